Background: an optimization exercise with open tools, aiming at small area and a short achievable clock period. Do not read the settings as production practice. Where RTL was checked, it was by simulation tests only, not by an equivalence proof against the original. Runs are listed by start time; runs that overlapped did not see each other's results, and the first one shown may already differ from the original design. The series may have gaps, and a smaller design here may also do less where the tests do not look. Function not checked in runs 2 and 3: the RTL went through the layout flow alone. No activity file was given, so power comes from the tool's default toggle rates.

[flow/design.v]
module output_shift_byte_counter (clk, reset, data, pos, b_left,
                                  av0, av2, av3, av4, av5, av8,
                                  e2, e3, e4, e5, e8, unk,
                                  mss, scale_wnd, sack_nbr, sack, time_stp);
  input clk, reset;
  input [31:0] data;
  input [2:0] pos;
  output reg [5:0] b_left;
  output reg av0, av2, av3, av4, av5, av8;
  output reg e2, e3, e4, e5, e8, unk;
  output reg [15:0] mss;
  output reg [7:0] scale_wnd;
  output reg [2:0] sack_nbr;
  output reg [255:0] sack;      
  output reg [63:0] time_stp;
  wire [7:0] B0 = data[31:24];
  wire [7:0] B1 = data[23:16];
  wire [7:0] B2 = data[15:8];
  wire [7:0] B3 = data[7:0];
  function [7:0] lane;
    input [1:0] l;
    case (l)
      2'd0: lane = B0;
      2'd1: lane = B1;
      2'd2: lane = B2;
      default: lane = B3;
    endcase
  endfunction
  reg k2, k3, k4, k5, k8;
  reg [1:0] a;
  reg [3:0] j;
  wire ready = (b_left == 6'd0);
  wire st = ready & ~pos[2];
  wire [1:0] p = pos[1:0];
  wire [7:0] kb = lane(p);
  wire nk0 = (kb == 8'd0);
  wire nk2 = (kb == 8'd2);
  wire nk3 = (kb == 8'd3);
  wire nk4 = (kb == 8'd4);
  wire nk5 = (kb == 8'd5);
  wire nk8 = (kb == 8'd8);
  wire n_valid = (sack_nbr != 3'd0) && (sack_nbr <= 3'd4);
  wire to_unk = ~ready & ~unk & k5 & (j == {3'b000, a == 2'd3}) & ~n_valid;
  wire cont = ~ready & ~unk & ~to_unk;
  wire act = st | cont;
  wire K2 = st ? nk2 : k2;
  wire K3 = st ? nk3 : k3;
  wire K4 = st ? nk4 : k4;
  wire K5 = st ? nk5 : k5;
  wire K8 = st ? nk8 : k8;
  wire [1:0] A = st ? p : a;
  wire [3:0] J = st ? 4'd0 : j + 4'd1;
  wire LW = (A == 2'd3);
  wire at_len = act & (J == {3'b000, LW});
  wire [7:0] lenb = lane(A + 2'd1);
  wire [7:0] lenm2 = lenb - 8'd2;
  wire [7:0] R0 = lane(A + 2'd2);
  wire [7:0] R1 = lane(A + 2'd3);
  wire [7:0] R2 = lane(A);
  wire [7:0] R3 = lane(A + 2'd1);
  wire [31:0] rot = {R0, R1, R2, R3};
  function in_win;
    input [5:0] b;
    reg [6:0] t;
    begin
      t = {1'b0, b} + {5'd0, A} + 7'd2;
      in_win = (J == t[5:2]);
    end
  endfunction
  wire qa = act & K5 & (A == 2'd2) & (J == 4'd8);    
  wire qb = (A == 2'd3) & (J == 4'd9);               
  integer b;
  always @(posedge clk) begin
    if (reset) begin
      b_left <= 6'd0;
      av0 <= 0; av2 <= 0; av3 <= 0; av4 <= 0; av5 <= 0; av8 <= 0;
      e2 <= 0; e3 <= 0; e4 <= 0; e5 <= 0; e8 <= 0; unk <= 0;
      mss <= 0; scale_wnd <= 0; sack_nbr <= 0; sack <= 0; time_stp <= 0;
    end else begin
      if (to_unk) unk <= 1'b1;
      if (st) begin
        k2 <= nk2; k3 <= nk3; k4 <= nk4; k5 <= nk5; k8 <= nk8;
        a <= p;
        j <= 4'd0;
        if (nk0) av0 <= 1'b1;
        if (nk2) av2 <= 1'b1;
        if (nk3) av3 <= 1'b1;
        if (nk4) av4 <= 1'b1;
        if (nk5) av5 <= 1'b1;
        if (nk8) av8 <= 1'b1;
      end else if (cont) begin
        j <= j + 4'd1;
      end
      if (st) begin
        if (nk2) b_left <= {4'd0, p};
        else if (nk3) b_left <= (p == 2'd0) ? 6'd0 : {4'd0, p - 2'd1};
        else if (nk4) b_left <= (p[1] == 1'b0) ? 6'd0 : {5'd0, p[0]};
        else if (nk8) b_left <= 6'd6 + {4'd0, p};
        else if (nk5) b_left <= (p == 2'd3) ? 6'd1 : (lenb[5:0] - 6'd4);
        else b_left <= 6'd0;
      end else if (cont) begin
        if (K5 & at_len)
          b_left <= lenb[5:0] - 6'd4;
        else if (K5 & (J == {3'b000, LW} + 4'd1))
          b_left <= {sack_nbr, 3'b000} + {4'd0, A} - (LW ? 6'd10 : 6'd6);
        else
          b_left <= (b_left > 6'd4) ? (b_left - 6'd4) : 6'd0;
      end
      if (at_len) begin
        if (K2 && lenb != 8'd4) e2 <= 1'b1;
        if (K3 && lenb != 8'd3) e3 <= 1'b1;
        if (K4 && lenb != 8'd2) e4 <= 1'b1;
        if (K8 && lenb != 8'd10) e8 <= 1'b1;
        if (K5) begin
          if (lenb != 8'd10 && lenb != 8'd18 && lenb != 8'd26 && lenb != 8'd34) e5 <= 1'b1;
          sack_nbr <= lenm2[5:3];
        end
      end
      if (act & K2) begin
        if (in_win(0)) mss[15:8] <= rot[31:24];
        if (in_win(1)) mss[7:0] <= rot[23:16];
      end
      if (act & K3) begin
        if (in_win(0)) scale_wnd <= rot[31:24];
      end
      if (act & K8) begin
        for (b = 0; b < 8; b = b + 1)
          if (in_win(b)) time_stp[63-8*b -: 8] <= rot[31-8*(b%4) -: 8];
      end
      if (act & K5) begin
        for (b = 0; b < 32; b = b + 1)
          if (in_win(b) && (b < 3 || (b / 8) < sack_nbr) && !(qa && b >= 28)) begin
            if (b == 31 && qb)
              sack[255-8*b -: 8] <= rot[15:8];
            else
              sack[255-8*b -: 8] <= rot[31-8*(b%4) -: 8];
          end
      end
      if (qa) sack[255-8*20 -: 32] <= rot;
    end
  end
endmodule
module TCP_option_decoder (data, clk, reset,
                           option_av, mss, scale_wnd,
                           sack_nbr, sack_n0, sack_n1, sack_n2, sack_n3,
                           time_stp, option_err, av0);
  input [31:0] data;
  input clk, reset;
  output [8:0] option_av;
  output [15:0] mss;
  output [7:0] scale_wnd;
  output [2:0] sack_nbr;
  output [63:0] sack_n0, sack_n1, sack_n2, sack_n3;
  output [63:0] time_stp;
  output [8:0] option_err;
  output av0;
  wire [7:0] B0 = data[31:24];
  wire [7:0] B1 = data[23:16];
  wire [7:0] B2 = data[15:8];
  wire [7:0] B3 = data[7:0];
  function is_opt;
    input [7:0] x;
    is_opt = (x == 8'd0) || (x == 8'd2) || (x == 8'd3) ||
             (x == 8'd4) || (x == 8'd5) || (x == 8'd8);
  endfunction
  wire [3:0] det = {is_opt(B3), is_opt(B2), is_opt(B1), is_opt(B0)};
  function [2:0] first_from;
    input [3:0] d;
    input [5:0] s;
    begin
      if (d[0] && s < 6'd1) first_from = 3'd0;
      else if (d[1] && s < 6'd2) first_from = 3'd1;
      else if (d[2] && s < 6'd3) first_from = 3'd2;
      else if (d[3] && s < 6'd4) first_from = 3'd3;
      else first_from = 3'd4;
    end
  endfunction
  wire [5:0] b_left_0, b_left_1;
  wire bz0 = (b_left_0 == 6'd0);
  wire bz1 = (b_left_1 == 6'd0);
  wire fix0 = (b_left_0 == 6'd1) && (B1 == 8'd4);
  wire fix1 = (b_left_1 == 6'd1) && (B1 == 8'd4);
  wire [2:0] pos0_a = first_from(det, 6'd0);
  reg [7:0] kb0;
  always @(*) begin
    case (pos0_a[1:0])
      2'd0: kb0 = B0;
      2'd1: kb0 = B1;
      2'd2: kb0 = B2;
      default: kb0 = B3;
    endcase
  end
  wire [5:0] s1_a = pos0_a[2] ? 6'd4 :
                    (kb0 == 8'd3) ? {3'd0, pos0_a} + 6'd3 :
                    (kb0 == 8'd4) ? {3'd0, pos0_a} + 6'd2 : 6'd4;
  wire [2:0] pos0 = bz1 ? pos0_a : first_from(det, fix1 ? 6'd3 : b_left_1);
  wire [2:0] pos1 = bz0 ? first_from(det, s1_a) : first_from(det, fix0 ? 6'd3 : b_left_0);
  wire enable_fix = (~bz0 & bz1 & fix0) | (bz0 & ~bz1 & fix1);
  reg opt4_av;
  always @(posedge clk)
    if (reset) opt4_av <= 1'b0;
    else if (enable_fix) opt4_av <= 1'b1;
  wire a0_0, a2_0, a3_0, a4_0, a5_0, a8_0, e2_0, e3_0, e4_0, e5_0, e8_0, u_0;
  wire a0_1, a2_1, a3_1, a4_1, a5_1, a8_1, e2_1, e3_1, e4_1, e5_1, e8_1, u_1;
  wire [15:0] mss_0, mss_1;
  wire [7:0] sw_0, sw_1;
  wire [2:0] nbr_0, nbr_1;
  wire [255:0] sack_0, sack_1;
  wire [63:0] ts_0, ts_1;
  output_shift_byte_counter decoder0 (.clk(clk), .reset(reset), .data(data), .pos(pos0),
    .b_left(b_left_0), .av0(a0_0), .av2(a2_0), .av3(a3_0), .av4(a4_0), .av5(a5_0), .av8(a8_0),
    .e2(e2_0), .e3(e3_0), .e4(e4_0), .e5(e5_0), .e8(e8_0), .unk(u_0),
    .mss(mss_0), .scale_wnd(sw_0), .sack_nbr(nbr_0), .sack(sack_0), .time_stp(ts_0));
  output_shift_byte_counter decoder1 (.clk(clk), .reset(reset), .data(data), .pos(pos1),
    .b_left(b_left_1), .av0(a0_1), .av2(a2_1), .av3(a3_1), .av4(a4_1), .av5(a5_1), .av8(a8_1),
    .e2(e2_1), .e3(e3_1), .e4(e4_1), .e5(e5_1), .e8(e8_1), .unk(u_1),
    .mss(mss_1), .scale_wnd(sw_1), .sack_nbr(nbr_1), .sack(sack_1), .time_stp(ts_1));
  wire u = u_0 | u_1;
  assign av0 = a0_0 | a0_1;
  assign option_av = {a8_0 | a8_1, 2'b00, a5_0 | a5_1, a4_0 | a4_1 | opt4_av,
                      a3_0 | a3_1, a2_0 | a2_1, 1'b0, av0};
  assign option_err = {e8_0 | e8_1 | u, u, u, e5_0 | e5_1 | u, e4_0 | e4_1 | u,
                       e3_0 | e3_1 | u, e2_0 | e2_1 | u, u, u};
  assign mss = mss_0 | mss_1;
  assign scale_wnd = sw_0 | sw_1;
  assign sack_nbr = nbr_0 | nbr_1;
  wire [255:0] sack = sack_0 | sack_1;
  assign sack_n0 = sack[255:192];
  assign sack_n1 = sack[191:128];
  assign sack_n2 = sack[127:64];
  assign sack_n3 = sack[63:0];
  assign time_stp = ts_0 | ts_1;
endmodule
module IP_decoder (data, start, clk, reset,
                   version, IHL, type_of_ser, total_length, identification, flag,
                   frag_offset, time_to_live, protocol, src_ip, dest_ip,
                   len_out, data_out, wr_en, ok, fin,
                   s_r3, s_r4, s_r5, dq, n_fin, ok_nx);
  input [31:0] data;
  input start;
  input clk;
  input reset;
  output reg [3:0] version;
  output reg [3:0] IHL;
  output reg [7:0] type_of_ser;
  output reg [15:0] total_length;
  output reg [15:0] identification;
  output reg [2:0] flag;
  output reg [12:0] frag_offset;
  output reg [7:0] time_to_live;
  output reg [7:0] protocol;
  output reg [31:0] src_ip;
  output reg [31:0] dest_ip;
  output reg [15:0] len_out;
  output reg [31:0] data_out;
  output wr_en;
  output reg ok;
  output fin;
  output reg s_r3, s_r4, s_r5;
  output reg [31:0] dq;
  output n_fin;
  output ok_nx;
  reg s_idle, s_r1, s_r2, s_opt, s_data, s_fin;
  reg [13:0] bl_hi;
  reg bl_lo;
  reg [3:0] owl;
  wire bl_nz = (|bl_hi) | bl_lo;
  wire hdr_end = s_r5 | s_opt;
  wire owl_nz = |owl;
  wire n_r1 = s_idle & start;
  wire n_opt = hdr_end & owl_nz;
  wire n_data = ((hdr_end & ~owl_nz) | s_data) & bl_nz;
  assign n_fin = ((hdr_end & ~owl_nz) | s_data) & ~bl_nz | s_fin;
  assign wr_en = s_data;
  assign fin = s_fin;
  always @(posedge clk) begin
    if (reset) begin
      s_idle <= 1'b1; s_r1 <= 1'b0; s_r2 <= 1'b0; s_r3 <= 1'b0; s_r4 <= 1'b0;
      s_r5 <= 1'b0; s_opt <= 1'b0; s_data <= 1'b0; s_fin <= 1'b0;
    end else begin
      s_idle <= s_idle & ~start;
      s_r1 <= n_r1;
      s_r2 <= s_r1;
      s_r3 <= s_r2;
      s_r4 <= s_r3;
      s_r5 <= s_r4;
      s_opt <= n_opt;
      s_data <= n_data;
      s_fin <= n_fin;
    end
  end
  always @(posedge clk) begin
    if (s_r1) begin
      bl_hi <= len_out[15:2];
      bl_lo <= |len_out[1:0];
      owl <= IHL - 4'd5;
    end else begin
      if (n_data) begin
        if (|bl_hi) bl_hi <= bl_hi - 14'd1;
        else bl_lo <= 1'b0;
      end
      if (n_opt) owl <= owl - 4'd1;
    end
  end
  always @(posedge clk) begin
    if (reset) begin
      version <= 0; IHL <= 0; type_of_ser <= 0; total_length <= 0;
      identification <= 0; flag <= 0; frag_offset <= 0; time_to_live <= 0;
      protocol <= 8'hFF; src_ip <= 0; dest_ip <= 0; len_out <= 0;
    end else begin
      if (n_r1) begin
        version <= data[31:28];
        IHL <= data[27:24];
        type_of_ser <= data[23:16];
        total_length <= data[15:0];
        len_out <= {data[15:2] - {10'd0, data[27:24]}, data[1:0]};
      end
      if (s_r1) begin
        identification <= data[31:16];
        flag <= data[15:13];
        frag_offset <= data[12:0];
      end
      if (s_r2) begin
        time_to_live <= data[31:24];
        protocol <= data[23:16];
      end
      if (s_r3) src_ip <= data;
      if (s_r4) dest_ip <= data;
    end
  end
  always @(posedge clk)
    data_out <= (n_data & ~reset) ? data : 32'd0;
  always @(posedge clk) dq <= data;
  reg [15:0] acc;
  wire acc_en = s_r1 | s_r2 | s_r3 | s_r4 | s_r5 | s_opt;
  wire [17:0] t1 = {2'b00, acc} + {2'b00, dq[31:16]} + {2'b00, dq[15:0]};
  wire [16:0] t2 = {1'b0, t1[15:0]} + {15'd0, t1[17:16]};
  wire [15:0] acc_sum = t2[15:0] + {15'd0, t2[16]};
  wire [15:0] acc_d = acc_en ? acc_sum : acc;
  assign ok_nx = n_fin & (acc_d == 16'hFFFF);
  always @(posedge clk) begin
    if (reset) begin
      acc <= 16'd0;
      ok <= 1'b0;
    end else begin
      acc <= acc_d;
      ok <= ok_nx;
    end
  end
endmodule
module TCP_decoder (clk, reset, start, is_tcp, is_udp, len_ip, data,
                    pseudo_en, pseudo,
                    ports, seq_num, ack_num, flags, window, urg_ptr,
                    len_data, data_l4, wr_en, fin, n_fin, l4ok_nx, no_ck,
                    option_av, mss, scale_wnd, sack_nbr,
                    sack_n0, sack_n1, sack_n2, sack_n3, time_stp, option_err);
  input clk, reset, start;
  input is_tcp, is_udp;
  input [15:0] len_ip;
  input [31:0] data;
  input pseudo_en;
  input [31:0] pseudo;
  output reg [31:0] ports;
  output reg [31:0] seq_num;
  output reg [31:0] ack_num;
  output reg [5:0] flags;
  output reg [15:0] window;
  output reg [15:0] urg_ptr;
  output reg [15:0] len_data;
  output reg [31:0] data_l4;
  output wr_en;
  output fin;
  output n_fin;
  output l4ok_nx;
  output reg no_ck;
  output [8:0] option_av;
  output [15:0] mss;
  output [7:0] scale_wnd;
  output [2:0] sack_nbr;
  output [63:0] sack_n0, sack_n1, sack_n2, sack_n3;
  output [63:0] time_stp;
  output [8:0] option_err;
  reg l_idle, l_r1, l_r2, l_r3, l_r4, l_r5, l_opt, l_data, l_fin;
  reg [13:0] bl_hi;
  reg bl_lo;
  reg [3:0] doff;
  reg [3:0] owl;
  wire bl_nz = (|bl_hi) | bl_lo;
  wire hdr_end = l_r5 | l_opt;
  wire owl_nz = |owl;
  wire l_start = l_idle & start;
  wire n_opt = hdr_end & owl_nz;
  wire n_data = ((hdr_end & ~owl_nz) | l_data) & bl_nz | (l_r2 & is_udp);
  assign n_fin = ((hdr_end & ~owl_nz) | l_data) & ~bl_nz | l_fin;
  assign wr_en = l_data;
  assign fin = l_fin;
  always @(posedge clk) begin
    if (reset) begin
      l_idle <= 1'b1; l_r1 <= 1'b0; l_r2 <= 1'b0; l_r3 <= 1'b0; l_r4 <= 1'b0;
      l_r5 <= 1'b0; l_opt <= 1'b0; l_data <= 1'b0; l_fin <= 1'b0;
    end else begin
      l_idle <= l_idle & ~start;
      l_r1 <= l_start;
      l_r2 <= l_r1;
      l_r3 <= l_r2 & is_tcp;
      l_r4 <= l_r3;
      l_r5 <= l_r4;
      l_opt <= n_opt;
      l_data <= n_data;
      l_fin <= n_fin;
    end
  end
  wire [3:0] sub_x = l_r3 ? data[31:28] : l_idle ? 4'd1 : doff;
  wire [13:0] sub_hi = len_ip[15:2] - {10'd0, sub_x};
  always @(posedge clk) begin
    if (l_start | l_r3) begin
      bl_hi <= sub_hi;
      bl_lo <= |len_ip[1:0];
    end else if (l_r1 | n_data) begin
      if (|bl_hi) bl_hi <= bl_hi - 14'd1;
      else bl_lo <= 1'b0;
    end
    if (l_r3) doff <= data[31:28];
    if (l_r4) owl <= doff - 4'd5;
    else if (n_opt) owl <= owl - 4'd1;
  end
  always @(posedge clk) begin
    if (reset) begin
      ports <= 0; seq_num <= 0; ack_num <= 0; flags <= 0; window <= 0;
      urg_ptr <= 0; len_data <= 0; no_ck <= 0;
    end else begin
      if (l_start) ports <= data;
      if (l_r1 & is_tcp) seq_num <= data;
      if (l_r1 & is_udp) begin
        len_data <= data[31:16] - 16'd8;
        if (data[15:0] == 16'd0) no_ck <= 1'b1;
      end
      if (l_r2 & is_tcp) ack_num <= data;
      if (l_r3) begin
        flags <= data[21:16];
        window <= data[15:0];
      end
      if (l_r4) urg_ptr <= data[15:0];
      if (n_fin & is_tcp) len_data <= {sub_hi, len_ip[1:0]};
    end
  end
  always @(posedge clk)
    data_l4 <= (n_data & ~reset) ? data : 32'd0;
  reg [15:0] acc;
  wire acc_en = (~l_idle & ~l_fin & ~n_fin) | l_start | pseudo_en;
  wire [31:0] x = data | pseudo;
  wire [17:0] t1 = {2'b00, acc} + {2'b00, x[31:16]} + {2'b00, x[15:0]};
  wire [16:0] t2 = {1'b0, t1[15:0]} + {15'd0, t1[17:16]};
  wire [15:0] acc_sum = t2[15:0] + {15'd0, t2[16]};
  wire [15:0] acc_d = acc_en ? acc_sum : acc;
  assign l4ok_nx = (acc_d == 16'h0000) | (acc_d == 16'hFFFF);
  always @(posedge clk)
    if (reset) acc <= 16'd0;
    else acc <= acc_d;
  wire av0;
  wire [31:0] opt_data = (n_opt & ~av0) ? data : 32'h0101_0101;
  TCP_option_decoder opt (.data(opt_data), .clk(clk), .reset(reset),
    .option_av(option_av), .mss(mss), .scale_wnd(scale_wnd), .sack_nbr(sack_nbr),
    .sack_n0(sack_n0), .sack_n1(sack_n1), .sack_n2(sack_n2), .sack_n3(sack_n3),
    .time_stp(time_stp), .option_err(option_err), .av0(av0));
endmodule
module combine_decoder (data, start, clk, reset, 
                        version, IHL, type_of_ser, 
                        total_length, identification, flag, frag_offset,
                        time_to_live, protocol, src_ip, dest_ip,
                        len_ip_out, data_ip_out, wr_en_ip, ok_ip, fin_ip,
                        src_port_tcp, dest_port_tcp, seq_num, ack_num,
                        f_urg, f_ack, f_psh, f_rst, f_syn, f_fin, 
                        window, urg_ptr, option_av, mss, scale_wnd,
                        sack_nbr, sack_n0, sack_n1, sack_n2, sack_n3,
                        time_stp, option_err, len_tcp_data, data_tcp_out,
                        wr_en_tcp, ok_tcp, fin_tcp,
                        dest_port_udp, src_port_udp, len_udp_data, data_udp_out,
                        wr_en_udp, ok_udp, fin_udp, ok, fin);
  input [31:0] data;
  input start;
  input clk;
  input reset;
  output [3:0] version;
  output [3:0] IHL;
  output [7:0] type_of_ser;
  output [15:0] total_length;
  output [15:0] identification;
  output [2:0] flag;
  output [12:0] frag_offset;
  output [7:0] time_to_live;
  output [7:0] protocol;
  output [31:0] src_ip;
  output [31:0] dest_ip;
  output [15:0] len_ip_out;
  output [31:0] data_ip_out;
  output wr_en_ip;
  output ok_ip;
  output fin_ip;
  output [15:0] src_port_tcp;
  output [15:0] dest_port_tcp;
  output [31:0] seq_num;
  output [31:0] ack_num;
  output f_urg, f_ack, f_psh, f_rst, f_syn, f_fin;
  output [15:0] window;
  output [15:0] urg_ptr;
  output [8:0] option_av;
    output [15:0] mss;  
    output [7:0] scale_wnd;  
    output [2:0] sack_nbr;  
      output [63:0] sack_n0, sack_n1, sack_n2, sack_n3;  
    output [63:0] time_stp;  
  output [8:0] option_err;
  output [15:0] len_tcp_data;
  output [31:0] data_tcp_out;
  output wr_en_tcp;
  output ok_tcp;
  output fin_tcp;
  output [15:0] dest_port_udp;
  output [15:0] src_port_udp;
  output [15:0] len_udp_data;
  output [31:0] data_udp_out;
  output wr_en_udp;
  output ok_udp;
  output fin_udp;
  output ok;
  output fin;
  wire s_r3, s_r4, s_r5;
  wire [31:0] dq;
  wire ip_n_fin, ip_ok_nx;
  IP_decoder ip_d
  (.data(data), .start(start), .clk(clk), .reset(reset),
   .version(version), .IHL(IHL), .type_of_ser(type_of_ser),
   .total_length(total_length), .identification(identification), .flag(flag),
   .frag_offset(frag_offset), .time_to_live(time_to_live),
   .protocol(protocol), .src_ip(src_ip), .dest_ip(dest_ip),
   .len_out(len_ip_out), .data_out(data_ip_out),
   .wr_en(wr_en_ip), .ok(ok_ip), .fin(fin_ip),
   .s_r3(s_r3), .s_r4(s_r4), .s_r5(s_r5), .dq(dq), .n_fin(ip_n_fin), .ok_nx(ip_ok_nx));
  reg is_tcp, is_udp;
  always @(posedge clk) begin
    if (reset) begin
      is_tcp <= 1'b0;
      is_udp <= 1'b0;
    end else if (s_r3) begin
      is_tcp <= (protocol == 8'd6);
      is_udp <= (protocol == 8'd17);
    end
  end
  wire [31:0] ports, data_l4;
  wire [15:0] len_l4;
  wire wr_l4, fin_l4, l4_n_fin, l4ok_nx, no_ck;
  wire [5:0] flags;
  wire pseudo_en = s_r3 | s_r4 | s_r5;
  wire [31:0] pseudo = ({32{s_r3}} & {len_ip_out, 8'd0, protocol}) |
                       ({32{s_r4 | s_r5}} & dq);
  TCP_decoder l4_d
  (.clk(clk), .reset(reset), .start(wr_en_ip), .is_tcp(is_tcp), .is_udp(is_udp),
   .len_ip(len_ip_out), .data(data_ip_out), .pseudo_en(pseudo_en), .pseudo(pseudo),
   .ports(ports), .seq_num(seq_num), .ack_num(ack_num), .flags(flags),
   .window(window), .urg_ptr(urg_ptr), .len_data(len_l4), .data_l4(data_l4),
   .wr_en(wr_l4), .fin(fin_l4), .n_fin(l4_n_fin), .l4ok_nx(l4ok_nx), .no_ck(no_ck),
   .option_av(option_av), .mss(mss), .scale_wnd(scale_wnd), .sack_nbr(sack_nbr),
   .sack_n0(sack_n0), .sack_n1(sack_n1), .sack_n2(sack_n2), .sack_n3(sack_n3),
   .time_stp(time_stp), .option_err(option_err));
  assign {f_urg, f_ack, f_psh, f_rst, f_syn, f_fin} = flags;
  assign src_port_tcp = ports[31:16] & {16{is_tcp}};
  assign dest_port_tcp = ports[15:0] & {16{is_tcp}};
  assign src_port_udp = ports[31:16] & {16{is_udp}};
  assign dest_port_udp = ports[15:0] & {16{is_udp}};
  assign len_tcp_data = len_l4 & {16{is_tcp}};
  assign len_udp_data = len_l4 & {16{is_udp}};
  assign data_tcp_out = data_l4 & {32{is_tcp}};
  assign data_udp_out = data_l4 & {32{is_udp}};
  assign wr_en_tcp = wr_l4 & is_tcp;
  assign wr_en_udp = wr_l4 & is_udp;
  assign fin_tcp = fin_l4 & is_tcp;
  assign fin_udp = fin_l4 & is_udp;
  reg l4ok;
  always @(posedge clk)
    if (reset) l4ok <= 1'b0;
    else l4ok <= l4ok_nx;
  assign ok_tcp = fin_tcp & l4ok & ~(|option_err);
  assign ok_udp = fin_udp & (no_ck | l4ok);
  assign ok = ok_ip & (~is_tcp | ok_tcp) & (~is_udp | ok_udp);
  assign fin = fin_ip & (~is_tcp | fin_tcp) & (~is_udp | fin_udp);
endmodule
[flow/constraint.sdc]
create_clock -name core_clock -period 35.0 [get_ports {clk}]
set_input_delay 7.0000 -clock core_clock [delete_from_list [all_inputs] [get_ports {clk}]]
set_output_delay 7.0000 -clock core_clock [all_outputs]
set_load 0.01 [all_outputs]
[flow/config.mk]
export PLATFORM = sky130hd
export DESIGN_NAME = combine_decoder
export DESIGN_NICKNAME = combine_decoder
export VERILOG_FILES = /design/flow/design.v
export SDC_FILE = /design/flow/constraint.sdc
export NUM_CORES = 4
export LEC_CHECK = 0
export CAP_MARGIN = 20
export CORE_MARGIN = 2
export CORE_UTILIZATION = 30
export PLACE_DENSITY = 0.45
export SLEW_MARGIN = 20
[flow/run.sh]
#!/bin/bash
# synth_recipe.tcl (not shown) runs the flow's synth.tcl, then flattens the netlist and writes it again
# the make line also repeats each setting of config.mk as NAME=value (left out here)
make -C /OpenROAD-flow-scripts/flow DESIGN_CONFIG=/design/flow/config.mk WORK_HOME=/design/flow/orfs CLKGATE_MAP_FILE= SYNTH_SCRIPT=/design/flow/synth_recipe.tcl finish
==> metrics.md, run 1 <==
| Metric | Value |
|---|---|
| Result of the run | `complete, no violations` |
| Actual transition at the worst max-transition pin | `1.13 ns` |
| Count of cells along the worst register-to-register path | `42` |
| Horizontal die dimension | `about 450 um` |
| Tcrit/Tclk final | `0.298` |
| Synthesized instance count | `around 6900` |
| Hold WC Path Type | `reg -> reg` |
| Max-cap violations | `0` |
| Setup crit end kind | `output port` |
| Core outline area | `202000 um2` |
| Setup repair after global routing missed its margin | `false` |
| EDFF count, synth | `64` |
| Post-route setup TNS | `0 ns` |
| Setup Crit Path Kind | `reg -> out` |
| Effective utilization at floorplan | `0.301` |
| Reg2reg end | `l4ok` |
| Cell internal power dissipation | `between 0.002 and 0.003 W` |
| Number of warnings printed during yosys synthesis | `5` |
| Placement Rows | `165` |
| Maximum net fanout on the critical path | `6` |
| Later-pin clock latency in the skew report | `around 0.84 ns` |
| Iteration count of the initial detailed-routing pass | `13` |
| Synthesized flop and latch total | `1254` |
| Worst Hold Path Cells | `2` |
| Via count of the first global-routing pass | `50278` |
| First-pass GRT wire length | `377 mm` |
| Switching Fraction | `0.397` |
| Peak ir drop on the vdd network | `between 60 and 70 uV` |
| Leakage Power | `slightly above 30 nW` |
| RD Place Congestion | `slightly above 0.9` |
| Fraction of power consumed by combinational cells | `0.355` |
| Startpoint of the most critical hold path | `l4_d.opt.decoder0.av2` |
| Hold Path Sink | `l4_d.opt.decoder0.av2` |
| Reg-to-reg startpoint | `ip_d.s_r4` |
| Final hold viol count | `0` |
| Number of buffer cells added on primary ports | `861` |
| Part of the power in registers | `0.316` |
| Clock slew at reported path FFs | `0.06 ns` |
| Total I/O pin count | `approximately 870` |
| Fmax | `roughly 96 MHz` |
| CTS sink cnt | `~1300` |
| Clock group share of total power | `0.329` |
| HPWL after detailed placement | `190 mm` |
| Endpoints failing setup | `0` |
| Fraction of final layout cells with drive strength greater than 1 | `0.121` |
| Overall die height | `454 um` |
| Reg-to-reg slack, setup | `~25 ns` |
| CTS tree | `yes` |
| Number of buffers added by the clock tree synthesis step | `about 150` |
| Power per cell area | `between 60 and 70 nW/um2` |
| Remaining global-route overflow | `0` |
| Distinct cell type count after synthesis | `about 120` |
| Setup crit start kind | `register` |
| Wire length per cell after detailed routing | `roughly 26 um` |
| Total of fill cells in the finished design | `just over 20000` |
| Detailed-route DRC error count | `0` |
| Final-report max-slew violation count | `0` |
| Post-CTS Repair Setup Buffers | `0` |
| Worst max-slew margin expressed relative to the limit | `0.244` |
| Synth Flop Type | `dfxtp_1` |
| Tot GR Track Use | `0.251` |
| Maximum clock skew at final layout | `between 0.05 and 0.06 ns` |
| Post-cts hold buffer count | `0` |
| Sequential cell area fraction in the yosys report | `0.424` |
| Total power consumption of the routed design | `roughly 0.005 W` |
| H-tree lvl count | `4` |
| Via count | `between 50000 and 60000` |
| Required time of the critical path | `~28 ns` |
| Synthesized cell area | `60700 um2` |
| Post-detailed-route count of antenna-violating nets | `0` |
| Switching power | `approximately 0.0020 W` |
| Worst Path Arrival | `about 3.4 ns` |
| Largest net degree at the start of global routing | `190` |
| Layout overhead on the synthesized area | `27.4%` |
| Share of flip-flops with an asynchronous set or reset | `0` |
| Final nets | `roughly 7700` |
| Per-cell via count in the routed design | `approximately 5.1` |
| Mean instance size in the synthesized netlist | `~8.8 um2` |
| Number of gates given a new drive strength after cts | `0` |
| Antenna violations before repair | `22` |
| Die footprint | `around 200000 um2` |
| Violation count after the first detailed-route iteration | `5156` |
| Highest-count cells in the layout ignoring fill and taps | `1164 x nor2_1, 1164 x dfxtp_1, 860 x mux2i_1, 860 x clkdlybuf4s50_1, 544 x nand2_1` |
| Number of buffers on the longest clock path | `3` |
| Clk Tree Root Cell | `clkbuf_16` |
| Worst hold-check slack | `approximately 0.44 ns` |
| Final WL | `approximately 270 mm` |
| Min Clock Period, post-route | `between 10 and 15 ns` |
-- critical path: stages (launching register included) --
cell and delay (ns):
dfxtp_1 0.35, nor2_1 0.26, inv_1 0.26, or3_1 0.57
nor4_2 0.38, o221a_2 0.23, clkdlybuf4s50_1 0.53
-- metrics by stage --
step                      worst slack [ns]  instances  utilization  area (um2)
after floorplan                      26.16       6870            -       60700
after global placement               23.88      10070        0.357       72100
after detailed placement             23.82      10071        0.357       72100
after CTS                            24.47      10342        0.383       77200
after global routing                 23.81      10345        0.383       77300
final                                24.58      10350        0.383       77300
-- cells by family after synthesis --
| logic type | after synthesis | share of synthesized area |
|---|---|---|
| buf+inv | 611 | 0.0406 |
| xor+xnor | 171 | 0.0255 |
| flops | 1254 | 0.424 |
| simple gates | 2841 | 0.223 |
| fa+ha+maj | 139 | 0.0296 |
| other cells | 1 | 0.0000618 |
| compound gates | 985 | 0.114 |
| mux | 866 | 0.143 |
-- worst max-delay path by stage --
stage,from,endpoint,slack [ns]
6_report,l4_d.opt.decoder1.unk,ok,24.58
5_1_grt,ip_d.s_r4,l4ok,23.81
4_1_cts,l4_d.opt.decoder1.unk,ok,24.47
3_5_place_dp,reset,l4_d.opt.decoder0.j[2],23.82
3_3_place_gp,reset,l4_d.opt.decoder0.j[0],23.88
2_1_floorplan,l4_d.opt.decoder1.unk,ok,26.16
-- power groups by stage --
stage               clock network [W]  logic [W]  registers, W
finish                        0.00162    0.00175       0.00156
global route                  0.00172    0.00187       0.00156
floorplan                           0    0.00109       0.00156
global placement                    0    0.00172       0.00158
CTS                           0.00166    0.00173       0.00155
detailed placement                  0    0.00172       0.00159
-- synth_stat cells, types with 51 or more instances --
cell type | instances | area, um2
nand2_1 | 545 | 2050
a21oi_1 | 361 | 1810
o21ai_0 | 125 | 626
nor2_1 | 1184 | 4440
a211oi_1 | 63 | 473
inv_1 | 117 | 439
nand3_1 | 95 | 475
xnor2_1 | 117 | 1020
clkbuf_1 | 393 | 1480
edfxtp_1 | 64 | 1920
or2_2 | 364 | 2280
nor3_1 | 111 | 556
ha_1 | 129 | 1610
dfxtp_1 | 1190 | 23800
mux2i_1 | 862 | 8630
and2_1 | 252 | 1580
xor2_1 | 51 | 447
-- flip-flops by register name, summed over array words and instances (netlist names), 16 cells and up --
name                        flops
ip_d.data_out                  32
l4_d.len_data                  16
l4_d.ack_num                   32
l4_d.acc                       16
l4_d.data_l4                   32
ip_d.len_out                   16
l4_d.window                    16
ip_d.dest_ip                   32
l4_d.urg_ptr                   16
l4_d.opt.decoder0.mss          16
ip_d.dq                        32
l4_d.opt.decoder0.sack        256
l4_d.opt.decoder1.mss          16
l4_d.ports                     32
l4_d.opt.decoder1.time_stp     64
l4_d.opt.decoder1.sack        256
ip_d.src_ip                    32
ip_d.acc                       16
l4_d.seq_num                   32
ip_d.identification            16
l4_d.opt.decoder0.time_stp     64
-- area by class of cell --
cell class              instances  area (um2)  share of cell area
multi-input cells            5005       32700               0.423
flip-flops and latches       1254       25800               0.333
clock inverters                47         721             0.00932
clock buffers                 224        4420              0.0571
inverters                     120         452             0.00584
repair buffers               1022        9860               0.128
diodes                          6        15.0            0.000194
well taps                    2672        3340              0.0432
-- layer usage --
layer,GRT usage,vias to the layer above,share of wire
met1,0.336,26074,0.44
met3,0.0463,343,0.064
met2,0.406,1869,0.46
met5,0,-,0
met4,0.0803,0,0.033
li1,-,24980,-
==> inputs of run 2 (changes only) <==
--- a/flow/design.v
+++ b/flow/design.v
@@ -3,3 +3,3 @@
                                   e2, e3, e4, e5, e8, unk,
-                                  mss, scale_wnd, sack_nbr, sack, time_stp);
+                                  mss, scale_wnd, sack_nbr, sack, time_stp, err_set);
   input clk, reset;
@@ -15,2 +15,3 @@
   output reg [63:0] time_stp;
+  output err_set;
   wire [7:0] B0 = data[31:24];
@@ -71,72 +72,97 @@
   wire qb = (A == 2'd3) & (J == 4'd9);               
-  integer b;
+  wire [1:0] en_mss;
+  assign en_mss[0] = act & K2 & in_win(0);
+  assign en_mss[1] = act & K2 & in_win(1);
+  wire en_sw = act & K3 & in_win(0);
+  wire [7:0] en_ts;
+  wire [31:0] en_sk;
+  genvar g;
+  generate
+    for (g = 0; g < 8; g = g + 1) begin : ts_en
+      assign en_ts[g] = act & K8 & in_win(g);
+    end
+    for (g = 0; g < 32; g = g + 1) begin : sk_en
+      if (g >= 20 && g < 24)
+        assign en_sk[g] = (act & K5 & in_win(g) & ((g / 8) < sack_nbr)) | qa;
+      else if (g >= 28)
+        assign en_sk[g] = act & K5 & in_win(g) & ((g / 8) < sack_nbr) & ~qa;
+      else if (g < 3)
+        assign en_sk[g] = act & K5 & in_win(g);
+      else
+        assign en_sk[g] = act & K5 & in_win(g) & ((g / 8) < sack_nbr);
+    end
+  endgenerate
+  wire [31:0] rg = rot & {32{~reset}};
+  wire [7:0] last_src = qb ? rg[15:8] : rg[7:0];
+  generate
+    for (g = 0; g < 2; g = g + 1) begin : mss_r
+      always @(posedge clk)
+        if (reset | en_mss[g]) mss[15-8*g -: 8] <= rg[31-8*g -: 8];
+    end
+    for (g = 0; g < 8; g = g + 1) begin : ts_r
+      always @(posedge clk)
+        if (reset | en_ts[g]) time_stp[63-8*g -: 8] <= rg[31-8*(g%4) -: 8];
+    end
+    for (g = 0; g < 32; g = g + 1) begin : sk_r
+      if (g == 31) begin : l
+        always @(posedge clk)
+          if (reset | en_sk[g]) sack[7:0] <= last_src;
+      end else begin : n
+        always @(posedge clk)
+          if (reset | en_sk[g]) sack[255-8*g -: 8] <= rg[31-8*(g%4) -: 8];
+      end
+    end
+  endgenerate
+  always @(posedge clk)
+    if (reset | en_sw) scale_wnd <= rg[31:24];
   always @(posedge clk) begin
-    if (reset) begin
-      b_left <= 6'd0;
-      av0 <= 0; av2 <= 0; av3 <= 0; av4 <= 0; av5 <= 0; av8 <= 0;
-      e2 <= 0; e3 <= 0; e4 <= 0; e5 <= 0; e8 <= 0; unk <= 0;
-      mss <= 0; scale_wnd <= 0; sack_nbr <= 0; sack <= 0; time_stp <= 0;
+    if (st) begin
+      k2 <= nk2; k3 <= nk3; k4 <= nk4; k5 <= nk5; k8 <= nk8;
+      a <= p;
+    end
+    if (st | cont) j <= J;
+  end
+  reg [5:0] bl_nx;
+  always @(*) begin
+    if (st) begin
+      if (nk2) bl_nx = {4'd0, p};
+      else if (nk3) bl_nx = (p == 2'd0) ? 6'd0 : {4'd0, p - 2'd1};
+      else if (nk4) bl_nx = (p[1] == 1'b0) ? 6'd0 : {5'd0, p[0]};
+      else if (nk8) bl_nx = 6'd6 + {4'd0, p};
+      else if (nk5) bl_nx = (p == 2'd3) ? 6'd1 : (lenb[5:0] - 6'd4);
+      else bl_nx = 6'd0;
     end else begin
-      if (to_unk) unk <= 1'b1;
-      if (st) begin
-        k2 <= nk2; k3 <= nk3; k4 <= nk4; k5 <= nk5; k8 <= nk8;
-        a <= p;
-        j <= 4'd0;
-        if (nk0) av0 <= 1'b1;
-        if (nk2) av2 <= 1'b1;
-        if (nk3) av3 <= 1'b1;
-        if (nk4) av4 <= 1'b1;
-        if (nk5) av5 <= 1'b1;
-        if (nk8) av8 <= 1'b1;
-      end else if (cont) begin
-        j <= j + 4'd1;
-      end
-      if (st) begin
-        if (nk2) b_left <= {4'd0, p};
-        else if (nk3) b_left <= (p == 2'd0) ? 6'd0 : {4'd0, p - 2'd1};
-        else if (nk4) b_left <= (p[1] == 1'b0) ? 6'd0 : {5'd0, p[0]};
-        else if (nk8) b_left <= 6'd6 + {4'd0, p};
-        else if (nk5) b_left <= (p == 2'd3) ? 6'd1 : (lenb[5:0] - 6'd4);
-        else b_left <= 6'd0;
-      end else if (cont) begin
-        if (K5 & at_len)
-          b_left <= lenb[5:0] - 6'd4;
-        else if (K5 & (J == {3'b000, LW} + 4'd1))
-          b_left <= {sack_nbr, 3'b000} + {4'd0, A} - (LW ? 6'd10 : 6'd6);
-        else
-          b_left <= (b_left > 6'd4) ? (b_left - 6'd4) : 6'd0;
-      end
-      if (at_len) begin
-        if (K2 && lenb != 8'd4) e2 <= 1'b1;
-        if (K3 && lenb != 8'd3) e3 <= 1'b1;
-        if (K4 && lenb != 8'd2) e4 <= 1'b1;
-        if (K8 && lenb != 8'd10) e8 <= 1'b1;
-        if (K5) begin
-          if (lenb != 8'd10 && lenb != 8'd18 && lenb != 8'd26 && lenb != 8'd34) e5 <= 1'b1;
-          sack_nbr <= lenm2[5:3];
-        end
-      end
-      if (act & K2) begin
-        if (in_win(0)) mss[15:8] <= rot[31:24];
-        if (in_win(1)) mss[7:0] <= rot[23:16];
-      end
-      if (act & K3) begin
-        if (in_win(0)) scale_wnd <= rot[31:24];
-      end
-      if (act & K8) begin
-        for (b = 0; b < 8; b = b + 1)
-          if (in_win(b)) time_stp[63-8*b -: 8] <= rot[31-8*(b%4) -: 8];
-      end
-      if (act & K5) begin
-        for (b = 0; b < 32; b = b + 1)
-          if (in_win(b) && (b < 3 || (b / 8) < sack_nbr) && !(qa && b >= 28)) begin
-            if (b == 31 && qb)
-              sack[255-8*b -: 8] <= rot[15:8];
-            else
-              sack[255-8*b -: 8] <= rot[31-8*(b%4) -: 8];
-          end
-      end
-      if (qa) sack[255-8*20 -: 32] <= rot;
+      if (K5 & at_len)
+        bl_nx = lenb[5:0] - 6'd4;
+      else if (K5 & (J == {3'b000, LW} + 4'd1))
+        bl_nx = {sack_nbr, 3'b000} + {4'd0, A} - (LW ? 6'd10 : 6'd6);
+      else
+        bl_nx = (b_left > 6'd4) ? (b_left - 6'd4) : 6'd0;
     end
   end
+  always @(posedge clk)
+    if (reset | st | cont) b_left <= reset ? 6'd0 : bl_nx;
+  wire len_k5 = at_len & K5;
+  always @(posedge clk)
+    if (reset | len_k5) sack_nbr <= reset ? 3'd0 : lenm2[5:3];
+  wire set_e2 = at_len & K2 & (lenb != 8'd4);
+  wire set_e3 = at_len & K3 & (lenb != 8'd3);
+  wire set_e4 = at_len & K4 & (lenb != 8'd2);
+  wire set_e8 = at_len & K8 & (lenb != 8'd10);
+  wire set_e5 = len_k5 & (lenb != 8'd10) & (lenb != 8'd18) & (lenb != 8'd26) & (lenb != 8'd34);
+  assign err_set = to_unk | set_e2 | set_e3 | set_e4 | set_e5 | set_e8;
+  always @(posedge clk) begin
+    if (reset | to_unk) unk <= ~reset;
+    if (reset | set_e2) e2 <= ~reset;
+    if (reset | set_e3) e3 <= ~reset;
+    if (reset | set_e4) e4 <= ~reset;
+    if (reset | set_e5) e5 <= ~reset;
+    if (reset | set_e8) e8 <= ~reset;
+    if (reset | (st & nk0)) av0 <= ~reset;
+    if (reset | (st & nk2)) av2 <= ~reset;
+    if (reset | (st & nk3)) av3 <= ~reset;
+    if (reset | (st & nk4)) av4 <= ~reset;
+    if (reset | (st & nk5)) av5 <= ~reset;
+    if (reset | (st & nk8)) av8 <= ~reset;
+  end
 endmodule
@@ -145,3 +171,3 @@
                            sack_nbr, sack_n0, sack_n1, sack_n2, sack_n3,
-                           time_stp, option_err, av0);
+                           time_stp, option_err, av0, err_any_nx);
   input [31:0] data;
@@ -156,2 +182,3 @@
   output av0;
+  output err_any_nx;
   wire [7:0] B0 = data[31:24];
@@ -200,4 +227,3 @@
   always @(posedge clk)
-    if (reset) opt4_av <= 1'b0;
-    else if (enable_fix) opt4_av <= 1'b1;
+    if (reset | enable_fix) opt4_av <= ~reset;
   wire a0_0, a2_0, a3_0, a4_0, a5_0, a8_0, e2_0, e3_0, e4_0, e5_0, e8_0, u_0;
@@ -209,2 +235,3 @@
   wire [63:0] ts_0, ts_1;
+  wire es_0, es_1;
   output_shift_byte_counter decoder0 (.clk(clk), .reset(reset), .data(data), .pos(pos0),
@@ -212,3 +239,3 @@
     .e2(e2_0), .e3(e3_0), .e4(e4_0), .e5(e5_0), .e8(e8_0), .unk(u_0),
-    .mss(mss_0), .scale_wnd(sw_0), .sack_nbr(nbr_0), .sack(sack_0), .time_stp(ts_0));
+    .mss(mss_0), .scale_wnd(sw_0), .sack_nbr(nbr_0), .sack(sack_0), .time_stp(ts_0), .err_set(es_0));
   output_shift_byte_counter decoder1 (.clk(clk), .reset(reset), .data(data), .pos(pos1),
@@ -216,3 +243,3 @@
     .e2(e2_1), .e3(e3_1), .e4(e4_1), .e5(e5_1), .e8(e8_1), .unk(u_1),
-    .mss(mss_1), .scale_wnd(sw_1), .sack_nbr(nbr_1), .sack(sack_1), .time_stp(ts_1));
+    .mss(mss_1), .scale_wnd(sw_1), .sack_nbr(nbr_1), .sack(sack_1), .time_stp(ts_1), .err_set(es_1));
   wire u = u_0 | u_1;
@@ -232,2 +259,3 @@
   assign time_stp = ts_0 | ts_1;
+  assign err_any_nx = (|option_err) | es_0 | es_1;
 endmodule
@@ -304,27 +332,23 @@
   end
+  wire [31:0] dg = data & {32{~reset}};
+  wire [13:0] len_hi = data[15:2] - {10'd0, data[27:24]};
   always @(posedge clk) begin
-    if (reset) begin
-      version <= 0; IHL <= 0; type_of_ser <= 0; total_length <= 0;
-      identification <= 0; flag <= 0; frag_offset <= 0; time_to_live <= 0;
-      protocol <= 8'hFF; src_ip <= 0; dest_ip <= 0; len_out <= 0;
-    end else begin
-      if (n_r1) begin
-        version <= data[31:28];
-        IHL <= data[27:24];
-        type_of_ser <= data[23:16];
-        total_length <= data[15:0];
-        len_out <= {data[15:2] - {10'd0, data[27:24]}, data[1:0]};
-      end
-      if (s_r1) begin
-        identification <= data[31:16];
-        flag <= data[15:13];
-        frag_offset <= data[12:0];
-      end
-      if (s_r2) begin
-        time_to_live <= data[31:24];
-        protocol <= data[23:16];
-      end
-      if (s_r3) src_ip <= data;
-      if (s_r4) dest_ip <= data;
+    if (reset | n_r1) begin
+      version <= dg[31:28];
+      IHL <= dg[27:24];
+      type_of_ser <= dg[23:16];
+      total_length <= dg[15:0];
+      len_out <= {len_hi & {14{~reset}}, dg[1:0]};
+    end
+    if (reset | s_r1) begin
+      identification <= dg[31:16];
+      flag <= dg[15:13];
+      frag_offset <= dg[12:0];
+    end
+    if (reset | s_r2) begin
+      time_to_live <= dg[31:24];
+      protocol <= data[23:16] | {8{reset}};
     end
+    if (reset | s_r3) src_ip <= dg;
+    if (reset | s_r4) dest_ip <= dg;
   end
@@ -333,12 +357,11 @@
   always @(posedge clk) dq <= data;
-  reg [15:0] acc;
+  reg [17:0] acc;
   wire acc_en = s_r1 | s_r2 | s_r3 | s_r4 | s_r5 | s_opt;
-  wire [17:0] t1 = {2'b00, acc} + {2'b00, dq[31:16]} + {2'b00, dq[15:0]};
-  wire [16:0] t2 = {1'b0, t1[15:0]} + {15'd0, t1[17:16]};
-  wire [15:0] acc_sum = t2[15:0] + {15'd0, t2[16]};
-  wire [15:0] acc_d = acc_en ? acc_sum : acc;
-  assign ok_nx = n_fin & (acc_d == 16'hFFFF);
+  wire [17:0] acc_sum = {2'b00, acc[15:0]} + {16'd0, acc[17:16]} +
+                        {2'b00, dq[31:16]} + {2'b00, dq[15:0]};
+  wire [17:0] acc_d = acc_en ? acc_sum : acc;
+  assign ok_nx = n_fin & ((acc_d == 18'h0FFFF) | (acc_d == 18'h1FFFE) | (acc_d == 18'h2FFFD));
   always @(posedge clk) begin
     if (reset) begin
-      acc <= 16'd0;
+      acc <= 18'd0;
       ok <= 1'b0;
@@ -355,3 +378,3 @@
                     option_av, mss, scale_wnd, sack_nbr,
-                    sack_n0, sack_n1, sack_n2, sack_n3, time_stp, option_err);
+                    sack_n0, sack_n1, sack_n2, sack_n3, time_stp, option_err, err_any_nx);
   input clk, reset, start;
@@ -382,2 +405,3 @@
   output [8:0] option_err;
+  output err_any_nx;
   reg l_idle, l_r1, l_r2, l_r3, l_r4, l_r5, l_opt, l_data, l_fin;
@@ -426,21 +450,17 @@
   end
+  wire udp_r2 = l_r1 & is_udp;
+  wire tcp_fin = n_fin & is_tcp;
+  wire [31:0] dg = data & {32{~reset}};
+  wire [15:0] len_nx = udp_r2 ? data[31:16] - 16'd8 : {sub_hi, len_ip[1:0]};
   always @(posedge clk) begin
-    if (reset) begin
-      ports <= 0; seq_num <= 0; ack_num <= 0; flags <= 0; window <= 0;
-      urg_ptr <= 0; len_data <= 0; no_ck <= 0;
-    end else begin
-      if (l_start) ports <= data;
-      if (l_r1 & is_tcp) seq_num <= data;
-      if (l_r1 & is_udp) begin
-        len_data <= data[31:16] - 16'd8;
-        if (data[15:0] == 16'd0) no_ck <= 1'b1;
-      end
-      if (l_r2 & is_tcp) ack_num <= data;
-      if (l_r3) begin
-        flags <= data[21:16];
-        window <= data[15:0];
-      end
-      if (l_r4) urg_ptr <= data[15:0];
-      if (n_fin & is_tcp) len_data <= {sub_hi, len_ip[1:0]};
-    end
+    if (reset | l_start) ports <= dg;
+    if (reset | (l_r1 & is_tcp)) seq_num <= dg;
+    if (reset | (l_r2 & is_tcp)) ack_num <= dg;
+    if (reset | l_r3) begin
+      flags <= dg[21:16];
+      window <= dg[15:0];
+    end
+    if (reset | l_r4) urg_ptr <= dg[15:0];
+    if (reset | udp_r2 | tcp_fin) len_data <= len_nx & {16{~reset}};
+    if (reset | (udp_r2 & (data[15:0] == 16'd0))) no_ck <= ~reset;
   end
@@ -448,12 +468,12 @@
     data_l4 <= (n_data & ~reset) ? data : 32'd0;
-  reg [15:0] acc;
+  reg [17:0] acc;
   wire acc_en = (~l_idle & ~l_fin & ~n_fin) | l_start | pseudo_en;
   wire [31:0] x = data | pseudo;
-  wire [17:0] t1 = {2'b00, acc} + {2'b00, x[31:16]} + {2'b00, x[15:0]};
-  wire [16:0] t2 = {1'b0, t1[15:0]} + {15'd0, t1[17:16]};
-  wire [15:0] acc_sum = t2[15:0] + {15'd0, t2[16]};
-  wire [15:0] acc_d = acc_en ? acc_sum : acc;
-  assign l4ok_nx = (acc_d == 16'h0000) | (acc_d == 16'hFFFF);
+  wire [17:0] acc_sum = {2'b00, acc[15:0]} + {16'd0, acc[17:16]} +
+                        {2'b00, x[31:16]} + {2'b00, x[15:0]};
+  wire [17:0] acc_d = acc_en ? acc_sum : acc;
+  assign l4ok_nx = (acc_d == 18'h00000) | (acc_d == 18'h0FFFF) |
+                   (acc_d == 18'h1FFFE) | (acc_d == 18'h2FFFD);
   always @(posedge clk)
-    if (reset) acc <= 16'd0;
+    if (reset) acc <= 18'd0;
     else acc <= acc_d;
@@ -464,3 +484,3 @@
     .sack_n0(sack_n0), .sack_n1(sack_n1), .sack_n2(sack_n2), .sack_n3(sack_n3),
-    .time_stp(time_stp), .option_err(option_err), .av0(av0));
+    .time_stp(time_stp), .option_err(option_err), .av0(av0), .err_any_nx(err_any_nx));
 endmodule
@@ -551,3 +571,3 @@
   wire [15:0] len_l4;
-  wire wr_l4, fin_l4, l4_n_fin, l4ok_nx, no_ck;
+  wire wr_l4, fin_l4, l4_n_fin, l4ok_nx, no_ck, err_any_nx;
   wire [5:0] flags;
@@ -564,3 +584,3 @@
    .sack_n0(sack_n0), .sack_n1(sack_n1), .sack_n2(sack_n2), .sack_n3(sack_n3),
-   .time_stp(time_stp), .option_err(option_err));
+   .time_stp(time_stp), .option_err(option_err), .err_any_nx(err_any_nx));
   assign {f_urg, f_ack, f_psh, f_rst, f_syn, f_fin} = flags;
@@ -578,10 +598,17 @@
   assign fin_udp = fin_l4 & is_udp;
-  reg l4ok;
-  always @(posedge clk)
-    if (reset) l4ok <= 1'b0;
-    else l4ok <= l4ok_nx;
-  assign ok_tcp = fin_tcp & l4ok & ~(|option_err);
-  assign ok_udp = fin_udp & (no_ck | l4ok);
-  assign ok = ok_ip & (~is_tcp | ok_tcp) & (~is_udp | ok_udp);
-  assign fin = fin_ip & (~is_tcp | fin_tcp) & (~is_udp | fin_udp);
+  wire ok_tcp_nx = l4_n_fin & is_tcp & l4ok_nx & ~err_any_nx;
+  wire ok_udp_nx = l4_n_fin & is_udp & (no_ck | l4ok_nx);
+  wire ok_nx = ip_ok_nx & (~is_tcp | ok_tcp_nx) & (~is_udp | ok_udp_nx);
+  wire fin_nx = ip_n_fin & (~(is_tcp | is_udp) | l4_n_fin);
+  reg ok_tcp_r, ok_udp_r, ok_r, fin_r;
+  always @(posedge clk) begin
+    ok_tcp_r <= ~reset & ok_tcp_nx;
+    ok_udp_r <= ~reset & ok_udp_nx;
+    ok_r <= ~reset & ok_nx;
+    fin_r <= ~reset & fin_nx;
+  end
+  assign ok_tcp = ok_tcp_r;
+  assign ok_udp = ok_udp_r;
+  assign ok = ok_r;
+  assign fin = fin_r;
 endmodule
==> run 2 against run 1 <==
- setup slack improved by 0.67 ns
- flip-flop and latch count rose by 7
- synthesized area fell by 8.9%
- largest cell class is now flip-flops and latches
==> metrics.md, run 2 <==
| Metric | Value |
|---|---|
| Final-report max-slew violation count | `0` |
| Final WL | `around 230 mm` |
| Compound-gate portion of the synthesized area | `0.0788` |
| Most used standard cells in the synthesized netlist | `1090 x edfxtp_1, 375 x or2_2, 346 x nor2_1` |
| Cell with the most instances after synthesis | `edfxtp_1` |
| HPWL after detailed placement | `167 mm` |
| Synthesized cell area | `between 50000 and 60000 um2` |
| Hold Path Sink | `l4_d.opt.decoder1.k4` |
| Post-cts hold buffer count | `0` |
| Maximum clock skew at final layout | `approximately 0.055 ns` |
| Mean instance size in the synthesized netlist | `approximately 13 um2` |
| Via count | `39775` |
| Via count of the first global-routing pass | `between 30000 and 40000` |
| Distinct cell type count after synthesis | `approximately 110` |
| Horizontal die dimension | `between 400 and 500 um` |
| Share of flip-flops with an asynchronous set or reset | `0` |
| Synthesized-area fraction occupied by and/or/nand/nor cells | `0.165` |
| Later-pin clock latency in the skew report | `between 0.8 and 0.9 ns` |
| Required time of the critical path | `around 28 ns` |
| Number of buffer cells added on primary ports | `861` |
| Startpoint of the most critical hold path | `l4_d.opt.decoder1.k4` |
| Leakage Power | `26.8 nW` |
| Sequential cell area fraction in the yosys report | `0.654` |
| Result of the run | `complete, no violations` |
| Per-cell via count in the routed design | `just over 5` |
| Clock slew at reported path FFs | `about 0.07 ns` |
| Violation count after the first detailed-route iteration | `roughly 4700` |
| Reg2reg end | `ok_r` |
| Remaining global-route overflow | `0` |
| Largest registers | `l4_d.opt.decoder0.sack: 256 flops, l4_d.opt.decoder1.sack: 256 flops` |
| Maximum net fanout on the critical path | `9` |
| Worst Hold Path Cells | `2` |
| Total of fill cells in the finished design | `17621` |
| Core outline area | `about 180000 um2` |
| Area fraction of the dominant cell type after synthesis | `0.592` |
| Antenna violations before repair | `19` |
| Tot GR Track Use | `0.239` |
| Most common cell after layout, fill and taps aside | `edfxtp_1` |
| Die footprint | `188000 um2` |
| Iteration count of the initial detailed-routing pass | `14` |
| Layout overhead on the synthesized area | `30.3%` |
| H-tree lvl count | `4` |
| Post-route setup TNS | `0 ns` |
| Highest-count cells in the layout ignoring fill and taps | `1090 x edfxtp_1, 860 x clkdlybuf4s50_1, 375 x or2_2` |
| Most area-hungry cell type in the Yosys netlist | `edfxtp_1` |
| Number of gates given a new drive strength after cts | `0` |
| Min Clock Period, post-route | `around 10 ns` |
| Tcrit/Tclk final | `0.278` |
| Hold WC Path Type | `reg -> reg` |
| CTS tree | `yes` |
| CTS sink cnt | `roughly 1300` |
| Footprint of the flip-flops and latches | `about 36000 um2` |
| Fmax | `103 MHz` |
| Actual transition at the worst max-transition pin | `1.16 ns` |
| Reg-to-reg slack, setup | `25.26 ns` |
| Uppermost signal routing layer after detailed routing | `met5` |
| Effective utilization at floorplan | `0.302` |
| Synth Flop Type | `edfxtp_1` |
| EDFF count, synth | `between 1000 and 1500` |
| Detail Route met2 WL | `around 110 mm` |
| Fraction of final layout cells with drive strength greater than 1 | `0.153` |
| Overall die height | `~430 um` |
| Worst max-slew margin expressed relative to the limit | `0.224` |
| Final hold viol count | `0` |
| Largest net degree at the start of global routing | `127` |
| Setup crit end kind | `output port` |
| Count of cells along the worst register-to-register path | `29` |
| Synthesized flop and latch total | `~1300` |
| Reg-to-reg startpoint | `l4_d.owl[0]` |
| Setup repair after global routing missed its margin | `false` |
| Post-detailed-route count of antenna-violating nets | `0` |
| Power per cell area | `around 53 nW/um2` |
| Xor/xnor cell area share of the yosys netlist | `0.0249` |
| Clk Tree Root Cell | `clkbuf_16` |
| Total I/O pin count | `a little under 900` |
| Setup slack after layout | `~25 ns` |
| Largest family of logic cells by synthesized area | `simple AND/OR/NAND/NOR gates` |
| Number of warnings printed during yosys synthesis | `5` |
| Main area contributors after synthesis | `edfxtp_1 59%, dfxtp_1 6.2%, or2_2 4.2%, and2_1 2.6%, nor2_1 2.3%` |
| Setup Slack @ Placement | `24.70 ns` |
| Mux share of post-synthesis cell area | `0.0144` |
| Number of buffers added by the clock tree synthesis step | `around 150` |
| Synth Area in Adders | `0.0348` |
| RD Place Congestion | `between 0.9 and 1` |
| Worst Path Arrival | `between 2 and 3 ns` |
| Setup crit start kind | `register` |
| Final nets | `between 5000 and 6000` |
| Number of buffers on the longest clock path | `3` |
| Synthesized instance count | `between 4000 and 5000` |
| Detailed-route DRC error count | `0` |
| Placement Rows | `157` |
| Setup Crit Path Kind | `reg -> out` |
| M1 wire length | `a little under 100 mm` |
| Wire length per cell after detailed routing | `~30 um` |
| Peak ir drop on the vdd network | `around 48 uV` |
| Max-cap violations | `0` |
| Post-CTS Repair Setup Buffers | `0` |
| Endpoints failing setup | `0` |
| First-pass GRT wire length | `313 mm` |
| Routed length on met3 | `about 18 mm` |
| Area used by multi-input combinational logic | `~18000 um2` |
[run 2: cell count changes in the layout (fill, tap and decap cells not counted), sizes merged, moves of 226 or more]
cell	delta
a21oi	-226
dfxtp	-1019
edfxtp	+1026
mux2i	-812
nand2	-237
nor2	-841
[run 2: layout make-up]
cell class / instances / area share
Antenna cell: 5 / 0.000174
Tap cell: 2464 / 0.0428
Clock inverter: 88 / 0.0134
Sequential cell: 1261 / 0.502
Timing Repair Buffer: 989 / 0.133
Clock buffer: 180 / 0.0537
Inverter: 157 / 0.00822
Multi-Input combinational cell: 2705 / 0.246
[run 2: metal layers]
layer  track usage  vias to the layer above
li1              -                    17596
met1         0.328                    19989
met2         0.379                     1866
met3        0.0496                      320
met4        0.0707                        4
met5             0                        -
[run 2: metrics by stage]
step | cell area, um2 | power (W) | hold WS, ns | util | instances
6_report | 72000 | 0.00381 | 0.449 | 0.393 | 7849
2_1_floorplan | 55300 | 0.00206 | 0.410 | - | 4356
4_1_cts | 71900 | 0.00384 | 0.442 | 0.393 | 7839
3_3_place_gp | 67000 | 0.00230 | 0.420 | 0.366 | 7569
5_1_grt | 72000 | 0.00395 | 0.467 | 0.393 | 7844
3_5_place_dp | 67100 | 0.00230 | 0.426 | 0.366 | 7571
[run 2: worst max-delay path by stage]
stage,startpoint,end,slack [ns],cells past startpoint
2_1_floorplan,reset,ip_d.IHL[0],25.44,4
3_3_place_gp,reset,l4_d.opt.decoder0.sack[153],24.70,6
3_5_place_dp,reset,l4_d.opt.decoder1.sack[90],24.70,6
4_1_cts,l4_d.opt.decoder1.unk,option_err[8],25.15,3
5_1_grt,l4_d.owl[0],ok_r,24.89,29
6_report,l4_d.opt.decoder1.unk,option_err[8],25.25,3
[run 2: kinds of logic (layout without fill, tap and decap cells)]
group | Yosys count | after routing
xor+xnor | 157 | 157
mux | 76 | 76
fa+ha+maj | 131 | 131
simple gates | 1717 | 1717
other cells | 1 | 8
compound gates | 621 | 621
flops | 1261 | 1261
buf+inv | 390 | 1414
[run 2: worst max-delay path, stage by stage, from the launching register on]
cell and delay, ns:
edfxtp_1 0.42, or2_1 0.45, or3_1 0.50, clkdlybuf4s50_1 0.58
[run 2: power breakdown]
part	total (W)	internal [W]	switching [W]	leakage [nW]
Clock	0.00153	0.000878	0.000656	2.33
Combinational	0.000511	0.000188	0.000323	11.9
Sequential	0.00176	0.00171	0.0000517	12.5
Total	0.00381	0.00278	0.00103	26.8
==> inputs of run 3 (changes only) <==
==> flow/flow/run.sh (new file) <==
#!/bin/bash
# Standard ORFS layout, but the port buffers are the smallest plain buffer
# (sky130_fd_sc_hd__buf_1) instead of the delay cell buffer_ports picks.
set -euo pipefail
bash standard.sh BUFFER_PORTS_ARGS="-buffer_cell sky130_fd_sc_hd__buf_1" finish > make_finish.log 2>&1
==> flow/standard.sh (new file) <==
#!/bin/bash
# synth_recipe.tcl (not shown) runs the flow's synth.tcl, then flattens the netlist and writes it again
# the make line also repeats each setting of config.mk as NAME=value (left out here)
make -C /OpenROAD-flow-scripts/flow DESIGN_CONFIG=/design/flow/config.mk WORK_HOME=/design/flow/orfs CLKGATE_MAP_FILE= SYNTH_SCRIPT=/design/flow/synth_recipe.tcl "${@:-finish}"
removed: flow/run.sh
==> run 3 against run 2 <==
- die area is the same
- power is 0.38% lower
- via count rose by 0.25%
- flip-flop and latch count is the same
- global-route usage shrank 0.37 points
- synthesized cell count unchanged
- hold slack worse by 0.0084 ns
- clock-buffer cell count rose by 1
- first-iteration DRC count shrank 8.7%
- critical path depth did not move
- largest cell class unchanged
- highest routed layer unchanged
==> metrics.md, run 3 <==
| Metric | Value |
|---|---|
| Worst Hold Path Cells | `2` |
| Placement Rows | `approximately 160` |
| Count of cells along the worst register-to-register path | `31` |
| Sequential cell area fraction in the yosys report | `0.654` |
| RD Place Congestion | `around 0.94` |
| Synthesized flop and latch total | `~1300` |
| Utilization after layout | `0.364` |
| Number of buffer cells added on primary ports | `861` |
| Required time of the critical path | `between 20 and 30 ns` |
| Setup crit end kind | `output port` |
| Cell area after placement | `61700 um2` |
| Setup repair after global routing missed its margin | `false` |
| Setup Crit Path Kind | `reg -> out` |
| Synthesized instance count | `about 4400` |
| Max-cap violations | `0` |
| Worst Path Arrival | `2.43 ns` |
| CTS tree | `yes` |
| Via count of the first global-routing pass | `~38000` |
| Worst max-slew margin expressed relative to the limit | `0.215` |
| EDFF count, synth | `between 1000 and 1500` |
| Number of buffers added by the clock tree synthesis step | `approximately 150` |
| Switching Fraction | `0.277` |
| Largest net degree at the start of global routing | `between 100 and 150` |
| Leakage Power | `approximately 25 nW` |
| Share of flip-flops with an asynchronous set or reset | `0` |
| Total of fill cells in the finished design | `18188` |
| Maximum net fanout on the critical path | `9` |
| Post-cts hold buffer count | `0` |
| Setup crit start kind | `register` |
| Peak ir drop on the vdd network | `about 46 uV` |
| Cell internal power dissipation | `approximately 0.0027 W` |
| Final nets | `around 5400` |
| Later-pin clock latency in the skew report | `around 0.8 ns` |
| Highest-count cells in the layout ignoring fill and taps | `1090 x edfxtp_1, 860 x buf_1, 375 x or2_2` |
| Via count | `around 40000` |
| Fraction of power consumed by combinational cells | `0.124` |
| Tot GR Track Use | `0.235` |
| Post-CTS Repair Setup Buffers | `0` |
| Largest family of logic cells by synthesized area | `simple AND/OR/NAND/NOR gates` |
| Source of the critical timing path | `l4_d.opt.decoder0.unk` |
| Largest registers | `l4_d.opt.decoder0.sack: 256 flops, l4_d.opt.decoder1.sack: 256 flops` |
| Number of gates given a new drive strength after cts | `0` |
| Synthesized cell area | `55300 um2` |
| Die footprint | `approximately 190000 um2` |
| Horizontal die dimension | `roughly 430 um` |
| Per-cell via count in the routed design | `5.08` |
| Startpoint of the most critical hold path | `l4_d.opt.decoder0.k4` |
| Post-detailed-route count of antenna-violating nets | `0` |
| H-tree lvl count | `4` |
| CTS sink cnt | `roughly 1300` |
| Number of warnings printed during yosys synthesis | `5` |
| Final-report max-slew violation count | `0` |
| Critical path's slowest cell | `or3_1` |
| Distinct cell type count after synthesis | `about 110` |
| Fraction of final layout cells with drive strength greater than 1 | `0.153` |
| Synth Flop Type | `edfxtp_1` |
| Clock group share of total power | `0.411` |
| Reg-to-reg startpoint | `l4_d.owl[0]` |
| Biggest cell delay along the critical path | `a little under 0.5 ns` |
| Reg-to-reg slack, setup | `between 20 and 30 ns` |
| WP buf/inv | `1` |
| Clock slew at reported path FFs | `0.06 ns` |
| Main area contributors after synthesis | `edfxtp_1 59%, dfxtp_1 6.2%, or2_2 4.2%, and2_1 2.6%, nor2_1 2.3%` |
| Total I/O pin count | `approximately 870` |
| Overall die height | `433 um` |
| Number of buffers on the longest clock path | `3` |
| Detailed-route DRC error count | `0` |
| First-pass GRT wire length | `309 mm` |
| Post-route setup TNS | `0 ns` |
| Hold Path Sink | `l4_d.opt.decoder0.k4` |
| Cell family with the largest share of critical-path delay | `simple AND/OR/NAND/NOR gates` |
| Most area-hungry cell type in the Yosys netlist | `edfxtp_1` |
| Min Clock Period, post-route | `around 9.4 ns` |
| Switching power | `~0.0010 W` |
| Antenna violations before repair | `21` |
| Most common cell after layout, fill and taps aside | `edfxtp_1` |
| Violation count after the first detailed-route iteration | `about 4300` |
| Compound-gate portion of the synthesized area | `0.0788` |
| Reg2reg end | `ok_r` |
| HPWL after detailed placement | `between 150 and 200 mm` |
| Area fraction of the dominant cell type after synthesis | `0.592` |
| Layout overhead on the synthesized area | `20.6%` |
| Tcrit/Tclk final | `0.269` |
| Synth Area in Adders | `0.0348` |
| Iteration count of the initial detailed-routing pass | `12` |
| Post-layout instance area | `66700 um2` |
| Clk Tree Root Cell | `clkbuf_16` |
| Maximum clock skew at final layout | `about 0.042 ns` |
| Part of the power in registers | `0.465` |
| CP Cell Sequence | `or2_1 > or3_1 > buf_1` |
| Fmax | `roughly 110 MHz` |
| Final hold viol count | `0` |
| Most used standard cells in the synthesized netlist | `1090 x edfxtp_1, 375 x or2_2, 346 x nor2_1` |
| Endpoints failing setup | `0` |
| Remaining global-route overflow | `0` |
| Mean instance size in the synthesized netlist | `12.7 um2` |
| Final WL | `around 230 mm` |
| Wire length per cell after detailed routing | `roughly 29 um` |
| Xor/xnor cell area share of the yosys netlist | `0.0249` |
| Mux share of post-synthesis cell area | `0.0144` |
| Power per cell area | `between 50 and 60 nW/um2` |
| Actual transition at the worst max-transition pin | `about 1.2 ns` |
| Synthesized-area fraction occupied by and/or/nand/nor cells | `0.165` |
| Hold WC Path Type | `reg -> reg` |
| Core outline area | `between 150000 and 200000 um2` |
| Result of the run | `complete, no violations` |
| Effective utilization at floorplan | `0.302` |
| Cell with the most instances after synthesis | `edfxtp_1` |
## run 3: cell counts after synthesis
Identical to the previous run, type by type.
## run 3: worst max path at each step
stage	to	slack [ns]	cells past startpoint
2_1_floorplan	ip_d.IHL[0]	25.44	4
3_3_place_gp	l4_d.opt.decoder0.sack[81]	25.10	5
3_5_place_dp	l4_d.opt.decoder0.sack[84]	25.06	5
4_1_cts	option_err[5]	25.44	3
5_1_grt	ok_r	25.19	32
6_report	option_err[5]	25.57	3
## run 3: metal layers
layer,track usage,vias to the layer above,part of all wire
met1,0.317,20043,0.43
met5,0,-,0.00012
met4,0.0787,4,0.034
met3,0.0551,339,0.081
li1,-,17569,-
met2,0.371,1921,0.46
## run 3: area by class of cell
type / instances / area [um2] / area share
Multi-Input combinational cell: 2705 / 17700 / 0.266
Sequential cell: 1261 / 36200 / 0.542
Timing Repair Buffer: 982 / 4180 / 0.0626
Tap cell: 2464 / 3080 / 0.0462
Inverter: 157 / 592 / 0.00888
Antenna cell: 7 / 17.5 / 0.000263
Clock buffer: 181 / 3910 / 0.0586
Clock inverter: 89 / 1020 / 0.0153
## run 3: cell families after synthesis
kind of cell    after synthesis
simple gates               1717
compound gates              621
buf+inv                     390
xor+xnor                    157
other cells                   1
flops                      1261
fa+ha+maj                   131
mux                          76
## run 3: worst register-to-register path, delay by kind of cell (launching register included)
kind / cells / cell delay, ns
and+or+nand+nor: 11 / 3.32
muxes: 2 / 0.61
adders and majority gates: 4 / 1.20
AOI/OAI and AO/OA: 8 / 2.47
buffers and inverters: 6 / 1.33
DFF: 1 / 0.42
## run 3: power groups by stage
stage | clock (W) | sequential (W) | combinational, W
6_report | 0.00156 | 0.00177 | 0.000469
5_1_grt | 0.00165 | 0.00177 | 0.000509
4_1_cts | 0.00160 | 0.00177 | 0.000463
3_5_place_dp | 0 | 0.00180 | 0.000461
3_3_place_gp | 0 | 0.00180 | 0.000464
2_1_floorplan | 0 | 0.00178 | 0.000284
## run 3: through the flow
stage / cells / hold WS (ns) / total power, W / setup WS, ns
final: 7846 / 0.441 / 0.00380 / 25.57
after global placement: 7563 / 0.423 / 0.00226 / 25.10
after CTS: 7837 / 0.441 / 0.00383 / 25.44
after floorplan: 4356 / 0.410 / 0.00206 / 25.44
after detailed placement: 7567 / 0.427 / 0.00226 / 25.06
after global routing: 7841 / 0.495 / 0.00393 / 25.19
==> inputs of run 4 (changes only) <==
--- a/flow/design.v
+++ b/flow/design.v
@@ -1,2 +1,2 @@
-module output_shift_byte_counter (clk, reset, data, pos, b_left,
+module output_shift_byte_counter (clk, reset, data, pos, ext_av4, b_left,
                                   av0, av2, av3, av4, av5, av8,
@@ -7,2 +7,3 @@
   input [2:0] pos;
+  input ext_av4;
   output reg [5:0] b_left;
@@ -155,7 +156,7 @@
     if (reset | to_unk) unk <= ~reset;
-    if (reset | set_e2) e2 <= ~reset;
-    if (reset | set_e3) e3 <= ~reset;
-    if (reset | set_e4) e4 <= ~reset;
-    if (reset | set_e5) e5 <= ~reset;
-    if (reset | set_e8) e8 <= ~reset;
+    if (reset | set_e2 | to_unk) e2 <= ~reset;
+    if (reset | set_e3 | to_unk) e3 <= ~reset;
+    if (reset | set_e4 | to_unk) e4 <= ~reset;
+    if (reset | set_e5 | to_unk) e5 <= ~reset;
+    if (reset | set_e8 | to_unk) e8 <= ~reset;
     if (reset | (st & nk0)) av0 <= ~reset;
@@ -163,3 +164,3 @@
     if (reset | (st & nk3)) av3 <= ~reset;
-    if (reset | (st & nk4)) av4 <= ~reset;
+    if (reset | (st & nk4) | ext_av4) av4 <= ~reset;
     if (reset | (st & nk5)) av5 <= ~reset;
@@ -225,5 +226,2 @@
   wire enable_fix = (~bz0 & bz1 & fix0) | (bz0 & ~bz1 & fix1);
-  reg opt4_av;
-  always @(posedge clk)
-    if (reset | enable_fix) opt4_av <= ~reset;
   wire a0_0, a2_0, a3_0, a4_0, a5_0, a8_0, e2_0, e3_0, e4_0, e5_0, e8_0, u_0;
@@ -236,3 +234,3 @@
   wire es_0, es_1;
-  output_shift_byte_counter decoder0 (.clk(clk), .reset(reset), .data(data), .pos(pos0),
+  output_shift_byte_counter decoder0 (.clk(clk), .reset(reset), .data(data), .pos(pos0), .ext_av4(enable_fix),
     .b_left(b_left_0), .av0(a0_0), .av2(a2_0), .av3(a3_0), .av4(a4_0), .av5(a5_0), .av8(a8_0),
@@ -240,3 +238,3 @@
     .mss(mss_0), .scale_wnd(sw_0), .sack_nbr(nbr_0), .sack(sack_0), .time_stp(ts_0), .err_set(es_0));
-  output_shift_byte_counter decoder1 (.clk(clk), .reset(reset), .data(data), .pos(pos1),
+  output_shift_byte_counter decoder1 (.clk(clk), .reset(reset), .data(data), .pos(pos1), .ext_av4(1'b0),
     .b_left(b_left_1), .av0(a0_1), .av2(a2_1), .av3(a3_1), .av4(a4_1), .av5(a5_1), .av8(a8_1),
@@ -246,6 +244,6 @@
   assign av0 = a0_0 | a0_1;
-  assign option_av = {a8_0 | a8_1, 2'b00, a5_0 | a5_1, a4_0 | a4_1 | opt4_av,
+  assign option_av = {a8_0 | a8_1, 2'b00, a5_0 | a5_1, a4_0 | a4_1,
                       a3_0 | a3_1, a2_0 | a2_1, 1'b0, av0};
-  assign option_err = {e8_0 | e8_1 | u, u, u, e5_0 | e5_1 | u, e4_0 | e4_1 | u,
-                       e3_0 | e3_1 | u, e2_0 | e2_1 | u, u, u};
+  assign option_err = {e8_0 | e8_1, u, u, e5_0 | e5_1, e4_0 | e4_1,
+                       e3_0 | e3_1, e2_0 | e2_1, u, u};
   assign mss = mss_0 | mss_1;
@@ -265,3 +263,3 @@
                    len_out, data_out, wr_en, ok, fin,
-                   s_r3, s_r4, s_r5, dq, n_fin, ok_nx);
+                   s_r2, s_r3, s_r4, s_r5, dq, n_fin, ok_nx);
   input [31:0] data;
@@ -282,3 +280,3 @@
   output reg [15:0] len_out;
-  output reg [31:0] data_out;
+  output [31:0] data_out;
   output wr_en;
@@ -286,3 +284,3 @@
   output fin;
-  output reg s_r3, s_r4, s_r5;
+  output reg s_r2, s_r3, s_r4, s_r5;
   output reg [31:0] dq;
@@ -290,3 +288,3 @@
   output ok_nx;
-  reg s_idle, s_r1, s_r2, s_opt, s_data, s_fin;
+  reg s_idle, s_r1, s_opt, s_data, s_fin;
   reg [13:0] bl_hi;
@@ -354,4 +352,3 @@
   end
-  always @(posedge clk)
-    data_out <= (n_data & ~reset) ? data : 32'd0;
+  assign data_out = dq & {32{s_data}};
   always @(posedge clk) dq <= data;
@@ -480,3 +477,6 @@
   wire av0;
-  wire [31:0] opt_data = (n_opt & ~av0) ? data : 32'h0101_0101;
+  reg opt_q;
+  always @(posedge clk)
+    opt_q <= ~reset & ((l_r4 & (doff != 4'd5)) | (n_opt & (owl != 4'd1)));
+  wire [31:0] opt_data = (opt_q & ~av0) ? data : 32'h0101_0101;
   TCP_option_decoder opt (.data(opt_data), .clk(clk), .reset(reset),
@@ -547,3 +547,3 @@
   output fin;
-  wire s_r3, s_r4, s_r5;
+  wire s_r2, s_r3, s_r4, s_r5;
   wire [31:0] dq;
@@ -558,3 +558,3 @@
    .wr_en(wr_en_ip), .ok(ok_ip), .fin(fin_ip),
-   .s_r3(s_r3), .s_r4(s_r4), .s_r5(s_r5), .dq(dq), .n_fin(ip_n_fin), .ok_nx(ip_ok_nx));
+   .s_r2(s_r2), .s_r3(s_r3), .s_r4(s_r4), .s_r5(s_r5), .dq(dq), .n_fin(ip_n_fin), .ok_nx(ip_ok_nx));
   reg is_tcp, is_udp;
@@ -586,15 +586,34 @@
   assign {f_urg, f_ack, f_psh, f_rst, f_syn, f_fin} = flags;
-  assign src_port_tcp = ports[31:16] & {16{is_tcp}};
-  assign dest_port_tcp = ports[15:0] & {16{is_tcp}};
-  assign src_port_udp = ports[31:16] & {16{is_udp}};
-  assign dest_port_udp = ports[15:0] & {16{is_udp}};
-  assign len_tcp_data = len_l4 & {16{is_tcp}};
-  assign len_udp_data = len_l4 & {16{is_udp}};
-  assign data_tcp_out = data_l4 & {32{is_tcp}};
-  assign data_udp_out = data_l4 & {32{is_udp}};
-  assign wr_en_tcp = wr_l4 & is_tcp;
-  assign wr_en_udp = wr_l4 & is_udp;
-  assign fin_tcp = fin_l4 & is_tcp;
-  assign fin_udp = fin_l4 & is_udp;
-  wire ok_tcp_nx = l4_n_fin & is_tcp & l4ok_nx & ~err_any_nx;
+  reg [3:0] gt, gu;
+  always @(posedge clk) begin
+    if (reset | s_r2) begin
+      gt[0] <= ~reset & (data[23:16] == 8'd6);
+      gu[0] <= ~reset & (data[23:16] == 8'd17);
+    end
+    if (reset | s_r3) begin
+      gt[1] <= ~reset & (protocol == 8'd6);
+      gu[1] <= ~reset & (protocol == 8'd17);
+    end
+    if (reset | s_r4) begin
+      gt[2] <= ~reset & (protocol == 8'd6);
+      gu[2] <= ~reset & (protocol == 8'd17);
+    end
+    if (reset | s_r5) begin
+      gt[3] <= ~reset & (protocol == 8'd6);
+      gu[3] <= ~reset & (protocol == 8'd17);
+    end
+  end
+  assign src_port_tcp = ports[31:16] & {16{gt[0]}};
+  assign dest_port_tcp = ports[15:0] & {16{gt[1]}};
+  assign src_port_udp = ports[31:16] & {16{gu[0]}};
+  assign dest_port_udp = ports[15:0] & {16{gu[1]}};
+  assign len_tcp_data = len_l4 & {16{gt[2]}};
+  assign len_udp_data = len_l4 & {16{gu[2]}};
+  assign data_tcp_out = data_l4 & {32{gt[3]}};
+  assign data_udp_out = data_l4 & {32{gu[3]}};
+  assign wr_en_tcp = wr_l4 & gt[2];
+  assign wr_en_udp = wr_l4 & gu[2];
+  assign fin_tcp = fin_l4 & gt[1];
+  assign fin_udp = fin_l4 & gu[1];
+  wire ok_tcp_nx = l4_n_fin & is_tcp & l4ok_nx;
   wire ok_udp_nx = l4_n_fin & is_udp & (no_ck | l4ok_nx);
@@ -602,3 +621,3 @@
   wire fin_nx = ip_n_fin & (~(is_tcp | is_udp) | l4_n_fin);
-  reg ok_tcp_r, ok_udp_r, ok_r, fin_r;
+  reg ok_tcp_r, ok_udp_r, ok_r, fin_r, kill;
   always @(posedge clk) begin
@@ -608,6 +627,7 @@
     fin_r <= ~reset & fin_nx;
+    kill <= ~reset & is_tcp & err_any_nx;
   end
-  assign ok_tcp = ok_tcp_r;
+  assign ok_tcp = ok_tcp_r & ~kill;
   assign ok_udp = ok_udp_r;
-  assign ok = ok_r;
+  assign ok = ok_r & ~kill;
   assign fin = fin_r;
==> flow/flow/run.sh (replaced) <==
#!/bin/bash
# The standard ORFS layout with three changes: the port buffers are the
# plain sky130_fd_sc_hd__buf_1 (buffer_ports otherwise picks a delay cell),
# clock tree sinks are clustered by up to 24 within 60 um under clkbuf_16
# without dummy loads, and the timing repair after CTS and global routing aims
# at a setup slack of 25.8 ns instead of 0, so the longest paths get sized and
# buffered.  Each make run's full output goes to its own log here; the tools'
# own logs are under orfs/logs.
set -euo pipefail
V=("BUFFER_PORTS_ARGS=-buffer_cell sky130_fd_sc_hd__buf_1"
   "CTS_ARGS=-sink_clustering_enable -repair_clock_nets -dont_use_dummy_load -sink_clustering_size 24 -sink_clustering_max_diameter 60 -buf_list sky130_fd_sc_hd__clkbuf_16")
bash standard.sh "${V[@]}" place > make_place.log 2>&1
bash standard.sh "${V[@]}" SETUP_SLACK_MARGIN=25.8 finish > make_finish.log 2>&1
--- a/flow/config.mk
+++ b/flow/config.mk
@@ -9,4 +9,4 @@
 export CORE_MARGIN = 2
-export CORE_UTILIZATION = 30
-export PLACE_DENSITY = 0.45
+export CORE_UTILIZATION = 50
+export PLACE_DENSITY = 0.6
 export SLEW_MARGIN = 20
==> run 4 against run 3 <==
- combinational power is 5.3% higher
- first-iteration DRC count up 17%
- synthesized area shrank 1.3%
- hold slack improved by 0.031 ns
- routed wire length decreased by 12%
- fmax is 2.1% higher
- register-to-register slack gained 0.74 ns
- utilization up 21 points
- sequential share of layout area rose by 3.1 points
- largest cell class unchanged
==> metrics.md, run 4 <==
| Metric | Value |
|---|---|
| Horizontal die dimension | `approximately 330 um` |
| Uppermost signal routing layer after detailed routing | `met5` |
| Largest net degree at the start of global routing | `64` |
| Tot GR Track Use | `0.349` |
| Final-report max-slew violation count | `0` |
| Most common cell after layout, fill and taps aside | `edfxtp_1` |
| Total I/O pin count | `just under 900` |
| Synthesized instance count | `4291` |
| Setup crit start kind | `input port` |
| Clock slew at reported path FFs | `about 0.07 ns` |
| Highest-count cells in the layout ignoring fill and taps | `1097 x edfxtp_1, 855 x buf_1, 381 x or2_2` |
| Main area contributors after synthesis | `edfxtp_1 60%, dfxtp_1 5.2%, or2_2 4.4%, and2_1 2.3%, nand2_1 2.3%` |
| Number of buffers on the longest clock path | `3` |
| Number of warnings printed during yosys synthesis | `5` |
| Actual transition at the worst max-transition pin | `~1.2 ns` |
| Cell family with the largest share of critical-path delay | `buffers and inverters` |
| Cell with the most instances after synthesis | `edfxtp_1` |
| Clk Tree Root Cell | `clkbuf_16` |
| Peak ir drop on the vdd network | `~42 uV` |
| Required time of the critical path | `~35 ns` |
| Later-pin clock latency in the skew report | `approximately 0.71 ns` |
| Max-cap violations | `0` |
| Synthesized flop and latch total | `1238` |
| Final nets | `approximately 5300` |
| Overall die height | `between 300 and 400 um` |
| HPWL after detailed placement | `about 150 mm` |
| Detail Route met2 WL | `slightly below 90 mm` |
| Post-cts hold buffer count | `0` |
| Setup Slack @ Placement | `roughly 25 ns` |
| EDFF count, synth | `1097` |
| Number of buffer cells added on primary ports | `861` |
| Per-cell via count in the routed design | `between 6 and 7` |
| Area fraction of the dominant cell type after synthesis | `0.604` |
| Synthesized cell area | `~55000 um2` |
| Antenna violations before repair | `19` |
| Setup crit end kind | `register` |
| Core outline area | `approximately 110000 um2` |
| Utilization after layout | `0.575` |
| CTS sink cnt | `roughly 1200` |
| Placement Rows | `121` |
| Detailed-route DRC error count | `0` |
| Sequential cell area fraction in the yosys report | `0.656` |
| Routed length on met3 | `around 22 mm` |
| Distinct cell type count after synthesis | `100` |
| Most area-hungry cell type in the Yosys netlist | `edfxtp_1` |
| Violation count after the first detailed-route iteration | `about 5000` |
| Critical path's slowest cell | `a211oi_2` |
| Worst Path Arrival | `about 9.6 ns` |
| RD Place Congestion | `just under 1` |
| Most used standard cells in the synthesized netlist | `1097 x edfxtp_1, 381 x or2_2, 336 x nand2_1` |
| Via count | `about 40000` |
| First-pass GRT wire length | `about 280 mm` |
| Post-detailed-route count of antenna-violating nets | `0` |
| Final hold viol count | `0` |
| Maximum net fanout on the critical path | `39` |
| Tcrit/Tclk final | `0.264` |
| Largest registers | `l4_d.opt.decoder0.sack: 256 flops, l4_d.opt.decoder1.sack: 256 flops` |
| H-tree lvl count | `3` |
| Min Clock Period, post-route | `9.23 ns` |
| CP Cell Sequence | `clkbuf_4 > inv_4 > nand2_1 > buf_4 > a211oi_2` |
| WP buf/inv | `3` |
| Layout overhead on the synthesized area | `14.4%` |
| Setup slack after layout | `around 26 ns` |
| Effective utilization at floorplan | `0.502` |
| Wire length per cell after detailed routing | `30.4 um` |
| M1 wire length | `81.2 mm` |
| Leakage Power | `approximately 23 nW` |
| Power per cell area | `a little over 50 nW/um2` |
| Fraction of final layout cells with drive strength greater than 1 | `0.141` |
| Setup Crit Path Kind | `in -> reg` |
| Post-route setup TNS | `0 ns` |
| Footprint of the flip-flops and latches | `35800 um2` |
| Die footprint | `about 110000 um2` |
| Fmax | `~110 MHz` |
| Synth Flop Type | `edfxtp_1` |
| CTS tree | `yes` |
| Result of the run | `complete, no violations` |
| Total of fill cells in the finished design | `9143` |
| Maximum clock skew at final layout | `0.105 ns` |
| Share of flip-flops with an asynchronous set or reset | `0` |
| Remaining global-route overflow | `0` |
| Via count of the first global-routing pass | `between 30000 and 40000` |
| Iteration count of the initial detailed-routing pass | `8` |
| Mean instance size in the synthesized netlist | `around 13 um2` |
| Biggest cell delay along the critical path | `0.92 ns` |
| Final WL | `~200 mm` |
| Endpoints failing setup | `0` |
| Hold WC Path Type | `reg -> reg` |
| Area used by multi-input combinational logic | `between 15000 and 20000 um2` |
| Setup repair after global routing missed its margin | `true` |
| Worst max-slew margin expressed relative to the limit | `0.208` |
| Number of buffers added by the clock tree synthesis step | `92` |
-- run 4: area by class of cell --
class | count | share of cell area
diodes | 4 | 0.000160
clock buffers | 92 | 0.0369
inverters | 194 | 0.0121
multi-input cells | 2669 | 0.282
flip-flops and latches | 1238 | 0.573
well taps | 1414 | 0.0284
repair buffers | 976 | 0.0667
-- run 4: final timing paths --
path                                   from                    endpoint  slack, ns  cells after the start
worst min-delay path            ip_d.s_idle                 ip_d.s_idle       0.47                      2
worst min register to register  ip_d.s_idle                 ip_d.s_idle       0.47                      2
worst max-delay path                  reset  l4_d.opt.decoder0.sack[30]      25.77                      5
worst max register to register   l4_d.opt_q        l4_d.opt.decoder1.e5      26.32                     27
-- run 4: kinds of logic (layout without fill, tap and decap cells) --
family	count (synthesis)	count (layout)	share of synthesized area
multiplexers	63	63	0.0121
flip-flops	1238	1238	0.656
AO/OA/AOI/OAI	700	700	0.0898
XOR/XNOR	150	150	0.0241
buffers and inverters	386	1262	0.0276
AND/OR/NAND/NOR	1624	1624	0.156
other	1	7	0.0000688
adder cells (fa/ha/maj)	129	129	0.0348
-- run 4: worst register-to-register path, delay by kind of cell (launching register included) --
kind / cells / cell delay, ns
fa+ha+maj: 2 / 0.62
compound gates: 16 / 4.96
flops: 1 / 0.47
simple gates: 5 / 1.28
buf+inv: 4 / 1.03
-- run 4: power breakdown --
group          switching [W]  total, W  internal [W]
registers          0.0000583   0.00174       0.00168
clock network       0.000469  0.000930      0.000462
logic               0.000343  0.000494      0.000151
total               0.000870   0.00317       0.00230
-- run 4: routing by layer --
layer	vias to the layer above	track usage
met3	370	0.0921
met1	19718	0.487
met4	18	0.113
met2	2328	0.533
met5	-	0
li1	17182	-
-- run 4: per-stage QoR --
stage	power (W)	hold slack [ns]	instances	cell area [um2]
final	0.00317	0.472	6587	62400
after detailed placement	0.00225	0.458	6482	59800
after CTS	0.00316	0.470	6578	62300
after global placement	0.00225	0.444	6482	59800
after floorplan	0.00206	0.430	4293	54500
after global routing	0.00327	0.488	6584	62400
-- run 4: what timing repair did --
item / CTS / global route
buffers inserted: 4 / 3
setup endpoints to repair: 134 / 182
pin swaps: 0 / 0
resized for setup: 45 / 8
==> inputs of run 5 (changes only) <==
--- a/flow/flow/run.sh
+++ b/flow/flow/run.sh
@@ -5,3 +5,3 @@
 # without dummy loads, and the timing repair after CTS and global routing aims
-# at a setup slack of 25.8 ns instead of 0, so the longest paths get sized and
+# at a setup slack of 26.2 ns instead of 0, so the longest paths get sized and
 # buffered.  Each make run's full output goes to its own log here; the tools'
@@ -12,2 +12,2 @@
 bash standard.sh "${V[@]}" place > make_place.log 2>&1
-bash standard.sh "${V[@]}" SETUP_SLACK_MARGIN=25.8 finish > make_finish.log 2>&1
+bash standard.sh "${V[@]}" SETUP_SLACK_MARGIN=26.2 finish > make_finish.log 2>&1
--- a/flow/config.mk
+++ b/flow/config.mk
@@ -9,4 +9,4 @@
 export CORE_MARGIN = 2
-export CORE_UTILIZATION = 50
-export PLACE_DENSITY = 0.6
+export CORE_UTILIZATION = 65
+export PLACE_DENSITY = 0.75
 export SLEW_MARGIN = 20
==> run 5 against run 4 <==
- still clean on timing, DRC and antenna
- synthesized cell count unchanged
- clock skew up 0.0051 ns
- non-clock buffer count up 3
- clock power down 7.4%
- flip-flop and latch count unchanged
- first-iteration DRC count up 29%
- sequential share of layout area up 0.47 points
- via count up 3.2%
- die area down 23%
- fmax up 4.6%
- register-to-register slack better by 0.08 ns
- critical path type is now reg -> out
- largest power group unchanged
- highest routed layer unchanged
==> metrics.md, run 5 <==
| Metric | Value |
|---|---|
| Area fraction of the dominant cell type after synthesis | `0.604` |
| Result of the run | `complete, no violations` |
| Remaining global-route overflow | `0` |
| Synth Area in Adders | `0.0348` |
| Synthesized instance count | `between 4000 and 5000` |
| Mean instance size in the synthesized netlist | `12.7 um2` |
| Utilization after layout | `0.742` |
| Setup crit end kind | `output port` |
| H-tree lvl count | `3` |
| Xor/xnor cell area share of the yosys netlist | `0.0241` |
| Leakage Power | `between 20 and 25 nW` |
| Required time of the critical path | `around 28 ns` |
| Horizontal die dimension | `roughly 300 um` |
| Final-report max-slew violation count | `0` |
| Clock slew at reported path FFs | `roughly 0.08 ns` |
| Area used by multi-input combinational logic | `17600 um2` |
| Total I/O pin count | `a little under 900` |
| Via count | `about 41000` |
| Post-route setup TNS | `0 ns` |
| Worst hold-check slack | `0.479 ns` |
| Reg-to-reg startpoint | `ip_d.s_data` |
| Synthesized flop and latch total | `approximately 1200` |
| Clk Tree Root Cell | `clkbuf_16` |
| Per-cell via count in the routed design | `between 6 and 7` |
| Hold Path Sink | `ip_d.s_r3` |
| Setup Crit Path Kind | `reg -> out` |
| Worst Path Arrival | `about 1.8 ns` |
| Synthesized-area fraction occupied by and/or/nand/nor cells | `0.156` |
| Tot GR Track Use | `0.443` |
| Most used standard cells in the synthesized netlist | `1097 x edfxtp_1, 381 x or2_2, 336 x nand2_1` |
| Worst Hold Path Cells | `1` |
| CTS tree | `yes` |
| Count of cells along the worst register-to-register path | `31` |
| Violation count after the first detailed-route iteration | `~6500` |
| Distinct cell type count after synthesis | `100` |
| Total of fill cells in the finished design | `about 5700` |
| Highest-count cells in the layout ignoring fill and taps | `1097 x edfxtp_1, 842 x buf_1, 380 x or2_2` |
| HPWL after detailed placement | `143 mm` |
| Reg-to-reg slack, setup | `26.40 ns` |
| Share of flip-flops with an asynchronous set or reset | `0` |
| Number of warnings printed during yosys synthesis | `5` |
| Via count of the first global-routing pass | `36884` |
| Detailed-route DRC error count | `0` |
| Antenna violations before repair | `11` |
| Effective utilization at floorplan | `0.654` |
| Setup repair after global routing missed its margin | `true` |
| First-pass GRT wire length | `268 mm` |
| Layout overhead on the synthesized area | `13.6%` |
| Power per cell area | `approximately 50 nW/um2` |
| Synthesized cell area | `roughly 55000 um2` |
| Wire length per cell after detailed routing | `between 30 and 40 um` |
| CTS sink cnt | `1238` |
| Post-detailed-route count of antenna-violating nets | `0` |
| Startpoint of the most critical hold path | `ip_d.s_r2` |
| Number of buffer cells added on primary ports | `861` |
| Min Clock Period, post-route | `approximately 9 ns` |
| Setup crit start kind | `register` |
| Most common cell after layout, fill and taps aside | `edfxtp_1` |
| Footprint of the flip-flops and latches | `roughly 36000 um2` |
| Max-cap violations | `0` |
| Later-pin clock latency in the skew report | `0.68 ns` |
| Actual transition at the worst max-transition pin | `around 1.3 ns` |
| Final WL | `roughly 200 mm` |
| Worst max-slew margin expressed relative to the limit | `0.110` |
| Placement Rows | `between 100 and 150` |
| Number of buffers added by the clock tree synthesis step | `a little over 80` |
| Largest net degree at the start of global routing | `66` |
| Iteration count of the initial detailed-routing pass | `9` |
| Number of buffers on the longest clock path | `3` |
| Fraction of final layout cells with drive strength greater than 1 | `0.148` |
| Overall die height | `roughly 300 um` |
| Sequential cell area fraction in the yosys report | `0.656` |
| Fmax | `approximately 110 MHz` |
| Compound-gate portion of the synthesized area | `0.0898` |
| Final nets | `5327` |
| Maximum clock skew at final layout | `about 0.11 ns` |
| Peak ir drop on the vdd network | `between 40 and 50 uV` |
| Most area-hungry cell type in the Yosys netlist | `edfxtp_1` |
| Core outline area | `83400 um2` |
| EDFF count, synth | `~1100` |
| Final hold viol count | `0` |
| Maximum net fanout on the critical path | `6` |
| Cell with the most instances after synthesis | `edfxtp_1` |
| Main area contributors after synthesis | `edfxtp_1 60%, dfxtp_1 5.2%, or2_2 4.4%, and2_1 2.3%, nand2_1 2.3%` |
| Endpoints failing setup | `0` |
| RD Place Congestion | `between 1 and 1.5` |
| Reg2reg end | `kill` |
| Tcrit/Tclk final | `0.252` |
| Hold WC Path Type | `reg -> reg` |
| Die footprint | `86200 um2` |
| Total power consumption of the routed design | `roughly 0.0031 W` |
| Synth Flop Type | `edfxtp_1` |
| Mux share of post-synthesis cell area | `0.0121` |
| Largest family of logic cells by synthesized area | `simple AND/OR/NAND/NOR gates` |
| Largest registers | `l4_d.opt.decoder0.sack: 256 flops, l4_d.opt.decoder1.sack: 256 flops` |
## run 5: cell count changes in the layout (fill, tap and decap cells not counted), moves of 7 or more
cell and delta:
a211oi_1 +10, buf_2 +12, nor2_2 -7, buf_4 -9, buf_1 -13, nand2_1 -8
buf_12 +8, clkbuf_16 -11, a211oi_2 -12, dfxtp_1 -20, nor2_1 +7, dfxtp_2 +18
## run 5: logic make-up after synthesis
| group | Yosys count |
|---|---|
| AO/OA/AOI/OAI | 700 |
| XOR/XNOR | 150 |
| adder cells (fa/ha/maj) | 129 |
| buffers and inverters | 386 |
| flip-flops | 1238 |
| multiplexers | 63 |
| other | 1 |
| AND/OR/NAND/NOR | 1624 |
## run 5: layout make-up
type                            count  area share
Timing Repair Buffer              979      0.0702
Tap cell                         1080      0.0218
Sequential cell                  1238       0.578
Antenna cell                        3    0.000121
Inverter                          194      0.0123
Multi-Input combinational cell   2669       0.285
Clock buffer                       81      0.0327
## run 5: critical path, stage by stage, from the launching register on
cell and delay (ns):
dfxtp_1 0.57, nand2_2 0.24, inv_2 0.21, buf_1 0.21
## run 5: how the worst max path moves through the flow
stage / slack, ns / end / startpoint / depth (start not counted)
finish: 26.18 / data_ip_out[1] / ip_d.dq[1] / 3
global route: 26.16 / kill / l4_d.opt_q / 32
CTS: 26.11 / data_ip_out[3] / ip_d.s_data / 4
detailed placement: 24.79 / l4_d.opt.decoder1.sack[236] / reset / 5
global placement: 24.91 / l4_d.opt.decoder1.sack[153] / reset / 5
floorplan: 25.27 / ip_d.IHL[0] / reset / 5
## run 5: per-layer routing
metal | vias up | share of wire | global-route usage
met5 | - | 0.00059 | 0
met4 | 18 | 0.060 | 0.219
met3 | 568 | 0.16 | 0.167
met2 | 3416 | 0.44 | 0.649
met1 | 19739 | 0.35 | 0.587
li1 | 17162 | - | -
## run 5: timing repair
| item | in CTS | in global routing |
|---|---|---|
| setup buffers | 19 | 3 |
| pin swaps | 8 | 2 |
| gates resized for setup | 114 | 24 |
| endpoints found under the setup margin | 732 | 386 |
| hold buffers | 0 | 0 |
| gates cloned | 2 | 0 |
## run 5: where the power goes
| part | internal, W | switching [W] |
|---|---|---|
| clock | 0.000409 | 0.000452 |
| sequential | 0.00168 | 0.0000583 |
| combinational | 0.000154 | 0.000348 |
| total | 0.00225 | 0.000858 |
## run 5: through the flow
stage / worst slack [ns] / instances / instance area, um2
after global routing: 26.16 / 6241 / 61900
after floorplan: 25.27 / 4293 / 54500
after CTS: 26.11 / 6237 / 61700
final: 26.18 / 6244 / 61900
after global placement: 24.91 / 6134 / 59200
after detailed placement: 24.79 / 6135 / 59200
==> inputs of run 6 (changes only) <==
--- a/flow/design.v
+++ b/flow/design.v
@@ -155,14 +155,14 @@
   always @(posedge clk) begin
-    if (reset | to_unk) unk <= ~reset;
-    if (reset | set_e2 | to_unk) e2 <= ~reset;
-    if (reset | set_e3 | to_unk) e3 <= ~reset;
-    if (reset | set_e4 | to_unk) e4 <= ~reset;
-    if (reset | set_e5 | to_unk) e5 <= ~reset;
-    if (reset | set_e8 | to_unk) e8 <= ~reset;
-    if (reset | (st & nk0)) av0 <= ~reset;
-    if (reset | (st & nk2)) av2 <= ~reset;
-    if (reset | (st & nk3)) av3 <= ~reset;
-    if (reset | (st & nk4) | ext_av4) av4 <= ~reset;
-    if (reset | (st & nk5)) av5 <= ~reset;
-    if (reset | (st & nk8)) av8 <= ~reset;
+    unk <= ~reset & (unk | to_unk);
+    e2 <= ~reset & (e2 | set_e2 | to_unk);
+    e3 <= ~reset & (e3 | set_e3 | to_unk);
+    e4 <= ~reset & (e4 | set_e4 | to_unk);
+    e5 <= ~reset & (e5 | set_e5 | to_unk);
+    e8 <= ~reset & (e8 | set_e8 | to_unk);
+    av0 <= ~reset & (av0 | (st & nk0));
+    av2 <= ~reset & (av2 | (st & nk2));
+    av3 <= ~reset & (av3 | (st & nk3));
+    av4 <= ~reset & (av4 | (st & nk4) | ext_av4);
+    av5 <= ~reset & (av5 | (st & nk5));
+    av8 <= ~reset & (av8 | (st & nk8));
   end
@@ -461,5 +461,6 @@
     if (reset | udp_r2 | tcp_fin) len_data <= len_nx & {16{~reset}};
-    if (reset | (udp_r2 & (data[15:0] == 16'd0))) no_ck <= ~reset;
   end
   always @(posedge clk)
+    no_ck <= ~reset & (no_ck | (udp_r2 & (data[15:0] == 16'd0)));
+  always @(posedge clk)
     data_l4 <= (n_data & ~reset) ? data : 32'd0;
@@ -561,9 +562,4 @@
   always @(posedge clk) begin
-    if (reset) begin
-      is_tcp <= 1'b0;
-      is_udp <= 1'b0;
-    end else if (s_r3) begin
-      is_tcp <= (protocol == 8'd6);
-      is_udp <= (protocol == 8'd17);
-    end
+    is_tcp <= ~reset & (is_tcp | (s_r3 & (protocol == 8'd6)));
+    is_udp <= ~reset & (is_udp | (s_r3 & (protocol == 8'd17)));
   end
@@ -586,20 +582,22 @@
   assign {f_urg, f_ack, f_psh, f_rst, f_syn, f_fin} = flags;
-  reg [3:0] gt, gu;
+  reg [7:0] gt, gu;
+  wire pt = (protocol == 8'd6);
+  wire pu = (protocol == 8'd17);
   always @(posedge clk) begin
-    if (reset | s_r2) begin
-      gt[0] <= ~reset & (data[23:16] == 8'd6);
-      gu[0] <= ~reset & (data[23:16] == 8'd17);
-    end
-    if (reset | s_r3) begin
-      gt[1] <= ~reset & (protocol == 8'd6);
-      gu[1] <= ~reset & (protocol == 8'd17);
-    end
-    if (reset | s_r4) begin
-      gt[2] <= ~reset & (protocol == 8'd6);
-      gu[2] <= ~reset & (protocol == 8'd17);
-    end
-    if (reset | s_r5) begin
-      gt[3] <= ~reset & (protocol == 8'd6);
-      gu[3] <= ~reset & (protocol == 8'd17);
-    end
+    gt[0] <= ~reset & (gt[0] | (s_r2 & (data[23:16] == 8'd6)));
+    gu[0] <= ~reset & (gu[0] | (s_r2 & (data[23:16] == 8'd17)));
+    gt[1] <= ~reset & (gt[1] | (s_r3 & pt));
+    gu[1] <= ~reset & (gu[1] | (s_r3 & pu));
+    gt[2] <= ~reset & (gt[2] | (s_r4 & gt[0]));
+    gu[2] <= ~reset & (gu[2] | (s_r4 & gu[0]));
+    gt[3] <= ~reset & (gt[3] | (s_r4 & gt[1]));
+    gu[3] <= ~reset & (gu[3] | (s_r4 & gu[1]));
+    gt[4] <= ~reset & (gt[4] | (s_r5 & gt[0]));
+    gu[4] <= ~reset & (gu[4] | (s_r5 & gu[0]));
+    gt[5] <= ~reset & (gt[5] | (s_r5 & gt[1]));
+    gu[5] <= ~reset & (gu[5] | (s_r5 & gu[1]));
+    gt[6] <= ~reset & (gt[6] | (s_r5 & gt[2]));
+    gu[6] <= ~reset & (gu[6] | (s_r5 & gu[2]));
+    gt[7] <= ~reset & (gt[7] | (s_r5 & gt[3]));
+    gu[7] <= ~reset & (gu[7] | (s_r5 & gu[3]));
   end
@@ -611,8 +609,10 @@
   assign len_udp_data = len_l4 & {16{gu[2]}};
-  assign data_tcp_out = data_l4 & {32{gt[3]}};
-  assign data_udp_out = data_l4 & {32{gu[3]}};
-  assign wr_en_tcp = wr_l4 & gt[2];
-  assign wr_en_udp = wr_l4 & gu[2];
-  assign fin_tcp = fin_l4 & gt[1];
-  assign fin_udp = fin_l4 & gu[1];
+  assign data_tcp_out = {data_l4[31:24] & {8{gt[3]}}, data_l4[23:16] & {8{gt[4]}},
+                         data_l4[15:8] & {8{gt[5]}}, data_l4[7:0] & {8{gt[6]}}};
+  assign data_udp_out = {data_l4[31:24] & {8{gu[3]}}, data_l4[23:16] & {8{gu[4]}},
+                         data_l4[15:8] & {8{gu[5]}}, data_l4[7:0] & {8{gu[6]}}};
+  assign wr_en_tcp = wr_l4 & gt[7];
+  assign wr_en_udp = wr_l4 & gu[7];
+  assign fin_tcp = fin_l4 & gt[7];
+  assign fin_udp = fin_l4 & gu[7];
   wire ok_tcp_nx = l4_n_fin & is_tcp & l4ok_nx;
--- a/flow/flow/run.sh
+++ b/flow/flow/run.sh
@@ -5,3 +5,3 @@
 # without dummy loads, and the timing repair after CTS and global routing aims
-# at a setup slack of 26.2 ns instead of 0, so the longest paths get sized and
+# at a setup slack of 26.3 ns instead of 0, so the longest paths get sized and
 # buffered.  Each make run's full output goes to its own log here; the tools'
@@ -12,2 +12,2 @@
 bash standard.sh "${V[@]}" place > make_place.log 2>&1
-bash standard.sh "${V[@]}" SETUP_SLACK_MARGIN=26.2 finish > make_finish.log 2>&1
+bash standard.sh "${V[@]}" SETUP_SLACK_MARGIN=26.3 finish > make_finish.log 2>&1
==> run 6 against run 5 <==
- clock-buffer cell count is 2 lower
- critical path depth is 2 higher
- via count is 0.73% lower
- first-iteration DRC count is 11% lower
==> metrics.md, run 6 <==
| Metric | Value |
|---|---|
| Result of the run | `complete, no violations` |
| Cell area after placement | `~59000 um2` |
| Startpoint of the most critical hold path | `l4_d.opt.decoder1.k4` |
| Max-cap violations | `0` |
| Maximum clock skew at final layout | `0.113 ns` |
| Most used standard cells in the synthesized netlist | `1064 x edfxtp_1, 386 x or2_2, 360 x nor2_1` |
| Total of fill cells in the finished design | `5550` |
| Remaining global-route overflow | `0` |
| Leakage Power | `23.5 nW` |
| Per-cell via count in the routed design | `~6.4` |
| Synthesized cell area | `~55000 um2` |
| Final nets | `about 5400` |
| Worst Path Arrival | `between 1.5 and 2 ns` |
| CTS sink cnt | `1246` |
| Effective utilization at floorplan | `0.654` |
| Final-report max-slew violation count | `0` |
| Largest registers | `l4_d.opt.decoder0.sack: 256 flops, l4_d.opt.decoder1.sack: 256 flops` |
| Tcrit/Tclk final | `0.251` |
| Reg-to-reg slack, setup | `26.67 ns` |
| Total power consumption of the routed design | `between 0.003 and 0.004 W` |
| Layout overhead on the synthesized area | `14.1%` |
| CP Cell Sequence | `buf_4 > buf_4 > nand2_2 > inv_4 > buf_4` |
| Utilization after layout | `0.746` |
| Worst max-slew margin expressed relative to the limit | `0.179` |
| Hold WC Path Type | `reg -> reg` |
| Clk Tree Root Cell | `clkbuf_16` |
| Die footprint | `approximately 86000 um2` |
| Worst Hold Path Cells | `2` |
| Endpoints failing setup | `0` |
| Antenna violations before repair | `9` |
| Final hold viol count | `0` |
| Main area contributors after synthesis | `edfxtp_1 59%, dfxtp_1 6.7%, or2_2 4.4%, nor2_1 2.5%, nand2_1 2.3%` |
| Number of buffer cells added on primary ports | `between 800 and 900` |
| Largest net degree at the start of global routing | `72` |
| Iteration count of the initial detailed-routing pass | `10` |
| Post-route setup TNS | `0 ns` |
| Reg-to-reg startpoint | `ip_d.s_data` |
| Detailed-route DRC error count | `0` |
| Required time of the critical path | `~28 ns` |
| Area used by multi-input combinational logic | `18000 um2` |
| Share of flip-flops with an asynchronous set or reset | `0` |
| Count of cells along the worst register-to-register path | `28` |
| WP buf/inv | `4` |
| Hold Path Sink | `l4_d.opt.decoder1.k4` |
| Post-layout instance area | `just over 60000 um2` |
| Fmax | `around 110 MHz` |
| Power per cell area | `~52 nW/um2` |
| Later-pin clock latency in the skew report | `slightly below 0.7 ns` |
| Via count | `~41000` |
| Tot GR Track Use | `0.430` |
| Post-detailed-route count of antenna-violating nets | `0` |
| Synthesized instance count | `4326` |
| Sequential cell area fraction in the yosys report | `0.652` |
| EDFF count, synth | `1064` |
| Highest-count cells in the layout ignoring fill and taps | `1064 x edfxtp_1, 831 x buf_1, 383 x or2_2` |
| Core outline area | `~83000 um2` |
| First-pass GRT wire length | `264 mm` |
| Setup Slack @ Placement | `~25 ns` |
| Critical path's slowest cell | `dfxtp_4` |
| Peak ir drop on the vdd network | `about 48 uV` |
| Horizontal die dimension | `around 300 um` |
| Via count of the first global-routing pass | `roughly 38000` |
| Actual transition at the worst max-transition pin | `~1.2 ns` |
| Violation count after the first detailed-route iteration | `5758` |
| Setup Crit Path Kind | `reg -> out` |
| Cell family with the largest share of critical-path delay | `buffers and inverters` |
| CTS tree | `yes` |
| Total I/O pin count | `865` |
| Distinct cell type count after synthesis | `between 100 and 150` |
| HPWL after detailed placement | `around 140 mm` |
| Placement Rows | `around 110` |
| RD Place Congestion | `approximately 1.1` |
| Footprint of the flip-flops and latches | `about 36000 um2` |
| Final WL | `approximately 190 mm` |
| Number of buffers added by the clock tree synthesis step | `just under 80` |
| Cell with the most instances on the worst path | `buf_4` |
| Wire length per cell after detailed routing | `~30 um` |
| Reg2reg end | `kill` |
| Most area-hungry cell type in the Yosys netlist | `edfxtp_1` |
| Cell with the most instances after synthesis | `edfxtp_1` |
| H-tree lvl count | `3` |
| Setup repair after global routing missed its margin | `true` |
| Clock slew at reported path FFs | `roughly 0.09 ns` |
| Post-cts hold buffer count | `0` |
| Setup crit end kind | `output port` |
| Area fraction of the dominant cell type after synthesis | `0.585` |
| Fraction of final layout cells with drive strength greater than 1 | `0.164` |
| Setup crit start kind | `register` |
| Mean instance size in the synthesized netlist | `about 13 um2` |
| Overall die height | `a little under 300 um` |
| Biggest cell delay along the critical path | `approximately 0.49 ns` |
| Min Clock Period, post-route | `between 8 and 9 ns` |
| Setup slack after layout | `between 20 and 30 ns` |
| Synth Flop Type | `edfxtp_1` |
| Number of buffers on the longest clock path | `3` |
| Synthesized flop and latch total | `approximately 1200` |
| Maximum net fanout on the critical path | `7` |
| Number of warnings printed during yosys synthesis | `5` |
| Most common cell after layout, fill and taps aside | `edfxtp_1` |
run 6: changes by cell type after synthesis, sizes merged, moves of 22 or more:
cell    previous run  this run
xnor2            112        90
a221oi             4        26
nand3             92        68
nor2             310       363
a21oi            111       140
dfxtp            141       182
xor2              38        61
edfxtp          1097      1064
run 6: through the flow:
stage,cells,hold WS (ns)
after floorplan,4328,0.410
after global placement,6175,0.431
after detailed placement,6175,0.437
after CTS,6269,0.451
after global routing,6295,0.468
final,6299,0.444
run 6: power breakdown:
| group | switching (W) | internal [W] | leakage [nW] |
|---|---|---|---|
| Combinational | 0.000419 | 0.000180 | 10.1 |
| Clock | 0.000452 | 0.000400 | 0.974 |
| Sequential | 0.0000607 | 0.00170 | 12.4 |
run 6: area by class of cell:
type | instances | share of cell area
Antenna cell | 4 | 0.000161
Clock buffer | 79 | 0.0317
Tap cell | 1080 | 0.0217
Sequential cell | 1246 | 0.572
Inverter | 187 | 0.0120
Multi-Input combinational cell | 2703 | 0.290
Timing Repair Buffer | 1000 | 0.0725
run 6: worst max-delay path by stage:
stage	slack, ns	end	start	cells past startpoint
4_1_cts	26.09	data_ip_out[23]	ip_d.dq[23]	4
6_report	26.21	data_ip_out[18]	ip_d.s_data	5
3_5_place_dp	24.88	l4_d.opt.decoder1.sack[94]	reset	5
2_1_floorplan	25.98	ip_d.IHL[0]	reset	4
3_3_place_gp	24.90	l4_d.opt.decoder1.sack[90]	reset	5
5_1_grt	26.20	data_ip_out[18]	ip_d.s_data	5
run 6: repair_timing:
action | CTS | global route
gates cloned | 1 | 1
buffers inserted | 14 | 23
gates resized for setup | 112 | 91
endpoints found under the setup margin | 1190 | 212
pin swaps | 0 | 0
run 6: tightest hold or removal path, delay by kind of cell, from the launching register on:
kind,cells,cell delay [ns]
simple gates,2,0.11
flops,1,0.31
run 6: cell families after synthesis:
kind of cell / synth area share
xor+xnor: 0.0242
buf+inv: 0.0271
fa+ha+maj: 0.0357
compound gates: 0.0898
mux: 0.0144
flops: 0.652
other cells: 0.0000687
simple gates: 0.157
run 6: layer usage:
layer / track usage / part of all wire / up-vias
li1: - / - / 17277
met1: 0.549 / 0.34 / 19707
met2: 0.671 / 0.46 / 2965
met3: 0.119 / 0.13 / 644
met4: 0.240 / 0.069 / 10
met5: 0 / 0.00071 / -
==> inputs of run 7 (changes only) <==
--- a/flow/flow/run.sh
+++ b/flow/flow/run.sh
@@ -5,3 +5,3 @@
 # without dummy loads, and the timing repair after CTS and global routing aims
-# at a setup slack of 26.3 ns instead of 0, so the longest paths get sized and
+# at a setup slack of 26.6 ns instead of 0, so the longest paths get sized and
 # buffered.  Each make run's full output goes to its own log here; the tools'
@@ -12,2 +12,2 @@
 bash standard.sh "${V[@]}" place > make_place.log 2>&1
-bash standard.sh "${V[@]}" SETUP_SLACK_MARGIN=26.3 finish > make_finish.log 2>&1
+bash standard.sh "${V[@]}" SETUP_SLACK_MARGIN=26.6 finish > make_finish.log 2>&1
==> run 7 against run 6 <==
- sequential power about the same
- utilization is 6.9 points higher
- flip-flop and latch count stayed put
- clock power up 2.9%
- cell area grew 9.2%
- setup slack gained 0.11 ns
- synthesized area stayed put
- fmax up 1.2%
- synthesized cell count unchanged
- highest routed layer unchanged
==> metrics.md, run 7 <==
| Metric | Value |
|---|---|
| Overall die height | `a little under 300 um` |
| CTS tree | `yes` |
| Maximum net fanout on the critical path | `6` |
| Leakage Power | `26.3 nW` |
| Final WL | `roughly 210 mm` |
| Post-detailed-route count of antenna-violating nets | `0` |
| Via count of the first global-routing pass | `roughly 40000` |
| Distinct cell type count after synthesis | `106` |
| Most common cell after layout, fill and taps aside | `edfxtp_1` |
| CP Cell Sequence | `buf_8 > buf_12 > nand2_8 > inv_6 > buf_6` |
| Endpoints failing setup | `0` |
| Per-cell via count in the routed design | `~6.7` |
| Worst max-slew margin expressed relative to the limit | `0.138` |
| Area fraction of the dominant cell type after synthesis | `0.585` |
| Routing usage on met2 | `0.732` |
| Number of buffers added by the clock tree synthesis step | `around 80` |
| Setup crit start kind | `register` |
| Highest-utilization routing layer at the global route stage | `met2` |
| Most used standard cells in the synthesized netlist | `1064 x edfxtp_1, 386 x or2_2, 360 x nor2_1` |
| Biggest cell delay along the critical path | `about 0.41 ns` |
| Critical path's slowest cell | `dfxtp_4` |
| Tcrit/Tclk final | `0.248` |
| Final nets | `5481` |
| CTS sink cnt | `approximately 1200` |
| Largest registers | `l4_d.opt.decoder0.sack: 256 flops, l4_d.opt.decoder1.sack: 256 flops` |
| RD Place Congestion | `between 1 and 1.5` |
| Largest net degree at the start of global routing | `72` |
| Wire length per cell after detailed routing | `33.1 um` |
| Iteration count of the initial detailed-routing pass | `9` |
| Effective utilization at floorplan | `0.654` |
| EDFF count, synth | `between 1000 and 1500` |
| Result of the run | `complete, no violations` |
| Fraction of final layout cells with drive strength greater than 1 | `0.286` |
| Violation count after the first detailed-route iteration | `6844` |
| Core outline area | `about 83000 um2` |
| Peak ir drop on the vdd network | `50.5 uV` |
| Main area contributors after synthesis | `edfxtp_1 59%, dfxtp_1 6.7%, or2_2 4.4%, nor2_1 2.5%, nand2_1 2.3%` |
| Number of buffers on the longest clock path | `3` |
| Setup repair after global routing missed its margin | `true` |
| Worst Path Arrival | `approximately 1.7 ns` |
| Highest-count cells in the layout ignoring fill and taps | `1064 x edfxtp_1, 422 x buf_6, 380 x buf_1` |
| Max-cap violations | `0` |
| Actual transition at the worst max-transition pin | `around 1.3 ns` |
| Number of buffer cells added on primary ports | `about 860` |
| Post-route setup TNS | `0 ns` |
| First-pass GRT wire length | `between 200 and 300 mm` |
| Sequential cell area fraction in the yosys report | `0.652` |
| Final-report max-slew violation count | `0` |
| Total of fill cells in the finished design | `4480` |
| Required time of the critical path | `approximately 28 ns` |
| Final hold viol count | `0` |
| Hold WC Path Type | `reg -> reg` |
| Cell with the most instances after synthesis | `edfxtp_1` |
| Synth Flop Type | `edfxtp_1` |
| Synthesized instance count | `between 4000 and 5000` |
| Clock slew at reported path FFs | `0.09 ns` |
| Number of warnings printed during yosys synthesis | `5` |
| Total I/O pin count | `between 800 and 900` |
| Via count | `42708` |
| Remaining global-route overflow | `0` |
| Total power consumption of the routed design | `about 0.0033 W` |
| Die footprint | `between 80000 and 90000 um2` |
| Synthesized flop and latch total | `~1200` |
| Detailed-route DRC error count | `0` |
| H-tree lvl count | `3` |
| Global routing met1 resource utilization | `0.563` |
| Antenna violations before repair | `14` |
| HPWL after detailed placement | `~140 mm` |
| Synthesized cell area | `54600 um2` |
| Horizontal die dimension | `a little under 300 um` |
| Setup Crit Path Kind | `reg -> out` |
| Area used by multi-input combinational logic | `slightly below 20000 um2` |
| Clk Tree Root Cell | `clkbuf_16` |
| Mean instance size in the synthesized netlist | `between 10 and 15 um2` |
| Power per cell area | `roughly 49 nW/um2` |
| Min Clock Period, post-route | `just under 9 ns` |
| Share of flip-flops with an asynchronous set or reset | `0` |
| Most area-hungry cell type in the Yosys netlist | `edfxtp_1` |
| Layout overhead on the synthesized area | `24.6%` |
| Placement Rows | `106` |
| Fmax | `roughly 120 MHz` |
| Maximum clock skew at final layout | `0.120 ns` |
| Later-pin clock latency in the skew report | `0.69 ns` |
| Tot GR Track Use | `0.471` |
| Setup crit end kind | `output port` |
| Global-route met3 utilization | `0.158` |
| Post-cts hold buffer count | `0` |
| Footprint of the flip-flops and latches | `approximately 36000 um2` |
==> run 7: area by class of cell <==
type | count | area share
Sequential cell | 1246 | 0.525
Inverter | 187 | 0.0124
Antenna cell | 5 | 0.000184
Multi-Input combinational cell | 2703 | 0.287
Clock buffer | 79 | 0.0291
Tap cell | 1080 | 0.0199
Timing Repair Buffer | 1096 | 0.126
==> run 7: per-layer routing <==
| layer | vias up | wire length [um] |
|---|---|---|
| met5 | - | 133 |
| li1 | 17474 | - |
| met1 | 20464 | 66800 |
| met4 | 18 | 18300 |
| met3 | 962 | 30400 |
| met2 | 3790 | 96000 |
==> run 7: cells by family after synthesis <==
logic type               share of synthesized area
multiplexers                                0.0144
AO/OA/AOI/OAI                               0.0898
adder cells (fa/ha/maj)                     0.0357
buffers and inverters                       0.0271
AND/OR/NAND/NOR                              0.157
XOR/XNOR                                    0.0242
flip-flops                                   0.652
other                                    0.0000687
==> run 7: critical path, delay by kind of cell, from the launching register on <==
family / cells / cell delay, ns
buf+inv: 4 / 0.53
simple gates: 1 / 0.09
flops: 1 / 0.41
==> run 7: timing repair <==
item | CTS | global route
endpoints found under the setup margin | 1918 | 583
pin swaps | 215 | 129
setup buffers | 73 | 56
cloned | 3 | 2
gates resized for setup | 1518 | 208
==> run 7: power by group <==
part / switching [W] / total (W) / internal (W) / leakage (nW)
logic: 0.000444 / 0.000681 / 0.000237 / 12.9
clock network: 0.000476 / 0.000877 / 0.000401 / 0.974
registers: 0.0000679 / 0.00177 / 0.00170 / 12.4
==> run 7: worst paths after layout <==
kind,start,end,slack [ns],depth (start not counted)
worst max-delay path,ip_d.s_data,data_ip_out[19],26.32,5
worst max register to register,ip_d.s_data,kill,26.75,29
worst min register to register,l4_d.opt.decoder1.k4,l4_d.opt.decoder1.k4,0.45,2
worst min-delay path,l4_d.opt.decoder1.k4,l4_d.opt.decoder1.k4,0.45,2
==> run 7: metrics by stage <==
step                       util  hold slack, ns  instances  cell area (um2)  setup WS, ns
after global routing      0.815           0.471       6392            68000         26.29
final                     0.815           0.449       6396            68000         26.32
after CTS                 0.800           0.451       6330            66700         26.36
after global placement    0.711           0.431       6175            59300         24.90
after floorplan               -           0.410       4328            54600         25.98
after detailed placement  0.711           0.437       6175            59300         24.88
==> inputs of run 8 (changes only) <==
--- a/flow/flow/run.sh
+++ b/flow/flow/run.sh
@@ -5,3 +5,3 @@
 # without dummy loads, and the timing repair after CTS and global routing aims
-# at a setup slack of 26.6 ns instead of 0, so the longest paths get sized and
+# at a setup slack of 26.45 ns instead of 0, so the longest paths get sized and
 # buffered.  Each make run's full output goes to its own log here; the tools'
@@ -12,2 +12,2 @@
 bash standard.sh "${V[@]}" place > make_place.log 2>&1
-bash standard.sh "${V[@]}" SETUP_SLACK_MARGIN=26.6 finish > make_finish.log 2>&1
+bash standard.sh "${V[@]}" SETUP_SLACK_MARGIN=26.45 finish > make_finish.log 2>&1
--- a/flow/config.mk
+++ b/flow/config.mk
@@ -9,4 +9,4 @@
 export CORE_MARGIN = 2
-export CORE_UTILIZATION = 65
-export PLACE_DENSITY = 0.75
+export CORE_UTILIZATION = 70
+export PLACE_DENSITY = 0.8
 export SLEW_MARGIN = 20
==> run 8 against run 7 <==
- non-clock buffer count fell by 88
- hold slack got worse by 0.0026 ns
- sequential power barely moved
- utilization fell by 0.57 points
- cell count fell by 2.0%
- register-to-register slack got worse by 0.13 ns
- flip-flop and latch count did not move
- critical endpoint is now data_ip_out[3]
- critical path depth fell by 1
- routed wire length fell by 9.5%
- clock-buffer cell count fell by 2
- setup slack got worse by 0.038 ns
- via count fell by 2.2%
==> metrics.md, run 8 <==
| Metric | Value |
|---|---|
| Total of fill cells in the finished design | `between 4000 and 5000` |
| Share of flip-flops with an asynchronous set or reset | `0` |
| Finished Layout Cells | `about 6300` |
| Die footprint | `between 80000 and 90000 um2` |
| Total I/O pin count | `865` |
| Most area-hungry cell type in the Yosys netlist | `edfxtp_1` |
| Setup crit end kind | `output port` |
| Endpoints failing setup | `0` |
| Cell with the most instances after synthesis | `edfxtp_1` |
| Per-cell via count in the routed design | `around 6.7` |
| Count of cells along the worst register-to-register path | `28` |
| RD Place Congestion | `between 1 and 1.5` |
| Horizontal die dimension | `283 um` |
| Reg-to-reg slack, setup | `between 20 and 30 ns` |
| Clock slew at reported path FFs | `about 0.060 ns` |
| Actual transition at the worst max-transition pin | `1.18 ns` |
| Tcrit/Tclk final | `0.249` |
| Worst hold-check slack | `~0.45 ns` |
| Result of the run | `complete, no violations` |
| Via count | `41751` |
| Sequential cell area fraction in the yosys report | `0.652` |
| Tot GR Track Use | `0.466` |
| Required time of the critical path | `around 28 ns` |
| CTS tree | `yes` |
| Placement Rows | `between 100 and 150` |
| Final WL | `around 190 mm` |
| Final-report max-slew violation count | `0` |
| Fraction of final layout cells with drive strength greater than 1 | `0.172` |
| EDFF count, synth | `about 1100` |
| Cell area after placement | `roughly 60000 um2` |
| Setup crit start kind | `register` |
| Largest registers | `l4_d.opt.decoder0.sack: 256 flops, l4_d.opt.decoder1.sack: 256 flops` |
| Antenna violations before repair | `9` |
| Hold Path Sink | `l4_d.opt.decoder1.av3` |
| Highest-count cells in the layout ignoring fill and taps | `1064 x edfxtp_1, 813 x buf_1, 359 x or2_2` |
| Area used by multi-input combinational logic | `18200 um2` |
| Core outline area | `77300 um2` |
| Worst Hold Path Cells | `2` |
| Synthesized cell area | `between 50000 and 60000 um2` |
| Post-layout instance area | `62600 um2` |
| Post-route setup TNS | `0 ns` |
| Total power consumption of the routed design | `0.00320 W` |
| Post-detailed-route count of antenna-violating nets | `0` |
| Wire length per cell after detailed routing | `30.6 um` |
| Worst max-slew margin expressed relative to the limit | `0.211` |
| Final hold viol count | `0` |
| Maximum clock skew at final layout | `~0.07 ns` |
| Min Clock Period, post-route | `8.72 ns` |
| Clk Tree Root Cell | `clkbuf_16` |
| Footprint of the flip-flops and latches | `approximately 36000 um2` |
| Post-cts hold buffer count | `0` |
| CTS sink cnt | `1246` |
| Setup Crit Path Kind | `reg -> out` |
| Synthesized flop and latch total | `1246` |
| Area fraction of the dominant cell type after synthesis | `0.585` |
| Overall die height | `283 um` |
| Later-pin clock latency in the skew report | `about 0.66 ns` |
| Reg2reg end | `kill` |
| Via count of the first global-routing pass | `around 39000` |
| H-tree lvl count | `3` |
| Effective utilization at floorplan | `0.706` |
| Setup repair after global routing missed its margin | `true` |
| Fmax | `between 100 and 150 MHz` |
| Maximum net fanout on the critical path | `12` |
| Number of buffers on the longest clock path | `3` |
| Synthesized instance count | `4326` |
| Peak ir drop on the vdd network | `roughly 47 uV` |
| Main area contributors after synthesis | `edfxtp_1 59%, dfxtp_1 6.7%, or2_2 4.4%, nor2_1 2.5%, nand2_1 2.3%` |
| Iteration count of the initial detailed-routing pass | `10` |
| First-pass GRT wire length | `268 mm` |
| Max-cap violations | `0` |
| Leakage Power | `approximately 24 nW` |
| Hold WC Path Type | `reg -> reg` |
| Most common cell after layout, fill and taps aside | `edfxtp_1` |
| Largest net degree at the start of global routing | `just over 70` |
| Violation count after the first detailed-route iteration | `approximately 6600` |
| Startpoint of the most critical hold path | `l4_d.opt.decoder1.av3` |
| Power per cell area | `51.1 nW/um2` |
| Most used standard cells in the synthesized netlist | `1064 x edfxtp_1, 386 x or2_2, 360 x nor2_1` |
| Reg-to-reg startpoint | `ip_d.s_data` |
| Synth Flop Type | `edfxtp_1` |
| Layout overhead on the synthesized area | `14.7%` |
| Number of warnings printed during yosys synthesis | `5` |
| Mean instance size in the synthesized netlist | `around 13 um2` |
| Remaining global-route overflow | `0` |
| Worst Path Arrival | `around 1.7 ns` |
| Number of buffers added by the clock tree synthesis step | `77` |
| Number of buffer cells added on primary ports | `~860` |
| HPWL after detailed placement | `142 mm` |
| Cell Count Post-Placement | `slightly above 6000` |
| Distinct cell type count after synthesis | `between 100 and 150` |
| Detailed-route DRC error count | `0` |
| Final nets | `5392` |
run 8: area by class of cell:
cell class	count	share of cell area
clock buffer	77	0.0308
antenna	7	0.000280
timing repair buffer	1008	0.0746
inverter	187	0.0125
tap	1040	0.0208
multi-input combinational	2704	0.291
sequential	1246	0.570
run 8: kinds of logic after synthesis:
family | after synthesis | synth area share
AO/OA/AOI/OAI | 695 | 0.0898
XOR/XNOR | 151 | 0.0242
adder cells (fa/ha/maj) | 133 | 0.0357
buffers and inverters | 379 | 0.0271
flip-flops | 1246 | 0.652
multiplexers | 73 | 0.0144
other | 1 | 0.0000687
AND/OR/NAND/NOR | 1648 | 0.157
run 8: power breakdown:
| part | switching [W] | internal [W] |
|---|---|---|
| clock network | 0.000443 | 0.000390 |
| logic | 0.000418 | 0.000181 |
| registers | 0.0000649 | 0.00170 |
| total | 0.000926 | 0.00227 |
run 8: worst max-delay path, cell delays in order, from the launching register on:
cell and delay [ns]:
dfxtp_4 0.44, buf_12 0.21, nand2_2 0.15, inv_2 0.16, buf_2 0.16
run 8: per-stage QoR:
stage | util | worst slack [ns]
final | 0.809 | 26.28
after global routing | 0.809 | 26.28
after CTS | 0.801 | 26.31
after detailed placement | 0.766 | 25.21
after global placement | 0.766 | 25.24
after floorplan | - | 25.98
run 8: layer usage:
metal | part of all wire | routed length, um | GRT usage | up-vias
met2 | 0.46 | 87500 | 0.731 | 3709
li1 | - | - | - | 17290
met1 | 0.32 | 61100 | 0.590 | 19950
met3 | 0.15 | 28800 | 0.129 | 796
met4 | 0.074 | 14100 | 0.265 | 6
met5 | 0.00022 | 42 | 0 | -
run 8: repair_timing:
item	4_1_cts	5_1_grt
pin swaps	0	1
setup endpoints to repair	1095	325
cloned	2	1
resized for setup	221	129
setup buffers	22	21
endpoints found under the hold margin	0	0
run 8: how the worst max path moves through the flow:
stage | start | depth (start not counted) | endpoint | slack, ns
after detailed placement | reset | 4 | l4_d.window[12] | 25.21
after global placement | reset | 4 | l4_d.window[12] | 25.24
after CTS | ip_d.s_data | 4 | data_ip_out[18] | 26.31
after global routing | ip_d.s_data | 4 | data_ip_out[30] | 26.28
final | ip_d.s_data | 4 | data_ip_out[3] | 26.28
after floorplan | reset | 4 | ip_d.IHL[0] | 25.98
==> inputs of run 9 (changes only) <==
==> flow/flow/run.sh (replaced) <==
#!/bin/bash
# The standard ORFS layout with three changes: the port buffers are the
# plain sky130_fd_sc_hd__buf_1 (buffer_ports otherwise picks a delay cell),
# clock tree sinks are clustered by up to 24 within 60 um under clkbuf_16
# without dummy loads, and the timing repair after global routing aims at a
# setup slack of 26.3 ns instead of 0, so the longest paths get sized and
# buffered.  Each make run's full output goes to its own log here; the tools'
# own logs are under orfs/logs.
set -euo pipefail
V=("BUFFER_PORTS_ARGS=-buffer_cell sky130_fd_sc_hd__buf_1"
   "CTS_ARGS=-sink_clustering_enable -repair_clock_nets -dont_use_dummy_load -sink_clustering_size 24 -sink_clustering_max_diameter 60 -buf_list sky130_fd_sc_hd__clkbuf_16")
bash standard.sh "${V[@]}" cts > make_cts.log 2>&1
bash standard.sh "${V[@]}" SETUP_SLACK_MARGIN=26.3 finish > make_finish.log 2>&1
--- a/flow/config.mk
+++ b/flow/config.mk
@@ -9,4 +9,4 @@
 export CORE_MARGIN = 2
-export CORE_UTILIZATION = 70
-export PLACE_DENSITY = 0.8
+export CORE_UTILIZATION = 65
+export PLACE_DENSITY = 0.75
 export SLEW_MARGIN = 20
==> run 9 against run 8 <==
- critical path depth is the same
- global-route usage decreased by 3.8 points
- synthesized area unchanged
- via count shrank 3.3%
- critical path type unchanged
- setup slack worse by 0.23 ns
- still clean on timing, DRC and antenna
==> metrics.md, run 9 <==
| Metric | Value |
|---|---|
| Result of the run | `complete, no violations` |
| H-tree lvl count | `3` |
| Maximum clock skew at final layout | `between 0.1 and 0.15 ns` |
| Number of buffers added by the clock tree synthesis step | `between 70 and 80` |
| Number of buffers on the longest clock path | `3` |
| Min Clock Period, post-route | `slightly below 9 ns` |
| Required time of the critical path | `28.00 ns` |
| Number of buffer cells added on primary ports | `approximately 860` |
| Setup slack after layout | `~26 ns` |
| Via count of the first global-routing pass | `between 30000 and 40000` |
| Clock slew at reported path FFs | `about 0.090 ns` |
| Setup crit start kind | `register` |
| Violation count after the first detailed-route iteration | `~5400` |
| Hold WC Path Type | `reg -> reg` |
| CTS sink cnt | `1246` |
| Effective utilization at floorplan | `0.654` |
| Total of fill cells in the finished design | `between 5000 and 6000` |
| Share of flip-flops with an asynchronous set or reset | `0` |
| Most used standard cells in the synthesized netlist | `1064 x edfxtp_1, 386 x or2_2, 360 x nor2_1` |
| Synthesized flop and latch total | `1246` |
| Power per cell area | `about 52 nW/um2` |
| Most area-hungry cell type in the Yosys netlist | `edfxtp_1` |
| Clk Tree Root Cell | `clkbuf_16` |
| Post-detailed-route count of antenna-violating nets | `0` |
| Tcrit/Tclk final | `0.256` |
| Antenna violations before repair | `9` |
| Core outline area | `83400 um2` |
| WP buf/inv | `3` |
| Setup Slack @ Placement | `about 25 ns` |
| Setup Crit Path Kind | `reg -> out` |
| Overall die height | `between 200 and 300 um` |
| Setup crit end kind | `output port` |
| Largest net degree at the start of global routing | `between 70 and 80` |
| First-pass GRT wire length | `263 mm` |
| Wire length per cell after detailed routing | `roughly 30 um` |
| Leakage Power | `roughly 23 nW` |
| Worst max-slew margin expressed relative to the limit | `0.122` |
| Setup repair after global routing missed its margin | `true` |
| Highest-count cells in the layout ignoring fill and taps | `1064 x edfxtp_1, 837 x buf_1, 382 x or2_2` |
| Biggest cell delay along the critical path | `0.40 ns` |
| Mean instance size in the synthesized netlist | `~13 um2` |
| Critical path's slowest cell | `dfxtp_4` |
| HPWL after detailed placement | `approximately 140 mm` |
| Maximum net fanout on the critical path | `5` |
| Final nets | `5380` |
| Actual transition at the worst max-transition pin | `1.32 ns` |
| Placement Rows | `about 110` |
| Iteration count of the initial detailed-routing pass | `6` |
| Endpoints failing setup | `0` |
| Peak ir drop on the vdd network | `around 48 uV` |
| Fraction of final layout cells with drive strength greater than 1 | `0.160` |
| Sequential cell area fraction in the yosys report | `0.652` |
| Total I/O pin count | `around 870` |
| Worst Path Arrival | `roughly 2.0 ns` |
| Number of warnings printed during yosys synthesis | `5` |
| Remaining global-route overflow | `0` |
| Later-pin clock latency in the skew report | `0.69 ns` |
| Utilization after layout | `0.744` |
| Largest registers | `l4_d.opt.decoder0.sack: 256 flops, l4_d.opt.decoder1.sack: 256 flops` |
| CP Cell Sequence | `buf_12 > nand2_1 > clkinvlp_4 > buf_1` |
| Layout overhead on the synthesized area | `13.7%` |
| Synth Flop Type | `edfxtp_1` |
| Die footprint | `between 80000 and 90000 um2` |
| Post-route setup TNS | `0 ns` |
| Synthesized cell area | `approximately 55000 um2` |
| Via count | `approximately 40000` |
| Final-report max-slew violation count | `0` |
| Cell family with the largest share of critical-path delay | `buffers and inverters` |
| Max-cap violations | `0` |
| Fmax | `about 110 MHz` |
| Per-cell via count in the routed design | `approximately 6.4` |
| Cell with the most instances after synthesis | `edfxtp_1` |
| EDFF count, synth | `1064` |
| Final WL | `between 150 and 200 mm` |
| Final hold viol count | `0` |
| RD Place Congestion | `1.08` |
| CTS tree | `yes` |
| Horizontal die dimension | `about 300 um` |
| Area fraction of the dominant cell type after synthesis | `0.585` |
| Most common cell after layout, fill and taps aside | `edfxtp_1` |
| Distinct cell type count after synthesis | `between 100 and 150` |
| Detailed-route DRC error count | `0` |
| Tot GR Track Use | `0.429` |
| Synthesized instance count | `between 4000 and 5000` |
| Main area contributors after synthesis | `edfxtp_1 59%, dfxtp_1 6.7%, or2_2 4.4%, nor2_1 2.5%, nand2_1 2.3%` |
## run 9: cell counts after synthesis
No cell type changed its count.
## run 9: what timing repair did
| item | CTS | global route |
|---|---|---|
| resized for setup | 0 | 152 |
| hold buffers | 0 | 0 |
| endpoints found under the hold margin | 0 | 0 |
| endpoints found under the setup margin | 0 | 1371 |
| setup buffers | 0 | 34 |
## run 9: cells by family after synthesis
family                   Yosys count  synth area share
AND/OR/NAND/NOR                 1648             0.157
flip-flops                      1246             0.652
XOR/XNOR                         151            0.0242
other                              1         0.0000687
adder cells (fa/ha/maj)          133            0.0357
AO/OA/AOI/OAI                    695            0.0898
multiplexers                      73            0.0144
buffers and inverters            379            0.0271
## run 9: per-stage QoR
stage / instances / power [W] / area (um2) / hold slack, ns
after floorplan: 4328 / 0.00213 / 54600 / 0.410
after global placement: 6175 / 0.00236 / 59300 / 0.431
after detailed placement: 6175 / 0.00236 / 59300 / 0.437
after CTS: 6254 / 0.00318 / 61300 / 0.451
after global routing: 6291 / 0.00330 / 62100 / 0.468
final: 6293 / 0.00322 / 62100 / 0.448
## run 9: layer usage
layer / GRT usage / part of all wire
met4: 0.232 / 0.070
met5: 0 / 0.00029
met1: 0.551 / 0.35
met3: 0.112 / 0.12
met2: 0.671 / 0.46
## run 9: worst reg2reg max path, delay by kind of cell (launching register included)
kind	cells	cell delay, ns
simple gates	7	1.64
fa+ha+maj	3	1.05
compound gates	11	2.90
buf+inv	7	1.42
mux	1	0.61
flops	1	0.43
## run 9: where the power goes
part / leakage, nW / switching (W) / internal (W)
Sequential: 12.4 / 0.0000608 / 0.00170
Clock: 0.974 / 0.000453 / 0.000400
Combinational: 9.93 / 0.000420 / 0.000180
## run 9: area by class of cell
type / count / area (um2) / area share
multi-input combinational: 2703 / 17900 / 0.289
clock buffer: 79 / 1980 / 0.0319
timing repair buffer: 995 / 4410 / 0.0711
inverter: 187 / 729 / 0.0118
sequential: 1246 / 35600 / 0.574
tap: 1080 / 1350 / 0.0218
antenna: 3 / 7.51 / 0.000121
## run 9: final timing paths
path | cells past startpoint | slack [ns] | from | end
max | 4 | 26.05 | ip_d.s_data | data_ip_out[22]
min | 2 | 0.45 | l4_d.opt.decoder1.k4 | l4_d.opt.decoder1.k4
max reg2reg | 29 | 26.83 | ip_d.s_data | kill
min reg2reg | 2 | 0.45 | l4_d.opt.decoder1.k4 | l4_d.opt.decoder1.k4
==> inputs of run 10 (changes only) <==
==> flow/flow/run.sh (replaced) <==
#!/bin/bash
# The standard ORFS layout with three changes: the port buffers are the
# plain sky130_fd_sc_hd__buf_1 (buffer_ports otherwise picks a delay cell),
# clock tree sinks are clustered by up to 24 within 60 um under clkbuf_16
# without dummy loads, and the timing repair after CTS and global routing aims
# at a setup slack of 26.2 ns instead of 0, so the longest paths get sized and
# buffered.  Each make run's full output goes to its own log here; the tools'
# own logs are under orfs/logs.
set -euo pipefail
V=("BUFFER_PORTS_ARGS=-buffer_cell sky130_fd_sc_hd__buf_1"
   "CTS_ARGS=-sink_clustering_enable -repair_clock_nets -dont_use_dummy_load -sink_clustering_size 24 -sink_clustering_max_diameter 60 -buf_list sky130_fd_sc_hd__clkbuf_16")
bash standard.sh "${V[@]}" place > make_place.log 2>&1
bash standard.sh "${V[@]}" SETUP_SLACK_MARGIN=26.2 finish > make_finish.log 2>&1
==> run 10 against run 9 <==
- clock power about the same
- via count decreased by 0.28%
- first-iteration DRC count increased by 3.3%
- fmax increased by 1.2%
- utilization decreased by 0.49 points
- hold slack got worse by 0.00085 ns
- largest cell class unchanged
- clock skew decreased by 0.0011 ns
- global-route usage increased by 0.13 points
- largest power group unchanged
- setup slack improved by 0.11 ns
- power about the same
- still clean on timing, DRC and antenna
- sequential power about the same
- die area unchanged
==> metrics.md, run 10 <==
| Metric | Value |
|---|---|
| H-tree lvl count | `3` |
| Most used standard cells in the synthesized netlist | `1064 x edfxtp_1, 386 x or2_2, 360 x nor2_1` |
| Post-route setup TNS | `0 ns` |
| CTS tree | `yes` |
| Clock slew at reported path FFs | `approximately 0.09 ns` |
| Number of buffers on the longest clock path | `3` |
| Total power consumption of the routed design | `~0.0032 W` |
| Endpoints failing setup | `0` |
| Iteration count of the initial detailed-routing pass | `9` |
| Synth Area in Adders | `0.0357` |
| Per-cell via count in the routed design | `6.43` |
| Sequential cell area fraction in the yosys report | `0.652` |
| Final-report max-slew violation count | `0` |
| Maximum net fanout on the critical path | `8` |
| Cell Count Post-Placement | `6175` |
| Highest-count cells in the layout ignoring fill and taps | `1064 x edfxtp_1, 846 x buf_1, 385 x or2_2` |
| Number of buffers added by the clock tree synthesis step | `79` |
| Share of flip-flops with an asynchronous set or reset | `0` |
| Antenna violations before repair | `9` |
| Setup crit end kind | `output port` |
| Utilization after layout | `0.739` |
| Result of the run | `complete, no violations` |
| Min Clock Period, post-route | `8.84 ns` |
| Wire length per cell after detailed routing | `about 30 um` |
| Horizontal die dimension | `between 200 and 300 um` |
| Critical path's slowest cell | `dfxtp_1` |
| First-pass GRT wire length | `263 mm` |
| Finished Layout Cells | `around 6300` |
| Effective utilization at floorplan | `0.654` |
| Tcrit/Tclk final | `0.253` |
| Number of buffer cells added on primary ports | `around 860` |
| CTS sink cnt | `approximately 1200` |
| Setup Crit Path Kind | `reg -> out` |
| Total I/O pin count | `a little under 900` |
| Synthesized cell area | `between 50000 and 60000 um2` |
| Fraction of final layout cells with drive strength greater than 1 | `0.149` |
| Compound-gate portion of the synthesized area | `0.0898` |
| Synthesized instance count | `4326` |
| Post-detailed-route count of antenna-violating nets | `0` |
| Synthesized-area fraction occupied by and/or/nand/nor cells | `0.157` |
| Main area contributors after synthesis | `edfxtp_1 59%, dfxtp_1 6.7%, or2_2 4.4%, nor2_1 2.5%, nand2_1 2.3%` |
| Synthesized flop and latch total | `1246` |
| Worst Path Arrival | `1.84 ns` |
| Fmax | `between 100 and 150 MHz` |
| Tot GR Track Use | `0.430` |
| Power per cell area | `roughly 52 nW/um2` |
| Worst max-slew margin expressed relative to the limit | `0.156` |
| Most common cell after layout, fill and taps aside | `edfxtp_1` |
| Mean instance size in the synthesized netlist | `between 10 and 15 um2` |
| Layout overhead on the synthesized area | `12.9%` |
| Overall die height | `slightly below 300 um` |
| Later-pin clock latency in the skew report | `between 0.6 and 0.7 ns` |
| Xor/xnor cell area share of the yosys netlist | `0.0242` |
| Final nets | `approximately 5400` |
| Mux share of post-synthesis cell area | `0.0144` |
| RD Place Congestion | `1.08` |
| Clk Tree Root Cell | `clkbuf_16` |
| Leakage Power | `~23 nW` |
| HPWL after detailed placement | `between 100 and 150 mm` |
| Setup crit start kind | `register` |
| CP Cell Sequence | `buf_4 > nand2_2 > inv_4 > clkbuf_2` |
| Via count | `~40000` |
| Largest family of logic cells by synthesized area | `simple AND/OR/NAND/NOR gates` |
| Via count of the first global-routing pass | `roughly 38000` |
| Hold WC Path Type | `reg -> reg` |
| WP buf/inv | `3` |
| Distinct cell type count after synthesis | `about 110` |
| Area fraction of the dominant cell type after synthesis | `0.585` |
| Cell area after placement | `approximately 60000 um2` |
| Peak ir drop on the vdd network | `about 49 uV` |
| Post-layout instance area | `approximately 60000 um2` |
| Placement Rows | `approximately 110` |
| Die footprint | `~86000 um2` |
| Post-cts hold buffer count | `0` |
| Biggest cell delay along the critical path | `between 0.3 and 0.4 ns` |
| Cell family with the largest share of critical-path delay | `buffers and inverters` |
| Maximum clock skew at final layout | `roughly 0.11 ns` |
| Detailed-route DRC error count | `0` |
| Final hold viol count | `0` |
| Final WL | `about 190 mm` |
| Core outline area | `approximately 83000 um2` |
| Largest net degree at the start of global routing | `~70` |
| Number of warnings printed during yosys synthesis | `5` |
| Synth Flop Type | `edfxtp_1` |
| Violation count after the first detailed-route iteration | `roughly 5600` |
| Most area-hungry cell type in the Yosys netlist | `edfxtp_1` |
| Actual transition at the worst max-transition pin | `between 1 and 1.5 ns` |
| Max-cap violations | `0` |
| EDFF count, synth | `1064` |
| Remaining global-route overflow | `0` |
| Reg-to-reg slack, setup | `roughly 27 ns` |
| Cell with the most instances after synthesis | `edfxtp_1` |
| Required time of the critical path | `approximately 28 ns` |
| Setup repair after global routing missed its margin | `true` |
| Largest registers | `l4_d.opt.decoder0.sack: 256 flops, l4_d.opt.decoder1.sack: 256 flops` |
[run 10: changes by cell type in the layout (fill, tap and decap cells not counted), sizes merged]
cell      previous run  this run
clkinv               1         2
clkinvlp             4         0
clkbuf             102        88
diode                3         2
inv                182       185
buf                972       960
[run 10: worst paths after layout]
check	cells past startpoint	start	to
hold / removal	2	l4_d.opt.decoder1.k4	l4_d.opt.decoder1.k4
setup reg to reg	29	ip_d.s_data	kill
setup / recovery	4	ip_d.dq[23]	data_ip_out[23]
hold reg to reg	2	l4_d.opt.decoder1.k4	l4_d.opt.decoder1.k4
[run 10: stage by stage]
| stage | setup WS [ns] | hold slack (ns) |
|---|---|---|
| CTS | 26.09 | 0.451 |
| finish | 26.16 | 0.447 |
| detailed placement | 24.88 | 0.437 |
| global route | 26.15 | 0.468 |
| global placement | 24.90 | 0.431 |
| floorplan | 25.98 | 0.410 |
[run 10: logic make-up (layout without fill, tap and decap cells)]
family | Yosys count | after routing
AOI/OAI and AO/OA | 695 | 695
xor gates and xnor gates | 151 | 151
adders and majority gates | 133 | 133
buffers and inverters | 379 | 1235
DFF | 1246 | 1246
muxes | 73 | 73
other | 1 | 5
and+or+nand+nor | 1648 | 1648
[run 10: final cells by class]
class	count	area, um2
Timing Repair Buffer	969	4140
Fill cell	5629	21800
Antenna cell	2	5.00
Multi-Input combinational cell	2703	17800
Tap cell	1080	1350
Sequential cell	1246	35600
Inverter	187	722
Clock buffer	79	1980
[run 10: routing by layer]
layer,track usage,part of all wire,vias to the layer above
met5,0,0.00037,-
met4,0.239,0.070,8
met3,0.117,0.13,616
met2,0.671,0.46,3017
met1,0.549,0.34,19432
li1,-,-,17189
[run 10: power breakdown]
part / internal, W / switching (W) / leakage (nW) / total [W]
registers: 0.00170 / 0.0000606 / 12.4 / 0.00176
logic: 0.000179 / 0.000418 / 9.71 / 0.000597
clock network: 0.000400 / 0.000454 / 0.974 / 0.000854
total: 0.00228 / 0.000933 / 23.1 / 0.00321
[run 10: tightest hold or removal path: stages, from the launching register on]
cell	delay, ns
dfxtp_1	0.31
nand2_1	0.06
nand2_1	0.05
[run 10: repair_timing]
item,in CTS,in global routing
setup buffers,4,4
gates resized for setup,65,27
setup endpoints to repair,957,48

-- afterwards: timing with drivers on the ports --
In the flow no input, the clock included, has a driving cell. The finished layouts below were timed again as built, in two steps. Step 1 assumes that a clkbuf_16 drives the clock port and a buf_2 every other input. Step 2 moves the port delays by t, midway between the first and last clock arrival at a register: inputs arrive t later, outputs are due t later. That takes back most of the time a late clock gives input paths. a / b / c = ideal ports / drivers / drivers and shift; a / b = the first two.
| run | t, ns | setup slack, ns | hold slack, ns | worst data-port slew with drivers (ns) |
|---|---|---|---|---|
| run 1 | 0.904 | 24.582 / 24.489 / 23.787 | 0.444 / 0.444 / 0.444 | 0.06 |
| run 2 | 0.864 | 25.254 / 25.173 / 24.698 | 0.449 / 0.449 / 0.449 | 0.09 |
| run 3 | 0.870 | 25.575 / 25.492 / 25.068 | 0.441 / 0.441 / 0.441 | 0.12 |
| run 4 | 0.737 | 25.769 / 25.741 / 25.089 | 0.472 / 0.472 / 0.472 | 0.13 |
| run 5 | 0.700 | 26.175 / 26.104 / 25.622 | 0.479 / 0.479 / 0.479 | 0.07 |
| run 6 | 0.703 | 26.211 / 26.140 / 25.643 | 0.444 / 0.444 / 0.444 | 0.11 |
| run 7 | 0.709 | 26.320 / 26.244 / 25.881 | 0.449 / 0.449 / 0.449 | 0.11 |
| run 8 | 0.705 | 26.281 / 26.199 / 25.761 | 0.447 / 0.447 / 0.447 | 0.08 |
| run 9 | 0.706 | 26.047 / 25.974 / 25.656 | 0.448 / 0.448 / 0.448 | 0.09 |
| run 10 | 0.705 | 26.157 / 26.082 / 25.636 | 0.447 / 0.447 / 0.447 | 0.09 |
After both steps setup and hold are still met in every run listed. For run 1, which loses most, drivers alone change the setup slack by -0.093 ns; drivers and shift together by -0.795 ns.
